This design comes from an exercise in tuning for small area on the open sky130 flow, not from production work. At most, simulation tests tie the RTL to the original design; equivalence was not proved. Order is by start time. A run may have started before the one above it ended, and the first run may already hold edits. The series may have gaps, and a smaller design here may also do less where the tests do not look. No functional check of the RTL was part of runs 1 and 2. No activity file was given, so power comes from the tool's default toggle rates.

--- flow/design.v ---
`timescale 1ns/10ps
`timescale 1ns/10ps
module oc8051_top (
		wb_rst_i, 
		wb_clk_i,
		wbi_adr_o, 
		wbi_dat_i, 
		wbi_stb_o, 
		wbi_ack_i, 
		wbi_cyc_o, 
		wbi_err_i,
		wbd_dat_i, 
		wbd_dat_o,
		wbd_adr_o, 
		wbd_we_o, 
		wbd_ack_i,
		wbd_stb_o, 
		wbd_cyc_o, 
		wbd_err_i,
		p0_i,
		p0_o,
		p1_i,
		p1_o,
		t0_i, t1_i,
		t2_i, t2ex_i,
		ea_in
		);
input				wb_rst_i,		 
					wb_clk_i;		 
wire				wb_rst_s;
wire				wb_rst_w;
wire				wb_clk_s;				  
wire           int0_i,		 
					int1_i;		 
assign int0_i = 1'b1;
assign int1_i = 1'b1;
input				ea_in;		 
		input   			wbi_ack_i,	 
							wbi_err_i;	 
		input [31:0]	wbi_dat_i;	 
		output	      wbi_stb_o,	 
							wbi_cyc_o;	 
		output [15:0]	wbi_adr_o;	 
		output 			wbd_we_o,	 
							wbd_stb_o,	 
							wbd_cyc_o;	 
wire        iack_i,
				istb_o;
wire [31:0]	idat_i;
wire [15:0] iadr_o;
	input [7:0]		wbd_dat_i;	 
	input				wbd_ack_i,	 
						wbd_err_i;	 
	output [7:0]	wbd_dat_o;	 
	output [15:0]	wbd_adr_o;	 
	input  [7:0]  p0_i;		 
	output [7:0]  p0_o;		 
	input  [7:0]  p1_i;		 
	output [7:0]  p1_o;		 
	input         t0_i,		 
					  t1_i;		 
	input         t2_i,		 
					  t2ex_i;		
wire [7:0]	dptr_hi,
				dptr_lo, 
				ri, 
				data_out,
            op1,
            op2,
				op3,
            acc,
				acc_bypass,
            p0_out,
				p1_out,
				p2_out,
				p3_out,
            sp,
            sp_w;
wire [31:0] idat_onchip;
wire [15:0] pc,dptr;
assign wbd_cyc_o = wbd_stb_o;
wire [1:0]  src_sel3;
wire [1:0]  wr_sfr;
wire [2:0]  src_sel2;
wire [2:0]  ram_rd_sel,	 
            ram_wr_sel;	 
wire [3:0]  src_sel1;
wire [7:0]  ram_data,
            ram_out,	 
				wr_dat,
            wr_addr,	 
            rd_addr;	 
wire [7:0] 	sfr_out;
wire [7:0] 	sfr_out_s;
wire        sfr_bit_s;				
wire        sfr_bit;
wire [1:0]  cy_sel,	 
            bank_sel;
wire        rom_addr_sel,	 
            rmw,
				ea_int;
wire        reti,
            intr,
				int_ack,
				istb;
wire [7:0]  int_src;
wire        mem_wait;
wire [2:0]  mem_act;
wire [3:0]  alu_op;	 
wire [1:0]  psw_set;     
wire [7:0]  src1,	 
            src2,	 
            src3,	 
				des_acc,
				des1,	 
				des2;	 
wire        desCy,	 
            desAc,
				desOv,	 
				alu_cy,
				wr,		 
				wr_o;
wire        rd,		 
            pc_wr;
wire [2:0]  pc_wr_sel;	 
wire [7:0]  op1_n,  
            op2_n,
				op3_n;
wire [1:0]  comp_sel;	 
wire        eq,		 
            srcAc,
				cy,
				wr_ind,
				comp_wait;
wire [2:0]  op1_cur;
wire        bit_addr,	 
            bit_data,	 
				bit_out,	 
				bit_addr_o,
				wait_data;
reg 			wr_bit_r;
always @(posedge wb_clk_s or posedge wb_rst_w)
begin
  if (wb_rst_w) begin
    wr_bit_r <= 1'b0;
  end else begin
    wr_bit_r <= bit_addr_o;
  end
end
	assign 
		wb_rst_s = ~wb_rst_i,
		wb_clk_s = wb_clk_i;
	assign wb_rst_w = wb_rst_s;
wire sfr_wait;	
wire [7:0] opcs;
oc8051_decoder oc8051_decoder1(.clk(wb_clk_s), 
                               .rst(wb_rst_w), 
			       .op_in(op1_n), 
			       .op1_c(op1_cur),
			       .ram_rd_sel_o(ram_rd_sel), 
			       .ram_wr_sel_o(ram_wr_sel), 
			       .bit_addr(bit_addr),
			       .src_sel1(src_sel1),
			       .src_sel2(src_sel2),
			       .src_sel3(src_sel3),
			       .alu_op_o(alu_op),
			       .psw_set(psw_set),
			       .cy_sel(cy_sel),
			       .wr_o(wr),
			       .pc_wr(pc_wr),
			       .pc_sel(pc_wr_sel),
			       .comp_sel(comp_sel),
			       .eq(eq),
			       .wr_sfr_o(wr_sfr),
			       .rd(rd),
			       .rmw(rmw),
			       .istb(istb),
			       .mem_act(mem_act),
			       .mem_wait(mem_wait),
			       .wait_data(wait_data | sfr_wait),
					 .op_cur(opcs));
wire [7:0] sub_result;
oc8051_alu oc8051_alu1(.rst(wb_rst_w),
                       .clk(wb_clk_s),
		       .op_code(alu_op),
		       .src1(src1),
		       .src2(src2),
		       .src3(src3),
		       .srcCy(alu_cy),
		       .srcAc(srcAc),
		       .des_acc(des_acc),
		       .sub_result(sub_result),
		       .des1(des1),
		       .des2(des2),
		       .desCy(desCy),
		       .desAc(desAc),
		       .desOv(desOv),
		       .bit_in(bit_out));
oc8051_ram_top oc8051_ram_top1(.clk(wb_clk_s),
                               .rst(wb_rst_w),
			       .rd_addr(rd_addr),
			       .rd_data(ram_data),
			       .wr_addr(wr_addr),
			       .bit_addr(bit_addr_o),
			       .wr_data(wr_dat),
			       .wr(wr_o && (!wr_addr[7] || wr_ind)),
			       .bit_data_in(desCy),
			       .bit_data_out(bit_data)
			       );
oc8051_alu_src_sel oc8051_alu_src_sel1(.clk(wb_clk_s),
                                       .rst(wb_rst_w),
				       .rd(rd),
				       .sel1(src_sel1),
				       .sel2(src_sel2),
				       .sel3(src_sel3),
				       .acc(acc),
				       .ram(ram_out),
				       .pc(pc),
				       .dptr({dptr_hi, dptr_lo}),
				       .op1(op1_n),
				       .op2(op2_n),
				       .op3(op3_n),
				       .src1(src1),
				       .src2(src2),
				       .src3(src3));
oc8051_comp oc8051_comp1(.sel(comp_sel),
                         .eq(eq),
			 .b_in(bit_out),
			 .cy(cy),
			 .acc(acc),
			 .des(sub_result)
			 );
	assign ea_int = 1'b1;
	assign idat_onchip = 32'h0;
oc8051_cy_select oc8051_cy_select1(.cy_sel(cy_sel), 
                                   .cy_in(cy), 
				   .data_in(bit_out),
				   .data_out(alu_cy));
oc8051_indi_addr oc8051_indi_addr1 (.clk(wb_clk_s), 
                                    .rst(wb_rst_w), 
				    .wr_addr(wr_addr),
				    .data_in(wr_dat),
				    .wr(wr_o),
				    .wr_bit(bit_addr_o), 
				    .ri_out(ri),
				    .sel(op1_cur[0]),
				    .bank(bank_sel));
wire need_sync;
	wire [28:0] sfr_bus_1e;
	wire [28:0] sfr_bus_1;
	wire [8:0] sfr_bus_1p;
	wire [8:0] sfr_bus_1c;
	wire sfr_get;
	wire sfr_rrdy;
	wire sfr_wrdy;
	wire sfr_put;
	reg sfr_pget;
	reg sfr_preput;
	reg sfr_pput;
	reg sfr_postget;
	wire sfr_pwrdy;
	wire sfr_prrdy;
	wire od;
	wire sfr_bit1;
	wire [7:0] sfr_out1;
	assign
		sfr_bit =  sfr_bit_s | (sfr_postget ? sfr_bus_1p[0] : 1'b0),
		sfr_out =  sfr_out_s | (sfr_postget ? sfr_bus_1p[8:1] : 8'h00);
	always @(posedge wb_clk_s)
	if ( wb_rst_w)
		sfr_pput <= 0;
	else
		sfr_pput <= sfr_preput;
	always @(posedge wb_clk_s)
	if ( wb_rst_w)
		sfr_postget <= 1'b0;
	else
		sfr_postget <= sfr_get;
	always @(posedge wb_clk_s)
	begin
		if ( wb_rst_w)
		begin
			sfr_pget <= 0;
			sfr_preput <= 0;
		end
		else if ( sfr_prrdy)
		begin
			sfr_pget <= 1;
			sfr_preput <= 0;
		end
		else if ( sfr_pget & sfr_pwrdy & sfr_bus_1[3])
		begin
			sfr_pget <= 0;
			sfr_preput <= 1;
		end
		else if ( sfr_preput)
		begin
			sfr_preput <= 0;
		end
	end
	lp805x_sfrbuse sfrbus_1
	(
		.clk(wb_clk_s),
		.wr_addr(wr_addr[7:0]),
		.rd_addr(rd_addr[7:0]),
		.data_in(wr_dat),
		.wr(wr_o && !wr_ind),
		.rd(!(wr_o && !wr_ind)),
		.bit_in(desCy),
		.wr_bit(wr_bit_r),
		.rd_bit(1'b1),
		.load( need_sync),
		.sfr_bus( sfr_bus_1e)
   );
	lp805x_sfrbusd sfrbus_1d
	(
		.clk(wb_clk_s),
		.data_out( sfr_out1),
		.bit_out( sfr_bit1),
		.load( od),
		.sfr_bus( sfr_bus_1p)
   );
	lp805x_syncg #(.DATA_WIDTH(9)) sync_1fp
	(
		.wclk(wb_clk_s),
		.wrst(wb_rst_w),
		.data_in(sfr_bus_1p),
		.wput(sfr_pput),
		.wrdy(sfr_pwrdy),
		.rclk(wb_clk_s),
		.rrst(wb_rst_w),
		.data_out(sfr_bus_1c),
		.rget(sfr_get),
		.rrdy(sfr_rrdy)
	);
	lp805x_syncg #(.DATA_WIDTH(29)) sync_1tp
	(
		.wclk(wb_clk_s),
		.wrst(wb_rst_w),
		.data_in(sfr_bus_1e),
		.wput(sfr_put),
		.wrdy(sfr_wrdy),
		.rclk(wb_clk_s),
		.rrst(wb_rst_w),
		.data_out(sfr_bus_1),
		.rget(sfr_pget),
		.rrdy(sfr_prrdy)
	);
  oc8051_ports oc8051_ports1(
				.output_data( od),
				.clk(wb_clk_s),
            .rst(wb_rst_w),
			   .bit_in( sfr_bus_1[2]),
				.bit_out( sfr_bit1),
			   .data_in( sfr_bus_1[12:5]),
				.data_out( sfr_out1),
			   .wr( sfr_bus_1[4]),
				.rd( sfr_bus_1[3]),
			   .wr_bit( sfr_bus_1[1]),
				.rd_bit( sfr_bus_1[0]),
			   .wr_addr( sfr_bus_1[28:21]),
				.rd_addr( sfr_bus_1[20:13]),
			   .p0_out(p0_o),
			   .p0_in(p0_i),
			   .p1_out(p1_o),
			   .p1_in(p1_i),
			   .rmw(rmw));
oc8051_memory_interface oc8051_memory_interface1
		(
			.clk(wb_clk_s), 
         .rst(wb_rst_w),
			.wr_i(wr), 
			.wr_o(wr_o), 
			.wr_bit_i(bit_addr), 
			.wr_bit_o(bit_addr_o), 
			.wr_dat(wr_dat),
			.des_acc(des_acc),
			.des1(des1),
			.des2(des2),
			.rd_addr(rd_addr),
			.wr_addr(wr_addr),
			.wr_ind(wr_ind),
			.bit_in(bit_data),
			.in_ram(ram_data),
			.sfr(sfr_out),
			.sfr_bit(sfr_bit),
			.bit_out(bit_out),
			.iram_out(ram_out),
			.iack_i(iack_i),
			.iadr_o(iadr_o),
			.idat_i(idat_i),
			.istb_o(istb_o),
			.idat_onchip(idat_onchip),
			.dadr_o(wbd_adr_o),
			.ddat_o(wbd_dat_o),
			.dwe_o(wbd_we_o),
			.dstb_o(wbd_stb_o),
			.ddat_i(wbd_dat_i),
			.dack_i(wbd_ack_i),
			.rd_sel(ram_rd_sel),
			.wr_sel(ram_wr_sel),
			.rn({bank_sel, op1_cur}),
			.rd(rd),
			.mem_act(mem_act),
			.mem_wait(mem_wait),
			.ea(ea_in),
			.ea_int(ea_int),
			.op1_out(op1_n),
			.op2_out(op2_n),
			.op3_out(op3_n),
			.intr(intr), 
			.int_v(int_src), 
			.int_ack(int_ack), 
			.istb(istb),
			.reti(reti),
			.pc_wr_sel(pc_wr_sel), 
			.pc_wr(pc_wr & comp_wait),
			.pc(pc),
			.sp_w(sp_w), 
			.dptr({dptr_hi, dptr_lo}),
			.dptr_bypass( dptr),
			.ri(ri), 
			.acc(acc),
			.acc_bypass(acc_bypass),
			.sp(sp),
			.sfr_put(sfr_put),
			.sfr_get(sfr_get),
			.sfr_wrdy(sfr_wrdy),
			.sfr_rrdy(sfr_rrdy),
			.need_sync(need_sync),
			.sfr_wait(sfr_wait),
			.op_cur(opcs)
		);
wire ntf0,ntr0;
assign ntf0 = 1'b0;
assign ntr0 = 1'b0;
oc8051_sfr oc8051_sfr1(
				.rst(wb_rst_w), 
				.clk(wb_clk_s), 
		      .adr0(rd_addr[7:0]), 
		      .adr1(wr_addr[7:0]),
		      .data_out(sfr_out_s),
		      .dat1(wr_dat),
		      .dat2(des2),
		      .des_acc(des_acc),
		      .we(wr_o && !wr_ind),
		      .bit_in(desCy),
		      .bit_out(sfr_bit_s), 
		      .wr_bit(bit_addr_o),
		      .ram_rd_sel(ram_rd_sel),
		      .ram_wr_sel(ram_wr_sel),
		      .wr_sfr(wr_sfr),
		      .comp_sel(comp_sel),
		      .comp_wait(comp_wait),
		      .acc(acc),
				.acc_bypass(acc_bypass),
		      .sp(sp), 
		      .sp_w(sp_w),
		      .bank_sel(bank_sel), 
		      .desAc(desAc), 
		      .desOv(desOv), 
		      .psw_set(psw_set),
		      .srcAc(srcAc), 
		      .cy(cy),
		       .int_ack(int_ack),
		       .intr(intr),
		       .int0(int0_i),
		       .int1(int1_i),
		       .reti(reti),
		       .int_src(int_src),
				 .ntf(ntf0),
				 .ntr(ntr0),
		       .t0(t0_i),
		       .t1(t1_i),
		       .t2(t2_i),
		       .t2ex(t2ex_i),
		       .dptr_hi(dptr_hi),
		       .dptr_lo(dptr_lo),
				 .dptr(dptr),
		       .wait_data(wait_data)
		       );
    assign wbi_adr_o = iadr_o    ;
    assign idat_i    = wbi_dat_i ;
    assign wbi_stb_o = 1'b1      ;
    assign iack_i    = wbi_ack_i ;
    assign wbi_cyc_o = 1'b1      ;
endmodule
`timescale 1ns/10ps
module oc8051_alu (clk, rst, op_code, src1, src2, src3, srcCy, srcAc, bit_in, 
                  des1, des2, des_acc, desCy, desAc, desOv, sub_result);
input        srcCy, srcAc, bit_in, clk, rst;
input  [3:0] op_code;
input  [7:0] src1, src2, src3;
output       desCy, desAc, desOv;
output [7:0] des1, des2, des_acc, sub_result;
reg desCy, desAc, desOv;
reg [7:0] des1, des2, des_acc;
wire [4:0] add1, add2, add3, add4;
wire [3:0] add5, add6, add7, add8;
wire [1:0] add9, adda, addb, addc;
wire [4:0] sub1, sub2, sub3, sub4;
wire [3:0] sub5, sub6, sub7, sub8;
wire [1:0] sub9, suba, subb, subc;
wire [7:0] sub_result;
  wire [7:0] mulsrc1, mulsrc2;
  wire mulOv;
  reg enable_mul;
wire [7:0] divsrc1,divsrc2;
wire divOv;
reg enable_div;
reg da_tmp, da_tmp1;
wire [15:0] inc, dec;
oc8051_multiply oc8051_mul1(.clk(clk), .rst(rst), .enable(enable_mul), .src1(src1), .src2(src2), .des1(mulsrc1), .des2(mulsrc2), .desOv(mulOv));
oc8051_divide oc8051_div1(.clk(clk), .rst(rst), .enable(enable_div), .src1(src1), .src2(src2), .des1(divsrc1), .des2(divsrc2), .desOv(divOv));
assign add1 = {1'b0,src1[3:0]};
assign add2 = {1'b0,src2[3:0]};
assign add3 = {3'b000,srcCy};
assign add4 = add1+add2+add3;
assign add5 = {1'b0,src1[6:4]};
assign add6 = {1'b0,src2[6:4]};
assign add7 = {1'b0,1'b0,1'b0,add4[4]};
assign add8 = add5+add6+add7;
assign add9 = {1'b0,src1[7]};
assign adda = {1'b0,src2[7]};
assign addb = {1'b0,add8[3]};
assign addc = add9+adda+addb;
assign sub1 = {1'b1,src1[3:0]};
assign sub2 = {1'b0,src2[3:0]};
assign sub3 = {1'b0,1'b0,1'b0,srcCy};
assign sub4 = sub1-sub2-sub3;
assign sub5 = {1'b1,src1[6:4]};
assign sub6 = {1'b0,src2[6:4]};
assign sub7 = {1'b0,1'b0,1'b0, !sub4[4]};
assign sub8 = sub5-sub6-sub7;
assign sub9 = {1'b1,src1[7]};
assign suba = {1'b0,src2[7]};
assign subb = {1'b0,!sub8[3]};
assign subc = sub9-suba-subb;
assign sub_result = {subc[0],sub8[2:0],sub4[3:0]};
assign inc = {src2, src1} + {15'h0, 1'b1};
assign dec = {src2, src1} - {15'h0, 1'b1};
always @(op_code or src1 or src2 or srcCy or srcAc or bit_in or src3 or mulsrc1
      or mulsrc2 or mulOv or divsrc1 or divsrc2 or divOv or addc or add8 or add4
      or sub4 or sub8 or subc or da_tmp or inc or dec or sub_result)
begin
  da_tmp = 1'b0;
  da_tmp1 = 1'b0;
  case (op_code)  
    4'b0001: begin
      des_acc = {addc[0],add8[2:0],add4[3:0]};
      des1 = src1;
      des2 = src3+ {7'b0, addc[1]};
      desCy = addc[1];
      desAc = add4[4];
      desOv = addc[1] ^ add8[3];
      enable_mul = 1'b0;
      enable_div = 1'b0;
    end
    4'b0010: begin
      des_acc = sub_result;
      des1 = 8'h00;
      des2 = 8'h00;
      desCy = !subc[1];
      desAc = !sub4[4];
      desOv = !subc[1] ^ !sub8[3];
      enable_mul = 1'b0;
      enable_div = 1'b0;
    end
    4'b0011: begin
      des_acc = mulsrc1;
      des1 = src1;
      des2 = mulsrc2;
      desOv = mulOv;
      desCy = 1'b0;
      desAc = 1'b0;
      enable_mul = 1'b1;
      enable_div = 1'b0;
    end
    4'b0100: begin
      des_acc = divsrc1;
      des1 = src1;
      des2 = divsrc2;
      desOv = divOv;
      desAc = 1'b0;
      desCy = 1'b0;
      enable_mul = 1'b0;
      enable_div = 1'b1;
    end
    4'b0101: begin
      if (srcAc==1'b1 | src1[3:0]>4'b1001) {da_tmp, des_acc[3:0]} = {1'b0, src1[3:0]}+ 5'b00110;
      else {da_tmp, des_acc[3:0]} = {1'b0, src1[3:0]};
      if (srcCy | da_tmp | src1[7:4]>4'b1001)
        {da_tmp1, des_acc[7:4]} = {srcCy, src1[7:4]}+ 5'b00110 + {4'b0, da_tmp};
      else {da_tmp1, des_acc[7:4]} = {srcCy, src1[7:4]} + {4'b0, da_tmp};
      desCy = da_tmp | da_tmp1;
      des1 = src1;
      des2 = 8'h00;
      desAc = 1'b0;
      desOv = 1'b0;
      enable_mul = 1'b0;
      enable_div = 1'b0;
    end
    4'b0110: begin
      des_acc = ~src1;
      des1 = ~src1;
      des2 = 8'h00;
      desCy = !srcCy;
      desAc = 1'b0;
      desOv = 1'b0;
      enable_mul = 1'b0;
      enable_div = 1'b0;
    end
    4'b0111: begin
      des_acc = src1 & src2;
      des1 = src1 & src2;
      des2 = 8'h00;
      desCy = srcCy & bit_in;
      desAc = 1'b0;
      desOv = 1'b0;
      enable_mul = 1'b0;
      enable_div = 1'b0;
    end
    4'b1000: begin
      des_acc = src1 ^ src2;
      des1 = src1 ^ src2;
      des2 = 8'h00;
      desCy = srcCy ^ bit_in;
      desAc = 1'b0;
      desOv = 1'b0;
      enable_mul = 1'b0;
      enable_div = 1'b0;
    end
    4'b1001: begin
      des_acc = src1 | src2;
      des1 = src1 | src2;
      des2 = 8'h00;
      desCy = srcCy | bit_in;
      desAc = 1'b0;
      desOv = 1'b0;
      enable_mul = 1'b0;
      enable_div = 1'b0;
    end
    4'b1010: begin
      des_acc = {src1[6:0], src1[7]};
      des1 = src1 ;
      des2 = 8'h00;
      desCy = srcCy | !bit_in;
      desAc = 1'b0;
      desOv = 1'b0;
      enable_mul = 1'b0;
      enable_div = 1'b0;
    end
    4'b1011: begin
      des_acc = {src1[6:0], srcCy};
      des1 = src1 ;
      des2 = {src1[3:0], src1[7:4]};
      desCy = src1[7];
      desAc = 1'b0;
      desOv = 1'b0;
      enable_mul = 1'b0;
      enable_div = 1'b0;
    end
    4'b1100: begin
      des_acc = {src1[0], src1[7:1]};
      des1 = src1 ;
      des2 = 8'h00;
      desCy = srcCy & !bit_in;
      desAc = 1'b0;
      desOv = 1'b0;
      enable_mul = 1'b0;
      enable_div = 1'b0;
    end
    4'b1101: begin
      des_acc = {srcCy, src1[7:1]};
      des1 = src1 ;
      des2 = 8'h00;
      desCy = src1[0];
      desAc = 1'b0;
      desOv = 1'b0;
      enable_mul = 1'b0;
      enable_div = 1'b0;
    end
    4'b1110: begin
      if (srcCy) begin
        des_acc = dec[7:0];
	des1 = dec[7:0];
        des2 = dec[15:8];
      end else begin
        des_acc = inc[7:0];
	des1 = inc[7:0];
        des2 = inc[15:8];
      end
      desCy = 1'b0;
      desAc = 1'b0;
      desOv = 1'b0;
      enable_mul = 1'b0;
      enable_div = 1'b0;
    end
    4'b1111: begin
      if (srcCy)
      begin
        des_acc = src2;
        des1 = src2;
        des2 = src1;
      end else begin
        des_acc = {src1[7:4],src2[3:0]};
        des1 = {src1[7:4],src2[3:0]};
        des2 = {src2[7:4],src1[3:0]};
      end
      desCy = 1'b0;
      desAc = 1'b0;
      desOv = 1'b0;
      enable_mul = 1'b0;
      enable_div = 1'b0;
    end
    4'b0000: begin
      des_acc = src1;
      des1 = src1;
      des2 = src2;
      desCy = srcCy;
      desAc = srcAc;
      desOv = 1'b0;
      enable_mul = 1'b0;
      enable_div = 1'b0;
    end
  endcase
end
endmodule
`timescale 1ns/10ps
module oc8051_multiply (clk, rst, enable, src1, src2, des1, des2, desOv);
input clk, rst, enable;
input [7:0] src1, src2;
output desOv;
output [7:0] des1, des2;
wire [15:0] mul_result1, mul_result, shifted;
reg [1:0] cycle;
reg [15:0] tmp_mul;
assign mul_result1 = src1 * (cycle == 2'h0 ? src2[7:6] 
                           : cycle == 2'h1 ? src2[5:4]
                           : cycle == 2'h2 ? src2[3:2]
                           : src2[1:0]);
assign shifted = (cycle == 2'h0 ? 16'h0 : {tmp_mul[13:0], 2'b00});
assign mul_result = mul_result1 + shifted;
assign des1 = mul_result[15:8];
assign des2 = mul_result[7:0];
assign desOv = | des1;
always @(posedge clk or posedge rst)
begin
  if (rst) begin
    cycle <= 2'b0;
    tmp_mul <= 16'b0;
  end else begin
    if (enable) cycle <= cycle + 2'b1;
    tmp_mul <= mul_result;
  end
end
endmodule
`timescale 1ns/10ps
module oc8051_divide (clk, rst, enable, src1, src2, des1, des2, desOv);
input clk, rst, enable;
input [7:0] src1, src2;
output desOv;
output [7:0] des1, des2;
wire desOv;
wire div0, div1;
wire [7:0] rem0, rem1, rem2;
wire [8:0] sub0, sub1;
wire [15:0] cmp0, cmp1;
wire [7:0] div_out, rem_out;
reg [1:0] cycle;
reg [5:0] tmp_div;
reg [7:0] tmp_rem;
assign cmp1 = src2 << ({2'h3 - cycle, 1'b0} + 3'h1);
assign cmp0 = src2 << ({2'h3 - cycle, 1'b0} + 3'h0);
assign rem2 = cycle != 0 ? tmp_rem : src1;
assign sub1 = {1'b0, rem2} - {1'b0, cmp1[7:0]};
assign div1 = |cmp1[15:8] ? 1'b0 : !sub1[8];
assign rem1 = div1 ? sub1[7:0] : rem2[7:0];
assign sub0 = {1'b0, rem1} - {1'b0, cmp0[7:0]};
assign div0 = |cmp0[15:8] ? 1'b0 : !sub0[8];
assign rem0 = div0 ? sub0[7:0] : rem1[7:0];
assign div_out = {tmp_div, div1, div0};
assign rem_out = rem0;
assign desOv = src2 == 8'h0;
always @(posedge clk or posedge rst)
begin
  if (rst) begin
    cycle <= 2'b0;
    tmp_div <= 6'h0;
    tmp_rem <= 8'h0;
  end else begin
    if (enable) cycle <= cycle + 2'b1;
    tmp_div <= div_out[5:0];
    tmp_rem <= rem_out;
  end
end
assign des1 = rem_out;
assign des2 = div_out;
endmodule
`timescale 1ns/10ps
module oc8051_ram_top (clk, 
                       rst, 
		       rd_addr, 
		       rd_data, 
		       wr_addr, 
		       bit_addr, 
		       wr_data, 
		       wr, 
		       bit_data_in, 
		       bit_data_out
		       );
parameter ram_aw = 8;  
input clk, wr, bit_addr, bit_data_in, rst;
input [7:0] wr_data;
input [7:0] rd_addr, wr_addr;
output bit_data_out;
output [7:0] rd_data;
reg [7:0] wr_data_m;
reg [7:0] rd_addr_m, wr_addr_m;
wire       rd_en;
reg        bit_addr_r,
           rd_en_r;
reg  [7:0] wr_data_r;
wire [7:0] rd_data_m;
reg  [2:0] bit_select;
assign bit_data_out = rd_data[bit_select];
assign rd_data = rd_en_r ? wr_data_r: rd_data_m;
assign rd_en   = (rd_addr_m == wr_addr_m) & wr;
oc8051_ram_256x8_two_bist oc8051_idata(
                           .clk     ( clk        ),
                           .rst     ( rst        ),
			   .rd_addr ( rd_addr_m  ),
			   .rd_data ( rd_data_m  ),
			   .rd_en   ( !rd_en     ),
			   .wr_addr ( wr_addr_m  ),
			   .wr_data ( wr_data_m  ),
			   .wr_en   ( 1'b1       ),
			   .wr      ( wr         )
			   );
always @(posedge clk)
  if (rst) begin
    bit_addr_r <= 1'b0;
    bit_select <= 3'b0;
  end else begin
    bit_addr_r <= bit_addr;
    bit_select <= rd_addr[2:0];
  end
always @(posedge clk)
  if (rst) begin
    rd_en_r    <= 1'b0;
    wr_data_r  <= 8'h0;
  end else begin
    rd_en_r    <= rd_en;
    wr_data_r  <= wr_data_m;
  end
always @(rd_addr or bit_addr)
  casex ( {bit_addr, rd_addr[7]} )  
      2'b0?: rd_addr_m = rd_addr;
      2'b10: rd_addr_m = {4'b0010, rd_addr[6:3]};
      2'b11: rd_addr_m = {1'b1, rd_addr[6:3], 3'b000};
  endcase
always @(wr_addr or bit_addr_r)
  casex ( {bit_addr_r, wr_addr[7]} )  
      2'b0?: wr_addr_m = wr_addr;
      2'b10: wr_addr_m = {8'h00, 4'b0010, wr_addr[6:3]};
      2'b11: wr_addr_m = {8'h00, 1'b1, wr_addr[6:3], 3'b000};
  endcase
always @(rd_data or bit_select or bit_data_in or wr_data or bit_addr_r)
  casex ( {bit_addr_r, bit_select} )  
      4'b0_???: wr_data_m = wr_data;
      4'b1_000: wr_data_m = {rd_data[7:1], bit_data_in};
      4'b1_001: wr_data_m = {rd_data[7:2], bit_data_in, rd_data[0]};
      4'b1_010: wr_data_m = {rd_data[7:3], bit_data_in, rd_data[1:0]};
      4'b1_011: wr_data_m = {rd_data[7:4], bit_data_in, rd_data[2:0]};
      4'b1_100: wr_data_m = {rd_data[7:5], bit_data_in, rd_data[3:0]};
      4'b1_101: wr_data_m = {rd_data[7:6], bit_data_in, rd_data[4:0]};
      4'b1_110: wr_data_m = {rd_data[7], bit_data_in, rd_data[5:0]};
      4'b1_111: wr_data_m = {bit_data_in, rd_data[6:0]};
  endcase
endmodule
`timescale 1ns/10ps
module oc8051_ram_256x8_two_bist (
                     clk,
                     rst,
		     rd_addr,
		     rd_data,
		     rd_en,
		     wr_addr,
		     wr_data,
		     wr_en,
		     wr
		     );
input         clk, 
              wr, 
	      rst,
	      rd_en,
	      wr_en;
input  [7:0]  wr_data;
input  [7:0]  rd_addr,
              wr_addr;
output [7:0]  rd_data;
      reg    [7:0]  rd_data;
      reg    [7:0]  buff [0:255];
      always @(posedge clk)
      begin
       if (wr)
          buff[wr_addr] <= wr_data;
      end
      always @(posedge clk)
      begin
        if (rst)
          rd_data <= 8'h0;
        else if ((wr_addr==rd_addr) & wr & rd_en)
          rd_data <= wr_data;
        else if (rd_en)
          rd_data <= buff[rd_addr];
      end
endmodule
`timescale 1ns/10ps
module oc8051_alu_src_sel (clk, rst, rd, sel1, sel2, sel3,
                     acc, ram, pc, dptr,
                     op1, op2, op3,
                     src1, src2, src3);
input clk, rst, rd;
input [1:0] sel3;
input [2:0] sel2;
input [3:0] sel1;
input [7:0] acc, ram;
input [15:0] dptr;
input [15:0] pc;
input [7:0] op1, op2, op3;
output [7:0] src1, src2, src3;
reg [7:0] src1, src2, src3;
reg [7:0] op1_r, op2_r, op3_r;
always @(sel1 or op1_r or op2_r or op3_r or pc or acc or ram)
begin
  case (sel1)  
    4'b0000: src1 = ram;
    4'b0011: src1 = acc;
    4'b0111: src1 = op1_r;
    4'b0001: src1 = op2_r;
    4'b0010: src1 = op3_r;
    4'b0100: src1 = pc[15:8];
    4'b0101: src1 = pc[7:0];
	 4'b1000: src1 = 8'h00;
    default: src1 = 8'h00;
  endcase
end
always @(sel2 or op2_r or acc or ram or op1_r)
begin
  case (sel2)  
    3'b001: src2= acc;
    3'b010: src2= 8'h00;
    3'b000: src2= ram;
    3'b011: src2= op2_r;
	 3'b100: src2= 8'h00;
    default: src2= 8'h00;
  endcase
end
always @(sel3 or pc[15:8] or dptr[15:8] or op1_r)
begin
  case (sel3)  
    2'b00:   src3= dptr[15:8];
    2'b01:   src3= pc[15:8];
	 2'b10: src3=16'h0;
    default: src3= 16'h0;
  endcase
end
always @(posedge clk or posedge rst)
  if (rst) begin
    op1_r <= 8'h00;
    op2_r <= 8'h00;
    op3_r <= 8'h00;
  end else begin
    op1_r <= op1;
    op2_r <= op2;
    op3_r <= op3;
  end
endmodule
`timescale 1ns/10ps
module oc8051_comp (sel, b_in, cy, acc, des,  eq);
input [1:0] sel;
input b_in, cy ;
input [7:0] acc, des;
output eq;
reg eq_r;
assign eq = eq_r; 
always @(sel or b_in or cy or acc or des)
begin
  case (sel)  
    2'b00  : eq_r = (acc == 8'h00);
    2'b01 : eq_r = (des == 8'h00);
    2'b10  : eq_r = cy;
    2'b11 : eq_r = b_in;
  endcase
end
endmodule
`timescale 1ns/10ps
module oc8051_cy_select (cy_sel, cy_in, data_in, data_out);
input [1:0] cy_sel;
input cy_in, data_in;
output data_out;
reg data_out;
always @(cy_sel or cy_in or data_in)
begin
  case (cy_sel)  
    2'b00: data_out = 1'b0;
    2'b01: data_out = cy_in;
    2'b10: data_out = data_in;
    2'b11: data_out = 1'b1;
  endcase
end
endmodule
`timescale 1ns/10ps
module oc8051_indi_addr (clk, rst, wr_addr, data_in, wr, wr_bit, ri_out, sel, bank);
input        clk,	 
             rst,	 
	     wr,	 
             sel,	 
	     wr_bit;	 
input  [1:0] bank;	 
input  [7:0] data_in;	 
input  [7:0] wr_addr;	 
output [7:0] ri_out;
reg wr_bit_r;
reg [7:0] buff [0:7];
always @(posedge clk or posedge rst)
begin
  if (rst) begin
    buff[3'b000] <= 8'h00;
    buff[3'b001] <= 8'h00;
    buff[3'b010] <= 8'h00;
    buff[3'b011] <= 8'h00;
    buff[3'b100] <= 8'h00;
    buff[3'b101] <= 8'h00;
    buff[3'b110] <= 8'h00;
    buff[3'b111] <= 8'h00;
  end else begin
    if ((wr) & !(wr_bit_r)) begin
      case (wr_addr)  
        8'h00: buff[3'b000] <= data_in;
        8'h01: buff[3'b001] <= data_in;
        8'h08: buff[3'b010] <= data_in;
        8'h09: buff[3'b011] <= data_in;
        8'h10: buff[3'b100] <= data_in;
        8'h11: buff[3'b101] <= data_in;
        8'h18: buff[3'b110] <= data_in;
        8'h19: buff[3'b111] <= data_in;
      endcase
    end
  end
end
assign ri_out = (({3'b000, bank, 2'b00, sel}==wr_addr) & (wr) & !wr_bit_r) ?
                 data_in : buff[{bank, sel}];
always @(posedge clk or posedge rst)
  if (rst) begin
    wr_bit_r <= 1'b0;
  end else begin
    wr_bit_r <= wr_bit;
  end
endmodule
`timescale 1ns / 1ps
module lp805x_sfrbuse(
	 input clk,
    input [7:0] wr_addr,
    input [7:0] rd_addr,
    input [7:0] data_in,
    input wr,
    input rd,
    input bit_in,
    input wr_bit,
    input rd_bit,
	 input load,
	 output reg [28:0] sfr_bus
    );
	 wire [28:0] sfr_bus_;
	assign 
		sfr_bus_ = { wr_addr, rd_addr, data_in, 
						wr, rd, bit_in, wr_bit, rd_bit };
	always @(posedge clk)
		if ( load)
			sfr_bus <= sfr_bus_;
endmodule
module lp805x_sfrbusd(
	 input clk,
    input [7:0] data_out,
    input bit_out,
	 input load,
	 output reg [8:0] sfr_bus
    );
	 wire [8:0] sfr_bus_;
	assign 
		sfr_bus_ = { data_out, bit_out };
	always @(posedge clk)
		if ( load)
			sfr_bus <= sfr_bus_;
endmodule
`timescale 1ns / 1ps
module lp805x_syncg(
		wclk,
		wrst,
		data_in,
		wput,
		wrdy,
		rclk,
		rrst,
		data_out,
		rget,
		rrdy
    );
	parameter WR=0;
	parameter RD=1;
	parameter DATA_WIDTH = 40;
	input [DATA_WIDTH-1:0] data_in;
	input wclk,wrst,wput;
	output wrdy;
	output [DATA_WIDTH-1:0] data_out;
	input rclk,rrst,rget;
	output rrdy;
	wire we,wptr;
	wire rd,rptr;
	wire wq2_rptr,rq2_wptr;
	rwctl #(.OPERATION(WR)) wctl( .clk( wclk), .rst(wrst), .ld(wput),
							.rdy(wrdy), .en(we), .ptr(wptr), .q2_ptr(wq2_rptr));
	sync2 syncrtow( .clk( wclk), .rst( wrst), .in(rptr), .out(wq2_rptr));
	rwctl #(.OPERATION(RD)) rctl( .clk( rclk), .rst(rrst), .ld(rget),
							.rdy(rrdy), .en(rd), .ptr(rptr), .q2_ptr(rq2_wptr));
	sync2 syncwtor( .clk( rclk), .rst( rrst), .in(wptr), .out(rq2_wptr));						
	myfifo #(.DATA_WIDTH(DATA_WIDTH))
	fifo_1
	(
		.wclk( wclk),
		.we( we),
		.waddr( wptr),
		.wdata( data_in),
		.rclk( rclk),
		.rrst( rrst),
		.rd( rd),
		.raddr( rptr),
		.rdata( data_out)
	);
endmodule
module myfifo(
	wclk,
	we,
	waddr,
	wdata,
	rclk,
	rrst,
	rd,
	raddr,
	rdata
	);
	parameter DATA_WIDTH = 40;
	parameter ADDR_WIDTH = 1;
	input wclk,we;
	input [DATA_WIDTH-1:0] wdata;
	input [ADDR_WIDTH-1:0] waddr;
	input rclk,rd;
	input rrst;
	output reg [DATA_WIDTH-1:0] rdata;
	input [ADDR_WIDTH-1:0] raddr;
	reg [DATA_WIDTH-1:0] buff [0:(1<<ADDR_WIDTH)-1];  
	always @(posedge wclk)
		if ( we)
			buff[waddr] <= wdata;
	always @(posedge rclk)
		if ( rrst)
			rdata <= 0;
		else if ( rd)
			rdata <= buff[raddr];
endmodule
module rwctl( clk, rst, ld, rdy, en, ptr, q2_ptr);
	input clk,rst;
	input ld;
	input q2_ptr;
	output rdy;
	output ptr;
	output en;
	reg ffd;
	parameter WR=0;
	parameter RD=1;
	parameter OPERATION = WR;
	generate
		if ( OPERATION==WR)
			assign rdy = ~(ptr ^ q2_ptr);
		else
			assign rdy = (ptr ^ q2_ptr);
	endgenerate
	assign
		en = ld & rdy,
		ptr = ffd;
	always @(posedge clk or posedge rst)
		if ( rst)
			ffd <= 0;
		else
			ffd <= ffd ^ en;
endmodule
module sync2( clk, rst, in, out );
	input clk,rst;
	input in;
	output out;
	reg ff1,ff2;
	assign out = ff2;
	always @(posedge clk or posedge rst)
	begin
		if ( rst) begin
			ff1 <= 0;
			ff2 <= 0;
		end else begin
			ff1 <= in;
			ff2 <= ff1;
		end
	end
endmodule
`timescale 1ns/10ps
module oc8051_ports(
output_data,
			clk, 
         rst,
			bit_in,
			bit_out,
		   data_in,
			data_out,
		   wr, 
		   wr_bit,
			rd,
			rd_bit,
		   wr_addr, 
			rd_addr,
		    p0_out,
          p0_in,
		    p1_out,
		    p1_in,
		   rmw);
input   clk,	 
        rst,	 
	     wr,	 
		  rd,
	     wr_bit,	 
		  rd_bit,
	     bit_in,	 
	     rmw;	 
output 	bit_out;
input [7:0]  wr_addr,	 
				 rd_addr,
             data_in; 	 
output [7:0] data_out;
reg [7:0] data_read;
output output_data;
  input  [7:0] p0_in;
  output [7:0] p0_out;
  wire    [7:0] p0_data;
  reg    [7:0] p0_out;
  assign p0_data = rmw ? p0_out : p0_in;
  input  [7:0] p1_in;
  output [7:0] p1_out;
  wire    [7:0] p1_data;
  reg    [7:0] p1_out;
  assign p1_data = rmw ? p1_out : p1_in;
always @(posedge clk or posedge rst)
begin
  if (rst) begin
    p0_out <= 8'b1111_1111;
    p1_out <= 8'b1111_1111;
  end else if (wr) begin
    if (!wr_bit) begin
      case (wr_addr)
        8'h80: p0_out <= data_in;
        8'h90: p1_out <= data_in;
      endcase
    end else begin
      case (wr_addr[7:3])
        5'b10000: p0_out[wr_addr[2:0]] <= bit_in;
        5'b10010: p1_out[wr_addr[2:0]] <= bit_in;
      endcase
    end
  end
end
wire bit_out;
reg bit_outc;
reg bit_outd;
assign bit_out = bit_outc ? bit_outd : 1'b0;
always @(posedge clk or posedge rst)
begin
  if (rst)
   {bit_outc,bit_outd} <= {1'b0,1'b0};
  else
   if ( rd_bit)
    case (rd_addr[7:3])
      5'b10000:    {bit_outc,bit_outd} <= {1'b1,p0_data[rd_addr[2:0]]};
      5'b10010:    {bit_outc,bit_outd} <= {1'b1,p1_data[rd_addr[2:0]]};
	default:		{bit_outc,bit_outd} <= {1'b0,1'b0};
    endcase
end
reg output_data;
always @(posedge clk or posedge rst)
begin
  if (rst) begin
    {output_data,data_read} <= {1'b0,8'h0};
	end
  else
    case (rd_addr)
      8'h80: 		{output_data,data_read} <= {1'b1,p0_data};
      8'h90: 		{output_data,data_read} <= {1'b1,p1_data};
      default:             {output_data,data_read} <= {1'b0,8'h0};
    endcase
end
assign data_out = output_data ? data_read : 8'h00;
endmodule
`timescale 1ns/10ps
module oc8051_memory_interface (clk, rst,
     wr_i,
     wr_bit_i,
     rd_sel,
     wr_sel,
     pc_wr_sel,
     pc_wr,
     pc,
     rd,
     mem_wait,
     mem_act,
     istb,
     wr_o, 
     wr_bit_o, 
     rd_addr, 
     wr_addr, 
     wr_ind, 
     wr_dat,
     bit_in, 
     in_ram, 
     sfr, 
     sfr_bit, 
     bit_out, 
     iram_out,
     iadr_o, 
     ea, 
     ea_int,
     op1_out, 
     op2_out, 
     op3_out,
     idat_onchip,
     iack_i, 
     istb_o, 
     idat_i,
     dadr_o, 
     dwe_o, 
     dstb_o, 
     dack_i,
     ddat_i, 
     ddat_o,
     intr, 
     int_v, 
     int_ack,
     des_acc, 
     des1, 
     des2,
     dptr, 
	  dptr_bypass,
     ri, 
     sp,  
     sp_w, 
     rn, 
     acc, 
	  acc_bypass,
     reti,
	  sfr_put,
	  sfr_get,
	  sfr_wrdy,
	  sfr_rrdy,
	  need_sync,
	  sfr_wait,
	  op_cur
   );
	input [7:0] op_cur;
	output sfr_put;
	output sfr_get;
	input sfr_wrdy;
	input sfr_rrdy;
	output sfr_wait;
	output need_sync;
input         clk,
              rst,
	      wr_i,
	      wr_bit_i;
input         bit_in,
              sfr_bit,
	      dack_i;
input [2:0]   mem_act;
input [7:0]   in_ram,
              sfr,
	      acc,
			acc_bypass,
	      sp_w;
input [31:0]  idat_i;
output        bit_out,
              mem_wait,
	      reti;
output [7:0]  iram_out,
              wr_dat;
reg           bit_out,
              reti;
reg [7:0]     iram_out,
              sp_r;
reg           rd_addr_r;
output        wr_o,
              wr_bit_o;
reg           dack_ir;
reg [23:0]    idat_ir;
input         iack_i;
input [7:0]   des_acc,
              des1,
	      des2;
output [15:0] iadr_o;
wire          ea_rom_sel;
input [7:0]   ri,
              ddat_i;
input [15:0]  dptr,dptr_bypass;
output        dstb_o,
              dwe_o;
output [7:0]  ddat_o;
output [15:0] dadr_o;
input [2:0]   rd_sel,
              wr_sel;
input [4:0]   rn;
input [7:0]   sp;
output          wr_ind;
output [7:0]  wr_addr,
              rd_addr;
reg           rd_ind,
              wr_ind;
reg [7:0]     wr_addr,
              rd_addr;
reg [4:0]     rn_r;
reg [7:0]     ri_r,
              imm_r,
	      imm2_r;
wire [7:0]    imm,
              imm2;
input         intr,
              rd,
	      ea, 
	      ea_int, 
	      istb;
input  [7:0]  int_v;
input  [31:0] idat_onchip;
output        int_ack,
              istb_o;
output  [7:0] op1_out,
              op3_out,
	      op2_out;
reg           int_ack_t,
              int_ack,
	      int_ack_buff;
reg [7:0]     int_vec_buff;
reg [7:0]     op1_out,
              op2_buff,
	      op3_buff;
reg [7:0]     op1_o,
              op2_o,
	      op3_o;
reg [7:0]     op3_xt, 
              op2_xt;
reg [7:0]     op1,
              op2,
	      op3;
wire [7:0]    op2_direct;
input [2:0]   pc_wr_sel;
input         pc_wr;
output [15:0] pc;
reg [15:0]    pc;
reg [15:0]    pc_buf;
wire [15:0]   alu;
reg           int_buff;
reg           istb_t,
              imem_wait,
	      dstb_o,
	      dwe_o;
reg [7:0]     ddat_o;
reg [15:0]    iadr_t,
              dadr_ot;
reg           dmem_wait;
wire          pc_wait;
wire [7:0]    isr_call;
reg [1:0]     op_length;
reg [2:0]     op_pos;
wire          inc_pc;
reg           pc_wr_r;
wire [15:0]   pc_out;
reg [31:0]    idat_cur,
              idat_old;
reg           pc_wr_r2;
reg [7:0]     cdata;
reg           cdone;
wire sfr_wait;
assign imm        = op2_out;
assign imm2       = op3_out;
assign alu        = {des2, des_acc};
assign ea_rom_sel = ea && ea_int;
assign wr_o       = wr_i;
assign wr_bit_o   = wr_bit_i;
assign mem_wait   = dmem_wait || imem_wait || pc_wr_r2; 
assign istb_o     = (istb || (istb_t & !iack_i)) && !dstb_o && !ea_rom_sel;
assign pc_wait    = rd && (ea_rom_sel || (!istb_t && iack_i));
assign wr_dat     = des1;
always @(rd_addr_r or in_ram or sfr or bit_in or sfr_bit or rd_ind)
begin
  if (rd_addr_r && !rd_ind) begin
    iram_out = sfr;
    bit_out = sfr_bit;
  end else begin
    iram_out = in_ram;
    bit_out = bit_in;
  end
end
always @(rd_sel or sp or ri or rn or imm or dadr_o[15:0]) 
begin
  case (rd_sel)  
    3'b000   : rd_addr = {3'h0, rn};
    3'b001    : rd_addr = ri;
    3'b010    : rd_addr = imm;
    3'b011   : rd_addr = sp;
    3'b100    : rd_addr = 8'hf0;
    3'b101 : rd_addr = 8'h82;
    3'b110  : rd_addr = 8'hd0;
    3'b111  : rd_addr = 8'he0;
    default          : rd_addr = 2'bxx;
  endcase
end
always @(wr_sel or sp_w or rn_r or imm_r or ri_r or imm2_r or dadr_o[15:0]) 
begin
  case (wr_sel)  
    3'b000 : wr_addr = {3'h0, rn_r};  
    3'b010  : wr_addr = ri_r;
    3'b001  : wr_addr = imm_r;
    3'b011 : wr_addr = sp_w;
    3'b101 : wr_addr = imm2_r;
    3'b111  : wr_addr = 8'hf0;
    default        : wr_addr = 2'bxx;
  endcase
end
always @(posedge clk or posedge rst)
  if (rst)
    rd_ind <= 1'b0;
  else if ((rd_sel==3'b001) || (rd_sel==3'b011))
    rd_ind <= 1'b1;
  else
    rd_ind <= 1'b0;
always @(wr_sel)
  if ((wr_sel==3'b010) || (wr_sel==3'b011))
    wr_ind = 1'b1;
  else
    wr_ind = 1'b0;
reg xwait;
assign iadr_o = (xwait) ? alu : pc_out;
always @(posedge clk or posedge rst)
begin
	if (rst) begin
		istb_t <= 1'b0;
		idat_ir <= 24'h0;
		imem_wait <= 1'b0;
		xwait <= 1'b0;
	end
	else if ( xwait) begin
		xwait <= 1'b0;
		istb_t <= 1'b1;
		imem_wait <= 1'b0;
	end
	else if (mem_act==3'b100) begin
		xwait <= 1'b1;
	end
	else if (ea_rom_sel && imem_wait) begin
		imem_wait <= 1'b0;
   end 
	else if (!imem_wait && istb_t) begin
		istb_t <= 1'b0;
   end
	else if (iack_i) begin
		imem_wait <= 1'b0;
		idat_ir <= idat_i [23:0];
	end
end
assign dadr_o = dadr_ot;
always @(posedge clk or posedge rst)
begin
  if (rst) begin
    dwe_o <= 1'b0;
    dmem_wait <= 1'b0;
    dstb_o <= 1'b0;
    ddat_o <= 8'h00;
    dadr_ot <= 23'h0;
  end else if (dack_i) begin
    dwe_o <= 1'b0;
    dstb_o <= 1'b0;
    dmem_wait <= 1'b0;
  end else begin
    case (mem_act)  
      3'b000: begin   
        dwe_o <= 1'b0;
        dstb_o <= 1'b1;
        ddat_o <= 8'h00;
        dadr_ot <= {7'h0, dptr_bypass};
        dmem_wait <= 1'b0;
      end
      3'b001: begin   
        dwe_o <= 1'b1;
        dstb_o <= 1'b1;
        ddat_o <= acc_bypass;
        dadr_ot <= {7'h0, dptr_bypass};
        dmem_wait <= 1'b0;
      end
      3'b010:   begin   
        dwe_o <= 1'b0;
        dstb_o <= 1'b1;
        ddat_o <= 8'h00;
        dadr_ot <= {15'h0, ri};
        dmem_wait <= 1'b0;
      end
      3'b011: begin     
        dwe_o <= 1'b1;
        dstb_o <= 1'b1;
        ddat_o <= acc_bypass;
        dadr_ot <= {15'h0, ri};
        dmem_wait <= 1'b0;
      end
    endcase
  end
end
always @(posedge clk or posedge rst)
begin
  if (rst) begin
    idat_cur <= 32'h0;
    idat_old <= 32'h0;
  end else if ((iack_i | ea_rom_sel) & (inc_pc | pc_wr_r2)) begin
    idat_cur <= ea_rom_sel ? idat_onchip : idat_i;
    idat_old <= idat_cur;
  end
end
always @(*)
begin
	cdata = 1'b0;
	cdone = 1'b0;
  if (rst) begin
    cdata = 8'h00;
    cdone = 1'b0;
  end else if (istb_t) begin
    cdata = ea_rom_sel ? idat_onchip[7:0] : idat_i[7:0];
    cdone = 1'b1;
  end
end
always @(op_pos or idat_cur or idat_old)
begin
  case (op_pos)   
    3'b000: begin
       op1 = idat_old[7:0]  ;
       op2 = idat_old[15:8] ;
       op3 = idat_old[23:16];
      end
    3'b001: begin
       op1 = idat_old[15:8] ;
       op2 = idat_old[23:16];
       op3 = idat_old[31:24];
      end
    3'b010: begin
       op1 = idat_old[23:16];
       op2 = idat_old[31:24];
       op3 = idat_cur[7:0]  ;
      end
    3'b011: begin
       op1 = idat_old[31:24];
       op2 = idat_cur[7:0]  ;
       op3 = idat_cur[15:8] ;
      end
    3'b100: begin
       op1 = idat_cur[7:0]  ;
       op2 = idat_cur[15:8] ;
       op3 = idat_cur[23:16];
      end
    default: begin
       op1 = idat_cur[15:8] ;
       op2 = idat_cur[23:16];
       op3 = idat_cur[31:24];
      end
  endcase
end
always @( *)
  if (dack_i)
    op1_out = ddat_i;
  else if (cdone)
    op1_out = cdata;
  else
    op1_out = op1_o;
assign op3_out = (rd) ? op3_o : op3_buff;
assign op2_out = (rd) ? op2_o : op2_buff;
always @(idat_i or iack_i or idat_ir or rd)
begin
  if (iack_i) begin
    op2_xt = idat_i[15:8];
    op3_xt = idat_i[23:16];
  end else if (!rd) begin
    op2_xt = idat_ir[15:8];
    op3_xt = idat_ir[23:16];
  end else begin
    op2_xt = 8'h00;
    op3_xt = 8'h00;
  end
end
always @(op1 or op2 or op3 or int_ack_t or int_vec_buff or iack_i or ea_rom_sel)
begin
  if (int_ack_t && (iack_i || ea_rom_sel)) begin
    op1_o = 8'b0001_0010;
    op2_o = 8'h00;
    op3_o = int_vec_buff;
  end else begin
    op1_o = op1;
    op2_o = op2;
    op3_o = op3;
  end
end
always @(posedge clk or posedge rst)
  if (rst) reti <= 1'b0;
  else if ((op1_o==8'b0011_0010) & rd & !mem_wait) reti <= 1'b1;
  else reti <= 1'b0;
always @(posedge clk or posedge rst)
begin
  if (rst) begin
    op2_buff <= 8'h0;
    op3_buff <= 8'h0;
  end else if (rd) begin
    op2_buff <= op2_o;
    op3_buff <= op3_o;
  end
end
always @(op1_out)
begin
        casex (op1_out)  
          8'bxxx1_0001 :  op_length = 2'h2;
          8'bxxx0_0001 :   op_length = 2'h2;
          8'b1011_1xxx : op_length = 2'h3;
          8'b1101_1xxx : op_length = 2'h2;
          8'b1010_1xxx : op_length = 2'h2;
          8'b0111_1xxx : op_length = 2'h2;
          8'b1000_1xxx : op_length = 2'h2;
          8'b1011_011x : op_length = 2'h3;
          8'b1000_011x : op_length = 2'h2;
          8'b1010_011x : op_length = 2'h2;
          8'b0111_011x : op_length = 2'h2;
          8'b0010_0101 :  op_length = 2'h2;
          8'b0010_0100 :  op_length = 2'h2;
          8'b0011_0101 : op_length = 2'h2;
          8'b0011_0100 : op_length = 2'h2;
          8'b0101_0101 :  op_length = 2'h2;
          8'b0101_0100 :  op_length = 2'h2;
          8'b0101_0010 : op_length = 2'h2;
          8'b0101_0011 : op_length = 2'h3;
          8'b1000_0010 :  op_length = 2'h2;
          8'b1011_0000 : op_length = 2'h2;
          8'b1011_0101 : op_length = 2'h3;
          8'b1011_0100 : op_length = 2'h3;
          8'b1100_0010 :  op_length = 2'h2;
          8'b1011_0010 :  op_length = 2'h2;
          8'b0001_0101 :  op_length = 2'h2;
          8'b1101_0101 : op_length = 2'h3;
          8'b0000_0101 :  op_length = 2'h2;
          8'b0010_0000 :     op_length = 2'h3;
          8'b0001_0000 :    op_length = 2'h3;
          8'b0100_0000 :     op_length = 2'h2;
          8'b0011_0000 :    op_length = 2'h3;
          8'b0101_0000 :    op_length = 2'h2;
          8'b0111_0000 :    op_length = 2'h2;
          8'b0110_0000 :     op_length = 2'h2;
          8'b0001_0010 :  op_length = 2'h3;
          8'b0000_0010 :   op_length = 2'h3;
          8'b1110_0101 :  op_length = 2'h2;
          8'b0111_0100 :  op_length = 2'h2;
          8'b1111_0101 : op_length = 2'h2;
          8'b1000_0101 : op_length = 2'h3;
          8'b0111_0101 : op_length = 2'h3;
          8'b1010_0010 : op_length = 2'h2;
          8'b1001_0010 : op_length = 2'h2;
          8'b1001_0000 : op_length = 2'h3;
          8'b0100_0101 :  op_length = 2'h2;
          8'b0100_0100 :  op_length = 2'h2;
          8'b0100_0010 : op_length = 2'h2;
          8'b0100_0011 : op_length = 2'h3;
          8'b0111_0010 :  op_length = 2'h2;
          8'b1010_0000 : op_length = 2'h2;
          8'b1101_0000 :    op_length = 2'h2;
          8'b1100_0000 :   op_length = 2'h2;
          8'b1101_0010 : op_length = 2'h2;
          8'b1000_0000 :   op_length = 2'h2;
          8'b1001_0101 : op_length = 2'h2;
          8'b1001_0100 : op_length = 2'h2;
          8'b1100_0101 :  op_length = 2'h2;
          8'b0110_0101 :  op_length = 2'h2;
          8'b0110_0100 :  op_length = 2'h2;
          8'b0110_0010 : op_length = 2'h2;
          8'b0110_0011 : op_length = 2'h3;
          default:         op_length = 2'h1;
        endcase
end
assign inc_pc = ((op_pos[2] | (&op_pos[1:0])) & rd) | pc_wr_r2;
always @(posedge rst or posedge clk)
begin
  if (rst) begin
    op_pos <= 3'h3;
  end else if (pc_wr_r2) begin
    op_pos <= 3'h4; 
  end else if (inc_pc & rd) begin
    op_pos[2]   <= op_pos[2] & !op_pos[1] & op_pos[0] & (&op_length);
    op_pos[1:0] <= op_pos[1:0] + op_length;
  end else if (rd) begin
    op_pos <= op_pos + {1'b0, op_length};
  end
end
always @(posedge clk or posedge rst)
 if (rst) begin
   int_ack_t <= 1'b0;
   int_vec_buff <= 8'h00;
 end else if (intr) begin
   int_ack_t <= 1'b1;
   int_vec_buff <= int_v;
 end else if (rd && (ea_rom_sel || iack_i) && !pc_wr_r2) int_ack_t <= 1'b0;
always @(posedge clk or posedge rst)
  if (rst) int_ack_buff <= 1'b0;
  else int_ack_buff <= int_ack_t;
always @(posedge clk or posedge rst)
  if (rst) int_ack <= 1'b0;
  else begin
    if ((int_ack_buff) & !(int_ack_t))
      int_ack <= 1'b1;
    else int_ack <= 1'b0;
  end
always @(posedge clk or posedge rst)
  if (rst) begin
    int_buff <= 1'b0;
  end else if (intr) begin
    int_buff <= 1'b1;
  end else if (pc_wait)
    int_buff <= 1'b0;
wire [7:0]  pcs_source;
reg  [15:0] pcs_result;
reg         pcs_cy;
assign pcs_source = pc_wr_sel[0] ? op3_out : op2_out;
always @(pcs_source or pc or pcs_cy)
begin
	pcs_cy = 1'b0;
  if (pcs_source[7]) begin
    {pcs_cy, pcs_result[7:0]} = {1'b0, pc[7:0]} + {1'b0, pcs_source};
    pcs_result[15:8] = pc[15:8] - {7'h0, !pcs_cy};
  end else pcs_result = pc + {8'h00, pcs_source};
end
always @(posedge clk or posedge rst)
begin
  if (rst)
    pc <= 16'h0;
  else if (pc_wr_r2)
    pc <= pc_buf;
  else if (rd & !int_ack_t)
    pc <= pc_buf - 16'h8 + {13'h0, op_pos} + {14'h0, op_length};
end
always @(posedge clk or posedge rst)
begin
  if (rst) begin
    pc_buf <= 23'h0;
  end else if (pc_wr) begin
      case (pc_wr_sel)  
        3'b110: pc_buf        <= alu;
        3'b000:  pc_buf[7:0]   <= alu[7:0];
        3'b001:  pc_buf[15:8]  <= alu[7:0];
        3'b100: pc_buf[10:0]  <= {op1_out[7:5], op2_out};
        3'b101: pc_buf        <= {op2_out, op3_out};
        3'b010: pc_buf        <= pcs_result;
        3'b011: pc_buf        <= pcs_result;
      endcase
  end else begin
      pc_buf <= pc_out;
  end
end
assign pc_out = inc_pc ? pc_buf + 16'h4
                       : pc_buf ;
always @(posedge clk or posedge rst)
  if (rst) begin
    rn_r      <= 5'd0;
    ri_r      <= 8'h00;
    imm_r     <= 8'h00;
    imm2_r    <= 8'h00;
    rd_addr_r <= 1'b0;
    dack_ir   <= 1'b0;
    sp_r      <= 1'b0;
    pc_wr_r   <= 1'b0;
    pc_wr_r2  <= 1'b0;
  end else begin
    rn_r      <= rn;
    ri_r      <= ri;
    imm_r     <= imm;
    imm2_r    <= imm2;
    rd_addr_r <= rd_addr[7]; 
    dack_ir   <= dack_i & dstb_o;
    sp_r      <= sp;
    pc_wr_r   <= pc_wr && (pc_wr_sel != 3'b001);
    pc_wr_r2  <= pc_wr_r;
  end
reg need_syncr;
reg need_syncw;
assign need_sync = need_syncr | need_syncw | sfr_stall;
always @(*)
begin
	need_syncr = 0;
	if ( rd_sel == 3'b010)
	begin
		case ( rd_addr)
		8'h80:
			need_syncr = 1;
		8'h90:
			need_syncr = 1;
		default: 
			need_syncr=0;
		endcase
	end
end
always @(*)
begin
	need_syncw = 0;
	if ( (wr_sel == 3'b101) | (wr_sel == 3'b110) | (wr_sel == 3'b001))
	begin
		case ( wr_addr)
		8'h80:
			need_syncw = 1;
		8'h90:
			need_syncw = 1;
		default: 
			need_syncw=0;
		endcase
	end
end
reg sfr_stall;
reg sfr_put;
reg sfr_get;
reg wr;
assign sfr_wait = sfr_stall;
always @(posedge clk)
begin
	if ( rst) begin
		sfr_stall <= 0;
		sfr_put <= 0;
		sfr_get <= 0;
		wr <= 0;
	end else if ( (need_syncw | need_syncr) & !sfr_stall ) begin
		wr <= wr_o & !wr_ind;
		sfr_stall <= 1;
		sfr_put <= 1;
		sfr_get <= 0;
	end else if ( sfr_put) begin
		sfr_put <= 0;
	end else if ( sfr_get) begin
		sfr_get <= 0;
		sfr_stall <= 0;
	end else if ( sfr_rrdy) begin
		sfr_put <= 0;
		sfr_get <= 1;
	end else if ( sfr_wrdy & wr) begin
		sfr_stall <= 0;
	end
end
endmodule
`timescale 1ns/10ps
module oc8051_sfr (rst, clk,
       adr0, adr1, data_out, 
       dat1, dat2, bit_in,
       des_acc,
       we, wr_bit,
       bit_out,
       wr_sfr, acc, acc_bypass,
       ram_wr_sel, ram_rd_sel, 
       sp, sp_w, 
       bank_sel, 
       desAc, desOv,
       srcAc, cy,
       psw_set,
       comp_sel,
       comp_wait,
       int_ack, intr,
       int0, int1,
       int_src,
       reti,
		 ntf,
		 ntr,
       t0, t1,
       t2, t2ex,
       dptr_hi, dptr_lo, dptr,
       wait_data);
input ntf,ntr;
input       rst,	 
	    clk,	 
            we,		 
	    bit_in,
	    desAc,
	    desOv;
input       int_ack,
            int0,
	    int1,
            reti,
	    wr_bit;
input [1:0] psw_set,
            wr_sfr,
	    comp_sel;
input [2:0] ram_rd_sel,
            ram_wr_sel;
input [7:0] adr0, 	 
            adr1, 	 
	    des_acc,
	    dat1,	 
            dat2;	 
output       bit_out,
             intr,
             srcAc,
	     cy,
	     wait_data,
	     comp_wait;
output [1:0] bank_sel;
output [7:0] int_src,
	     dptr_hi,
	     dptr_lo,
	     acc,
		  acc_bypass;
output [15:0] dptr;		  
output [7:0] data_out;	 
output [7:0] sp,
             sp_w;
input	     t0, t1;
input	     t2, t2ex;
wire		bit_out;
reg        bit_outd, 
           wait_data;
reg [7:0]  adr0_r;
reg        wr_bit_r;
reg [2:0]  ram_wr_sel_r;
wire       p,
           uart_int,
	   tf0,
	   tf1,
	   tr0,
	   tr1,
           rclk,
           tclk,
	   brate2,
	   tc2_int;
wire [7:0] b_reg, 
           psw,
	   t2con, 
	   tl2, 
	   th2, 
	   rcap2l, 
	   rcap2h,
	   tmod, 
	   tl0, 
	   th0, 
	   tl1,
	   th1,
	   ie, 
	   tcon, 
	   ip;
reg        pres_ow;
reg [3:0]  prescaler;
assign cy = psw[7];
assign srcAc = psw [6];
oc8051_acc oc8051_acc1(.clk(clk), 
                       .rst(rst), 
		       .bit_in(bit_in), 
		       .data_in(des_acc),
		       .data2_in(dat2),
		       .wr(we),
		       .wr_bit(wr_bit_r),
		       .wr_sfr(wr_sfr),
		       .wr_addr(adr1),
		       .data_out(acc),
				 .acc(acc_bypass),
		       .p(p));
oc8051_b_register oc8051_b_register (.clk(clk),
                                     .rst(rst),
				     .bit_in(bit_in),
				     .data_in(des_acc),
				     .wr(we), 
				     .wr_bit(wr_bit_r), 
				     .wr_addr(adr1),
				     .data_out(b_reg));
oc8051_sp oc8051_sp1(.clk(clk), 
                     .rst(rst), 
		     .ram_rd_sel(ram_rd_sel), 
		     .ram_wr_sel(ram_wr_sel), 
		     .wr_addr(adr1), 
		     .wr(we), 
		     .wr_bit(wr_bit_r), 
		     .data_in(dat1), 
		     .sp_out(sp), 
		     .sp_w(sp_w));
oc8051_dptr oc8051_dptr1(.clk(clk), 
                         .rst(rst), 
			 .addr(adr1), 
			 .data_in(des_acc),
			 .data2_in(dat2), 
			 .wr(we), 
			 .wr_bit(wr_bit_r),
			 .data_hi(dptr_hi),
			 .data_lo(dptr_lo), 
			 .wr_sfr(wr_sfr),
			 .dptr(dptr));
oc8051_psw oc8051_psw1 (
			.clk(clk), 
         .rst(rst), 
			.wr_addr(adr1), 
			.data_in(dat1),
			.wr(we), 
			.wr_bit(wr_bit_r), 
			.data_out(psw), 
			.p(p), 
			.cy_in(bit_in),
			.ac_in(desAc), 
			.ov_in(desOv), 
			.set(psw_set), 
			.bank_sel(bank_sel));
  assign uart_int = 1'b0;
oc8051_int oc8051_int1 (.clk(clk), 
                        .rst(rst), 
			.wr_addr(adr1), 
			.bit_in(bit_in),
			.ack(int_ack), 
			.data_in(dat1),
			.wr(we), 
			.wr_bit(wr_bit_r),
			.tf0(tf0), 
			.tf1(tf1), 
			.t2_int(tc2_int), 
			.tr0(tr0), 
			.tr1(tr1),
			.ie0(int0), 
			.ie1(int1),
			.uart_int(uart_int),
			.reti(reti),
			.intr(intr),
			.int_vec(int_src),
			.ie(ie),
			.tcon(tcon), 
			.ip(ip),
			.ntf(ntf),
			.ntr(ntr)
			);
  oc8051_tc oc8051_tc1(.clk(clk), 
                       .rst(rst), 
		       .wr_addr(adr1),
		       .data_in(dat1), 
		       .wr(we), 
		       .wr_bit(wr_bit_r), 
		       .ie0(int0), 
		       .ie1(int1), 
		       .tr0(tr0),
		       .tr1(tr1), 
		       .t0(t0), 
		       .t1(t1), 
		       .tf0(tf0), 
		       .tf1(tf1), 
		       .pres_ow(pres_ow),
		       .tmod(tmod), 
		       .tl0(tl0), 
		       .th0(th0), 
		       .tl1(tl1), 
		       .th1(th1));
  oc8051_tc2 oc8051_tc21(.clk(clk), 
                         .rst(rst), 
			 .wr_addr(adr1),
			 .data_in(dat1), 
			 .wr(we),
			 .wr_bit(wr_bit_r), 
			 .bit_in(bit_in), 
			 .t2(t2), 
			 .t2ex(t2ex),
			 .rclk(rclk), 
			 .tclk(tclk), 
			 .brate2(brate2), 
			 .tc2_int(tc2_int), 
			 .pres_ow(pres_ow),
			 .t2con(t2con), 
			 .tl2(tl2), 
			 .th2(th2), 
			 .rcap2l(rcap2l), 
			 .rcap2h(rcap2h));
always @(posedge clk or posedge rst)
  if (rst) begin
    adr0_r <= 8'h00;
    ram_wr_sel_r <= 3'b000;
    wr_bit_r <= 1'b0;
  end else begin
    adr0_r <= adr0;
    ram_wr_sel_r <= ram_wr_sel;
    wr_bit_r <= wr_bit;
  end
assign comp_wait = !(
                    ((comp_sel==2'b00) &
		       ((wr_sfr==2'b01) |
		        (wr_sfr==2'b10) |
			((adr1==8'he0) & we & !wr_bit_r) |
			((adr1[7:3]==5'b11100) & we & wr_bit_r))) |
		    ((comp_sel==2'b10) &
		       ((|psw_set) |
			((adr1==8'hd0) & we & !wr_bit_r) |
			((adr1[7:3]==5'b11010) & we & wr_bit_r))) |
		    ((comp_sel==2'b11) &
		       ((adr1[7:3]==adr0[7:3]) & (~&adr1[2:0]) &  we & !wr_bit_r) |
		       ((adr1==adr0) & adr1[7] & we & !wr_bit_r)));
reg [7:0] data_outd;
reg 		data_outc;
assign data_out = data_outc ? data_outd : 8'h00;
always @(posedge clk or posedge rst)
begin
  if (rst) begin
    {data_outc,data_outd} <= {1'b0,8'h00};
    wait_data <= 1'b0;
  end else if ((wr_sfr==2'b11) & (adr0==8'h82)) begin				 
    {data_outc,data_outd} <= {1'b1,des_acc};
    wait_data <= 1'b0;
  end else if (
      (
        ((wr_sfr==2'b01) & (adr0==8'he0)) | 	 
        (adr1[7] & (adr1==adr0) & we & !wr_bit_r) |			 
        (adr1[7] & (adr1[7:3]==adr0[7:3]) & (~&adr0[2:0]) &  we & wr_bit_r)  
      ) & !wait_data) begin
    wait_data <= 1'b1;
  end else if ((
      ((|psw_set) & (adr0==8'hd0)) |
      ((wr_sfr==2'b10) & (adr0==8'he0)) | 	 
      ((wr_sfr==2'b11) & (adr0==8'h83))	 
      ) & !wait_data) begin
    wait_data <= 1'b1;
  end else begin
    case (adr0)
      8'he0: 		{data_outc,data_outd} <= {1'b1,acc};
      8'hd0: 		{data_outc,data_outd} <= {1'b1,psw};
      8'h81: 		{data_outc,data_outd} <= {1'b1,sp};
      8'hf0: 		{data_outc,data_outd} <= {1'b1,b_reg};
      8'h83: 	{data_outc,data_outd} <= {1'b1,dptr_hi};
      8'h82: 	{data_outc,data_outd} <= {1'b1,dptr_lo};
      8'h8c: 		{data_outc,data_outd} <= {1'b1,th0};
      8'h8d: 		{data_outc,data_outd} <= {1'b1,th1};
      8'h8a: 		{data_outc,data_outd} <= {1'b1,tl0};
      8'h8b: 		{data_outc,data_outd} <= {1'b1,tl1};
      8'h89: 	{data_outc,data_outd} <= {1'b1,tmod};
      8'hb7: 		{data_outc,data_outd} <= {1'b1,ip};
      8'ha8: 		{data_outc,data_outd} <= {1'b1,ie};
      8'h88: 	{data_outc,data_outd} <= {1'b1,tcon};
      8'hcb: 	{data_outc,data_outd} <= {1'b1,rcap2h};
      8'hca: 	{data_outc,data_outd} <= {1'b1,rcap2l};
      8'hcd:    	{data_outc,data_outd} <= {1'b1,th2};
      8'hcc:    	{data_outc,data_outd} <= {1'b1,tl2};
      8'hc8:  	{data_outc,data_outd} <= {1'b1,t2con};
      default: 			{data_outc,data_outd} <= {1'b0,8'h00};
    endcase
    wait_data <= 1'b0;
  end
end
reg bit_outc;
assign bit_out = bit_outc ? bit_outd : 1'b0;
always @(posedge clk or posedge rst)
begin
  if (rst)
    {bit_outc,bit_outd} <= {1'b0,1'b0};
  else if (
          ((adr1[7:3]==adr0[7:3]) & (~&adr1[2:0]) &  we & !wr_bit_r) |
          ((wr_sfr==2'b01) & (adr0[7:3]==5'b11100)) 	 
	  )
    {bit_outc,bit_outd} <= {1'b1,dat1[adr0[2:0]]};
  else if ((adr1==adr0) & we & wr_bit_r)
    {bit_outc,bit_outd} <= {1'b1,bit_in};
  else
    case (adr0[7:3])  
      5'b11100:   {bit_outc,bit_outd} <= {1'b1,acc[adr0[2:0]]};
      5'b11010:   {bit_outc,bit_outd} <= {1'b1,psw[adr0[2:0]]};
      5'b11110:     {bit_outc,bit_outd} <= {1'b1,b_reg[adr0[2:0]]};
      5'b10111:    {bit_outc,bit_outd} <= {1'b1,ip[adr0[2:0]]};
      5'b10101:    {bit_outc,bit_outd} <= {1'b1,ie[adr0[2:0]]};
      5'b10001:  {bit_outc,bit_outd} <= {1'b1,tcon[adr0[2:0]]};
      5'b11001: {bit_outc,bit_outd} <= {1'b1,t2con[adr0[2:0]]};
      default:             {bit_outc,bit_outd} <= {1'b0,1'b0};
    endcase
end
always @(posedge clk or posedge rst)
begin
  if (rst) begin
    prescaler <= 4'h0;
    pres_ow <= 1'b0;
  end else if (prescaler==4'b1011) begin
    prescaler <= 4'h0;
    pres_ow <= 1'b1;
  end else begin
    prescaler <= prescaler + 4'h1;
    pres_ow <= 1'b0;
  end
end
endmodule
`timescale 1ns/10ps
module oc8051_acc (clk, rst, 
                 bit_in, data_in, data2_in, 
		 data_out,
		 acc,
		 wr, wr_bit, wr_addr,
		 p, wr_sfr);
input clk, rst, wr, wr_bit, bit_in;
input [1:0] wr_sfr;
input [7:0] wr_addr, data_in, data2_in;
output p;
output [7:0] data_out;
output [7:0] acc;
reg [7:0] data_out;
reg [7:0] acc;
wire wr_acc, wr2_acc, wr_bit_acc;
assign p = ^acc;
assign wr_acc     = (wr_sfr==2'b01) | (wr & !wr_bit & (wr_addr==8'he0));
assign wr2_acc    = (wr_sfr==2'b10);
assign wr_bit_acc = (wr & wr_bit & (wr_addr[7:3]==5'b11100));
always @(wr_sfr or data2_in or wr2_acc or wr_acc or wr_bit_acc or wr_addr[2:0] or data_in or bit_in or data_out)
begin
  if (wr2_acc)
    acc = data2_in;
  else if (wr_acc)
    acc = data_in;
  else if (wr_bit_acc)
    case (wr_addr[2:0])
      3'b000: acc = {data_out[7:1], bit_in};
      3'b001: acc = {data_out[7:2], bit_in, data_out[0]};
      3'b010: acc = {data_out[7:3], bit_in, data_out[1:0]};
      3'b011: acc = {data_out[7:4], bit_in, data_out[2:0]};
      3'b100: acc = {data_out[7:5], bit_in, data_out[3:0]};
      3'b101: acc = {data_out[7:6], bit_in, data_out[4:0]};
      3'b110: acc = {data_out[7],   bit_in, data_out[5:0]};
      3'b111: acc = {bit_in, data_out[6:0]};
    endcase
  else
    acc = data_out;
end
always @(posedge clk or posedge rst)
begin
  if (rst)
    data_out <= 8'h00;
  else
    data_out <= acc;
end
endmodule
`timescale 1ns/10ps
module oc8051_b_register (clk, rst, bit_in, data_in, wr, wr_bit,
              wr_addr, data_out);
input clk, rst, wr, wr_bit, bit_in;
input [7:0] wr_addr, data_in;
output [7:0] data_out;
reg [7:0] data_out;
always @(posedge clk or posedge rst)
begin
  if (rst)
    data_out <= 8'h00;
  else if (wr) begin
    if (!wr_bit) begin
      if (wr_addr==8'hf0)
        data_out <= data_in;
    end else begin
      if (wr_addr[7:3]==5'b11110)
        data_out[wr_addr[2:0]] <= bit_in;
    end
  end
end
endmodule
`timescale 1ns/10ps
module oc8051_sp (clk, rst, ram_rd_sel, ram_wr_sel, wr_addr, wr, wr_bit, data_in, sp_out, sp_w);
input clk, rst, wr, wr_bit;
input [2:0] ram_rd_sel, ram_wr_sel;
input [7:0] data_in, wr_addr;
output [7:0] sp_out, sp_w;
reg [7:0] sp_out, sp_w;
reg pop;
wire write;
wire [7:0] sp_t;
reg [7:0] sp;
assign write = ((wr_addr==8'h81) & (wr) & !(wr_bit));
assign sp_t= write ? data_in : sp;
always @(posedge clk or posedge rst)
begin
  if (rst)
    sp <= 8'b0000_0111;
  else if (write)
    sp <= data_in;
  else
    sp <= sp_out;
end
always @(sp or ram_wr_sel)
begin
  if (ram_wr_sel==3'b011) sp_w = sp + 8'h01;
  else sp_w = sp;
end
always @(sp_t or ram_wr_sel or pop or write)
begin
  if (write) sp_out = sp_t;
  else if (ram_wr_sel==3'b011) sp_out = sp_t + 8'h01;
  else sp_out = sp_t - {7'b0, pop};
end
always @(posedge clk or posedge rst)
begin
  if (rst)
    pop <= 1'b0;
  else if (ram_rd_sel==3'b011) pop <= 1'b1;
  else pop <= 1'b0;
end
endmodule
`timescale 1ns/10ps
module oc8051_dptr(clk, rst, addr, data_in, data2_in, wr, wr_sfr, wr_bit, data_hi, data_lo, dptr);
input clk, rst, wr, wr_bit;
input [1:0] wr_sfr;
input [7:0] addr, data_in, data2_in;
output [7:0] data_hi, data_lo;
output [15:0] dptr;
reg [7:0] data_hi, data_lo;
reg [15:0] dptr;
always @(*)
begin
	if (rst)
		dptr = {8'h00,8'h00};
	else if (wr_sfr==2'b11)
		dptr = {data2_in,data_in};
	else if ((addr==8'h83) & (wr) & !(wr_bit))
		dptr = {data_in,data_lo};
	else if ((addr==8'h82) & (wr) & !(wr_bit))
		dptr = {data_hi,data_in};
	else
		dptr = { data_hi, data_lo };
end
always @(posedge clk or posedge rst)
begin
  if (rst) begin
    data_hi <= 8'h00;
    data_lo <= 8'h00;
  end else if (wr_sfr==2'b11) begin
    data_hi <= data2_in;
    data_lo <= data_in;
  end else if ((addr==8'h83) & (wr) & !(wr_bit))
    data_hi <= data_in;
  else if ((addr==8'h82) & (wr) & !(wr_bit))
    data_lo <= data_in;
end
endmodule
`timescale 1ns/10ps
module oc8051_psw (clk, rst, wr_addr, data_in, wr, wr_bit, data_out, p,
                cy_in, ac_in, ov_in, set, bank_sel);
input clk, rst, wr, p, cy_in, ac_in, ov_in, wr_bit;
input [1:0] set;
input [7:0] wr_addr, data_in;
output [1:0] bank_sel;
output [7:0] data_out;
reg [7:1] data;
wire wr_psw;
assign wr_psw = (wr & (wr_addr==8'hd0) && !wr_bit);
assign bank_sel = wr_psw ? data_in[4:3]:data[4:3];
assign data_out = {data[7:1], p};
always @(posedge clk or posedge rst)
begin
  if (rst)
    data <= 8'h00;
  else begin
    if (wr & (wr_bit==1'b0) & (wr_addr==8'hd0))
      data[7:1] <= data_in[7:1];
    else if (wr & wr_bit & (wr_addr[7:3]==5'b11010))
      data[wr_addr[2:0]] <= cy_in;
    else begin
      case (set)  
        2'b01: begin
          data[7] <= cy_in;
        end
        2'b10: begin
          data[7] <= cy_in;
          data[2] <= ov_in;
        end
        2'b11:begin
          data[7] <= cy_in;
          data[6] <= ac_in;
          data[2] <= ov_in;
        end
      endcase
    end
  end
end
endmodule
`timescale 1ns/10ps
module oc8051_int (clk, rst, 
        wr_addr,  
	data_in, bit_in, 
	wr, wr_bit,
        tf0, tf1, t2_int,
	tr0, tr1,
	ntf,
	ntr,
        ie0, ie1,
        uart_int,
        intr, reti, int_vec, ack,
	ie, tcon, ip);
input ntf,ntr;
input [7:0] wr_addr, data_in;
input wr, tf0, tf1, t2_int, ie0, ie1, clk, rst, reti, wr_bit, bit_in, ack, uart_int;
output tr0, tr1, intr;
output [7:0] int_vec,
             ie,
	     tcon,
	     ip;
reg [7:0] ip, ie, int_vec;
reg [3:0] tcon_s;
reg tcon_tf1, tcon_tf0, tcon_ie1, tcon_ie0;
wire [2:0] isrc_cur;
reg [2:0] isrc [1:0];
reg [1:0] int_dept;
wire [1:0] int_dept_1;
reg int_proc;
reg [1:0] int_lev [1:0];
wire cur_lev;
assign isrc_cur = int_proc ? isrc[int_dept_1] : 2'h0;
assign int_dept_1 = int_dept - 2'b01;
assign cur_lev = int_lev[int_dept_1];
wire [5:0] int_l0, int_l1;
wire [5:0] ip_l0, ip_l1;
wire [5:0] int_src;
wire il0, il1;
reg tf0_buff, tf1_buff, ie0_buff, ie1_buff;
assign ip_l0 = ~ip[5:0];
assign ip_l1 = ip[5:0];
assign int_src = {t2_int, uart_int, tcon_tf1, tcon_ie1, tcon_tf0, tcon_ie0};
assign int_l0 = ip_l0 & {ie[5:0]} & int_src;
assign int_l1 = ip_l1 & {ie[5:0]} & int_src;
assign il0 = |int_l0;
assign il1 = |int_l1;
assign tcon = {tcon_tf1, tcon_s[3], tcon_tf0, tcon_s[2], tcon_ie1, tcon_s[1], tcon_ie0, tcon_s[0]};
assign tr0 = tcon_s[2];
assign tr1 = tcon_s[3];
assign intr = |int_vec;
always @(posedge clk or posedge rst)
begin
 if (rst) begin
   ip <= 8'b0000_0000;
 end else if ((wr) & !(wr_bit) & (wr_addr==8'hb7)) begin
   ip <= data_in;
 end else if ((wr) & (wr_bit) & (wr_addr[7:3]==5'b10111))
   ip[wr_addr[2:0]] <= bit_in;
end
always @(posedge clk or posedge rst)
begin
 if (rst) begin
   ie <= 8'b0000_0000;
 end else if ((wr) & !(wr_bit) & (wr_addr==8'ha8)) begin
   ie <= data_in;
 end else if ((wr) & (wr_bit) & (wr_addr[7:3]==5'b10101))
   ie[wr_addr[2:0]] <= bit_in;
end
always @(posedge clk or posedge rst)
begin
 if (rst) begin
   tcon_s <= 4'b0000;
 end else if ((wr) & !(wr_bit) & (wr_addr==8'h88)) begin
   tcon_s <= {data_in[6], data_in[4], data_in[2], data_in[0]};
 end else if ((wr) & (wr_bit) & (wr_addr[7:3]==5'b10001)) begin
   case (wr_addr[2:0])  
     3'b000: tcon_s[0] <= bit_in;
     3'b010: tcon_s[1] <= bit_in;
     3'b100: tcon_s[2] <= bit_in;
     3'b110: tcon_s[3] <= bit_in;
   endcase
 end
end
always @(posedge clk or posedge rst)
begin
 if (rst) begin
   tcon_tf1 <= 1'b0;
 end else if ((wr) & !(wr_bit) & (wr_addr==8'h88)) begin
   tcon_tf1 <= data_in[7];
 end else if ((wr) & (wr_bit) & (wr_addr=={5'b10001, 3'b111})) begin
   tcon_tf1 <= bit_in;
 end else if (!(tf1_buff) & (tf1)) begin
   tcon_tf1 <= 1'b1;
 end else if (ack & (isrc_cur==3'b100)) begin
   tcon_tf1 <= 1'b0;
 end
end
always @(posedge clk or posedge rst)
begin
 if (rst) begin
   tcon_tf0 <= 1'b0;
 end else if ((wr) & !(wr_bit) & (wr_addr==8'h88)) begin
   tcon_tf0 <= data_in[5];
 end else if ((wr) & (wr_bit) & (wr_addr=={5'b10001, 3'b101})) begin
   tcon_tf0 <= bit_in;
 end else if (!(tf0_buff) & (tf0)) begin
   tcon_tf0 <= 1'b1;
 end else if (ack & (isrc_cur==3'b010)) begin
   tcon_tf0 <= 1'b0;
 end
end
always @(posedge clk or posedge rst)
begin
 if (rst) begin
   tcon_ie0 <= 1'b0;
 end else if ((wr) & !(wr_bit) & (wr_addr==8'h88)) begin
   tcon_ie0 <= data_in[1];
 end else if ((wr) & (wr_bit) & (wr_addr=={5'b10001, 3'b001})) begin
   tcon_ie0 <= bit_in;
 end else if (((tcon_s[0]) & (ie0_buff) & !(ie0)) | (!(tcon_s[0]) & !(ie0))) begin
   tcon_ie0 <= 1'b1;
 end else if (ack & (isrc_cur==3'b001) & (tcon_s[0])) begin
   tcon_ie0 <= 1'b0;
 end else if (!(tcon_s[0]) & (ie0)) begin
   tcon_ie0 <= 1'b0;
 end
end
always @(posedge clk or posedge rst)
begin
 if (rst) begin
   tcon_ie1 <= 1'b0;
 end else if ((wr) & !(wr_bit) & (wr_addr==8'h88)) begin
   tcon_ie1 <= data_in[3];
 end else if ((wr) & (wr_bit) & (wr_addr=={5'b10001, 3'b011})) begin
   tcon_ie1 <= bit_in;
 end else if (((tcon_s[1]) & (ie1_buff) & !(ie1)) | (!(tcon_s[1]) & !(ie1))) begin
   tcon_ie1 <= 1'b1;
 end else if (ack & (isrc_cur==3'b011) & (tcon_s[1])) begin
   tcon_ie1 <= 1'b0;
 end else if (!(tcon_s[1]) & (ie1)) begin
   tcon_ie1 <= 1'b0;
 end
end
always @(posedge clk or posedge rst)
begin
  if (rst) begin
    int_vec <= 8'h00;
    int_dept <= 2'b0;
    isrc[0] <= 3'h0;
    isrc[1] <= 3'h0;
    int_proc <= 1'b0;
    int_lev[0] <= 1'b0;
    int_lev[1] <= 1'b0;
  end else if (reti & int_proc) begin   
   if (int_dept==2'b01)
     int_proc <= 1'b0;
   int_dept <= int_dept - 2'b01;
  end else if (((ie[7]) & (!cur_lev) || !int_proc) & il1) begin   
   int_proc <= 1'b1;
   int_lev[int_dept] <= 1'b1;
   int_dept <= int_dept + 2'b01;
   if (int_l1[0]) begin
     int_vec <= 8'h03;
     isrc[int_dept] <= 3'b001;
   end else if (int_l1[1]) begin
     int_vec <= 8'h0b;
     isrc[int_dept] <= 3'b010;
   end else if (int_l1[2]) begin
     int_vec <= 8'h13;
     isrc[int_dept] <= 3'b011;
   end else if (int_l1[3]) begin
     int_vec <= 8'h1b;
     isrc[int_dept] <= 3'b100;
   end else if (int_l1[4]) begin
     int_vec <= 8'h23;
     isrc[int_dept] <= 3'b101;
   end else if (int_l1[5]) begin
     int_vec <= 8'h2b;
     isrc[int_dept] <= 3'b110;
   end
 end else if ((ie[7]) & !int_proc & il0) begin   
   int_proc <= 1'b1;
   int_lev[int_dept] <= 1'b0;
   int_dept <= 2'b01;
   if (int_l0[0]) begin
     int_vec <= 8'h03;
     isrc[int_dept] <= 3'b001;
   end else if (int_l0[1]) begin
     int_vec <= 8'h0b;
     isrc[int_dept] <= 3'b010;
   end else if (int_l0[2]) begin
     int_vec <= 8'h13;
     isrc[int_dept] <= 3'b011;
   end else if (int_l0[3]) begin
     int_vec <= 8'h1b;
     isrc[int_dept] <= 3'b100;
   end else if (int_l0[4]) begin
     int_vec <= 8'h23;
     isrc[int_dept] <= 3'b101;
   end else if (int_l0[5]) begin
     int_vec <= 8'h2b;
     isrc[int_dept] <= 3'b110;
   end
 end else begin
   int_vec <= 8'h00;
 end
end
always @(posedge clk or posedge rst)
  if (rst) begin
    tf0_buff <= 1'b0;
    tf1_buff <= 1'b0;
    ie0_buff <= 1'b0;
    ie1_buff <= 1'b0;
  end else begin
    tf0_buff <= tf0;
    tf1_buff <= tf1;
    ie0_buff <= ie0;
    ie1_buff <= ie1;
  end
endmodule
`timescale 1ns/10ps
module oc8051_tc (clk, rst, 
            data_in,
            wr_addr,
	    wr, wr_bit,
	    ie0, ie1,
	    tr0, tr1,
	    t0, t1,
            tf0, tf1,
	    pres_ow,
	    tmod, tl0, th0, tl1, th1);
input [7:0]  wr_addr,
             data_in;
input        clk,
             rst,
	     wr,
	     wr_bit,
	     ie0,
	     ie1,
	     tr0,
	     tr1,
	     t0,
	     t1,
	     pres_ow;
output [7:0] tmod,
             tl0,
	     th0,
	     tl1,
	     th1;
output       tf0,
             tf1;
reg [7:0] tmod, tl0, th0, tl1, th1;
reg tf0, tf1_0, tf1_1, t0_buff, t1_buff;
wire tc0_add, tc1_add;
assign tc0_add = (tr0 & (!tmod[3] | !ie0) & ((!tmod[2] & pres_ow) | (tmod[2] & !t0 & t0_buff)));
assign tc1_add = (tr1 & (!tmod[7] | !ie1) & ((!tmod[6] & pres_ow) | (tmod[6] & !t1 & t1_buff)));
assign tf1= tf1_0 | tf1_1;
always @(posedge clk or posedge rst)
begin
 if (rst) begin
   tmod <= 8'b0000_0000;
 end else if ((wr) & !(wr_bit) & (wr_addr==8'h89))
    tmod <= data_in;
end
always @(posedge clk or posedge rst)
begin
 if (rst) begin
   tl0 <= 8'b0000_0000;
   th0 <= 8'b0000_0000;
   tf0 <= 1'b0;
   tf1_0 <= 1'b0;
 end else if ((wr) & !(wr_bit) & (wr_addr==8'h8a)) begin
   tl0 <= data_in;
   tf0 <= 1'b0;
   tf1_0 <= 1'b0;
 end else if ((wr) & !(wr_bit) & (wr_addr==8'h8c)) begin
   th0 <= data_in;
   tf0 <= 1'b0;
   tf1_0 <= 1'b0;
 end else begin
     case (tmod[1:0])  
      2'b00: begin                        
        tf1_0 <= 1'b0;
        if (tc0_add)
          {tf0, th0,tl0[4:0]} <= {1'b0, th0, tl0[4:0]}+ 1'b1;
      end
      2'b01: begin                        
        tf1_0 <= 1'b0;
        if (tc0_add)
          {tf0, th0,tl0} <= {1'b0, th0, tl0}+ 1'b1;
      end
      2'b10: begin                        
        tf1_0 <= 1'b0;
        if (tc0_add) begin
	  if (tl0 == 8'b1111_1111) begin
            tf0 <= 1'b1;
            tl0 <= th0;
           end
          else begin
            tl0 <= tl0 + 8'h1;
            tf0 <= 1'b0;
          end
	end
      end
      2'b11: begin                        
	 if (tc0_add)
	   {tf0, tl0} <= {1'b0, tl0} +1'b1;
         if (tr1 & pres_ow)
	   {tf1_0, th0} <= {1'b0, th0} +1'b1;
      end
    endcase
 end
end
always @(posedge clk or posedge rst)
begin
 if (rst) begin
   tl1 <= 8'b0000_0000;
   th1 <= 8'b0000_0000;
   tf1_1 <= 1'b0;
 end else if ((wr) & !(wr_bit) & (wr_addr==8'h8b)) begin
   tl1 <= data_in;
   tf1_1 <= 1'b0;
 end else if ((wr) & !(wr_bit) & (wr_addr==8'h8d)) begin
   th1 <= data_in;
   tf1_1 <= 1'b0;
 end else begin
     case (tmod[5:4])  
      2'b00: begin                        
        if (tc1_add)
          {tf1_1, th1,tl1[4:0]} <= {1'b0, th1, tl1[4:0]}+ 1'b1;
      end
      2'b01: begin                        
        if (tc1_add)
          {tf1_1, th1,tl1} <= {1'b0, th1, tl1}+ 1'b1;
      end
      2'b10: begin                        
        if (tc1_add) begin
	  if (tl1 == 8'b1111_1111) begin
            tf1_1 <= 1'b1;
            tl1 <= th1;
           end
          else begin
            tl1 <= tl1 + 8'h1;
            tf1_1 <= 1'b0;
          end
	end
      end
    endcase
 end
end
always @(posedge clk or posedge rst)
  if (rst) begin
    t0_buff <= 1'b0;
    t1_buff <= 1'b0;
  end else begin
    t0_buff <= t0;
    t1_buff <= t1;
  end
endmodule
`timescale 1ns/10ps
module oc8051_tc2 (clk, rst,
            wr_addr,
	    data_in, bit_in,
	    wr, wr_bit,
	    t2, t2ex,
            rclk, tclk,
	    brate2, tc2_int,
	    pres_ow,
	    t2con, tl2, th2, rcap2l, rcap2h);
input [7:0]  wr_addr,
             data_in;
input        clk,
             rst,
	     wr,
	     wr_bit,
	     t2,
	     t2ex,
	     bit_in,
	     pres_ow;	 
output [7:0] t2con,
             tl2,
	     th2,
	     rcap2l,
	     rcap2h;
output       tc2_int,
	     rclk,
	     tclk,
	     brate2;
reg brate2;
reg [7:0] t2con, tl2, th2, rcap2l, rcap2h;
reg neg_trans, t2ex_r, t2_r, tc2_event, tf2_set;
wire run;
wire tf2, exf2, exen2, tr2, ct2, cprl2;
assign tc2_int = tf2 | exf2;
assign tf2   = t2con[7];
assign exf2  = t2con[6];
assign rclk  = t2con[5];
assign tclk  = t2con[4];
assign exen2 = t2con[3];
assign tr2   = t2con[2];
assign ct2   = t2con[1];
assign cprl2 = t2con[0];
always @(posedge clk or posedge rst)
begin
  if (rst) begin
    t2con <= 8'h00;
  end else if ((wr) & !(wr_bit) & (wr_addr==8'hc8)) begin
    t2con <= data_in;
  end else if ((wr) & (wr_bit) & (wr_addr[7:3]==5'b11001)) begin
    t2con[wr_addr[2:0]] <= bit_in;
  end else if (tf2_set) begin
    t2con[7] <= 1'b1;
  end else if (exen2 & neg_trans) begin
    t2con[6] <= 1'b1;
  end
end
assign run = tr2 & ((!ct2 & pres_ow) | (ct2 & tc2_event));
always @(posedge clk or posedge rst)
begin
  if (rst) begin
    tl2 <= 8'h00;
    th2 <= 8'h00;
    brate2 <= 1'b0;
    tf2_set <= 1'b0;
  end else if ((wr) & !(wr_bit) & (wr_addr==8'hcd)) begin
    th2 <= data_in;
  end else if ((wr) & !(wr_bit) & (wr_addr==8'hcc)) begin
    tl2 <= data_in;
  end else if (!(rclk | tclk) & !cprl2 & exen2 & neg_trans) begin
    th2 <= rcap2h;
    tl2 <= rcap2l;
    tf2_set <= 1'b0;
  end else if (run) begin
    if (rclk | tclk) begin
      if (&{th2, tl2}) begin
        th2 <= rcap2h;
        tl2 <= rcap2l;
        brate2 <= 1'b1;
      end else begin
        {brate2, th2, tl2}  <= {1'b0, th2, tl2} + 17'h1;
      end
      tf2_set <= 1'b0;
    end else if (cprl2) begin
      {tf2_set, th2, tl2}  <= {1'b0, th2, tl2} + 17'h1;
    end else begin
      if (&{th2, tl2}) begin
        th2 <= rcap2h;
        tl2 <= rcap2l;
        tf2_set <= 1'b1;
      end else begin
        {tf2_set, th2, tl2} <= {1'b0, th2, tl2} + 17'h1;
      end
    end
  end else tf2_set <= 1'b0;
end
always @(posedge clk or posedge rst)
begin
  if (rst) begin
    rcap2l <= 8'h00;
    rcap2h <= 8'h00;
  end else if ((wr) & !(wr_bit) & (wr_addr==8'hcb)) begin
    rcap2h <= data_in;
  end else if ((wr) & !(wr_bit) & (wr_addr==8'hca)) begin
    rcap2l <= data_in;
  end else if (!(rclk | tclk) & exen2 & cprl2 & neg_trans) begin
    rcap2l <= tl2;
    rcap2h <= th2;
  end
end
always @(posedge clk or posedge rst)
begin
  if (rst) begin
    neg_trans <= 1'b0;
    t2ex_r <= 1'b0;
  end else if (t2ex) begin
    neg_trans <= 1'b0;
    t2ex_r <= 1'b1;
  end else if (t2ex_r) begin
    neg_trans <= 1'b1;
    t2ex_r <= 1'b0;
  end else begin
    neg_trans <= 1'b0;
    t2ex_r <= t2ex_r;
  end
end
always @(posedge clk or posedge rst)
begin
  if (rst) begin
    tc2_event <= 1'b0;
    t2_r <= 1'b0;
  end else if (t2) begin
    tc2_event <= 1'b0;
    t2_r <= 1'b1;
  end else if (!t2 & t2_r) begin
    tc2_event <= 1'b1;
    t2_r <= 1'b0;
  end else begin
    tc2_event <= 1'b0;
  end
end
endmodule
`timescale 1ns/10ps
module oc8051_decoder (clk, rst, op_in, op1_c,
  ram_rd_sel_o, ram_wr_sel_o,
  bit_addr, wr_o, wr_sfr_o,
  src_sel1, src_sel2, src_sel3,
  alu_op_o, psw_set, eq, cy_sel, comp_sel,
  pc_wr, pc_sel, rd, rmw, istb, mem_act, mem_wait,
  wait_data, op_cur
  );
output [7:0] op_cur;  
input clk, rst, eq, mem_wait, wait_data;
input [7:0] op_in;
output wr_o, bit_addr, pc_wr, rmw, istb;
output [1:0] psw_set, cy_sel, wr_sfr_o, comp_sel, src_sel3;
output [2:0] mem_act, ram_rd_sel_o, ram_wr_sel_o, pc_sel, op1_c, src_sel2;
output [3:0] alu_op_o, src_sel1;
output rd;
reg rmw;
reg wr,  bit_addr, pc_wr;
reg [1:0] src_sel3;
reg [3:0] alu_op;
reg [1:0] comp_sel, psw_set, cy_sel, wr_sfr;
reg [2:0] src_sel2;
reg [2:0] ram_wr_sel, ram_rd_sel, pc_sel;
reg [3:0] src_sel1;
reg  [1:0] state;
wire [1:0] state_dec;
reg  [7:0] op;
wire [7:0] op_cur;
reg  [2:0] ram_rd_sel_r;
reg stb_i;
assign rd = !state[0] && !state[1] && !wait_data; 
assign istb = (!state[1]) && stb_i;
assign state_dec = wait_data ? 2'b00 : state;
assign op_cur = mem_wait ? 8'h00
                : (state[0] || state[1] || mem_wait || wait_data) ? op : op_in;
assign op1_c = op_cur[2:0];
assign alu_op_o     = wait_data ? 4'b0000 : alu_op;
assign wr_sfr_o     = wait_data ? 2'b00   : wr_sfr;
assign ram_rd_sel_o = wait_data ? ram_rd_sel_r    : ram_rd_sel;
assign ram_wr_sel_o = wait_data ? 3'b000  : ram_wr_sel;
assign wr_o         = wait_data ? 1'b0            : wr;
always @(op_cur or eq or state_dec or mem_wait)
begin
    case (state_dec)  
      2'b01: begin
        casex (op_cur)  
          8'b1000_0100 : begin
              ram_rd_sel = 3'b100;
            end
          8'b1010_0100 : begin
              ram_rd_sel = 3'b100;
            end
          default begin
              ram_rd_sel = 3'b000;
          end
        endcase
        stb_i = 1'b1;
        bit_addr = 1'b0;
        pc_wr = 1'b0;
        pc_sel = 3'b000;
        comp_sel =  2'b01;
        rmw = 1'b0;
      end
      2'b10: begin
        casex (op_cur)  
          8'b1000_0000 : begin
              ram_rd_sel = 3'b000;
              pc_wr = 1'b1;
              pc_sel = 3'b010;
              comp_sel =  2'b01;
              bit_addr = 1'b0;
            end
          8'b0100_0000 : begin
              ram_rd_sel = 3'b110;
              pc_wr = eq;
              pc_sel = 3'b010;
              comp_sel =  2'b10;
              bit_addr = 1'b0;
            end
          8'b0101_0000 : begin
              ram_rd_sel = 3'b110;
              pc_wr = !eq;
              pc_sel = 3'b010;
              comp_sel =  2'b10;
              bit_addr = 1'b0;
            end
          8'b0111_0000 : begin
              ram_rd_sel = 3'b111;
              pc_wr = !eq;
              pc_sel = 3'b010;
              comp_sel =  2'b00;
              bit_addr = 1'b0;
            end
          8'b0110_0000 : begin
              ram_rd_sel = 3'b111;
              pc_wr = eq;
              pc_sel = 3'b010;
              comp_sel =  2'b00;
              bit_addr = 1'b0;
            end
          8'b0010_0010 : begin
              ram_rd_sel = 3'b000;
              pc_wr = 1'b1;
              pc_sel = 3'b000;
              comp_sel =  2'b01;
              bit_addr = 1'b0;
            end
          8'b0011_0010 : begin
              ram_rd_sel = 3'b000;
              pc_wr = 1'b1;
              pc_sel = 3'b000;
              comp_sel =  2'b01;
              bit_addr = 1'b0;
            end
          8'b1011_1xxx : begin
              ram_rd_sel = 3'b000;
              pc_wr = !eq;
              pc_sel = 3'b011;
              comp_sel =  2'b01;
              bit_addr = 1'b0;
            end
          8'b1011_011x : begin
              ram_rd_sel = 3'b000;
              pc_wr = !eq;
              pc_sel = 3'b011;
              comp_sel =  2'b01;
              bit_addr = 1'b0;
            end
          8'b1011_0101 : begin
              ram_rd_sel = 3'b000;
              pc_wr = !eq;
              pc_sel = 3'b011;
              comp_sel =  2'b01;
              bit_addr = 1'b0;
            end
          8'b1011_0100 : begin
              ram_rd_sel = 3'b000;
              pc_wr = !eq;
              pc_sel = 3'b011;
              comp_sel =  2'b01;
              bit_addr = 1'b0;
            end
          8'b1101_1xxx : begin
              ram_rd_sel = 3'b000;
              pc_wr = !eq;
              pc_sel = 3'b010;
              comp_sel =  2'b01;
              bit_addr = 1'b0;
            end
          8'b1101_0101 : begin
              ram_rd_sel = 3'b000;
              pc_wr = !eq;
              pc_sel = 3'b011;
              comp_sel =  2'b01;
              bit_addr = 1'b0;
            end
          8'b0010_0000 : begin
              ram_rd_sel = 3'b000;
              pc_wr = eq;
              pc_sel = 3'b011;
              comp_sel =  2'b11;
              bit_addr = 1'b0;
            end
          8'b0001_0000 : begin
              ram_rd_sel = 3'b000;
              pc_wr = eq;
              pc_sel = 3'b011;
              comp_sel =  2'b11;
              bit_addr = 1'b1;
            end
          8'b0111_0011 : begin
              ram_rd_sel = 3'b000;
              pc_wr = 1'b1;
              pc_sel = 3'b110;
              comp_sel =  2'b01;
              bit_addr = 1'b0;
            end
          8'b0011_0000 : begin
              ram_rd_sel = 3'b000;
              pc_wr = !eq;
              pc_sel = 3'b011;
              comp_sel =  2'b11;
              bit_addr = 1'b1;
            end
          8'b1000_0100 : begin
              ram_rd_sel = 3'b100;
              pc_wr = 1'b0;
              pc_sel = 3'b000;
              comp_sel =  2'b01;
              bit_addr = 1'b0;
            end
          8'b1010_0100 : begin
              ram_rd_sel = 3'b100;
              pc_wr = 1'b0;
              pc_sel = 3'b000;
              comp_sel =  2'b01;
              bit_addr = 1'b0;
            end
          default begin
              ram_rd_sel = 3'b000;
              pc_wr = 1'b0;
              pc_sel = 3'b000;
              comp_sel =  2'b01;
              bit_addr = 1'b0;
          end
        endcase
        rmw = 1'b0;
        stb_i = 1'b1;
      end
      2'b11: begin
        casex (op_cur)  
          8'b1011_1xxx : begin
              ram_rd_sel = 3'b000;
              pc_wr = 1'b0;
              pc_sel = 3'b000;
            end
          8'b1011_011x : begin
              ram_rd_sel = 3'b000;
              pc_wr = 1'b0;
              pc_sel = 3'b000;
            end
          8'b1011_0101 : begin
              ram_rd_sel = 3'b000;
              pc_wr = 1'b0;
              pc_sel = 3'b000;
            end
          8'b1011_0100 : begin
              ram_rd_sel = 3'b000;
              pc_wr = 1'b0;
              pc_sel = 3'b000;
            end
          8'b1101_1xxx : begin
              ram_rd_sel = 3'b000;
              pc_wr = 1'b0;
              pc_sel = 3'b000;
            end
          8'b1101_0101 : begin
              ram_rd_sel = 3'b000;
              pc_wr = 1'b0;
              pc_sel = 3'b000;
            end
          8'b0010_0010 : begin
              ram_rd_sel = 3'b011;
              pc_wr = 1'b1;
              pc_sel = 3'b001;
            end
          8'b0011_0010 : begin
              ram_rd_sel = 3'b011;
              pc_wr = 1'b1;
              pc_sel = 3'b001;
            end
          8'b1000_0100 : begin
              ram_rd_sel = 3'b100;
              pc_wr = 1'b0;
              pc_sel = 3'b000;
            end
          8'b1010_0100 : begin
              ram_rd_sel = 3'b100;
              pc_wr = 1'b0;
              pc_sel = 3'b000;
            end
         default begin
              ram_rd_sel = 3'b000;
              pc_wr = 1'b0;
              pc_sel = 3'b000;
          end
        endcase
        comp_sel =  2'b01;
        rmw = 1'b0;
        stb_i = 1'b1;
        bit_addr = 1'b0;
      end
      2'b00: begin
        casex (op_cur)  
		  8'b1000_0101 : begin
              ram_rd_sel = 3'b010;
              pc_wr = 1'b0;
              pc_sel = 3'b000;
              comp_sel =  2'b01;
              rmw = 1'b0;
              stb_i = 1'b1;
              bit_addr = 1'b0;
            end
          8'bxxx1_0001 :begin
              ram_rd_sel = 3'b000;
              pc_wr = 1'b1;
              pc_sel = 3'b100;
              comp_sel =  2'b01;
              rmw = 1'b0;
              stb_i = 1'b0;
              bit_addr = 1'b0;
            end
          8'bxxx0_0001 : begin
              ram_rd_sel = 3'b000;
              pc_wr = 1'b1;
              pc_sel = 3'b100;
              comp_sel =  2'b01;
              rmw = 1'b0;
              stb_i = 1'b0;
              bit_addr = 1'b0;
            end
          8'b0010_1xxx : begin
              ram_rd_sel = 3'b000;
              pc_wr = 1'b0;
              pc_sel = 3'b000;
              comp_sel =  2'b01;
              rmw = 1'b0;
              stb_i = 1'b1;
              bit_addr = 1'b0;
            end
          8'b0011_1xxx : begin
             ram_rd_sel = 3'b000;
              pc_wr = 1'b0;
              pc_sel = 3'b000;
              comp_sel =  2'b01;
              rmw = 1'b0;
              stb_i = 1'b1;
              bit_addr = 1'b0;
            end
          8'b0101_1xxx : begin
              ram_rd_sel = 3'b000;
              pc_wr = 1'b0;
              pc_sel = 3'b000;
              comp_sel =  2'b01;
              rmw = 1'b1;
              stb_i = 1'b1;
              bit_addr = 1'b0;
            end
          8'b1011_1xxx : begin
              ram_rd_sel = 3'b000;
              pc_wr = 1'b0;
              pc_sel = 3'b000;
              comp_sel =  2'b01;
              rmw = 1'b0;
              stb_i = 1'b0;
              bit_addr = 1'b0;
            end
          8'b0001_1xxx : begin
              ram_rd_sel = 3'b000;
              pc_wr = 1'b0;
              pc_sel = 3'b000;
              comp_sel =  2'b01;
              rmw = 1'b1;
              stb_i = 1'b1;
              bit_addr = 1'b0;
            end
          8'b1101_1xxx : begin
              ram_rd_sel = 3'b000;
              pc_wr = 1'b0;
              pc_sel = 3'b000;
              comp_sel =  2'b01;
              rmw = 1'b1;
              stb_i = 1'b0;
              bit_addr = 1'b0;
            end
          8'b0000_1xxx : begin
              ram_rd_sel = 3'b000;
              pc_wr = 1'b0;
              pc_sel = 3'b000;
              comp_sel =  2'b01;
              rmw = 1'b1;
              stb_i = 1'b1;
              bit_addr = 1'b0;
            end
          8'b1110_1xxx : begin
              ram_rd_sel = 3'b000;
              pc_wr = 1'b0;
              pc_sel = 3'b000;
              comp_sel =  2'b01;
              rmw = 1'b0;
              stb_i = 1'b1;
              bit_addr = 1'b0;
            end
          8'b1010_1xxx : begin
              ram_rd_sel = 3'b010;
              pc_wr = 1'b0;
              pc_sel = 3'b000;
              comp_sel =  2'b01;
              rmw = 1'b0;
              stb_i = 1'b1;
              bit_addr = 1'b0;
            end
          8'b1000_1xxx : begin
              ram_rd_sel = 3'b000;
              pc_wr = 1'b0;
              pc_sel = 3'b000;
              comp_sel =  2'b01;
              rmw = 1'b0;
              stb_i = 1'b1;
              bit_addr = 1'b0;
            end
          8'b0100_1xxx : begin
              ram_rd_sel = 3'b000;
              pc_wr = 1'b0;
              pc_sel = 3'b000;
              comp_sel =  2'b01;
              rmw = 1'b1;
              stb_i = 1'b1;
              bit_addr = 1'b0;
            end
          8'b1001_1xxx : begin
              ram_rd_sel = 3'b000;
              pc_wr = 1'b0;
              pc_sel = 3'b000;
              comp_sel =  2'b01;
              rmw = 1'b0;
              stb_i = 1'b1;
              bit_addr = 1'b0;
            end
          8'b1100_1xxx : begin
              ram_rd_sel = 3'b000;
              pc_wr = 1'b0;
              pc_sel = 3'b000;
              comp_sel =  2'b01;
              rmw = 1'b0;
              stb_i = 1'b1;
              bit_addr = 1'b0;
            end
          8'b0110_1xxx : begin
              ram_rd_sel = 3'b000;
              pc_wr = 1'b0;
              pc_sel = 3'b000;
              comp_sel =  2'b01;
              rmw = 1'b1;
              stb_i = 1'b1;
              bit_addr = 1'b0;
            end
          8'b0010_011x : begin
              ram_rd_sel = 3'b001;
              pc_wr = 1'b0;
              pc_sel = 3'b000;
              comp_sel =  2'b01;
              rmw = 1'b0;
              stb_i = 1'b1;
              bit_addr = 1'b0;
            end
          8'b0011_011x : begin
              ram_rd_sel = 3'b001;
              pc_wr = 1'b0;
              pc_sel = 3'b000;
              comp_sel =  2'b01;
              rmw = 1'b0;
              stb_i = 1'b1;
              bit_addr = 1'b0;
            end
          8'b0101_011x : begin
              ram_rd_sel = 3'b001;
              pc_wr = 1'b0;
              pc_sel = 3'b000;
              comp_sel =  2'b01;
              rmw = 1'b1;
              stb_i = 1'b1;
              bit_addr = 1'b0;
            end
          8'b1011_011x : begin
              ram_rd_sel = 3'b001;
              pc_wr = 1'b0;
              pc_sel = 3'b000;
              comp_sel =  2'b01;
              rmw = 1'b0;
              stb_i = 1'b0;
              bit_addr = 1'b0;
            end
          8'b0001_011x : begin
              ram_rd_sel = 3'b001;
              pc_wr = 1'b0;
              pc_sel = 3'b000;
              comp_sel =  2'b01;
              rmw = 1'b1;
              stb_i = 1'b1;
              bit_addr = 1'b0;
            end
          8'b0000_011x : begin
              ram_rd_sel = 3'b001;
              pc_wr = 1'b0;
              pc_sel = 3'b000;
              comp_sel =  2'b01;
              rmw = 1'b1;
              stb_i = 1'b1;
              bit_addr = 1'b0;
            end
          8'b1110_011x : begin
              ram_rd_sel = 3'b001;
              pc_wr = 1'b0;
              pc_sel = 3'b000;
              comp_sel =  2'b01;
              rmw = 1'b0;
              stb_i = 1'b1;
              bit_addr = 1'b0;
            end
          8'b1000_011x : begin
              ram_rd_sel = 3'b001;
              pc_wr = 1'b0;
              pc_sel = 3'b000;
              comp_sel =  2'b01;
              rmw = 1'b0;
              stb_i = 1'b1;
              bit_addr = 1'b0;
            end
          8'b1010_011x : begin
              ram_rd_sel = 3'b010;
              pc_wr = 1'b0;
              pc_sel = 3'b000;
              comp_sel =  2'b01;
              rmw = 1'b0;
              stb_i = 1'b1;
              bit_addr = 1'b0;
            end
          8'b1110_001x : begin
              ram_rd_sel = 3'b000;
              pc_wr = 1'b0;
              pc_sel = 3'b000;
              comp_sel =  2'b01;
              rmw = 1'b0;
              stb_i = 1'b0;
              bit_addr = 1'b0;
            end
          8'b1111_001x :begin
              ram_rd_sel = 3'b000;
              pc_wr = 1'b0;
              pc_sel = 3'b000;
              comp_sel =  2'b01;
              rmw = 1'b0;
              stb_i = 1'b0;
              bit_addr = 1'b0;
            end
          8'b0100_011x : begin
              ram_rd_sel = 3'b001;
              pc_wr = 1'b0;
              pc_sel = 3'b000;
              comp_sel =  2'b01;
              rmw = 1'b1;
              stb_i = 1'b1;
              bit_addr = 1'b0;
            end
          8'b1001_011x : begin
              ram_rd_sel = 3'b001;
              pc_wr = 1'b0;
              pc_sel = 3'b000;
              comp_sel =  2'b01;
              rmw = 1'b0;
              stb_i = 1'b1;
              bit_addr = 1'b0;
            end
          8'b1100_011x : begin
              ram_rd_sel = 3'b001;
              pc_wr = 1'b0;
              pc_sel = 3'b000;
              comp_sel =  2'b01;
              rmw = 1'b0;
              stb_i = 1'b1;
              bit_addr = 1'b0;
            end
          8'b1101_011x :begin
              ram_rd_sel = 3'b001;
              pc_wr = 1'b0;
              pc_sel = 3'b000;
              comp_sel =  2'b01;
              rmw = 1'b0;
              stb_i = 1'b1;
              bit_addr = 1'b0;
            end
          8'b0110_011x : begin
              ram_rd_sel = 3'b001;
              pc_wr = 1'b0;
              pc_sel = 3'b000;
              comp_sel =  2'b01;
              rmw = 1'b1;
              stb_i = 1'b1;
              bit_addr = 1'b0;
            end
          8'b0010_0101 : begin
              ram_rd_sel = 3'b010;
              pc_wr = 1'b0;
              pc_sel = 3'b000;
              comp_sel =  2'b01;
              rmw = 1'b0;
              stb_i = 1'b1;
              bit_addr = 1'b0;
            end
          8'b0011_0101 : begin
              ram_rd_sel = 3'b010;
              pc_wr = 1'b0;
              pc_sel = 3'b000;
              comp_sel =  2'b01;
              rmw = 1'b0;
              stb_i = 1'b1;
              bit_addr = 1'b0;
            end
          8'b0101_0101 : begin
              ram_rd_sel = 3'b010;
              pc_wr = 1'b0;
              pc_sel = 3'b000;
              comp_sel =  2'b01;
              rmw = 1'b1;
              stb_i = 1'b1;
              bit_addr = 1'b0;
            end
          8'b0101_0100 : begin
              ram_rd_sel = 3'b000;
              pc_wr = 1'b0;
              pc_sel = 3'b000;
              comp_sel =  2'b01;
              rmw = 1'b1;
              stb_i = 1'b1;
              bit_addr = 1'b0;
            end
          8'b0101_0010 : begin
              ram_rd_sel = 3'b010;
              pc_wr = 1'b0;
              pc_sel = 3'b000;
              comp_sel =  2'b01;
              rmw = 1'b1;
              stb_i = 1'b1;
              bit_addr = 1'b0;
            end
          8'b0101_0011 : begin
              ram_rd_sel = 3'b010;
              pc_wr = 1'b0;
              pc_sel = 3'b000;
              comp_sel =  2'b01;
              rmw = 1'b1;
              stb_i = 1'b1;
              bit_addr = 1'b0;
            end
          8'b1000_0010 : begin
              ram_rd_sel = 3'b010;
              pc_wr = 1'b0;
              pc_sel = 3'b000;
              comp_sel =  2'b01;
              rmw = 1'b1;
              stb_i = 1'b1;
              bit_addr = 1'b1;
            end
          8'b1011_0000 : begin
              ram_rd_sel = 3'b010;
              pc_wr = 1'b0;
              pc_sel = 3'b000;
              comp_sel =  2'b01;
              rmw = 1'b1;
              stb_i = 1'b1;
              bit_addr = 1'b1;
            end
          8'b1011_0101 : begin
              ram_rd_sel = 3'b010;
              pc_wr = 1'b0;
              pc_sel = 3'b000;
              comp_sel =  2'b01;
              rmw = 1'b0;
              stb_i = 1'b0;
              bit_addr = 1'b0;
            end
          8'b1011_0100 : begin
              ram_rd_sel = 3'b000;
              pc_wr = 1'b0;
              pc_sel = 3'b000;
              comp_sel =  2'b01;
              rmw = 1'b0;
              stb_i = 1'b0;
              bit_addr = 1'b0;
            end
          8'b1100_0010 : begin
              ram_rd_sel = 3'b010;
              pc_wr = 1'b0;
              pc_sel = 3'b000;
              comp_sel =  2'b01;
              rmw = 1'b1;
              stb_i = 1'b1;
              bit_addr = 1'b1;
            end
          8'b1011_0010 : begin
              ram_rd_sel = 3'b010;
              pc_wr = 1'b0;
              pc_sel = 3'b000;
              comp_sel =  2'b01;
              rmw = 1'b1;
              stb_i = 1'b1;
              bit_addr = 1'b1;
            end
          8'b0001_0101 : begin
              ram_rd_sel = 3'b010;
              pc_wr = 1'b0;
              pc_sel = 3'b000;
              comp_sel =  2'b01;
              rmw = 1'b1;
              stb_i = 1'b1;
              bit_addr = 1'b0;
            end
          8'b1000_0100 : begin
              ram_rd_sel = 3'b100;
              pc_wr = 1'b0;
              pc_sel = 3'b000;
              comp_sel =  2'b01;
              rmw = 1'b0;
              stb_i = 1'b0;
              bit_addr = 1'b0;
            end
          8'b1101_0101 : begin
              ram_rd_sel = 3'b010;
              pc_wr = 1'b0;
              pc_sel = 3'b000;
              comp_sel =  2'b01;
              rmw = 1'b1;
              stb_i = 1'b0;
              bit_addr = 1'b0;
            end
          8'b0000_0101 : begin
              ram_rd_sel = 3'b010;
              pc_wr = 1'b0;
              pc_sel = 3'b000;
              comp_sel =  2'b01;
              rmw = 1'b1;
              stb_i = 1'b1;
              bit_addr = 1'b0;
            end
          8'b1010_0011 : begin
              ram_rd_sel = 3'b101;
              pc_wr = 1'b0;
              pc_sel = 3'b000;
              comp_sel =  2'b01;
              rmw = 1'b0;
              stb_i = 1'b1;
              bit_addr = 1'b0;
            end
          8'b0010_0000 : begin
              ram_rd_sel = 3'b010;
              pc_wr = 1'b0;
              pc_sel = 3'b011;
              comp_sel =  2'b11;
              rmw = 1'b0;
              stb_i = 1'b0;
              bit_addr = 1'b1;
            end
          8'b0001_0000 : begin
              ram_rd_sel = 3'b010;
              pc_wr = 1'b0;
              pc_sel = 3'b000;
              comp_sel =  2'b11;
              rmw = 1'b0;
              stb_i = 1'b0;
              bit_addr = 1'b1;
            end
          8'b0111_0011 : begin
              ram_rd_sel = 3'b101;
              pc_wr = 1'b0;
              pc_sel = 3'b000;
              comp_sel =  2'b01;
              rmw = 1'b0;
              stb_i = 1'b0;
              bit_addr = 1'b0;
            end
          8'b0011_0000 : begin
              ram_rd_sel = 3'b010;
              pc_wr = 1'b0;
              pc_sel = 3'b011;
              comp_sel =  2'b11;
              rmw = 1'b0;
              stb_i = 1'b0;
              bit_addr = 1'b1;
            end
          8'b0001_0010 :begin
              ram_rd_sel = 3'b000;
              pc_wr = 1'b1;
              pc_sel = 3'b101;
              comp_sel =  2'b01;
              rmw = 1'b0;
              stb_i = 1'b0;
              bit_addr = 1'b0;
            end
          8'b0000_0010 : begin
              ram_rd_sel = 3'b000;
              pc_wr = 1'b1;
              pc_sel = 3'b101;
              comp_sel =  2'b01;
              rmw = 1'b0;
              stb_i = 1'b0;
              bit_addr = 1'b0;
            end
          8'b1110_0101 : begin
              ram_rd_sel = 3'b010;
              pc_wr = 1'b0;
              pc_sel = 3'b000;
              comp_sel =  2'b01;
              rmw = 1'b0;
              stb_i = 1'b1;
              bit_addr = 1'b0;
            end
          8'b1010_0010 : begin
              ram_rd_sel = 3'b010;
              pc_wr = 1'b0;
              pc_sel = 3'b000;
              comp_sel =  2'b01;
              rmw = 1'b0;
              stb_i = 1'b1;
              bit_addr = 1'b1;
            end
          8'b1001_0010 : begin
              ram_rd_sel = 3'b010;
              pc_wr = 1'b0;
              pc_sel = 3'b000;
              comp_sel =  2'b01;
              rmw = 1'b0;
              stb_i = 1'b1;
              bit_addr = 1'b1;
            end
          8'b1001_0011 :begin
              ram_rd_sel = 3'b101;
              pc_wr = 1'b0;
              pc_sel = 3'b000;
              comp_sel =  2'b01;
              rmw = 1'b0;
              stb_i = 1'b0;
              bit_addr = 1'b0;
            end
          8'b1000_0011 : begin
              ram_rd_sel = 3'b000;
              pc_wr = 1'b0;
              pc_sel = 3'b000;
              comp_sel =  2'b01;
              rmw = 1'b0;
              stb_i = 1'b0;
              bit_addr = 1'b0;
            end
          8'b1110_0000 : begin
              ram_rd_sel = 3'b000;
              pc_wr = 1'b0;
              pc_sel = 3'b000;
              comp_sel =  2'b01;
              rmw = 1'b0;
              stb_i = 1'b0;
              bit_addr = 1'b0;
            end
          8'b1111_0000 : begin
              ram_rd_sel = 3'b000;
              pc_wr = 1'b0;
              pc_sel = 3'b000;
              comp_sel =  2'b01;
              rmw = 1'b0;
              stb_i = 1'b0;
              bit_addr = 1'b0;
            end
          8'b1010_0100 : begin
              ram_rd_sel = 3'b100;
              pc_wr = 1'b0;
              pc_sel = 3'b000;
              comp_sel =  2'b01;
              rmw = 1'b0;
              stb_i = 1'b0;
              bit_addr = 1'b0;
            end
          8'b0100_0101 : begin
              ram_rd_sel = 3'b010;
              pc_wr = 1'b0;
              pc_sel = 3'b000;
              comp_sel =  2'b01;
              rmw = 1'b1;
              stb_i = 1'b1;
              bit_addr = 1'b0;
            end
          8'b0100_0010 : begin
              ram_rd_sel = 3'b010;
              pc_wr = 1'b0;
              pc_sel = 3'b000;
              comp_sel =  2'b01;
              rmw = 1'b1;
              stb_i = 1'b1;
              bit_addr = 1'b0;
            end
          8'b0100_0011 : begin
              ram_rd_sel = 3'b010;
              pc_wr = 1'b0;
              pc_sel = 3'b000;
              comp_sel =  2'b01;
              rmw = 1'b1;
              stb_i = 1'b1;
              bit_addr = 1'b0;
            end
          8'b0111_0010 : begin
              ram_rd_sel = 3'b010;
              pc_wr = 1'b0;
              pc_sel = 3'b000;
              comp_sel =  2'b01;
              rmw = 1'b1;
              stb_i = 1'b1;
              bit_addr = 1'b1;
            end
          8'b1010_0000 : begin
              ram_rd_sel = 3'b010;
              pc_wr = 1'b0;
              pc_sel = 3'b000;
              comp_sel =  2'b01;
              rmw = 1'b1;
              stb_i = 1'b1;
              bit_addr = 1'b1;
            end
          8'b1101_0000 : begin
              ram_rd_sel = 3'b011;
              pc_wr = 1'b0;
              pc_sel = 3'b000;
              comp_sel =  2'b01;
              rmw = 1'b0;
              stb_i = 1'b1;
              bit_addr = 1'b0;
            end
          8'b1100_0000 : begin
              ram_rd_sel = 3'b010;
              pc_wr = 1'b0;
              pc_sel = 3'b000;
              comp_sel =  2'b01;
              rmw = 1'b0;
              stb_i = 1'b1;
              bit_addr = 1'b0;
            end
          8'b0010_0010 : begin
              ram_rd_sel = 3'b011;
              pc_wr = 1'b0;
              pc_sel = 3'b000;
              comp_sel =  2'b01;
              rmw = 1'b0;
              stb_i = 1'b0;
              bit_addr = 1'b0;
            end
          8'b0011_0010 : begin
              ram_rd_sel = 3'b011;
              pc_wr = 1'b0;
              pc_sel = 3'b000;
              comp_sel =  2'b01;
              rmw = 1'b0;
              stb_i = 1'b0;
              bit_addr = 1'b0;
            end
          8'b1101_0010 : begin
              ram_rd_sel = 3'b010;
              pc_wr = 1'b0;
              pc_sel = 3'b000;
              comp_sel =  2'b01;
              rmw = 1'b1;
              stb_i = 1'b1;
              bit_addr = 1'b1;
            end
          8'b1001_0101 : begin
              ram_rd_sel = 3'b010;
              pc_wr = 1'b0;
              pc_sel = 3'b000;
              comp_sel =  2'b01;
              rmw = 1'b0;
              stb_i = 1'b1;
              bit_addr = 1'b0;
            end
          8'b1100_0101 : begin
              ram_rd_sel = 3'b010;
              pc_wr = 1'b0;
              pc_sel = 3'b000;
              comp_sel =  2'b01;
              rmw = 1'b0;
              stb_i = 1'b1;
              bit_addr = 1'b0;
            end
          8'b0110_0101 : begin
              ram_rd_sel = 3'b010;
              pc_wr = 1'b0;
              pc_sel = 3'b000;
              comp_sel =  2'b01;
              rmw = 1'b1;
              stb_i = 1'b1;
              bit_addr = 1'b0;
            end
          8'b0110_0010 : begin
              ram_rd_sel = 3'b010;
              pc_wr = 1'b0;
              pc_sel = 3'b000;
              comp_sel =  2'b01;
              rmw = 1'b1;
              stb_i = 1'b1;
              bit_addr = 1'b0;
            end
          8'b0110_0011 : begin
              ram_rd_sel = 3'b010;
              pc_wr = 1'b0;
              pc_sel = 3'b000;
              comp_sel =  2'b01;
              rmw = 1'b1;
              stb_i = 1'b1;
              bit_addr = 1'b0;
            end
          default: begin
              ram_rd_sel = 3'b000;
              pc_wr = 1'b0;
              pc_sel = 3'b000;
              comp_sel =  2'b01;
              rmw = 1'b0;
              stb_i = 1'b1;
              bit_addr = 1'b0;
           end
        endcase
      end
    endcase
end
always @(posedge clk or posedge rst)
begin
  if (rst) begin
    ram_wr_sel <= 3'b000;
    src_sel1 <= 4'b1000;
    src_sel2 <= 3'b100;
    alu_op <= 4'b0000;
    wr <= 1'b0;
    psw_set <= 2'b00;
    cy_sel <= 2'b00;
    src_sel3 <= 2'b10;
    wr_sfr <= 2'b00;
  end else if (!wait_data) begin
    case (state_dec)  
      2'b01: begin
        casex (op_cur)  
          8'b1001_0011 :begin
              ram_wr_sel <= 3'b000;
              src_sel1 <= 4'b0111;
              src_sel2 <= 3'b100;
              alu_op <= 4'b0000;
              wr <= 1'b0;
              psw_set <= 2'b00;
              wr_sfr <= 2'b01;
            end
          8'b1000_0011 :begin
              ram_wr_sel <= 3'b000;
              src_sel1 <= 4'b0111;
              src_sel2 <= 3'b100;
              alu_op <= 4'b0000;
              wr <= 1'b0;
              psw_set <= 2'b00;
              wr_sfr <= 2'b01;
            end
          8'b1110_0000 : begin
              ram_wr_sel <= 3'b000;
              src_sel1 <= 4'b0111;
              src_sel2 <= 3'b100;
              alu_op <= 4'b0000;
              wr <= 1'b0;
              psw_set <= 2'b00;
              wr_sfr <= 2'b01;
            end
          8'b1110_001x : begin
              ram_wr_sel <= 3'b000;
              src_sel1 <= 4'b0111;
              src_sel2 <= 3'b100;
              alu_op <= 4'b0000;
              wr <= 1'b0;
              psw_set <= 2'b00;
              wr_sfr <= 2'b01;
            end
          8'b1000_0100 : begin
              ram_wr_sel <= 3'b111;
              src_sel1 <= 4'b0011;
              src_sel2 <= 3'b000;
              alu_op <= 4'b0100;
              wr <= 1'b1;
              psw_set <= 2'b10;
              wr_sfr <= 2'b10;
            end
          8'b1010_0100 : begin
              ram_wr_sel <= 3'b111;
              src_sel1 <= 4'b0011;
              src_sel2 <= 3'b000;
              alu_op <= 4'b0011;
              wr <= 1'b1;
              psw_set <= 2'b10;
              wr_sfr <= 2'b10;
            end
          default begin
              ram_wr_sel <= 3'b000;
              src_sel1 <= 4'b1000;
              src_sel2 <= 3'b100;
              alu_op <= 4'b0000;
              wr <= 1'b0;
              psw_set <= 2'b00;
              wr_sfr <= 2'b00;
          end
        endcase
        cy_sel <= 2'b00;
        src_sel3 <= 2'b10;
      end
      2'b10: begin
        casex (op_cur)  
		  	8'b1000_0101 : begin
              ram_wr_sel <= 3'b101;
              src_sel1 <= 4'b0000;
              src_sel2 <= 3'b100;
              alu_op <= 4'b0000;
              wr <= 1'b1;
              psw_set <= 2'b00;
              cy_sel <= 2'b00;
              src_sel3 <= 2'b10;
              wr_sfr <= 2'b00;
            end
          8'bxxx1_0001 :begin
              ram_wr_sel <= 3'b011;
              src_sel1 <= 4'b0100;
              src_sel2 <= 3'b100;
              alu_op <= 4'b0000;
              wr <= 1'b1;
              psw_set <= 2'b00;
            end
          8'b0001_0010 :begin
              ram_wr_sel <= 3'b011;
              src_sel1 <= 4'b0100;
              src_sel2 <= 3'b100;
              alu_op <= 4'b0000;
              wr <= 1'b1;
              psw_set <= 2'b00;
            end
          8'b0001_0000 : begin
              ram_wr_sel <= 3'b001;
              src_sel1 <= 4'b1000;
              src_sel2 <= 3'b100;
              alu_op <= 4'b0000;
              wr <= 1'b1;
              psw_set <= 2'b00;
            end
          8'b1000_0100 : begin
              ram_wr_sel <= 3'b000;
              src_sel1 <= 4'b0011;
              src_sel2 <= 3'b000;
              alu_op <= 4'b0100;
              wr <= 1'b0;
              psw_set <= 2'b10;
            end
          8'b1010_0100 : begin
              ram_wr_sel <= 3'b000;
              src_sel1 <= 4'b0011;
              src_sel2 <= 3'b000;
              alu_op <= 4'b0011;
              wr <= 1'b0;
              psw_set <= 2'b10;
            end
          default begin
              ram_wr_sel <= 3'b000;
              src_sel1 <= 4'b1000;
              src_sel2 <= 3'b100;
              alu_op <= 4'b0000;
              wr <= 1'b0;
              psw_set <= 2'b00;
          end
        endcase
        cy_sel <= 2'b00;
        src_sel3 <= 2'b10;
        wr_sfr <= 2'b00;
      end
      2'b11: begin
        casex (op_cur)  
          8'b0010_0010 : begin
              src_sel1 <= 4'b0000;
              src_sel2 <= 3'b100;
              alu_op <= 4'b0000;
              psw_set <= 2'b00;
            end
          8'b0011_0010 : begin
              src_sel1 <= 4'b0000;
              src_sel2 <= 3'b100;
              alu_op <= 4'b0000;
              psw_set <= 2'b00;
            end
          8'b1000_0100 : begin
              src_sel1 <= 4'b0011;
              src_sel2 <= 3'b000;
              alu_op <= 4'b0100;
              psw_set <= 2'b10;
            end
          8'b1010_0100 : begin
              src_sel1 <= 4'b0011;
              src_sel2 <= 3'b000;
              alu_op <= 4'b0011;
              psw_set <= 2'b10;
            end
         default begin
              src_sel1 <= 4'b1000;
              src_sel2 <= 3'b100;
              alu_op <= 4'b0000;
              psw_set <= 2'b00;
          end
        endcase
        ram_wr_sel <= 3'b000;
        wr <= 1'b0;
        cy_sel <= 2'b00;
        src_sel3 <= 2'b10;
        wr_sfr <= 2'b00;
      end
      default: begin
        casex (op_cur)  
          8'bxxx1_0001 :begin
              ram_wr_sel <= 3'b011;
              src_sel1 <= 4'b0101;
              src_sel2 <= 3'b100;
              alu_op <= 4'b0000;
              wr <= 1'b1;
              psw_set <= 2'b00;
              cy_sel <= 2'b00;
              src_sel3 <= 2'b10;
              wr_sfr <= 2'b00;
            end
          8'bxxx0_0001 : begin
              ram_wr_sel <= 3'b000;
              src_sel1 <= 4'b1000;
              src_sel2 <= 3'b100;
              alu_op <= 4'b0000;
              wr <= 1'b0;
              psw_set <= 2'b00;
              cy_sel <= 2'b00;
              src_sel3 <= 2'b10;
              wr_sfr <= 2'b00;
            end
          8'b0010_1xxx : begin
              ram_wr_sel <= 3'b000;
              src_sel1 <= 4'b0011;
              src_sel2 <= 3'b000;
              alu_op <= 4'b0001;
              wr <= 1'b0;
              psw_set <= 2'b11;
              cy_sel <= 2'b00;
              src_sel3 <= 2'b10;
              wr_sfr <= 2'b01;
            end
          8'b0011_1xxx : begin
              ram_wr_sel <= 3'b000;
              src_sel1 <= 4'b0011;
              src_sel2 <= 3'b000;
              alu_op <= 4'b0001;
              wr <= 1'b0;
              psw_set <= 2'b11;
              cy_sel <= 2'b01;
              src_sel3 <= 2'b10;
              wr_sfr <= 2'b01;
            end
          8'b0101_1xxx : begin
              ram_wr_sel <= 3'b000;
              src_sel1 <= 4'b0011;
              src_sel2 <= 3'b000;
              alu_op <= 4'b0111;
              wr <= 1'b0;
              psw_set <= 2'b00;
              cy_sel <= 2'b00;
              src_sel3 <= 2'b10;
              wr_sfr <= 2'b01;
            end
          8'b1011_1xxx : begin
              ram_wr_sel <= 3'b000;
              src_sel1 <= 4'b0000;
              src_sel2 <= 3'b011;
              alu_op <= 4'b0010;
              wr <= 1'b0;
              psw_set <= 2'b01;
              cy_sel <= 2'b00;
              src_sel3 <= 2'b10;
              wr_sfr <= 2'b00;
            end
          8'b0001_1xxx : begin
              ram_wr_sel <= 3'b000;
              src_sel1 <= 4'b0000;
              src_sel2 <= 3'b010;
              alu_op <= 4'b1110;
              wr <= 1'b1;
              psw_set <= 2'b00;
              cy_sel <= 2'b11;
              src_sel3 <= 2'b10;
              wr_sfr <= 2'b00;
            end
          8'b1101_1xxx : begin
              ram_wr_sel <= 3'b000;
              src_sel1 <= 4'b0000;
              src_sel2 <= 3'b010;
              alu_op <= 4'b1110;
              wr <= 1'b1;
              psw_set <= 2'b00;
              cy_sel <= 2'b11;
              src_sel3 <= 2'b10;
              wr_sfr <= 2'b00;
            end
          8'b0000_1xxx : begin
              ram_wr_sel <= 3'b000;
              src_sel1 <= 4'b0000;
              src_sel2 <= 3'b010;
              alu_op <= 4'b1110;
              wr <= 1'b1;
              psw_set <= 2'b00;
              cy_sel <= 2'b00;
              src_sel3 <= 2'b10;
              wr_sfr <= 2'b00;
            end
          8'b1110_1xxx : begin
              ram_wr_sel <= 3'b000;
              src_sel1 <= 4'b0000;
              src_sel2 <= 3'b100;
              alu_op <= 4'b0000;
              wr <= 1'b0;
              psw_set <= 2'b00;
              cy_sel <= 2'b00;
              src_sel3 <= 2'b10;
              wr_sfr <= 2'b01;
            end
          8'b1111_1xxx : begin
              ram_wr_sel <= 3'b000;
              src_sel1 <= 4'b0011;
              src_sel2 <= 3'b100;
              alu_op <= 4'b0000;
              wr <= 1'b1;
              psw_set <= 2'b00;
              cy_sel <= 2'b00;
              src_sel3 <= 2'b10;
              wr_sfr <= 2'b00;
            end
          8'b1010_1xxx : begin
              ram_wr_sel <= 3'b000;
              src_sel1 <= 4'b0000;
              src_sel2 <= 3'b100;
              alu_op <= 4'b0000;
              wr <= 1'b1;
              psw_set <= 2'b00;
              cy_sel <= 2'b00;
              src_sel3 <= 2'b10;
              wr_sfr <= 2'b00;
            end
          8'b0111_1xxx : begin
              ram_wr_sel <= 3'b000;
              src_sel1 <= 4'b0001;
              src_sel2 <= 3'b100;
              alu_op <= 4'b0000;
              wr <= 1'b1;
              psw_set <= 2'b00;
              cy_sel <= 2'b00;
              src_sel3 <= 2'b10;
              wr_sfr <= 2'b00;
            end
          8'b1000_1xxx : begin
              ram_wr_sel <= 3'b001;
              src_sel1 <= 4'b0000;
              src_sel2 <= 3'b100;
              alu_op <= 4'b0000;
              wr <= 1'b1;
              psw_set <= 2'b00;
              cy_sel <= 2'b00;
              src_sel3 <= 2'b10;
              wr_sfr <= 2'b00;
            end
          8'b0100_1xxx : begin
              ram_wr_sel <= 3'b000;
              src_sel1 <= 4'b0000;
              src_sel2 <= 3'b001;
              alu_op <= 4'b1001;
              wr <= 1'b0;
              psw_set <= 2'b00;
              cy_sel <= 2'b00;
              src_sel3 <= 2'b10;
              wr_sfr <= 2'b01;
            end
          8'b1001_1xxx : begin
              ram_wr_sel <= 3'b000;
              src_sel1 <= 4'b0011;
              src_sel2 <= 3'b000;
              alu_op <= 4'b0010;
              wr <= 1'b0;
              psw_set <= 2'b11;
              cy_sel <= 2'b01;
              src_sel3 <= 2'b10;
              wr_sfr <= 2'b01;
            end
          8'b1100_1xxx : begin
              ram_wr_sel <= 3'b000;
              src_sel1 <= 4'b0000;
              src_sel2 <= 3'b001;
              alu_op <= 4'b1111;
              wr <= 1'b1;
              psw_set <= 2'b00;
              cy_sel <= 2'b11;
              src_sel3 <= 2'b10;
              wr_sfr <= 2'b10;
            end
          8'b0110_1xxx : begin
              ram_wr_sel <= 3'b000;
              src_sel1 <= 4'b0000;
              src_sel2 <= 3'b001;
              alu_op <= 4'b1000;
              wr <= 1'b0;
              psw_set <= 2'b00;
              cy_sel <= 2'b00;
              src_sel3 <= 2'b10;
              wr_sfr <= 2'b01;
            end
          8'b0010_011x : begin
              ram_wr_sel <= 3'b000;
              src_sel1 <= 4'b0011;
              src_sel2 <= 3'b000;
              alu_op <= 4'b0001;
              wr <= 1'b0;
              psw_set <= 2'b11;
              cy_sel <= 2'b00;
              src_sel3 <= 2'b10;
              wr_sfr <= 2'b01;
            end
          8'b0011_011x : begin
              ram_wr_sel <= 3'b000;
              src_sel1 <= 4'b0011;
              src_sel2 <= 3'b000;
              alu_op <= 4'b0001;
              wr <= 1'b0;
              psw_set <= 2'b11;
              cy_sel <= 2'b01;
              src_sel3 <= 2'b10;
              wr_sfr <= 2'b01;
            end
          8'b0101_011x : begin
              ram_wr_sel <= 3'b000;
              src_sel1 <= 4'b0011;
              src_sel2 <= 3'b000;
              alu_op <= 4'b0111;
              wr <= 1'b0;
              psw_set <= 2'b00;
              cy_sel <= 2'b00;
              src_sel3 <= 2'b10;
              wr_sfr <= 2'b01;
            end
          8'b1011_011x : begin
              ram_wr_sel <= 3'b000;
              src_sel1 <= 4'b0000;
              src_sel2 <= 3'b011;
              alu_op <= 4'b0010;
              wr <= 1'b0;
              psw_set <= 2'b01;
              cy_sel <= 2'b00;
              src_sel3 <= 2'b10;
              wr_sfr <= 2'b00;
            end
          8'b0001_011x : begin
              ram_wr_sel <= 3'b010;
              src_sel1 <= 4'b0000;
              src_sel2 <= 3'b010;
              alu_op <= 4'b1110;
              wr <= 1'b1;
              psw_set <= 2'b00;
              cy_sel <= 2'b11;
              src_sel3 <= 2'b10;
              wr_sfr <= 2'b00;
            end
          8'b0000_011x : begin
              ram_wr_sel <= 3'b010;
              src_sel1 <= 4'b0000;
              src_sel2 <= 3'b010;
              alu_op <= 4'b1110;
              wr <= 1'b1;
              psw_set <= 2'b00;
              cy_sel <= 2'b00;
              src_sel3 <= 2'b10;
              wr_sfr <= 2'b00;
            end
          8'b1110_011x : begin
              ram_wr_sel <= 3'b000;
              src_sel1 <= 4'b0000;
              src_sel2 <= 3'b100;
              alu_op <= 4'b0000;
              wr <= 1'b0;
              psw_set <= 2'b00;
              cy_sel <= 2'b00;
              src_sel3 <= 2'b10;
              wr_sfr <= 2'b01;
            end
          8'b1000_011x : begin
              ram_wr_sel <= 3'b001;
              src_sel1 <= 4'b0000;
              src_sel2 <= 3'b100;
              alu_op <= 4'b0000;
              wr <= 1'b1;
              psw_set <= 2'b00;
              cy_sel <= 2'b00;
              src_sel3 <= 2'b10;
              wr_sfr <= 2'b00;
            end
          8'b1111_011x : begin
              ram_wr_sel <= 3'b010;
              src_sel1 <= 4'b0011;
              src_sel2 <= 3'b100;
              alu_op <= 4'b0000;
              wr <= 1'b1;
              psw_set <= 2'b00;
              cy_sel <= 2'b00;
              src_sel3 <= 2'b10;
              wr_sfr <= 2'b00;
            end
          8'b1010_011x : begin
              ram_wr_sel <= 3'b010;
              src_sel1 <= 4'b0000;
              src_sel2 <= 3'b100;
              alu_op <= 4'b0000;
              wr <= 1'b1;
              psw_set <= 2'b00;
              cy_sel <= 2'b00;
              src_sel3 <= 2'b10;
              wr_sfr <= 2'b00;
            end
          8'b0111_011x : begin
              ram_wr_sel <= 3'b010;
              src_sel1 <= 4'b0001;
              src_sel2 <= 3'b100;
              alu_op <= 4'b0000;
              wr <= 1'b1;
              psw_set <= 2'b00;
              cy_sel <= 2'b00;
              src_sel3 <= 2'b10;
              wr_sfr <= 2'b00;
            end
          8'b1110_001x : begin
              ram_wr_sel <= 3'b000;
              src_sel1 <= 4'b1000;
              src_sel2 <= 3'b100;
              alu_op <= 4'b0000;
              wr <= 1'b0;
              psw_set <= 2'b00;
              cy_sel <= 2'b00;
              src_sel3 <= 2'b10;
              wr_sfr <= 2'b00;
            end
          8'b1111_001x :begin
              ram_wr_sel <= 3'b000;
              src_sel1 <= 4'b1000;
              src_sel2 <= 3'b100;
              alu_op <= 4'b0000;
              wr <= 1'b0;
              psw_set <= 2'b00;
              cy_sel <= 2'b00;
              src_sel3 <= 2'b10;
              wr_sfr <= 2'b00;
            end
          8'b0100_011x : begin
              ram_wr_sel <= 3'b000;
              src_sel1 <= 4'b0000;
              src_sel2 <= 3'b001;
              alu_op <= 4'b1001;
              wr <= 1'b0;
              psw_set <= 2'b00;
              cy_sel <= 2'b00;
              src_sel3 <= 2'b10;
              wr_sfr <= 2'b01;
            end
          8'b1001_011x : begin
              ram_wr_sel <= 3'b000;
              src_sel1 <= 4'b0011;
              src_sel2 <= 3'b000;
              alu_op <= 4'b0010;
              wr <= 1'b0;
              psw_set <= 2'b11;
              cy_sel <= 2'b01;
              src_sel3 <= 2'b10;
              wr_sfr <= 2'b01;
            end
          8'b1100_011x : begin
              ram_wr_sel <= 3'b010;
              src_sel1 <= 4'b0000;
              src_sel2 <= 3'b001;
              alu_op <= 4'b1111;
              wr <= 1'b1;
              psw_set <= 2'b00;
              cy_sel <= 2'b11;
              src_sel3 <= 2'b10;
              wr_sfr <= 2'b10;
            end
          8'b1101_011x :begin
              ram_wr_sel <= 3'b010;
              src_sel1 <= 4'b0000;
              src_sel2 <= 3'b001;
              alu_op <= 4'b1111;
              wr <= 1'b1;
              psw_set <= 2'b00;
              cy_sel <= 2'b00;
              src_sel3 <= 2'b10;
              wr_sfr <= 2'b10;
            end
          8'b0110_011x : begin
              ram_wr_sel <= 3'b000;
              src_sel1 <= 4'b0000;
              src_sel2 <= 3'b001;
              alu_op <= 4'b1000;
              wr <= 1'b0;
              psw_set <= 2'b00;
              cy_sel <= 2'b00;
              src_sel3 <= 2'b10;
              wr_sfr <= 2'b01;
            end
          8'b0010_0101 : begin
              ram_wr_sel <= 3'b000;
              src_sel1 <= 4'b0011;
              src_sel2 <= 3'b000;
              alu_op <= 4'b0001;
              wr <= 1'b0;
              psw_set <= 2'b11;
              cy_sel <= 2'b00;
              src_sel3 <= 2'b10;
              wr_sfr <= 2'b01;
            end
          8'b0010_0100 : begin
              ram_wr_sel <= 3'b000;
              src_sel1 <= 4'b0001;
              src_sel2 <= 3'b001;
              alu_op <= 4'b0001;
              wr <= 1'b0;
              psw_set <= 2'b11;
              cy_sel <= 2'b00;
              src_sel3 <= 2'b10;
              wr_sfr <= 2'b01;
            end
          8'b0011_0101 : begin
              ram_wr_sel <= 3'b000;
              src_sel1 <= 4'b0011;
              src_sel2 <= 3'b000;
              alu_op <= 4'b0001;
              wr <= 1'b0;
              psw_set <= 2'b11;
              cy_sel <= 2'b01;
              src_sel3 <= 2'b10;
              wr_sfr <= 2'b01;
            end
          8'b0011_0100 : begin
              ram_wr_sel <= 3'b000;
              src_sel1 <= 4'b0001;
              src_sel2 <= 3'b001;
              alu_op <= 4'b0001;
              wr <= 1'b0;
              psw_set <= 2'b11;
              cy_sel <= 2'b01;
              src_sel3 <= 2'b10;
              wr_sfr <= 2'b01;
            end
          8'b0101_0101 : begin
              ram_wr_sel <= 3'b000;
              src_sel1 <= 4'b0011;
              src_sel2 <= 3'b000;
              alu_op <= 4'b0111;
              wr <= 1'b0;
              psw_set <= 2'b00;
              cy_sel <= 2'b00;
              src_sel3 <= 2'b10;
              wr_sfr <= 2'b01;
            end
          8'b0101_0100 : begin
              ram_wr_sel <= 3'b000;
              src_sel1 <= 4'b0001;
              src_sel2 <= 3'b001;
              alu_op <= 4'b0111;
              wr <= 1'b0;
              psw_set <= 2'b00;
              cy_sel <= 2'b00;
              src_sel3 <= 2'b10;
              wr_sfr <= 2'b01;
            end
          8'b0101_0010 : begin
              ram_wr_sel <= 3'b001;
              src_sel1 <= 4'b0011;
              src_sel2 <= 3'b000;
              alu_op <= 4'b0111;
              wr <= 1'b1;
              psw_set <= 2'b00;
              cy_sel <= 2'b00;
              src_sel3 <= 2'b10;
              wr_sfr <= 2'b00;
            end
          8'b0101_0011 : begin
              ram_wr_sel <= 3'b001;
              src_sel1 <= 4'b0010;
              src_sel2 <= 3'b000;
              alu_op <= 4'b0111;
              wr <= 1'b1;
              psw_set <= 2'b00;
              cy_sel <= 2'b00;
              src_sel3 <= 2'b10;
              wr_sfr <= 2'b00;
            end
          8'b1000_0010 : begin
              ram_wr_sel <= 3'b000;
              src_sel1 <= 4'b1000;
              src_sel2 <= 3'b100;
              alu_op <= 4'b0111;
              wr <= 1'b0;
              psw_set <= 2'b01;
              cy_sel <= 2'b01;
              src_sel3 <= 2'b10;
              wr_sfr <= 2'b00;
            end
          8'b1011_0000 : begin
              ram_wr_sel <= 3'b000;
              src_sel1 <= 4'b1000;
              src_sel2 <= 3'b100;
              alu_op <= 4'b1100;
              wr <= 1'b0;
              psw_set <= 2'b01;
              cy_sel <= 2'b01;
              src_sel3 <= 2'b10;
              wr_sfr <= 2'b00;
            end
          8'b1011_0101 : begin
              ram_wr_sel <= 3'b000;
              src_sel1 <= 4'b0011;
              src_sel2 <= 3'b000;
              alu_op <= 4'b0010;
              wr <= 1'b0;
              psw_set <= 2'b01;
              cy_sel <= 2'b00;
              src_sel3 <= 2'b10;
              wr_sfr <= 2'b00;
            end
          8'b1011_0100 : begin
              ram_wr_sel <= 3'b000;
              src_sel1 <= 4'b0011;
              src_sel2 <= 3'b011;
              alu_op <= 4'b0010;
              wr <= 1'b0;
              psw_set <= 2'b01;
              cy_sel <= 2'b00;
              src_sel3 <= 2'b10;
              wr_sfr <= 2'b00;
            end
          8'b1110_0100 : begin
              ram_wr_sel <= 3'b000;
              src_sel1 <= 4'b0011;
              src_sel2 <= 3'b001;
              alu_op <= 4'b0010;
              wr <= 1'b0;
              psw_set <= 2'b00;
              cy_sel <= 2'b00;
              src_sel3 <= 2'b01;
              wr_sfr <= 2'b01;
            end
          8'b1100_0011 : begin
              ram_wr_sel <= 3'b000;
              src_sel1 <= 4'b1000;
              src_sel2 <= 3'b100;
              alu_op <= 4'b0000;
              wr <= 1'b0;
              psw_set <= 2'b01;
              cy_sel <= 2'b00;
              src_sel3 <= 2'b01;
              wr_sfr <= 2'b00;
            end
          8'b1100_0010 : begin
              ram_wr_sel <= 3'b001;
              src_sel1 <= 4'b1000;
              src_sel2 <= 3'b100;
              alu_op <= 4'b0000;
              wr <= 1'b1;
              psw_set <= 2'b00;
              cy_sel <= 2'b00;
              src_sel3 <= 2'b01;
              wr_sfr <= 2'b00;
            end
          8'b1111_0100 : begin
              ram_wr_sel <= 3'b000;
              src_sel1 <= 4'b0011;
              src_sel2 <= 3'b100;
              alu_op <= 4'b0110;
              wr <= 1'b0;
              psw_set <= 2'b00;
              cy_sel <= 2'b00;
              src_sel3 <= 2'b10;
              wr_sfr <= 2'b01;
            end
          8'b1011_0011 : begin
              ram_wr_sel <= 3'b000;
              src_sel1 <= 4'b1000;
              src_sel2 <= 3'b100;
              alu_op <= 4'b0110;
              wr <= 1'b0;
              psw_set <= 2'b01;
              cy_sel <= 2'b01;
              src_sel3 <= 2'b10;
              wr_sfr <= 2'b00;
            end
          8'b1011_0010 : begin
              ram_wr_sel <= 3'b001;
              src_sel1 <= 4'b1000;
              src_sel2 <= 3'b100;
              alu_op <= 4'b0110;
              wr <= 1'b1;
              psw_set <= 2'b00;
              cy_sel <= 2'b10;
              src_sel3 <= 2'b10;
              wr_sfr <= 2'b00;
            end
          8'b1101_0100 : begin
              ram_wr_sel <= 3'b000;
              src_sel1 <= 4'b0011;
              src_sel2 <= 3'b100;
              alu_op <= 4'b0101;
              wr <= 1'b0;
              psw_set <= 2'b01;
              cy_sel <= 2'b01;
              src_sel3 <= 2'b10;
              wr_sfr <= 2'b01;
            end
          8'b0001_0100 : begin
              ram_wr_sel <= 3'b000;
              src_sel1 <= 4'b0011;
              src_sel2 <= 3'b010;
              alu_op <= 4'b1110;
              wr <= 1'b0;
              psw_set <= 2'b00;
              cy_sel <= 2'b11;
              src_sel3 <= 2'b10;
              wr_sfr <= 2'b01;
            end
          8'b0001_0101 : begin
              ram_wr_sel <= 3'b001;
              src_sel1 <= 4'b0000;
              src_sel2 <= 3'b010;
              alu_op <= 4'b1110;
              wr <= 1'b1;
              psw_set <= 2'b00;
              cy_sel <= 2'b11;
              src_sel3 <= 2'b10;
              wr_sfr <= 2'b00;
            end
          8'b1000_0100 : begin
              ram_wr_sel <= 3'b000;
              src_sel1 <= 4'b0011;
              src_sel2 <= 3'b000;
              alu_op <= 4'b0100;
              wr <= 1'b0;
              psw_set <= 2'b10;
              cy_sel <= 2'b00;
              src_sel3 <= 2'b10;
              wr_sfr <= 2'b00;
            end
          8'b1101_0101 : begin
              ram_wr_sel <= 3'b001;
              src_sel1 <= 4'b0000;
              src_sel2 <= 3'b010;
              alu_op <= 4'b1110;
              wr <= 1'b1;
              psw_set <= 2'b00;
              cy_sel <= 2'b11;
              src_sel3 <= 2'b10;
              wr_sfr <= 2'b00;
            end
          8'b0000_0100 : begin
              ram_wr_sel <= 3'b000;
              src_sel1 <= 4'b0011;
              src_sel2 <= 3'b010;
              alu_op <= 4'b1110;
              wr <= 1'b0;
              psw_set <= 2'b00;
              cy_sel <= 2'b00;
              src_sel3 <= 2'b10;
              wr_sfr <= 2'b01;
            end
          8'b0000_0101 : begin
              ram_wr_sel <= 3'b001;
              src_sel1 <= 4'b0000;
              src_sel2 <= 3'b010;
              alu_op <= 4'b1110;
              wr <= 1'b1;
              psw_set <= 2'b00;
              cy_sel <= 2'b00;
              src_sel3 <= 2'b10;
              wr_sfr <= 2'b00;
            end
          8'b1010_0011 : begin
              ram_wr_sel <= 3'b000;
              src_sel1 <= 4'b0000;
              src_sel2 <= 3'b010;
              alu_op <= 4'b0001;
              wr <= 1'b0;
              psw_set <= 2'b00;
              cy_sel <= 2'b11;
              src_sel3 <= 2'b00;
              wr_sfr <= 2'b11;
            end
          8'b0010_0000 : begin
              ram_wr_sel <= 3'b000;
              src_sel1 <= 4'b1000;
              src_sel2 <= 3'b100;
              alu_op <= 4'b0000;
              wr <= 1'b0;
              psw_set <= 2'b00;
              cy_sel <= 2'b00;
              src_sel3 <= 2'b01;
              wr_sfr <= 2'b00;
            end
          8'b0001_0000 :begin
              ram_wr_sel <= 3'b000;
              src_sel1 <= 4'b1000;
              src_sel2 <= 3'b100;
              alu_op <= 4'b0000;
              wr <= 1'b0;
              psw_set <= 2'b00;
              cy_sel <= 2'b00;
              src_sel3 <= 2'b01;
              wr_sfr <= 2'b00;
            end
          8'b0100_0000 : begin
              ram_wr_sel <= 3'b000;
              src_sel1 <= 4'b1000;
              src_sel2 <= 3'b100;
              alu_op <= 4'b0000;
              wr <= 1'b0;
              psw_set <= 2'b00;
              cy_sel <= 2'b00;
              src_sel3 <= 2'b01;
              wr_sfr <= 2'b00;
            end
          8'b0111_0011 : begin
              ram_wr_sel <= 3'b000;
              src_sel1 <= 4'b0011;
              src_sel2 <= 3'b000;
              alu_op <= 4'b0001;
              wr <= 1'b0;
              psw_set <= 2'b00;
              cy_sel <= 2'b00;
              src_sel3 <= 2'b00;
              wr_sfr <= 2'b00;
            end
          8'b0011_0000 : begin
              ram_wr_sel <= 3'b000;
              src_sel1 <= 4'b1000;
              src_sel2 <= 3'b100;
              alu_op <= 4'b0000;
              wr <= 1'b0;
              psw_set <= 2'b00;
              cy_sel <= 2'b00;
              src_sel3 <= 2'b01;
              wr_sfr <= 2'b00;
            end
          8'b0101_0000 : begin
              ram_wr_sel <= 3'b000;
              src_sel1 <= 4'b1000;
              src_sel2 <= 3'b100;
              alu_op <= 4'b0000;
              wr <= 1'b0;
              psw_set <= 2'b00;
              cy_sel <= 2'b00;
              src_sel3 <= 2'b01;
              wr_sfr <= 2'b00;
            end
          8'b0111_0000 :begin
              ram_wr_sel <= 3'b000;
              src_sel1 <= 4'b1000;
              src_sel2 <= 3'b100;
              alu_op <= 4'b0000;
              wr <= 1'b0;
              psw_set <= 2'b00;
              cy_sel <= 2'b00;
              src_sel3 <= 2'b01;
              wr_sfr <= 2'b00;
            end
          8'b0110_0000 : begin
              ram_wr_sel <= 3'b000;
              src_sel1 <= 4'b1000;
              src_sel2 <= 3'b100;
              alu_op <= 4'b0000;
              wr <= 1'b0;
              psw_set <= 2'b00;
              cy_sel <= 2'b00;
              src_sel3 <= 2'b01;
              wr_sfr <= 2'b00;
            end
          8'b0001_0010 :begin
              ram_wr_sel <= 3'b011;
              src_sel1 <= 4'b0101;
              src_sel2 <= 3'b100;
              alu_op <= 4'b0000;
              wr <= 1'b1;
              psw_set <= 2'b00;
              cy_sel <= 2'b00;
              src_sel3 <= 2'b10;
              wr_sfr <= 2'b00;
            end
          8'b0000_0010 : begin
              ram_wr_sel <= 3'b000;
              src_sel1 <= 4'b1000;
              src_sel2 <= 3'b100;
              alu_op <= 4'b0000;
              wr <= 1'b0;
              psw_set <= 2'b00;
              cy_sel <= 2'b00;
              src_sel3 <= 2'b10;
              wr_sfr <= 2'b00;
            end
          8'b1110_0101 : begin
              ram_wr_sel <= 3'b000;
              src_sel1 <= 4'b0000;
              src_sel2 <= 3'b100;
              alu_op <= 4'b0000;
              wr <= 1'b0;
              psw_set <= 2'b00;
              cy_sel <= 2'b00;
              src_sel3 <= 2'b10;
              wr_sfr <= 2'b01;
            end
          8'b0111_0100 : begin
              ram_wr_sel <= 3'b000;
              src_sel1 <= 4'b0001;
              src_sel2 <= 3'b100;
              alu_op <= 4'b0000;
              wr <= 1'b0;
              psw_set <= 2'b00;
              cy_sel <= 2'b00;
              src_sel3 <= 2'b10;
              wr_sfr <= 2'b01;
            end
          8'b1111_0101 : begin
              ram_wr_sel <= 3'b001;
              src_sel1 <= 4'b0011;
              src_sel2 <= 3'b100;
              alu_op <= 4'b0000;
              wr <= 1'b1;
              psw_set <= 2'b00;
              cy_sel <= 2'b00;
              src_sel3 <= 2'b10;
              wr_sfr <= 2'b00;
            end
          8'b0111_0101 : begin
              ram_wr_sel <= 3'b001;
              src_sel1 <= 4'b0010;
              src_sel2 <= 3'b100;
              alu_op <= 4'b0000;
              wr <= 1'b1;
              psw_set <= 2'b00;
              cy_sel <= 2'b00;
              src_sel3 <= 2'b10;
              wr_sfr <= 2'b00;
            end
          8'b1010_0010 : begin
              ram_wr_sel <= 3'b000;
              src_sel1 <= 4'b1000;
              src_sel2 <= 3'b100;
              alu_op <= 4'b0000;
              wr <= 1'b0;
              psw_set <= 2'b01;
              cy_sel <= 2'b10;
              src_sel3 <= 2'b10;
              wr_sfr <= 2'b00;
            end
          8'b1001_0010 : begin
              ram_wr_sel <= 3'b001;
              src_sel1 <= 4'b1000;
              src_sel2 <= 3'b100;
              alu_op <= 4'b0000;
              wr <= 1'b1;
              psw_set <= 2'b00;
              cy_sel <= 2'b01;
              src_sel3 <= 2'b10;
              wr_sfr <= 2'b00;
            end
          8'b1001_0000 : begin
              ram_wr_sel <= 3'b000;
              src_sel1 <= 4'b0010;
              src_sel2 <= 3'b011;
              alu_op <= 4'b0000;
              wr <= 1'b0;
              psw_set <= 2'b00;
              cy_sel <= 2'b00;
              src_sel3 <= 2'b10;
              wr_sfr <= 2'b11;
            end
          8'b1001_0011 :begin
              ram_wr_sel <= 3'b000;
              src_sel1 <= 4'b0011;
              src_sel2 <= 3'b000;
              alu_op <= 4'b0001;
              wr <= 1'b0;
              psw_set <= 2'b00;
              cy_sel <= 2'b00;
              src_sel3 <= 2'b00;
              wr_sfr <= 2'b00;
            end
          8'b1000_0011 : begin
              ram_wr_sel <= 3'b000;
              src_sel1 <= 4'b0101;
              src_sel2 <= 3'b001;
              alu_op <= 4'b0001;
              wr <= 1'b0;
              psw_set <= 2'b00;
              cy_sel <= 2'b00;
              src_sel3 <= 2'b01;
              wr_sfr <= 2'b00;
            end
          8'b1110_0000 : begin
              ram_wr_sel <= 3'b000;
              src_sel1 <= 4'b1000;
              src_sel2 <= 3'b100;
              alu_op <= 4'b0000;
              wr <= 1'b0;
              psw_set <= 2'b00;
              cy_sel <= 2'b00;
              src_sel3 <= 2'b10;
              wr_sfr <= 2'b00;
            end
          8'b1111_0000 : begin
              ram_wr_sel <= 3'b000;
              src_sel1 <= 4'b1000;
              src_sel2 <= 3'b100;
              alu_op <= 4'b0000;
              wr <= 1'b0;
              psw_set <= 2'b00;
              cy_sel <= 2'b00;
              src_sel3 <= 2'b10;
              wr_sfr <= 2'b00;
            end
          8'b1010_0100 : begin
              ram_wr_sel <= 3'b000;
              src_sel1 <= 4'b0011;
              src_sel2 <= 3'b000;
              alu_op <= 4'b0011;
              wr <= 1'b0;
              psw_set <= 2'b10;
              cy_sel <= 2'b00;
              src_sel3 <= 2'b10;
              wr_sfr <= 2'b00;
            end
          8'b0100_0101 : begin
              ram_wr_sel <= 3'b000;
              src_sel1 <= 4'b0000;
              src_sel2 <= 3'b001;
              alu_op <= 4'b1001;
              wr <= 1'b0;
              psw_set <= 2'b00;
              cy_sel <= 2'b00;
              src_sel3 <= 2'b10;
              wr_sfr <= 2'b01;
            end
          8'b0100_0100 : begin
              ram_wr_sel <= 3'b000;
              src_sel1 <= 4'b0001;
              src_sel2 <= 3'b001;
              alu_op <= 4'b1001;
              wr <= 1'b0;
              psw_set <= 2'b00;
              cy_sel <= 2'b00;
              src_sel3 <= 2'b10;
              wr_sfr <= 2'b01;
            end
          8'b0100_0010 : begin
              ram_wr_sel <= 3'b001;
              src_sel1 <= 4'b0000;
              src_sel2 <= 3'b001;
              alu_op <= 4'b1001;
              wr <= 1'b1;
              psw_set <= 2'b00;
              cy_sel <= 2'b00;
              src_sel3 <= 2'b10;
              wr_sfr <= 2'b00;
            end
          8'b0100_0011 : begin
              ram_wr_sel <= 3'b001;
              src_sel1 <= 4'b0010;
              src_sel2 <= 3'b000;
              alu_op <= 4'b1001;
              wr <= 1'b1;
              psw_set <= 2'b00;
              cy_sel <= 2'b00;
              src_sel3 <= 2'b10;
              wr_sfr <= 2'b00;
            end
          8'b0111_0010 : begin
              ram_wr_sel <= 3'b000;
              src_sel1 <= 4'b1000;
              src_sel2 <= 3'b100;
              alu_op <= 4'b1001;
              wr <= 1'b0;
              psw_set <= 2'b01;
              cy_sel <= 2'b01;
              src_sel3 <= 2'b10;
              wr_sfr <= 2'b00;
            end
          8'b1010_0000 : begin
              ram_wr_sel <= 3'b000;
              src_sel1 <= 4'b1000;
              src_sel2 <= 3'b100;
              alu_op <= 4'b1010;
              wr <= 1'b0;
              psw_set <= 2'b01;
              cy_sel <= 2'b01;
              src_sel3 <= 2'b10;
              wr_sfr <= 2'b00;
            end
          8'b1101_0000 : begin
              ram_wr_sel <= 3'b001;
              src_sel1 <= 4'b0000;
              src_sel2 <= 3'b100;
              alu_op <= 4'b0000;
              wr <= 1'b1;
              psw_set <= 2'b00;
              cy_sel <= 2'b00;
              src_sel3 <= 2'b10;
              wr_sfr <= 2'b00;
            end
          8'b1100_0000 : begin
              ram_wr_sel <= 3'b011;
              src_sel1 <= 4'b0000;
              src_sel2 <= 3'b100;
              alu_op <= 4'b0000;
              wr <= 1'b1;
              psw_set <= 2'b00;
              cy_sel <= 2'b00;
              src_sel3 <= 2'b10;
              wr_sfr <= 2'b00;
            end
          8'b0010_0010 : begin
              ram_wr_sel <= 3'b000;
              src_sel1 <= 4'b0000;
              src_sel2 <= 3'b100;
              alu_op <= 4'b0000;
              wr <= 1'b0;
              psw_set <= 2'b00;
              cy_sel <= 2'b00;
              src_sel3 <= 2'b10;
              wr_sfr <= 2'b00;
            end
          8'b0011_0010 : begin
              ram_wr_sel <= 3'b000;
              src_sel1 <= 4'b0000;
              src_sel2 <= 3'b100;
              alu_op <= 4'b0000;
              wr <= 1'b0;
              psw_set <= 2'b00;
              cy_sel <= 2'b00;
              src_sel3 <= 2'b10;
              wr_sfr <= 2'b00;
            end
          8'b0010_0011 : begin
              ram_wr_sel <= 3'b000;
              src_sel1 <= 4'b0011;
              src_sel2 <= 3'b100;
              alu_op <= 4'b1010;
              wr <= 1'b0;
              psw_set <= 2'b00;
              cy_sel <= 2'b00;
              src_sel3 <= 2'b10;
              wr_sfr <= 2'b01;
            end
          8'b0011_0011 : begin
              ram_wr_sel <= 3'b000;
              src_sel1 <= 4'b0011;
              src_sel2 <= 3'b100;
              alu_op <= 4'b1011;
              wr <= 1'b0;
              psw_set <= 2'b01;
              cy_sel <= 2'b01;
              src_sel3 <= 2'b10;
              wr_sfr <= 2'b01;
            end
          8'b0000_0011 : begin
              ram_wr_sel <= 3'b000;
              src_sel1 <= 4'b0011;
              src_sel2 <= 3'b100;
              alu_op <= 4'b1100;
              wr <= 1'b0;
              psw_set <= 2'b00;
              cy_sel <= 2'b00;
              src_sel3 <= 2'b10;
              wr_sfr <= 2'b01;
            end
          8'b0001_0011 : begin
              ram_wr_sel <= 3'b000;
              src_sel1 <= 4'b0011;
              src_sel2 <= 3'b100;
              alu_op <= 4'b1101;
              wr <= 1'b0;
              psw_set <= 2'b01;
              cy_sel <= 2'b01;
              src_sel3 <= 2'b10;
              wr_sfr <= 2'b01;
            end
          8'b1101_0011 : begin
              ram_wr_sel <= 3'b000;
              src_sel1 <= 4'b1000;
              src_sel2 <= 3'b100;
              alu_op <= 4'b0000;
              wr <= 1'b0;
              psw_set <= 2'b01;
              cy_sel <= 2'b11;
              src_sel3 <= 2'b01;
              wr_sfr <= 2'b00;
            end
          8'b1101_0010 : begin
              ram_wr_sel <= 3'b001;
              src_sel1 <= 4'b1000;
              src_sel2 <= 3'b100;
              alu_op <= 4'b0000;
              wr <= 1'b1;
              psw_set <= 2'b00;
              cy_sel <= 2'b11;
              src_sel3 <= 2'b01;
              wr_sfr <= 2'b00;
            end
          8'b1000_0000 : begin
              ram_wr_sel <= 3'b000;
              src_sel1 <= 4'b1000;
              src_sel2 <= 3'b100;
              alu_op <= 4'b0000;
              wr <= 1'b0;
              psw_set <= 2'b00;
              cy_sel <= 2'b00;
              src_sel3 <= 2'b01;
              wr_sfr <= 2'b00;
            end
          8'b1001_0101 : begin
              ram_wr_sel <= 3'b000;
              src_sel1 <= 4'b0011;
              src_sel2 <= 3'b000;
              alu_op <= 4'b0010;
              wr <= 1'b0;
              psw_set <= 2'b11;
              cy_sel <= 2'b01;
              src_sel3 <= 2'b10;
              wr_sfr <= 2'b01;
            end
          8'b1001_0100 : begin
              ram_wr_sel <= 3'b000;
              src_sel1 <= 4'b0011;
              src_sel2 <= 3'b011;
              alu_op <= 4'b0010;
              wr <= 1'b0;
              psw_set <= 2'b11;
              cy_sel <= 2'b01;
              src_sel3 <= 2'b10;
              wr_sfr <= 2'b01;
            end
          8'b1100_0100 : begin
              ram_wr_sel <= 3'b000;
              src_sel1 <= 4'b0011;
              src_sel2 <= 3'b100;
              alu_op <= 4'b1011;
              wr <= 1'b0;
              psw_set <= 2'b00;
              cy_sel <= 2'b00;
              src_sel3 <= 2'b10;
              wr_sfr <= 2'b10;
            end
          8'b1100_0101 : begin
              ram_wr_sel <= 3'b001;
              src_sel1 <= 4'b0000;
              src_sel2 <= 3'b001;
              alu_op <= 4'b1111;
              wr <= 1'b1;
              psw_set <= 2'b00;
              cy_sel <= 2'b11;
              src_sel3 <= 2'b10;
              wr_sfr <= 2'b10;
            end
          8'b0110_0101 : begin
              ram_wr_sel <= 3'b000;
              src_sel1 <= 4'b0000;
              src_sel2 <= 3'b001;
              alu_op <= 4'b1000;
              wr <= 1'b0;
              psw_set <= 2'b00;
              cy_sel <= 2'b00;
              src_sel3 <= 2'b10;
              wr_sfr <= 2'b01;
            end
          8'b0110_0100 : begin
              ram_wr_sel <= 3'b000;
              src_sel1 <= 4'b0001;
              src_sel2 <= 3'b001;
              alu_op <= 4'b1000;
              wr <= 1'b0;
              psw_set <= 2'b00;
              cy_sel <= 2'b00;
              src_sel3 <= 2'b10;
              wr_sfr <= 2'b01;
            end
          8'b0110_0010 : begin
              ram_wr_sel <= 3'b001;
              src_sel1 <= 4'b0000;
              src_sel2 <= 3'b001;
              alu_op <= 4'b1000;
              wr <= 1'b1;
              psw_set <= 2'b00;
              cy_sel <= 2'b00;
              src_sel3 <= 2'b10;
              wr_sfr <= 2'b00;
            end
          8'b0110_0011 : begin
              ram_wr_sel <= 3'b001;
              src_sel1 <= 4'b0010;
              src_sel2 <= 3'b000;
              alu_op <= 4'b1000;
              wr <= 1'b1;
              psw_set <= 2'b00;
              cy_sel <= 2'b00;
              src_sel3 <= 2'b10;
              wr_sfr <= 2'b00;
            end
          default: begin
              ram_wr_sel <= 3'b000;
              src_sel1 <= 4'b1000;
              src_sel2 <= 3'b100;
              alu_op <= 4'b0000;
              wr <= 1'b0;
              psw_set <= 2'b00;
              cy_sel <= 2'b00;
              src_sel3 <= 2'b10;
              wr_sfr <= 2'b00;
           end
        endcase
      end
      endcase
  end
end
always @(posedge clk or posedge rst)
  if (rst) op <= 2'b00;
  else if (state==2'b00 & !wait_data) op <= op_in;
always @(posedge clk or posedge rst)
begin
  if (rst)
    state <= 2'b01;
  else if  (!mem_wait & !wait_data) begin
    case (state)  
      2'b10: state <= 2'b01;
      2'b11: state <= 2'b10;
      2'b00:
          casex (op_in)  
            8'bxxx1_0001   : state <= 2'b10;
            8'bxxx0_0001    : state <= 2'b10;
            8'b1011_1xxx  : state <= 2'b10;
            8'b1011_011x  : state <= 2'b10;
            8'b1011_0101  : state <= 2'b10;
            8'b1011_0100  : state <= 2'b10;
            8'b0000_0010    : state <= 2'b10;
            8'b1101_1xxx  : state <= 2'b10;
            8'b1101_0101  : state <= 2'b10;
            8'b0001_0010   : state <= 2'b10;
            8'b1001_0011 : state <= 2'b10;
            8'b1000_0011 : state <= 2'b10;
            8'b1110_001x : state <= 2'b10;
            8'b1111_001x : state <= 2'b01;
            8'b1110_0000 : state <= 2'b10;
            8'b1111_0000 : state <= 2'b01;
            8'b0010_0010     : state <= 2'b11;
            8'b0011_0010    : state <= 2'b11;
            8'b1000_0000    : state <= 2'b10;
            8'b0010_0000      : state <= 2'b10;
            8'b0001_0000     : state <= 2'b10;
            8'b0100_0000      : state <= 2'b10;
            8'b0111_0011   : state <= 2'b10;
            8'b0101_0000     : state <= 2'b10;
            8'b0011_0000     : state <= 2'b10;
            8'b0111_0000     : state <= 2'b10;
            8'b0110_0000      : state <= 2'b10;
            8'b1000_0100     : state <= 2'b11;
            8'b1010_0100     : state <= 2'b11;
				8'b0111_0101  : state <= 2'b01;
				8'b1111_0101  : state <= 2'b01;
				8'b1000_0101  : state <= 2'b11;
          endcase
      default: state <= 2'b00;
    endcase
  end
end
reg [2:0] mem_act;
always @(*)
begin
	 if ( !rd)
		mem_act = 3'b111;
	 else 
	 begin
		 casex (op_cur)  
			8'b1111_001x : mem_act = 3'b011;
			8'b1111_0000 : mem_act = 3'b001;
			8'b1110_001x : mem_act = 3'b010;
			8'b1110_0000 : mem_act = 3'b000;
			8'b1001_0011 : mem_act = 3'b100;
			8'b1000_0011 : mem_act = 3'b100;
			default : mem_act = 3'b111;
		 endcase
	 end
end
always @(posedge clk or posedge rst)
begin
  if (rst) begin
    ram_rd_sel_r <= 3'h0;
  end else begin
    ram_rd_sel_r <= ram_rd_sel;
  end
end
endmodule
--- flow/run.sh ---
#!/bin/bash
# synth_recipe.tcl (not shown) runs the flow's synth.tcl, then flattens the netlist and writes it again
# the make line also repeats each setting of config.mk as NAME=value (left out here)
make -C /OpenROAD-flow-scripts/flow DESIGN_CONFIG=/design/flow/config.mk WORK_HOME=/design/flow/orfs CLKGATE_MAP_FILE= SYNTH_SCRIPT=/design/flow/synth_recipe.tcl finish
--- flow/config.mk ---
export PLATFORM = sky130hd
export DESIGN_NAME = oc8051_top
export DESIGN_NICKNAME = oc8051_top
export VERILOG_FILES = /design/flow/design.v
export SDC_FILE = /design/flow/constraint.sdc
export NUM_CORES = 4
export LEC_CHECK = 0
export CAP_MARGIN = 20
export CORE_MARGIN = 2
export CORE_UTILIZATION = 40
export PLACE_DENSITY = 0.6
export SLEW_MARGIN = 20
--- flow/constraint.sdc ---
create_clock -name core_clock -period 20.0 [get_ports {wb_clk_i}]
set_input_delay 4.0000 -clock core_clock [delete_from_list [all_inputs] [get_ports {wb_clk_i}]]
set_output_delay 4.0000 -clock core_clock [all_outputs]
set_load 0.01 [all_outputs]
==> reports/results.ini, run 1 <==
[timing]
min_period_over_period_pct = 76.8
maxSlewHeadroom_pct = 18.2
tightest_slew_ns = 1.22
hold_viol_final = 0
rsz0062_at_grt = no
setup_violations = 0
worst_clock_skew_ns = 0.0893
fmax_mhz = 65.1
tns_ns = 0
post-route-min-period_ns = 15.36
finalMaxSlewViolations = 0

[floorplan]
fp.coreArea_mm2 = 0.321
die_y_um = 573
pin_count = 128
start_util_pct = 40.2
dieArea_mm2 = 0.328
num_rows = 208
die_x_um = 573

[global_routing]
antenna_found_initial = 10
grt_max_degree = 256
grt_overflow = 0
grt.total_usage_pct = 27.3
grt_pass1_wl_mm = 658
grt_pass1_vias = 91905

[final_layout]
fillCellCount = 29033
postLayoutCoreUtil_pct = 45.2
layout.nets = 11412
area_growth_pct = 12.4
drive_above_1_share_pct = 9.42

[yosys]
synth_warnings = 32
synth_top_family_by_area = simple AND/OR/NAND/NOR gates
yosysTopAreaCellShare_pct = 49.7
async_reset_ff_share_pct = 19.8
yosys.area.top_type = edfxtp_1
synth_seq_area_share_pct = 61.2
synthTopCellsByArea = edfxtp_1, dfrtp_1, nand2_1
synthXorXnorAreaFrac_pct = 0.935
synthMuxAreaShare_pct = 6.82
synth_most_common_cell = edfxtp_1
synthTopCellsByCount = edfxtp_1, nand2_1, nor2_1, a21oi_1, mux2i_1
synth-main-ff-cell = edfxtp_1
synth-simple-area-share_pct = 13.6
synth-edff-count = 2141
avgSynthCellArea_um2 = 11.6
synthCells = 11170
synth_fa_ha_area_share_pct = 1.77
synth_cell_types = 129
syn_area_mm2 = 0.129
synth_compound_area_share_pct = 12.6
ys_ff_latch = 2743

[route]
drt-total-wl_mm = 460
ant_nets = 0
wl_per_cell_um = 29.2
first_pass_iters = 7
drt_iter0_drc = 12622
via_per_inst = 6.16
vias = 96926
remaining_drc_errors = 0

[clocking]
cts_setup_buffers = 0
ctsResizeCount = 0
clock_path_buffers = 4
cts.sinks = 2743
cts_tree = yes
numCtsBuffers = 303
cts-root-buf = clkbuf_16
path_clk_slew_ns = 0.06
hold_buffers = 0
htree_levels = 5
clk_latency_ns = 0.96

[critical_path]
required_ns = 16.00
worstSetupPathType = flip-flop to primary output
crit_slowest_cell = nor2b_1
ff2ff_path_depth = 36
r2r-start = oc8051_memory_interface1.rd_addr_r
startpoint_type = flip-flop
startpoint = oc8051_memory_interface1.rd_addr_r
slowest_delay_ns = 0.86
crit_path_max_fanout = 12
arrival_ns = 11.36
cp-end-kind = primary output

[placed_design]
port_buffers = 123
place_hpwl_mm = 299
place_congestion = 0.996

[outcome]
run_status = finished clean

[job]
drv_cap = 0

[worst_hold_path]
whs_path_depth = 0
hold_class = flip-flop to flip-flop
min-delay-start = sync_1tp.syncrtow.ff1

stage by stage:
stage	hold WS (ns)	instance area, µm²	instances	worst slack (ns)
after detailed placement	0.340	135000	15175	5.03
after floorplan	0.331	129000	11171	5.48
after global placement	0.333	135000	15174	5.08
after CTS	0.351	145000	15722	4.21
final	0.352	145000	15735	4.64
after global routing	0.354	145000	15725	3.98
kinds of logic (layout without fill, tap and decap cells):
| family | count (synthesis) | in the layout |
|---|---|---|
| buffers and inverters | 936 | 1184 |
| AO/OA/AOI/OAI | 2489 | 2489 |
| adder cells (fa/ha/maj) | 168 | 168 |
| AND/OR/NAND/NOR | 3936 | 3936 |
| XOR/XNOR | 138 | 138 |
| other | 1 | 13 |
| flip-flops | 2743 | 2743 |
| multiplexers | 759 | 759 |
layout by cell type, fill, tap and decap left out, types with 76 or more instances in the layout:
cell and instances:
nor2_1 838, o22ai_1 89, mux4_2 90, nand2_1 1798
mux2i_1 593, buf_4 260, o21ai_0 546, ha_1 144
a221oi_1 77, a31oi_1 81, a21oi_1 725, xnor2_1 100
o211ai_1 76, edfxtp_1 2141, clkinv_1 80, clkbuf_16 307
clkdlybuf4s50_1 122, o221ai_1 192, inv_1 199, a211oi_1 113
nor3_1 189, nand4_1 89, nand3_1 499, dfrtp_1 518
area by class of cell:
cell class,count,area [µm²],share of cell area (%)
flip-flops and latches,2743,79100,54.4
multi-input cells,7492,46500,32.0
clock buffers,378,8060,5.54
well taps,4305,5390,3.71
repair buffers,402,3580,2.46
clock inverters,169,1790,1.23
inverters,235,887,0.610
diodes,11,27.5,0.0189
per-layer routing:
metal / global-route usage, % / vias to the layer above / wire (µm)
met5: 0 / - / 44
met4: 12.7 / 6 / 24400
met3: 5.29 / 1062 / 44100
met2: 42.7 / 5534 / 209000
met1: 36.7 / 48528 / 182000
li1: - / 41796 / -
final timing paths:
| path | end | slack, ns |
|---|---|---|
| worst max-delay path | wbi_adr_o[5] | 4.64 |
| worst min-delay path | sync_1tp.syncrtow.ff2 | 0.35 |
| worst max register to register | oc8051_ram_top1.oc8051_idata.rd_data[6] | 7.17 |
| worst min register to register | sync_1tp.syncrtow.ff2 | 0.35 |
| max in group asynchronous | oc8051_sfr1.oc8051_tc1.tf1_1 | 14.05 |
| min in group asynchronous | oc8051_memory_interface1.pc[7] | 3.06 |
state kept, by name, summed over array words and instances (netlist names), 9 cells and up, named ones only:
signal,flops
oc8051_memory_interface1.idat_cur,32
sync_1tp.fifo_1.buff,56
oc8051_indi_addr1.buff,64
sfrbus_1d.sfr_bus,9
oc8051_ram_top1.oc8051_idata.buff,2048
oc8051_memory_interface1.pc,16
sync_1tp.fifo_1.rdata,29
oc8051_memory_interface1.idat_old,32
sfrbus_1.sfr_bus,28
oc8051_alu1.oc8051_mul1.tmp_mul,14
oc8051_memory_interface1.dadr_ot,16
oc8051_memory_interface1.pc_buf,16
worst max-delay path, delay by kind of cell (launching register included):
kind	cells	cell delay, ns
AOI/OAI and AO/OA	14	4.07
and+or+nand+nor	10	3.61
buffers and inverters	2	0.86
muxes	2	0.78
adders and majority gates	2	0.73
DFF	1	0.42
Power of run 1 is not shown: the default activity estimate is doubtful for this run.
==> run 2, diff against run 1 <==
--- a/flow/config.mk
+++ b/flow/config.mk
@@ -7,6 +7,7 @@
 export LEC_CHECK = 0
 export CAP_MARGIN = 20
 export CORE_MARGIN = 2
-export CORE_UTILIZATION = 40
-export PLACE_DENSITY = 0.6
+export CORE_UTILIZATION = 65
+export CTS_BUF_LIST = sky130_fd_sc_hd__clkbuf_8
+export PLACE_DENSITY = 0.75
 export SLEW_MARGIN = 20
==> run 2 against run 1 <==
  * Critical endpoint unchanged
  * Global-route usage increased by 15 points
  * Critical path type unchanged
  * Clock-buffer cell count increased by 90
  * Non-clock buffer count decreased by 6
  * Register-to-register slack got worse by 0.78 ns
==> reports/results.ini, run 2 <==
[critical_path]
slowest_delay_ns = 0.70  ; -0.16 ns
startpoint_type = flip-flop
worst_path_most_repeated_cell = o21ai_0
crit_slowest_cell = dfxtp_1
arrival_ns = 11.32  ; -0.04 ns
required_ns = 16.00  ; about the same
worstSetupPathType = flip-flop to primary output
crit_path_max_fanout = 11  ; -1
cp-end-kind = primary output

[clocking]
cts_setup_buffers = 0  ; unchanged
cts.sinks = 2743  ; unchanged
clk_latency_ns = 1.15  ; +0.19 ns
cts-root-buf = clkbuf_8
path_clk_slew_ns = 0.06  ; about the same
ctsResizeCount = 0  ; unchanged
clock_path_buffers = 4  ; unchanged
numCtsBuffers = 433  ; +43%
htree_levels = 5  ; unchanged
cts_tree = yes
hold_buffers = 0  ; unchanged

[global_routing]
grt.total_usage_pct = 42.7  ; +15 points
grt_pass1_vias = 95111  ; +3.5%
antenna_found_initial = 11  ; +1
grt_max_degree = 199  ; -22%
grt_overflow = 0  ; unchanged
grt_pass1_wl_mm = 638  ; -3.0%

[timing]
setup_violations = 0  ; unchanged
tightest_slew_ns = 1.33  ; +0.108 ns
maxSlewHeadroom_pct = 9.95  ; -8.3 points
tns_ns = 0  ; unchanged
post-route-min-period_ns = 15.32  ; -0.0454 ns
min_period_over_period_pct = 76.6  ; -0.23 points
worst_clock_skew_ns = 0.125  ; +0.0362 ns
hold_viol_final = 0  ; unchanged
fmax_mhz = 65.3  ; +0.30%
rsz0062_at_grt = no
finalMaxSlewViolations = 0  ; unchanged
fin_hold_ws_ns = 0.312  ; -0.0401 ns

[final_layout]
layout.nets = 11536  ; +1.1%
final_common_cell = edfxtp_1
fillCellCount = 13424  ; -54%
largest_reg_flops = 2048  ; unchanged
largest-register = oc8051_ram_top1.oc8051_idata.buff
fin_area_mm2 = 0.141  ; -2.9%
top_regs = oc8051_ram_top1.oc8051_idata.buff: 2048 flops, oc8051_indi_addr1.buff: 64 flops, sync_1tp.fifo_1.buff: 56 flops
final_cell_mix = edfxtp_1, nand2_1, nor2_1, a21oi_1, mux2i_1
area_growth_pct = 9.22
drive_above_1_share_pct = 10.1  ; +0.64 points

[yosys]
synth-edff-count = 2141  ; unchanged
synthTopCellsByArea = edfxtp_1, dfrtp_1, nand2_1
synth_most_common_cell = edfxtp_1
yosysTopAreaCellShare_pct = 49.7  ; unchanged
avgSynthCellArea_um2 = 11.6  ; unchanged
async_reset_ff_share_pct = 19.8  ; unchanged
synth_warnings = 32  ; unchanged
ys_ff_latch = 2743  ; unchanged
yosys.area.top_type = edfxtp_1
synthCells = 11170  ; unchanged
synth_seq_area_share_pct = 61.2  ; unchanged
synthTopCellsByCount = edfxtp_1, nand2_1, nor2_1, a21oi_1, mux2i_1
synth-main-ff-cell = edfxtp_1
synth_cell_types = 129  ; unchanged
syn_area_mm2 = 0.129  ; unchanged

[route]
vias = 99425  ; +2.6%
remaining_drc_errors = 0  ; unchanged
drt-total-wl_mm = 438  ; -4.7%
wl_per_cell_um = 30.7  ; +5.0%
drt_iter0_drc = 15874  ; +26%
via_per_inst = 6.96  ; +13%
first_pass_iters = 11  ; +4
ant_nets = 0  ; unchanged

[outcome]
run_status = finished clean

[placed_design]
place_hpwl_mm = 285  ; -4.7%
port_buffers = 123  ; unchanged
post_dp_cell_area_mm2 = 0.133  ; -1.6%
place_congestion = 1.02  ; +2.9%

[worst_hold_path]
hold_class = flip-flop to flip-flop

[floorplan]
start_util_pct = 65.5  ; +25 points
pin_count = 128  ; unchanged
die_x_um = 450  ; -21%
num_rows = 163  ; -22%
die_y_um = 450  ; -21%
dieArea_mm2 = 0.202  ; -38%
fp.coreArea_mm2 = 0.197  ; -39%

[job]
drv_cap = 0  ; unchanged

-- run 2: cell counts after synthesis --
No cell type changed its count.
-- run 2: final timing paths --
check,start,slack [ns],endpoint,cells after the start
hold reg to reg,sync_1tp.syncrtow.ff1,0.31,sync_1tp.syncrtow.ff2,0
setup reg to reg,oc8051_ram_top1.rd_en_r,6.39,oc8051_ram_top1.oc8051_idata.rd_data[3],35
max in group asynchronous,wb_rst_i,14.28,oc8051_sfr1.oc8051_tc21.tf2_set,5
min in group asynchronous,wb_rst_i,3.04,oc8051_alu1.oc8051_div1.tmp_rem[7],2
setup / recovery,sfr_postget,4.68,wbi_adr_o[5],31
hold / removal,sync_1tp.syncrtow.ff1,0.31,sync_1tp.syncrtow.ff2,0
-- run 2: layout make-up --
class                           instances  area, µm²  area share (%)
Sequential cell                      2743      79100            56.0
Multi-Input combinational cell       7492      46500            32.9
Clock buffer                          468       6440            4.56
Timing Repair Buffer                  396       3500            2.48
Tap cell                             2640       3300            2.34
Clock inverter                        294       1450            1.03
Inverter                              235        887           0.628
Antenna cell                           14       35.0          0.0248
-- run 2: cells by family after synthesis --
logic type	after synthesis	synth area share, %
AND/OR/NAND/NOR	3936	13.6
flip-flops	2743	61.2
AO/OA/AOI/OAI	2489	12.6
buffers and inverters	936	3.13
multiplexers	759	6.82
adder cells (fa/ha/maj)	168	1.77
XOR/XNOR	138	0.935
other	1	0.00290
-- run 2: per-layer routing --
metal / vias up / wire, µm / global-route usage, %
met5: - / 42 / 0
met4: 6 / 34500 / 28.5
met3: 1623 / 54800 / 10.5
met2: 7638 / 196000 / 64.4
met1: 48078 / 153000 / 55.5
li1: 42080 / - / -
-- run 2: through the flow --
step | util [%] | setup WS, ns | std cells
CTS | 71.5 | 4.83 | 14265
detailed placement | 67.5 | 5.23 | 13503
floorplan | - | 5.48 | 11171
finish | 71.5 | 4.68 | 14282
global placement | 67.5 | 5.35 | 13502
global route | 71.5 | 4.37 | 14270
-- run 2: worst max-delay path, delay by kind of cell (launching register included) --
| kind | cells | cell delay [ns] |
|---|---|---|
| AOI/OAI and AO/OA | 16 | 3.91 |
| adders and majority gates | 2 | 0.66 |
| buffers and inverters | 3 | 1.31 |
| DFF | 1 | 0.70 |
| muxes | 2 | 0.71 |
| and+or+nand+nor | 8 | 2.87 |
Power of run 2 is not shown: the default activity estimate is doubtful for this run.
==> run 3, diff against run 2 <==
--- a/flow/design.v
+++ b/flow/design.v
@@ -246,8 +246,8 @@
 				    .sel(op1_cur[0]),
 				    .bank(bank_sel));
 wire need_sync;
-	wire [28:0] sfr_bus_1e;
-	wire [28:0] sfr_bus_1;
+	wire [19:0] sfr_bus_1e;
+	wire [19:0] sfr_bus_1;
 	wire [8:0] sfr_bus_1p;
 	wire [8:0] sfr_bus_1c;
 	wire sfr_get;
@@ -288,7 +288,7 @@
 			sfr_pget <= 1;
 			sfr_preput <= 0;
 		end
-		else if ( sfr_pget & sfr_pwrdy & sfr_bus_1[3])
+		else if ( sfr_pget & sfr_pwrdy & sfr_bus_1[0])
 		begin
 			sfr_pget <= 0;
 			sfr_preput <= 1;
@@ -305,10 +305,8 @@
 		.rd_addr(rd_addr[7:0]),
 		.data_in(wr_dat),
 		.wr(wr_o && !wr_ind),
-		.rd(!(wr_o && !wr_ind)),
 		.bit_in(desCy),
 		.wr_bit(wr_bit_r),
-		.rd_bit(1'b1),
 		.load( need_sync),
 		.sfr_bus( sfr_bus_1e)
    );
@@ -333,7 +331,7 @@
 		.rget(sfr_get),
 		.rrdy(sfr_rrdy)
 	);
-	lp805x_syncg #(.DATA_WIDTH(29)) sync_1tp
+	lp805x_syncg #(.DATA_WIDTH(20)) sync_1tp
 	(
 		.wclk(wb_clk_s),
 		.wrst(wb_rst_w),
@@ -349,22 +347,22 @@
   oc8051_ports oc8051_ports1(
 				.output_data( od),
 				.clk(wb_clk_s),
-            .rst(wb_rst_w),
-			   .bit_in( sfr_bus_1[2]),
+				.rst(wb_rst_w),
 				.bit_out( sfr_bit1),
-			   .data_in( sfr_bus_1[12:5]),
 				.data_out( sfr_out1),
-			   .wr( sfr_bus_1[4]),
-				.rd( sfr_bus_1[3]),
-			   .wr_bit( sfr_bus_1[1]),
-				.rd_bit( sfr_bus_1[0]),
-			   .wr_addr( sfr_bus_1[28:21]),
-				.rd_addr( sfr_bus_1[20:13]),
-			   .p0_out(p0_o),
-			   .p0_in(p0_i),
-			   .p1_out(p1_o),
-			   .p1_in(p1_i),
-			   .rmw(rmw));
+				.wval( sfr_bus_1[19:12]),
+				.widx( sfr_bus_1[11:9]),
+				.wbit( sfr_bus_1[8]),
+				.w1( sfr_bus_1[7]),
+				.w0( sfr_bus_1[6]),
+				.ridx( sfr_bus_1[5:3]),
+				.r1b( sfr_bus_1[2]),
+				.r0b( sfr_bus_1[1]),
+				.p0_out(p0_o),
+				.p0_in(p0_i),
+				.p1_out(p1_o),
+				.p1_in(p1_i),
+				.rmw(rmw));
 oc8051_memory_interface oc8051_memory_interface1
 		(
 			.clk(wb_clk_s), 
@@ -817,26 +815,68 @@
 output [7:0] rd_data;
 reg [7:0] wr_data_m;
 reg [7:0] rd_addr_m, wr_addr_m;
-wire       rd_en;
-reg        bit_addr_r,
-           rd_en_r;
-reg  [7:0] wr_data_r;
-wire [7:0] rd_data_m;
+reg        bit_addr_r;
 reg  [2:0] bit_select;
 assign bit_data_out = rd_data[bit_select];
-assign rd_data = rd_en_r ? wr_data_r: rd_data_m;
-assign rd_en   = (rd_addr_m == wr_addr_m) & wr;
-oc8051_ram_256x8_two_bist oc8051_idata(
-                           .clk     ( clk        ),
-                           .rst     ( rst        ),
-			   .rd_addr ( rd_addr_m  ),
-			   .rd_data ( rd_data_m  ),
-			   .rd_en   ( !rd_en     ),
-			   .wr_addr ( wr_addr_m  ),
-			   .wr_data ( wr_data_m  ),
-			   .wr_en   ( 1'b1       ),
-			   .wr      ( wr         )
-			   );
+reg           ph;
+reg           pw_wr,
+              pw_wr_n;
+reg    [7:0]  pw_addr,
+              pw_addr_n,
+              pw_dat;
+reg    [7:0]  rd_addr_r;
+reg           zero_r;
+reg    [2047:0] mem_q;
+always @(posedge clk)
+begin
+  ph        <= !ph;
+  pw_wr     <= wr;
+  pw_wr_n   <= !wr;
+  pw_addr   <= wr_addr_m;
+  pw_addr_n <= ~wr_addr_m;
+  pw_dat    <= wr_data_m;
+  zero_r    <= rst;
+  rd_addr_r <= rd_addr_m;
+end
+wire [15:0] wr_hi = pw_wr ? (16'h1 << pw_addr[7:4]) : 16'h0;
+wire [15:0] wr_lo = 16'h1 << pw_addr[3:0];
+wire [15:0] kp_hi = !pw_wr_n ? (16'h1 << ~pw_addr_n[7:4]) : 16'h0;
+wire [15:0] kp_lo = 16'h1 << ~pw_addr_n[3:0];
+wire [7:0]  wr_val_n = pw_dat ^ {8{ph}};
+genvar gr;
+generate
+  for (gr = 0; gr < 256; gr = gr + 1) begin : g_row
+    wire row_wr   = wr_hi[gr / 16] & wr_lo[gr % 16];
+    wire row_keep;
+    oc8051_ram_nd2 u_keep(.a(kp_hi[gr / 16]), .b(kp_lo[gr % 16]), .y(row_keep));
+    always @(posedge clk)
+      mem_q[gr*8 +: 8] <= ~((mem_q[gr*8 +: 8] | {8{row_wr}}) & ({8{row_keep}} | wr_val_n));
+  end
+endgenerate
+wire [15:0]  rd_hi = 16'h1 << rd_addr_r[7:4];
+wire [15:0]  rd_lo = 16'h1 << rd_addr_r[3:0];
+wire [255:0] rd_sel;
+wire [7:0]   rd_mux;
+genvar gs, gb, gt;
+generate
+  for (gs = 0; gs < 256; gs = gs + 1) begin : g_sel
+    assign rd_sel[gs] = rd_hi[gs / 16] & rd_lo[gs % 16];
+  end
+  for (gb = 0; gb < 8; gb = gb + 1) begin : g_rbit
+    wire [85:0] t;
+    for (gt = 0; gt < 85; gt = gt + 1) begin : g_t
+      oc8051_ram_ao3n u_ao(.a(mem_q[(3*gt)*8+gb]),   .b(rd_sel[3*gt]),
+                           .c(mem_q[(3*gt+1)*8+gb]), .d(rd_sel[3*gt+1]),
+                           .e(mem_q[(3*gt+2)*8+gb]), .f(rd_sel[3*gt+2]),
+                           .y(t[gt]));
+    end
+    assign t[85] = !(mem_q[255*8+gb] & rd_sel[255]);
+    assign rd_mux[gb] = !(&t);
+  end
+endgenerate
+wire [7:0] rd_cell = rd_mux ^ {8{ph}};
+assign rd_data = zero_r ? 8'h00 :
+                 (pw_wr && (pw_addr == rd_addr_r)) ? pw_dat : rd_cell;
 always @(posedge clk)
   if (rst) begin
     bit_addr_r <= 1'b0;
@@ -845,14 +885,6 @@
     bit_addr_r <= bit_addr;
     bit_select <= rd_addr[2:0];
   end
-always @(posedge clk)
-  if (rst) begin
-    rd_en_r    <= 1'b0;
-    wr_data_r  <= 8'h0;
-  end else begin
-    rd_en_r    <= rd_en;
-    wr_data_r  <= wr_data_m;
-  end
 always @(rd_addr or bit_addr)
   casex ( {bit_addr, rd_addr[7]} )  
       2'b0?: rd_addr_m = rd_addr;
@@ -878,6 +910,16 @@
       4'b1_111: wr_data_m = {bit_data_in, rd_data[6:0]};
   endcase
 endmodule
+module oc8051_ram_ao3n (a, b, c, d, e, f, y);
+input  a, b, c, d, e, f;
+output y;
+assign y = !((a & b) | (c & d) | (e & f));
+endmodule
+module oc8051_ram_nd2 (a, b, y);
+input  a, b;
+output y;
+assign y = !(a & b);
+endmodule
 `timescale 1ns/10ps
 module oc8051_ram_256x8_two_bist (
                      clk,
@@ -1066,17 +1108,17 @@
     input [7:0] rd_addr,
     input [7:0] data_in,
     input wr,
-    input rd,
     input bit_in,
     input wr_bit,
-    input rd_bit,
 	 input load,
-	 output reg [28:0] sfr_bus
+	 output reg [19:0] sfr_bus
     );
-	 wire [28:0] sfr_bus_;
-	assign 
-		sfr_bus_ = { wr_addr, rd_addr, data_in, 
-						wr, rd, bit_in, wr_bit, rd_bit };
+	wire w0 = wr & (wr_bit ? (wr_addr[7:3] == 5'b10000) : (wr_addr == 8'h80));
+	wire w1 = wr & (wr_bit ? (wr_addr[7:3] == 5'b10010) : (wr_addr == 8'h90));
+	wire [19:0] sfr_bus_;
+	assign
+		sfr_bus_ = { wr_bit ? {8{bit_in}} : data_in, wr_addr[2:0], wr_bit, w1, w0,
+						rd_addr[2:0], (rd_addr[7:3] == 5'b10010), (rd_addr[7:3] == 5'b10000), !wr };
 	always @(posedge clk)
 		if ( load)
 			sfr_bus <= sfr_bus_;
@@ -1089,7 +1131,7 @@
 	 output reg [8:0] sfr_bus
     );
 	 wire [8:0] sfr_bus_;
-	assign 
+	assign
 		sfr_bus_ = { data_out, bit_out };
 	always @(posedge clk)
 		if ( load)
@@ -1160,15 +1202,11 @@
 	input rrst;
 	output reg [DATA_WIDTH-1:0] rdata;
 	input [ADDR_WIDTH-1:0] raddr;
-	reg [DATA_WIDTH-1:0] buff [0:(1<<ADDR_WIDTH)-1];  
-	always @(posedge wclk)
-		if ( we)
-			buff[waddr] <= wdata;
 	always @(posedge rclk)
 		if ( rrst)
 			rdata <= 0;
 		else if ( rd)
-			rdata <= buff[raddr];
+			rdata <= wdata;
 endmodule
 module rwctl( clk, rst, ld, rdy, en, ptr, q2_ptr);
 	input clk,rst;
@@ -1215,96 +1253,94 @@
 endmodule
 `timescale 1ns/10ps
 module oc8051_ports(
-output_data,
-			clk, 
-         rst,
-			bit_in,
+			output_data,
+			clk,
+			rst,
 			bit_out,
-		   data_in,
 			data_out,
-		   wr, 
-		   wr_bit,
-			rd,
-			rd_bit,
-		   wr_addr, 
-			rd_addr,
-		    p0_out,
-          p0_in,
-		    p1_out,
-		    p1_in,
-		   rmw);
-input   clk,	 
-        rst,	 
-	     wr,	 
-		  rd,
-	     wr_bit,	 
-		  rd_bit,
-	     bit_in,	 
-	     rmw;	 
-output 	bit_out;
-input [7:0]  wr_addr,	 
-				 rd_addr,
-             data_in; 	 
+			w0,
+			w1,
+			wbit,
+			widx,
+			wval,
+			r0b,
+			r1b,
+			ridx,
+			p0_out,
+			p0_in,
+			p1_out,
+			p1_in,
+			rmw);
+input        clk,	 
+             rst,	 
+             w0,	 
+             w1,	 
+             wbit,	 
+             r0b,	 
+             r1b,	 
+             rmw;	 
+input  [2:0] widx,	 
+             ridx;	 
+input  [7:0] wval;	 
+output       bit_out;
 output [7:0] data_out;
-reg [7:0] data_read;
-output output_data;
-  input  [7:0] p0_in;
-  output [7:0] p0_out;
-  wire    [7:0] p0_data;
-  reg    [7:0] p0_out;
-  assign p0_data = rmw ? p0_out : p0_in;
-  input  [7:0] p1_in;
-  output [7:0] p1_out;
-  wire    [7:0] p1_data;
-  reg    [7:0] p1_out;
-  assign p1_data = rmw ? p1_out : p1_in;
+output       output_data;
+input  [7:0] p0_in;
+output [7:0] p0_out;
+reg    [7:0] p0_out;
+wire   [7:0] p0_data;
+assign p0_data = rmw ? p0_out : p0_in;
+input  [7:0] p1_in;
+output [7:0] p1_out;
+reg    [7:0] p1_out;
+wire   [7:0] p1_data;
+assign p1_data = rmw ? p1_out : p1_in;
 always @(posedge clk or posedge rst)
 begin
   if (rst) begin
     p0_out <= 8'b1111_1111;
     p1_out <= 8'b1111_1111;
-  end else if (wr) begin
-    if (!wr_bit) begin
-      case (wr_addr)
-        8'h80: p0_out <= data_in;
-        8'h90: p1_out <= data_in;
-      endcase
-    end else begin
-      case (wr_addr[7:3])
-        5'b10000: p0_out[wr_addr[2:0]] <= bit_in;
-        5'b10010: p1_out[wr_addr[2:0]] <= bit_in;
-      endcase
+  end else begin
+    if (w0) begin
+      if (wbit)
+        p0_out[widx] <= wval[0];
+      else
+        p0_out <= wval;
+    end
+    if (w1) begin
+      if (wbit)
+        p1_out[widx] <= wval[0];
+      else
+        p1_out <= wval;
     end
   end
 end
-wire bit_out;
 reg bit_outc;
 reg bit_outd;
 assign bit_out = bit_outc ? bit_outd : 1'b0;
 always @(posedge clk or posedge rst)
 begin
   if (rst)
-   {bit_outc,bit_outd} <= {1'b0,1'b0};
+    {bit_outc,bit_outd} <= {1'b0,1'b0};
+  else if (r0b)
+    {bit_outc,bit_outd} <= {1'b1,p0_data[ridx]};
+  else if (r1b)
+    {bit_outc,bit_outd} <= {1'b1,p1_data[ridx]};
   else
-   if ( rd_bit)
-    case (rd_addr[7:3])
-      5'b10000:    {bit_outc,bit_outd} <= {1'b1,p0_data[rd_addr[2:0]]};
-      5'b10010:    {bit_outc,bit_outd} <= {1'b1,p1_data[rd_addr[2:0]]};
-	default:		{bit_outc,bit_outd} <= {1'b0,1'b0};
-    endcase
+    {bit_outc,bit_outd} <= {1'b0,1'b0};
 end
 reg output_data;
+reg [7:0] data_read;
 always @(posedge clk or posedge rst)
 begin
-  if (rst) begin
+  if (rst)
     {output_data,data_read} <= {1'b0,8'h0};
-	end
+  else if (r0b && (ridx == 3'b000))
+    {output_data,data_read} <= {1'b1,p0_data};
+  else if (r1b && (ridx == 3'b000))
+    {output_data,data_read} <= {1'b1,p1_data};
   else
-    case (rd_addr)
-      8'h80: 		{output_data,data_read} <= {1'b1,p0_data};
-      8'h90: 		{output_data,data_read} <= {1'b1,p1_data};
-      default:             {output_data,data_read} <= {1'b0,8'h0};
-    endcase
+    {output_data,data_read} <= {1'b0,8'h0};
 end
 assign data_out = output_data ? data_read : 8'h00;
 endmodule
@@ -1903,7 +1939,7 @@
   end
 reg need_syncr;
 reg need_syncw;
-assign need_sync = need_syncr | need_syncw | sfr_stall;
+assign need_sync = (need_syncr | need_syncw) & !sfr_stall;
 always @(*)
 begin
 	need_syncr = 0;
==> flow/flow/run.sh (new file) <==
#!/bin/bash
# Layout flow: the standard flow (standard.sh) with these changes:
#  - synthesis: ABC maps the logic with an area-oriented script (flow/area.script)
#    instead of ORFS's speed script; registers are mapped exactly as in the
#    standard synthesis (ABC only maps the combinational logic);
#  - synthesis keeps two tiny cells of the internal RAM (oc8051_ram_ao3n, the
#    read multiplexer's AND-OR-invert, and oc8051_ram_nd2, the row keep NAND)
#    as their own modules, so ABC maps each to one library cell; the standard flow's
#    synthesis wrapper flattens them afterwards, as usual;
#  - the few flip-flops that synthesis leaves with generated instance names get
#    the names the standard synthesis gives them (flow/rename_flops.py), so every
#    register keeps its standard name;
#  - port buffers: the smallest buffer (buf_1) instead of the default choice;
set -euo pipefail
W=$PWD
R=$W/orfs/results/sky130hd/oc8051_top/base

# 1. the standard synthesis, for the flip-flop names
bash standard.sh synth > "$W/flow_std_synth.log" 2>&1
cp "$R/1_2_yosys.v" "$W/std_1_2_yosys.v"
rm -f "$R/1_2_yosys.v" "$R/1_2_yosys.sdc" "$R/1_synth.odb" "$R/1_synth.sdc"

# 2. the area-oriented synthesis: ORFS's synth.tcl with the ABC script swapped
#    right after its preamble, inside the standard flow's synthesis wrapper
sed "s#^source \$::env(SCRIPTS_DIR)/synth_preamble.tcl\$#source \$::env(SCRIPTS_DIR)/synth_preamble.tcl\nset abc_args [lreplace \$abc_args 1 1 $W/flow/area.script]#" \
  "$FLOW_HOME/scripts/synth.tcl" > "$W/synth_area.tcl"
grep -q "flow/area.script" "$W/synth_area.tcl"
sed "s#\$::env(SCRIPTS_DIR)/synth.tcl#$W/synth_area.tcl#" synth_recipe.tcl > "$W/synth_recipe_area.tcl"
grep -q "synth_area.tcl" "$W/synth_recipe_area.tcl"
ARGS=(SYNTH_SCRIPT="$W/synth_recipe_area.tcl" SYNTH_KEEP_MODULES="oc8051_ram_ao3n oc8051_ram_nd2")
bash standard.sh "${ARGS[@]}" "$R/1_2_yosys.v" > "$W/flow_synth.log" 2>&1
cp "$R/1_2_yosys.v" "$W/area_1_2_yosys.v"

# 3. standard flip-flop names
python3 "$W/flow/rename_flops.py" "$W/std_1_2_yosys.v" "$R/1_2_yosys.v" > "$W/flow_rename.log" 2>&1

# 4. the rest of the flow
CTS="-sink_clustering_enable -repair_clock_nets -sink_clustering_size 12 -sink_clustering_max_diameter 80 -buf_list sky130_fd_sc_hd__clkbuf_8 -dont_use_dummy_load"
bash standard.sh "${ARGS[@]}" CTS_ARGS="$CTS" BUFFER_PORTS_ARGS="-buffer_cell sky130_fd_sc_hd__buf_1" finish > "$W/flow_make.log" 2>&1

# the layout's netlist must still carry the renamed flip-flops
python3 - "$W/std_1_2_yosys.v" "$R/6_final.v" > "$W/flow_check.log" 2>&1 <<'PY'
import re, sys
ff = re.compile(r'^\s*(sky130_fd_sc_hd__(?:df|edf|sdf|dl)\w*)\s+(\S+)\s*\(', re.M)
a = {n for _, n in ff.findall(open(sys.argv[1]).read())}
b = {n for _, n in ff.findall(open(sys.argv[2]).read())}
print(len(a), len(b), sorted(a - b)[:5], sorted(b - a)[:5])
PY
==> flow/flow/area.script (new file) <==
&get -n
&st
&syn2
&synch2
&dch -f
&put
amap
topo
==> flow/flow/rename_flops.py (new file) <==
#!/usr/bin/env python3
"""Give the flip-flops of a netlist the instance names the standard synthesis gave them.

usage: rename_flops.py STANDARD.v MINE.v

Flip-flops are paired by the name of the net on their Q pin (or, when that net has
no name of its own, the net on their D pin), and must have the same cell type up to
drive strength. Only flip-flops whose names differ are renamed; the script fails if
any flip-flop cannot be paired one to one.
"""
import re, sys

INST = re.compile(r'^(\s*)(sky130_fd_sc_hd__\w+)\s+(\S+)\s*\(\s*$')
FF = re.compile(r'^sky130_fd_sc_hd__(df|edf|sdf|dl)\w*$')


def parse(path):
    lines = open(path).read().split('\n')
    insts = []  # (line index, cell, name, pins)
    i = 0
    while i < len(lines):
        m = INST.match(lines[i])
        if m:
            j = i
            body = []
            while not lines[j].rstrip().endswith(');'):
                j += 1
                body.append(lines[j])
            pins = dict(re.findall(r'\.(\w+)\(\s*([^()]*?)\s*\)', ' '.join(body)))
            insts.append((i, m.group(2), m.group(3), pins))
            i = j
        i += 1
    return lines, insts


def auto(net):
    return net is None or re.fullmatch(r'_\d+_', net) is not None


def key(cell, pins):
    base = re.sub(r'_\d+$', '', cell)
    q = pins.get('Q')
    if not auto(q):
        return (base, 'Q', q)
    d = pins.get('D')
    if not auto(d):
        return (base, 'D', d)
    return None


def main():
    _, std = parse(sys.argv[1])
    lines, mine = parse(sys.argv[2])
    std_ff = [(c, n, p) for _, c, n, p in std if FF.match(c)]
    my_ff = [(i, c, n, p) for i, c, n, p in mine if FF.match(c)]
    if len(std_ff) != len(my_ff):
        sys.exit(f'flip-flop counts differ: {len(std_ff)} vs {len(my_ff)}')
    std_names = {n for _, n, _ in std_ff}
    by_key = {}
    for c, n, p in std_ff:
        k = key(c, p)
        if k is not None:
            by_key.setdefault(k, []).append(n)
    used = {n for _, _, n, _ in mine}
    renames = {}
    for i, c, n, p in my_ff:
        if n in std_names:
            continue
        k = key(c, p)
        cands = by_key.get(k, []) if k else []
        if len(cands) != 1:
            sys.exit(f'cannot pair flip-flop {n} ({c}, {p})')
        renames[i] = (n, cands[0])
    targets = [t for _, t in renames.values()]
    if len(set(targets)) != len(targets):
        sys.exit('two flip-flops paired with one name')
    # move any other instance out of the way of a new name
    taken = set(targets)
    fresh = 0
    for i, c, n, p in mine:
        if n in taken and i not in renames:
            while f'_rn{fresh}_' in used:
                fresh += 1
            new = f'_rn{fresh}_'
            used.add(new)
            renames[i] = (n, new)
    for i, (old, new) in renames.items():
        m = INST.match(lines[i])
        lines[i] = f'{m.group(1)}{m.group(2)} {new} ('
    open(sys.argv[2], 'w').write('\n'.join(lines))
    # check
    _, after = parse(sys.argv[2])
    names = [n for _, _, n, _ in after]
    if len(names) != len(set(names)):
        sys.exit('duplicate instance names after renaming')
    if {n for _, c, n, _ in after if FF.match(c)} != std_names:
        sys.exit('flip-flop names still differ')
    print(f'renamed {len(renames)} instances')


main()
==> flow/standard.sh (new file) <==
#!/bin/bash
# synth_recipe.tcl (not shown) runs the flow's synth.tcl, then flattens the netlist and writes it again
# the make line also repeats each setting of config.mk as NAME=value (left out here)
make -C /OpenROAD-flow-scripts/flow DESIGN_CONFIG=/design/flow/config.mk WORK_HOME=/design/flow/orfs CLKGATE_MAP_FILE= SYNTH_SCRIPT=/design/flow/synth_recipe.tcl "${@:-finish}"
--- a/flow/config.mk
+++ b/flow/config.mk
@@ -5,9 +5,11 @@
 export SDC_FILE = /design/flow/constraint.sdc
 export NUM_CORES = 4
 export LEC_CHECK = 0
-export CAP_MARGIN = 20
+export CAP_MARGIN = 35
 export CORE_MARGIN = 2
 export CORE_UTILIZATION = 65
 export CTS_BUF_LIST = sky130_fd_sc_hd__clkbuf_8
+export CTS_CLUSTER_DIAMETER = 80
+export CTS_CLUSTER_SIZE = 12
 export PLACE_DENSITY = 0.75
-export SLEW_MARGIN = 20
+export SLEW_MARGIN = 35
removed: flow/run.sh
==> run 3 against run 2 <==
  * First-iteration DRC count up 64%
  * Utilization grew 0.22 points
  * Via count is 13% higher
  * Die area shrank 17%
  * Critical endpoint is now wbi_adr_o[4]
  * Synthesized cell count shrank 1.3%
  * Critical path depth rose by 19
==> reports/results.ini, run 3 <==
[outcome]
run_status = finished clean

[critical_path]
crit_slowest_cell = nor4_2
arrival_ns = 14.62  ; +3.30 ns
worstSetupEndpoint = wbi_adr_o[4]
r2r-start = oc8051_ram_top1.rd_addr_r[3]
slowest_delay_ns = 0.83  ; +0.13 ns
ff2ff_path_depth = 48  ; +37%
startpoint = oc8051_ram_top1.rd_addr_r[3]
required_ns = 16.00  ; about the same
crit_path_max_fanout = 13  ; +2
worstSetupPathType = flip-flop to primary output
startpoint_type = flip-flop
worstReg2RegEnd = oc8051_sfr1.data_outd[2]
cp-end-kind = primary output
rrSetupSlack_ns = 2.58  ; -3.81 ns

[timing]
tns_ns = 0  ; unchanged
min_period_over_period_pct = 93.1  ; +16 points
tightest_slew_ns = 1.15  ; -0.181 ns
finalMaxSlewViolations = 0  ; unchanged
hold_viol_final = 0  ; unchanged
setup_violations = 0  ; unchanged
postLayoutSetupSlackWorst_ns = 1.38  ; -3.30 ns
fmax_mhz = 53.7  ; -18%
rsz0062_at_grt = no
maxSlewHeadroom_pct = 23.2  ; +13 points
worst_clock_skew_ns = 0.157  ; +0.0312 ns
post-route-min-period_ns = 18.62  ; +3.30 ns
fin_hold_ws_ns = 0.321  ; +0.00944 ns

[floorplan]
pin_count = 128  ; unchanged
num_rows = 148  ; -9.2%
die_x_um = 409  ; -9.1%
fp.coreArea_mm2 = 0.163  ; -18%
die_y_um = 409  ; -9.1%
dieArea_mm2 = 0.167  ; -17%
start_util_pct = 65.5  ; about the same

[clocking]
cts-root-buf = clkbuf_8
cts_setup_buffers = 0  ; unchanged
clk_latency_ns = 1.13  ; -0.02 ns
cts_tree = yes
htree_levels = 5  ; unchanged
ctsResizeCount = 0  ; unchanged
clock_path_buffers = 4  ; unchanged
hold_buffers = 0  ; unchanged
cts.sinks = 2689  ; -2.0%
path_clk_slew_ns = 0.08  ; +0.02 ns
numCtsBuffers = 277  ; -36%

[power_and_ir_drop]
peakVddDrop_uv = 215
internal_power_mw = 9.79
clkPwrFrac_pct = 17.1
p_per_area_mw_per_mm2 = 153
power_frac_seq_pct = 39.7
p_leak_nw = 41.4
power.total_mw = 17.9
swShare_pct = 45.2
p_switching_mw = 8.09
combPwrFrac_pct = 43.1

[global_routing]
grtUsageMet2_pct = 74.5  ; +10 points
grt_use_met1_pct = 62.3  ; +6.8 points
grt_pass1_vias = 103496  ; +8.8%
met3_usage_pct = 19.6  ; +9.1 points
busiest_layer = met2
grt.total_usage_pct = 52.6  ; +9.9 points
antenna_found_initial = 39  ; +28
grt_max_degree = 158  ; -21%
grt_pass1_wl_mm = 669  ; +4.8%
grt_overflow = 0  ; unchanged

[yosys]
synth_seq_area_share_pct = 53.3  ; -7.9 points
async_reset_ff_share_pct = 20.2  ; +0.40 points
yosysTopAreaCellShare_pct = 39.7  ; -10 points
synthCells = 11020  ; -1.3%
avgSynthCellArea_um2 = 9.68  ; -16%
synthTopCellsByCount = o22ai_1, dfxtp_1, nor2_1, clkinv_1, a222oi_1
ys_ff_latch = 2689  ; -2.0%
synth-edff-count = 29  ; -99%
synth_cell_types = 65  ; -50%
synth_most_common_cell = o22ai_1
yosys.area.top_type = dfxtp_1
synth_warnings = 31  ; -3.1%
syn_area_mm2 = 0.107  ; -18%
synthTopCellsByArea = dfxtp_1, o22ai_1, dfrtp_1
synth-main-ff-cell = dfxtp_1

[final_layout]
multiInputGateArea_mm2 = 0.0474  ; +2.0%
layout.nets = 11964  ; +3.7%
top_regs = oc8051_ram_top1.mem_q: 2048 flops, oc8051_indi_addr1.buff: 64 flops
area_growth_pct = 9.50
largest-register = oc8051_ram_top1.mem_q
regArea_mm2 = 0.0569  ; -28%
final_cell_mix = o22ai_1, dfxtp_1, nor2_1, clkinv_1, a222oi_1
largest_reg_flops = 2048  ; unchanged
drive_above_1_share_pct = 5.98  ; -4.1 points
final_common_cell = o22ai_1
fin_area_mm2 = 0.117  ; -17%
fillCellCount = 11927  ; -11%

[route]
via_per_inst = 8.05  ; +16%
ant_nets = 0  ; unchanged
first_pass_iters = 19  ; +8
vias = 112192  ; +13%
wl_per_cell_um = 33.1  ; +7.7%
remaining_drc_errors = 0  ; unchanged
drt_iter0_drc = 25991  ; +64%
drt-total-wl_mm = 461  ; +5.1%

[worst_hold_path]
min-delay-start = sync_1fp.syncwtor.ff1
hold_class = flip-flop to flip-flop

[placed_design]
place_congestion = 1.11  ; +8.2%
port_buffers = 123  ; unchanged
place_hpwl_mm = 313  ; +10%
pre_cts_slack_ns = 3.49  ; -1.74 ns
post_dp_cell_area_mm2 = 0.113  ; -15%

[job]
drv_cap = 0  ; unchanged

## run 3: layout make-up
| class | count | share of cell area [%] |
|---|---|---|
| well taps | 2175 | 2.33 |
| clock buffers | 277 | 3.26 |
| inverters | 762 | 2.45 |
| diodes | 37 | 0.0793 |
| flip-flops and latches | 2689 | 48.7 |
| repair buffers | 437 | 2.58 |
| multi-input cells | 7565 | 40.6 |
## run 3: critical path, delay by kind of cell (launching register included)
kind | cells | cell delay, ns
flip-flops | 1 | 0.53
adder cells (fa/ha/maj) | 2 | 0.75
buffers and inverters | 12 | 3.09
AND/OR/NAND/NOR | 18 | 4.35
AO/OA/AOI/OAI | 18 | 4.80
## run 3: per-layer routing
layer | vias to the layer above | routed length (µm)
met5 | - | 351
met4 | 32 | 54100
met3 | 3081 | 69700
met2 | 10797 | 185000
met1 | 52152 | 151000
li1 | 46130 | -
## run 3: cell families (layout without fill, tap and decap cells)
family                   count (synthesis)  in the layout  share of synthesized area (%)
AO/OA/AOI/OAI                         4687           4687                           30.7
buffers and inverters                  767           1476                           2.71
other                                    1             39                        0.00352
flip-flops                            2689           2689                           53.3
AND/OR/NAND/NOR                       2710           2710                           11.1
XOR/XNOR                                 1              1                        0.00821
adder cells (fa/ha/maj)                165            165                           2.10
## run 3: per-stage QoR
step	instances	util [%]
finish	13942	71.8
global route	13909	71.7
CTS	13895	71.6
detailed placement	13618	69.2
global placement	13582	69.0
floorplan	11021	-
## run 3: how the worst min path moves through the flow
stage / to / slack [ns] / cells past startpoint
global route: sync_1fp.syncwtor.ff2 / 0.34 / 0
detailed placement: sync_1fp.syncwtor.ff2 / 0.34 / 0
global placement: oc8051_memory_interface1.pc_wr_r2 / 0.34 / 0
floorplan: oc8051_memory_interface1.pc_wr_r2 / 0.33 / 0
CTS: sync_1fp.syncwtor.ff2 / 0.33 / 0
finish: sync_1fp.syncwtor.ff2 / 0.32 / 0
## run 3: modules after synthesis (local to each module, per instance)
module	copies in the design	flip-flops and latches
oc8051_top	1	2689
oc8051_ram_nd2	256	0
oc8051_ram_ao3n	680	0
## run 3: power by group through the flow
stage	sequential [mW]	clock, mW	combinational, mW
floorplan	6.91	0	4.23
global route	7.16	3.22	7.96
finish	7.11	3.06	7.71
CTS	7.04	3.02	7.17
global placement	7.10	0	6.96
detailed placement	7.14	0	7.14
==> run 4, diff against run 3 <==
--- a/flow/design.v
+++ b/flow/design.v
@@ -818,7 +818,6 @@
 reg        bit_addr_r;
 reg  [2:0] bit_select;
 assign bit_data_out = rd_data[bit_select];
-reg           ph;
 reg           pw_wr,
               pw_wr_n;
 reg    [7:0]  pw_addr,
@@ -829,7 +828,6 @@
 reg    [2047:0] mem_q;
 always @(posedge clk)
 begin
-  ph        <= !ph;
   pw_wr     <= wr;
   pw_wr_n   <= !wr;
   pw_addr   <= wr_addr_m;
@@ -842,7 +840,6 @@
 wire [15:0] wr_lo = 16'h1 << pw_addr[3:0];
 wire [15:0] kp_hi = !pw_wr_n ? (16'h1 << ~pw_addr_n[7:4]) : 16'h0;
 wire [15:0] kp_lo = 16'h1 << ~pw_addr_n[3:0];
-wire [7:0]  wr_val_n = pw_dat ^ {8{ph}};
 genvar gr;
 generate
   for (gr = 0; gr < 256; gr = gr + 1) begin : g_row
@@ -850,7 +847,7 @@
     wire row_keep;
     oc8051_ram_nd2 u_keep(.a(kp_hi[gr / 16]), .b(kp_lo[gr % 16]), .y(row_keep));
     always @(posedge clk)
-      mem_q[gr*8 +: 8] <= ~((mem_q[gr*8 +: 8] | {8{row_wr}}) & ({8{row_keep}} | wr_val_n));
+      mem_q[gr*8 +: 8] <= (mem_q[gr*8 +: 8] | {8{row_wr}}) & ({8{row_keep}} | pw_dat);
   end
 endgenerate
 wire [15:0]  rd_hi = 16'h1 << rd_addr_r[7:4];
@@ -874,7 +871,7 @@
     assign rd_mux[gb] = !(&t);
   end
 endgenerate
-wire [7:0] rd_cell = rd_mux ^ {8{ph}};
+wire [7:0] rd_cell = rd_mux;
 assign rd_data = zero_r ? 8'h00 :
                  (pw_wr && (pw_addr == rd_addr_r)) ? pw_dat : rd_cell;
 always @(posedge clk)
==> run 4 against run 3 <==
  * Still clean
  * Flip-flop and latch count is 1 lower
  * Clock-buffer cell count did not move
  * Via count decreased by 0.94%
  * Global-route usage fell by 2.3 points
  * Non-clock buffer count shrank 38
  * Register-to-register slack improved by 2.0 ns
  * Combinational power barely moved
  * Sequential power about the same
  * Cell area increased by 4.1%
  * Final cell count up 0.16%
  * Area after synthesis increased by 4.8%
  * Critical endpoint unchanged
  * Largest cell class unchanged
==> reports/results.ini, run 4 <==
[outcome]
run_status = finished clean

[critical_path]
ff2ff_path_depth = 53  ; +10%
worst_path_most_repeated_cell = clkinv_1
required_ns = 16.00  ; about the same
crit_slowest_cell = a222oi_1
cp-end-kind = primary output
r2r-start = oc8051_ram_top1.rd_addr_r[2]
crit_path_max_fanout = 12  ; -1
arrival_ns = 13.71  ; -0.91 ns
worstReg2RegEnd = oc8051_sfr1.data_outd[0]
startpoint_type = flip-flop
startpoint = oc8051_ram_top1.rd_addr_r[2]
worstSetupEndpoint = wbi_adr_o[4]
slowest_delay_ns = 0.91  ; +0.08 ns
worstSetupPathType = flip-flop to primary output
rrSetupSlack_ns = 4.54  ; +1.96 ns

[clocking]
cts_tree = yes
ctsResizeCount = 0  ; unchanged
cts_setup_buffers = 0  ; unchanged
cts-root-buf = clkbuf_8
path_clk_slew_ns = 0.09  ; about the same
cts.sinks = 2688  ; -0.037%
hold_buffers = 0  ; unchanged
htree_levels = 5  ; unchanged
numCtsBuffers = 277  ; unchanged
clock_path_buffers = 4  ; unchanged
clk_latency_ns = 1.11  ; -0.02 ns

[timing]
min_period_over_period_pct = 88.6  ; -4.5 points
finalMaxSlewViolations = 0  ; unchanged
tightest_slew_ns = 1.07  ; -0.0772 ns
rsz0062_at_grt = no
setup_violations = 0  ; unchanged
hold_viol_final = 0  ; unchanged
fmax_mhz = 56.5  ; +5.1%
post-route-min-period_ns = 17.71  ; -0.908 ns
tns_ns = 0  ; unchanged
postLayoutSetupSlackWorst_ns = 2.29  ; +0.908 ns
maxSlewHeadroom_pct = 27.6  ; +4.4 points
worst_clock_skew_ns = 0.112  ; -0.0449 ns
fin_hold_ws_ns = 0.350  ; +0.0289 ns

[final_layout]
layout.nets = 11942  ; -0.18%
final_cell_mix = dfxtp_1, o22a_1, nor2_1, clkinv_1, a222oi_1
fillCellCount = 12699  ; +6.5%
largest_reg_flops = 2048  ; unchanged
drive_above_1_share_pct = 5.76  ; -0.22 points
stdcell_count = 13964  ; +0.16%
area_growth_pct = 8.79
largest-register = oc8051_ram_top1.mem_q
final_common_cell = dfxtp_1
top_regs = oc8051_ram_top1.mem_q: 2048 flops, oc8051_indi_addr1.buff: 64 flops

[floorplan]
dieArea_mm2 = 0.175  ; +4.7%
start_util_pct = 65.3  ; -0.23 points
die_y_um = 419  ; +2.3%
pin_count = 128  ; unchanged
fp.coreArea_mm2 = 0.171  ; +5.2%
num_rows = 152  ; +2.7%
die_x_um = 419  ; +2.3%

[yosys]
syn_area_mm2 = 0.112  ; +4.8%
synth_most_common_cell = dfxtp_1
synthCells = 11036  ; +0.15%
ys_ff_latch = 2688  ; -0.037%
async_reset_ff_share_pct = 20.2  ; about the same
yosys.area.top_type = dfxtp_1
synth_warnings = 31  ; unchanged
synth-main-ff-cell = dfxtp_1
synth_seq_area_share_pct = 50.9  ; -2.5 points
synthTopCellsByArea = dfxtp_1, o22a_1, dfrtp_1
avgSynthCellArea_um2 = 10.1  ; +4.6%
yosysTopAreaCellShare_pct = 37.9  ; -1.8 points
synthTopCellsByCount = dfxtp_1, o22a_1, nor2_1, clkinv_1, a222oi_1
synth-edff-count = 29  ; unchanged
synth_cell_types = 64  ; -1.5%

[power_and_ir_drop]
p_per_area_mw_per_mm2 = 147  ; -4.0%
p_leak_nw = 43.1  ; +4.0%
peakVddDrop_uv = 175  ; -18%

[route]
drt-total-wl_mm = 458  ; -0.70%
drt_iter0_drc = 21370  ; -18%
wl_per_cell_um = 32.8  ; -0.85%
via_per_inst = 7.96  ; -1.1%
vias = 111143  ; -0.94%
ant_nets = 0  ; unchanged
first_pass_iters = 17  ; -2
remaining_drc_errors = 0  ; unchanged

[placed_design]
port_buffers = 123  ; unchanged
place_hpwl_mm = 315  ; +0.37%
place_congestion = 1.11  ; about the same
post-place-cells = 13657  ; +0.29%
pre_cts_slack_ns = 3.69  ; +0.196 ns

[global_routing]
antenna_found_initial = 23  ; -41%
grt.total_usage_pct = 50.3  ; -2.3 points
grt_overflow = 0  ; unchanged
grt_max_degree = 173  ; +9.5%
grt_pass1_wl_mm = 663  ; -0.80%
grt_pass1_vias = 102606  ; -0.86%

[worst_hold_path]
hold_class = flip-flop to flip-flop

[job]
drv_cap = 0  ; unchanged

## run 4: cell types whose count changed after synthesis, moves of 16 or more
cell | previous run | this run
a21oi_1 | 333 | 284
a221oi_1 | 83 | 67
clkinv_1 | 762 | 783
nand2_1 | 617 | 634
nor2_1 | 1314 | 1358
o22a_1 | 45 | 2101
o22ai_1 | 2436 | 395
## run 4: cell families (layout without fill, tap and decap cells)
family                   Yosys count  after routing  synth area share [%]
other                              1             25               0.00336
AND/OR/NAND/NOR                 2760           2760                  10.8
buffers and inverters            788           1459                  2.66
XOR/XNOR                           1              1               0.00784
AO/OA/AOI/OAI                   4633           4633                  33.7
flip-flops                      2688           2688                  50.9
adder cells (fa/ha/maj)          165            165                  2.01
## run 4: final cells by class
type	count	area, µm²	area share, %
clock buffer	277	3810	3.14
multi-input combinational	7561	52400	43.1
sequential	2688	56900	46.8
tap	2233	2790	2.30
inverter	783	2940	2.42
antenna	23	57.6	0.0473
timing repair buffer	399	2740	2.25
## run 4: metrics by stage
step                      util, %  instance area (µm²)  power, mW
final                        71.0               122000       17.9
after global routing         71.0               122000       18.3
after CTS                    70.8               121000       17.3
after detailed placement     68.6               117000       14.4
after global placement       68.4               117000       14.2
after floorplan                 -               112000       11.2
## run 4: how the worst min path moves through the flow
stage,from,endpoint,slack [ns],cells after the start
after floorplan,oc8051_memory_interface1.pc_wr_r,oc8051_memory_interface1.pc_wr_r2,0.33,0
after global placement,oc8051_memory_interface1.pc_wr_r,oc8051_memory_interface1.pc_wr_r2,0.33,0
after detailed placement,sync_1tp.syncrtow.ff1,sync_1tp.syncrtow.ff2,0.33,0
after CTS,sync_1tp.syncrtow.ff1,sync_1tp.syncrtow.ff2,0.35,0
after global routing,sync_1tp.syncrtow.ff1,sync_1tp.syncrtow.ff2,0.35,0
final,sync_1tp.syncrtow.ff1,sync_1tp.syncrtow.ff2,0.35,0
## run 4: routing by layer
metal | GRT usage, % | wire length (µm) | vias to the layer above
li1 | - | - | 45928
met1 | 60.1 | 153000 | 52880
met2 | 72.8 | 188000 | 9594
met3 | 16.0 | 65500 | 2707
met4 | 44.3 | 50400 | 34
met5 | 0.333 | 318 | -
## run 4: power breakdown
group / internal (mW) / leakage [nW] / switching [mW]
Sequential: 6.31 / 24.4 / 0.824
Combinational: 2.28 / 16.7 / 5.41
Clock: 1.24 / 1.99 / 1.80
## run 4: critical path, delay by kind of cell, from the launching register on
family	cells	cell delay, ns
buffers and inverters	15	3.54
flip-flops	1	0.55
AND/OR/NAND/NOR	12	2.81
AO/OA/AOI/OAI	18	4.92
adder cells (fa/ha/maj)	2	0.72
## run 4: modules after synthesis, one instance, submodules excluded
module	flops+latches	area, µm²
oc8051_ram_ao3n	0	10.0
oc8051_ram_nd2	0	3.75
oc8051_top	2688	104000

-- separate check: timing with driven ports --
In the flow no input, the clock included, has a driving cell. The finished layouts below were timed again as built, in two steps. Step 1 assumes that a clkbuf_16 drives the clock port and a buf_2 every other input. Step 2 moves the port delays by t, midway between the first and last clock arrival at a register: inputs arrive t later, outputs are due t later. That takes back most of the time a late clock gives input paths. Three values: no drivers, after step 1, after step 2; two values: the first two.
| run | shift t [ns] | slack for setup (ns) | worst setup path at the end |
|---|---|---|---|
| run 1 | 1.013 | 4.636 / 4.534 / 5.075 | input to register |
| run 2 | 1.192 | 4.681 / 4.576 / 4.712 | input to register |
| run 3 | 1.143 | 1.382 / 1.285 / 2.429 | register to output |
| run 4 | 1.141 | 2.289 / 2.198 / 3.043 | input to register |
After both steps setup and hold are still met in every run listed.
